Source: an optimization exercise on an open RTL-to-GDS flow (aim: small area). Production flows keep margins and buffers that such runs may drop. In this exercise RTL edits were held to simulation tests only and were not proved equivalent to the original. Order is by start time. A run may have started before the one above it ended, and the first run may already hold edits. The series may have gaps, and a smaller design here may also do less where the tests do not look. In runs 6 to 20 the design's own scripts or RTL, not TritonCTS, make the clock network. The flow treats the clock pin as an ideal source. Dropping or thinning the clock tree relies on that and would not hold on a real chip. Power and IR drop assume default switching activity.

<file path="flow/config.mk">
export PLATFORM = sky130hd
export DESIGN_NAME = STI_DAC
export DESIGN_NICKNAME = STI_DAC
export VERILOG_FILES = /design/flow/design.v
export SDC_FILE = /design/flow/constraint.sdc
export NUM_CORES = 4
export LEC_CHECK = 0
export CAP_MARGIN = 20
export CORE_MARGIN = 2
export CORE_UTILIZATION = 40
export SLEW_MARGIN = 20
</file>
<file path="flow/constraint.sdc">
create_clock -name core_clock -period 5.0 [get_ports {clk}]
set_input_delay 1.0000 -clock core_clock [delete_from_list [all_inputs] [get_ports {clk}]]
set_output_delay 1.0000 -clock core_clock [all_outputs]
set_load 0.01 [all_outputs]
</file>
<file path="flow/design.v">
module STI_DAC(clk ,reset, load, pi_data, pi_length, pi_fill, pi_msb, pi_low, pi_end,
	       so_data, so_valid,
	       pixel_finish, pixel_dataout, pixel_addr,
	       pixel_wr);
input		clk, reset;
input		load, pi_msb, pi_low, pi_end; 
input	[15:0]	pi_data;
input	[1:0]	pi_length;
input		pi_fill;
output reg		so_data, so_valid;
output reg  pixel_finish, pixel_wr;
output reg [7:0] pixel_addr;
output reg [7:0] pixel_dataout;
reg [10:0] pix_count;
reg [10:0]so_count,cur;
reg [10:0] idx, last;
reg next_bit;
always@(posedge clk or posedge reset)begin
	if(reset)begin
		pixel_addr <= -8'd1;
		pix_count <= -11'd1;
		pixel_wr <= 1'd0;
	end
	else begin
	pixel_wr <= 1'd0;
	if (so_valid) begin
		pixel_dataout[7 - so_count[2:0]] <= so_data;
		if (so_count == 7 || so_count == 15 || so_count == 23 || so_count == 31) begin
			pixel_wr <= 1'd1;
			pixel_addr <= pixel_addr + 1;
			pix_count <= pix_count + 1;
		end
	end
	else if (pi_end && pix_count != 11'd255) begin
		pixel_wr <= 1'd1;
		pixel_dataout <= 8'd0;
		pixel_addr <= pixel_addr + 1;
		pix_count <= pix_count + 1;
	end
	end
end
always @(posedge clk or posedge reset) begin
	if(reset)begin
		so_valid <= 1'd0;
		so_count <= -11'd1;
	end
	else begin
		if (!so_valid) begin
			if (load) begin
				so_valid <= 1'd1;
				so_count <= 11'd0;
				so_data <= next_bit;
			end
		end
		else if (so_count == last) begin
			so_valid <= 1'd0;
			so_count <= -11'd1;
		end
		else begin
			so_count <= so_count + 11'd1;
			so_data <= next_bit;
		end
	end
end
always@(*)begin
	case (pi_length)
		2'b00:begin
			last = 11'd7;
			if (pi_low == 1'd0) begin
				if(pi_msb == 1'd0)begin
					cur = 0;
				end
				else begin
					cur = 1;
				end
			end
			else begin
				if(pi_msb == 1'd0)begin
					cur = 2;
				end
				else begin
					cur = 3;
				end
			end
		end
		2'b01:begin
			last = 11'd15;
			if (pi_msb == 1'd0) begin
				cur = 4;
			end
			else begin
				cur = 5;
			end
		end
		2'b10:begin
			last = 11'd23;
			if (pi_fill == 1'd0) begin
				if(pi_msb == 1'd0)begin
					cur = 6;
				end
				else begin
					cur = 7;
				end
			end
			else begin
				if(pi_msb == 1'd0)begin
					cur = 8;
				end
				else begin
					cur = 9;
				end
			end
		end
		default:begin
			last = 11'd31;
			if (pi_fill == 1'd0) begin
				if(pi_msb == 1'd0)begin
					cur = 10;
				end
				else begin
					cur = 11;
				end
			end
			else begin
				if(pi_msb == 1'd0)begin
					cur = 12;
				end
				else begin
					cur = 13;
				end
			end
		end  
	endcase
	if (so_valid) begin
		idx = so_count + 11'd1;
	end
	else begin
		idx = 11'd0;
	end
	next_bit = 1'd0;
	case (cur)
		0: next_bit = pi_data[idx[3:0]];
		1: next_bit = pi_data[7 - idx[3:0]];
		2: next_bit = pi_data[8 + idx[3:0]];
		3: next_bit = pi_data[15 - idx[3:0]];
		4: next_bit = pi_data[idx[3:0]];
		5: next_bit = pi_data[15 - idx[3:0]];
		6: if (idx <= 11'd15) next_bit = pi_data[idx[3:0]];
		7: if (idx >= 11'd8) next_bit = pi_data[23 - idx];
		8: if (idx >= 11'd8) next_bit = pi_data[idx - 8];
		9: if (idx <= 11'd15) next_bit = pi_data[15 - idx[3:0]];
		10: if (idx <= 11'd15) next_bit = pi_data[idx[3:0]];
		11: if (idx >= 11'd16) next_bit = pi_data[31 - idx];
		12: if (idx >= 11'd16) next_bit = pi_data[idx - 16];
		13: if (idx <= 11'd15) next_bit = pi_data[15 - idx[3:0]];
		default: next_bit = 1'd0;
	endcase
	if(pix_count == 255)begin 
	  pixel_finish = 1'd1;
	end
	else begin
		pixel_finish = 0;
	end
end
endmodule
</file>
<file path="flow/run.sh">
#!/bin/bash
# synth_recipe.tcl (not shown) runs the flow's synth.tcl, then flattens the netlist and writes it again
# the make line also repeats each setting of config.mk as NAME=value (left out here)
make -C /OpenROAD-flow-scripts/flow DESIGN_CONFIG=/design/flow/config.mk WORK_HOME=/design/flow/orfs CLKGATE_MAP_FILE= SYNTH_SCRIPT=/design/flow/synth_recipe.tcl finish
</file>
==> metrics.cfg, run 1 <==
[status]
run_status=complete, no violations

[yosys]
syn-num-nets=459
synthFlopType=dfstp_2
avgSynthCellArea_um2=8.69
syn_inst=427
synth_edf_count=9
yosys.area.top_type=dfstp_2
synth_cell_types=83
synth_async_sr_flop_share=0.780
netlist_area_um2=3710
synth_top_area_frac=0.212
ys_ff_latch=41
synth.area.top_cells=dfstp_2, edfxtp_1, nand2_1
synth-seq-area-share=0.299
yosys_warnings=1

[timing]
maxSlewHeadroom=0.457
tightest_slew_ps=812
holdWs_ps=491
finalSetupTns_ps=0
finalSetupViolations=0
hold_viol=0
slew_violations=0
clock_skew_ps=6.30
post-route-min-period_ps=3640
max_freq_ghz=0.275
rsz0062_at_grt=no
period_share=0.727

[critical_path]
r2r_start=so_count[1]
end_kind=flip-flop
criticalPathCategory=in -> reg
cp-start-kind=primary input
r2r_cells=10
crit_fanout=20
cp.required_ps=5020
rrSetupSlack_ps=1740
cp.arrival_ps=3650
rr_endpoint=so_data

[place]
dp_hpwl_um=6710
dp.cells=552
place.gp.congestion=0.826
portBuffers=44

[cells_and_area]
area_growth_pct=12.4
drive_above_1_share=0.158
insertedDiodeCount=0
instances_no_fill=560
fillers=897
fin_nets=480

[cts]
cts_htree_levels=2
cts_tree=done
cts_max_path_buffers=2
cts_buffers=5
insertion_delay_ps=290
postCtsSetupBuffers=0
post_cts_resized=0
clk_pin_slew_ps=80
root_buffer=clkbuf_8
ctsHoldBuffers=0
cts.sink_count=41

[detailed_routing]
vias_per_cell=5.98
drt_iter0_markers=213
num_vias=3348
totalWireLength_um=9540
remaining_drc_errors=0
drt-pass1-iter-count=4
wl_per_cell_um=17.0
antenna_left=0

[floorplan]
fp.dieArea_um2=10100
die_w_um=100
ios=45
die_h_um=100
core-area_um2=9110
num_rows=35
start_util=0.407

[min_path]
hold-path-endpoint=pix_count[10]
hold_class=reg -> reg
min_path_cells=1
hold_start=pix_count[10]

[global_route]
grt_antenna_before_repair=0
grt_pass1_vias=3146
grt_usage=0.192
grt_max_degree=45
grt_pass1_wl_um=15800
grt-ovfl-total=0

[run]
maxCapViolations=0

[power_and_ir_drop]
cellPowerDensity_nw_per_um2=649
power_mw=2.71
power.leakage_nw=1.53
peakVddDrop_v=0.000305

## layer usage
metal  share of wire  track usage  vias to the layer above
li1                -            -                     1636
met1            0.45        0.271                     1585
met2            0.47        0.314                      115
met3           0.053       0.0181                       12
met4           0.019       0.0558                        0
met5               0            0                        -
## cell type report
| type | instances | area (um2) | share of cell area |
|---|---|---|---|
| clock buffers | 7 | 76.3 | 0.0183 |
| clock inverters | 1 | 6.26 | 0.00150 |
| inverters | 12 | 50.0 | 0.0120 |
| multi-input cells | 337 | 2300 | 0.551 |
| flip-flops and latches | 41 | 1110 | 0.266 |
| well taps | 111 | 139 | 0.0333 |
| repair buffers | 51 | 493 | 0.118 |
## critical path, stage by stage
cell and delay, ps:
clkdlybuf4s50_1 600, and4bb_1 860, mux2i_1 260, o22ai_1 90, a311oi_1 300, a211oi_2 100
nand4b_1 140, a31o_1 160, o2111ai_1 140
## how the worst max path moves through the flow
stage,startpoint,to,depth (start not counted)
after floorplan,pi_fill,so_data,10
after global placement,pi_msb,so_data,9
after detailed placement,pi_msb,so_data,9
after CTS,pi_msb,so_data,9
after global routing,pi_msb,so_data,9
final,pi_msb,so_data,9
## Yosys cell counts (5+ instances only)
master,instances
nand2_1,47
nor2_1,34
dfstp_2,30
nand4_1,22
a21oi_1,21
nand3_1,21
xnor2_1,17
nor3_1,16
buf_2,12
o21ai_0,10
clkbuf_1,9
edfxtp_1,9
xor2_1,9
buf_6,8
inv_1,8
a31oi_1,7
ha_1,7
a211o_1,6
a311oi_1,6
mux2_1,6
mux2i_1,6
nand2b_1,6
o21ai_1,6
o22ai_1,6
and2_1,5
## per-stage QoR
step | area (um2) | utilization | setup slack [ps]
4_1_cts | 4170 | 0.458 | 1390
6_report | 4170 | 0.458 | 1360
3_5_place_dp | 4090 | 0.449 | 1120
5_1_grt | 4170 | 0.458 | 1220
2_1_floorplan | 3710 | - | 2280
3_3_place_gp | 4090 | 0.449 | 1200
## state kept, by name (all words and copies together) (netlist names)
name,cells
pix_count,11
so_valid,1
pixel_addr,8
pixel_wr,1
so_data,1
so_count,11
pixel_dataout,8
## placed cells by master (no fill, tap or decap), drive strengths merged, types with 4 or more instances in the layout
cell | synthesis | routed
nor3 | 16 | 16
a21oi | 21 | 21
nor2 | 34 | 34
dfstp | 30 | 30
a211o | 7 | 7
xnor2 | 17 | 17
nand2b | 6 | 6
xor2 | 9 | 9
o21ai | 17 | 17
buf | 28 | 7
nand3 | 24 | 24
nand4b | 4 | 4
a21o | 4 | 4
o22ai | 7 | 7
clkbuf | 9 | 7
and3 | 6 | 6
ha | 7 | 7
mux2 | 7 | 7
clkdlybuf4s50 | 0 | 44
and2 | 5 | 5
a31oi | 7 | 7
nand4 | 22 | 22
mux4 | 4 | 4
nand2 | 47 | 47
edfxtp | 9 | 9
a22oi | 4 | 4
mux2i | 7 | 7
a311oi | 6 | 6
inv | 11 | 12
## logic make-up (layout without fill, tap and decap cells)
kind of cell	after synthesis	after routing	share of synthesized area
compound gates	103	103	0.206
mux	18	18	0.0654
simple gates	182	182	0.259
xor+xnor	26	26	0.0614
flops	41	41	0.299
fa+ha+maj	8	8	0.0263
buf+inv	49	71	0.0823
## power breakdown
| group | internal, mW | total (mW) | switching (mW) | leakage, nW |
|---|---|---|---|---|
| Sequential | 0.532 | 0.684 | 0.152 | 0.425 |
| Combinational | 0.742 | 1.81 | 1.06 | 1.06 |
| Clock | 0.0994 | 0.216 | 0.117 | 0.0428 |
==> run 2: changes to the inputs <==
==> flow/design.v (replaced) <==
module STI_DAC(clk ,reset, load, pi_data, pi_length, pi_fill, pi_msb, pi_low, pi_end,
	       so_data, so_valid,
	       pixel_finish, pixel_dataout, pixel_addr,
	       pixel_wr);
input		clk, reset;
input		load, pi_msb, pi_low, pi_end;
input	[15:0]	pi_data;
input	[1:0]	pi_length;
input		pi_fill;
output		so_data;
output reg	so_valid;
output		pixel_finish;
output reg	pixel_wr;
output reg [7:0] pixel_addr;
output reg [7:0] pixel_dataout;
reg [4:0] k;
reg done;
wire last = (k[2:0] == 3'd7) && (k[4:3] == pi_length);
wire [1:0] b   = k[4:3];
wire [2:0] ib  = k[2:0] ^ {3{pi_msb}};
wire       fl  = pi_fill & pi_length[1];
wire [1:0] off = fl ? pi_length - 2'd1 : 2'd0;
wire [1:0] j   = pi_msb ? pi_length - b : b;
wire [1:0] d   = j - off;
wire       hi  = (pi_length == 2'd0) ? pi_low : d[0];
assign so_data = ~d[1] & pi_data[{hi, ib}];
assign pixel_finish = done | (pixel_wr & (&pixel_addr));
always @(posedge clk or posedge reset) begin
	if (reset) begin
		so_valid <= 1'b0;
		pixel_wr <= 1'b0;
		pixel_addr <= 8'd0;
		done <= 1'b0;
	end
	else begin
		so_valid <= so_valid ? ~last : load;
		pixel_wr <= so_valid ? (k[2:0] == 3'd7) : (pi_end & ~pixel_finish);
		pixel_addr <= pixel_addr + {7'd0, pixel_wr};
		done <= pixel_finish;
	end
end
always @(posedge clk) begin
	k <= so_valid ? k + 5'd1 : 5'd0;
	pixel_dataout <= so_valid ? {pixel_dataout[6:0], so_data} : 8'd0;
end
endmodule
==> metrics.cfg, run 2 <==
[yosys]
synth-seq-area-share=0.414  ; was 0.299
yosys.area.top_type=dfrtp_1  ; was dfstp_2
synth_cell_types=37  ; was 83
synth_top_area_frac=0.213  ; was 0.212
synth_edf_count=0  ; was 9
ys_ff_latch=24  ; was 41
synth_commonest_cells=dfxtp_1, and2_1, o221ai_1  ; was nand2_1, nor2_1, dfstp_2
yosysMostFrequentCell=dfxtp_1  ; was nand2_1
yosys_warnings=1  ; unchanged
synth.area.top_cells=dfrtp_1, dfxtp_1, o221ai_1  ; was dfstp_2, edfxtp_1, nand2_1
synth_async_sr_flop_share=0.458  ; was 0.780
synthFlopType=dfxtp_1  ; was dfstp_2
syn_inst=127  ; was 427
netlist_area_um2=1290  ; was 3710 um2
avgSynthCellArea_um2=10.2  ; was 8.69 um2
syn-num-nets=159  ; was 459

[cts]
post_cts_resized=0  ; unchanged
postCtsSetupBuffers=0  ; unchanged
insertion_delay_ps=300  ; was 290 ps
cts_htree_levels=1  ; was 2
cts_max_path_buffers=2  ; unchanged
cts_tree=done  ; unchanged
clk_pin_slew_ps=130  ; was 80 ps
cts.sink_count=24  ; was 41
root_buffer=clkbuf_4  ; was clkbuf_8
ctsHoldBuffers=0  ; unchanged
cts_buffers=3  ; was 5

[detailed_routing]
vias_per_cell=5.20  ; was 5.98
totalWireLength_um=2830  ; was 9540 um
remaining_drc_errors=0  ; unchanged
wl_per_cell_um=13.2  ; was 17.0 um
drt-pass1-iter-count=4  ; unchanged
drt_iter0_markers=18  ; was 213
num_vias=1113  ; was 3,348
antenna_left=0  ; unchanged

[critical_path]
end_kind=output pin  ; was flip-flop
crit_fanout=3  ; was 20
criticalPathCategory=in -> out  ; was in -> reg
cp.arrival_ps=3560  ; was 3650 ps
cp.required_ps=4000  ; was 5020 ps
cp-start-kind=primary input  ; unchanged

[place]
portBuffers=44  ; unchanged
dp_hpwl_um=2300  ; was 6710 um
placedInstanceArea_um2=1760  ; was 4090 um2
dp.cells=210  ; was 552
place.gp.congestion=0.794  ; was 0.826

[power_and_ir_drop]
switchingPower_mw=0.333  ; was 1.33 mW
peakVddDrop_v=0.000163  ; was 0.000305 V
cellPowerDensity_nw_per_um2=510  ; was 649 nW/um2
power.leakage_nw=0.738  ; was 1.53 nW
power_frac_comb=0.482  ; was 0.668
cellInternalPower_mw=0.588  ; was 1.37 mW
clkPwrFrac=0.126  ; was 0.080
seqPwrFrac=0.392  ; was 0.253
swShare=0.361  ; was 0.493
power_mw=0.920  ; was 2.71 mW

[cells_and_area]
drive_above_1_share=0.0412  ; was 0.158
fin_nets=203  ; was 480
layout_common_cells=clkdlybuf4s50_1, dfxtp_1, and2_1, o221ai_1, dfrtp_1  ; was nand2_1, clkdlybuf4s50_1, nor2_1
final_common_cell=clkdlybuf4s50_1  ; was nand2_1
instances_no_fill=214  ; was 560
reg_top3=pixel_addr: 8 flops, pixel_dataout: 8 flops, k: 5 flops  ; was pix_count: 11 flops, so_count: 11 flops
insertedDiodeCount=0  ; unchanged
area_growth_pct=39.5  ; was 12.4%
fin_area_um2=1800  ; was 4170 um2

[floorplan]
die_h_um=60.8  ; was 100 um
ios=45  ; unchanged
fp.dieArea_um2=3700  ; was 10,100 um2
num_rows=20  ; was 35
start_util=0.423  ; was 0.407
core-area_um2=3050  ; was 9110 um2
die_w_um=60.8  ; was 100 um

[min_path]
hold_class=reg -> reg  ; unchanged

[global_route]
grt_usage=0.165  ; was 0.192
grt-ovfl-total=0  ; unchanged
grt_pass1_vias=1110  ; was 3,146
grt_antenna_before_repair=0  ; unchanged
grt_max_degree=19  ; was 45
grt_pass1_wl_um=4570  ; was 15,800 um

[status]
run_status=complete, no violations  ; unchanged

[timing]
clock_skew_ps=1.97  ; was 6.30 ps
tightest_slew_ps=530  ; was 812 ps
period_share=0.913  ; was 0.727
maxSlewHeadroom=0.646  ; was 0.457
post-route-min-period_ps=4560  ; was 3640 ps
max_freq_ghz=0.219  ; was 0.275 GHz
finalSetupTns_ps=0  ; unchanged
slew_violations=0  ; unchanged
finalSetupViolations=0  ; unchanged
holdWs_ps=473  ; was 491 ps
rsz0062_at_grt=no  ; unchanged
hold_viol=0  ; unchanged

[run]
maxCapViolations=0  ; unchanged

-- run 2: changes by cell type after synthesis, sizes merged, moves of 13 or more --
cell,delta
dfxtp,+13
buf,-24
nand2,-43
a21oi,-19
dfstp,-30
o21ai,-14
nor3,-14
nor2,-33
nand3,-19
nand4,-21
-- run 2: path summary, 6_finish.rpt --
kind                                        from               end  slack [ps]  cells past startpoint
worst max register to register              k[3]  pixel_dataout[0]        2940                      8
worst min register to register  pixel_dataout[2]  pixel_dataout[3]         470                      1
worst min-delay path            pixel_dataout[2]  pixel_dataout[3]         470                      1
worst max-delay path                pi_length[0]           so_data         440                     11
min in group asynchronous                  reset     pixel_addr[0]         970                      2
max in group asynchronous                  reset     pixel_addr[5]        3740                      2
-- run 2: logic make-up after synthesis --
family / Yosys count / synth area share
DFF: 24 / 0.414
AOI/OAI and AO/OA: 28 / 0.174
muxes: 2 / 0.0155
adders and majority gates: 7 / 0.0678
and+or+nand+nor: 41 / 0.198
xor gates and xnor gates: 12 / 0.0813
buffers and inverters: 13 / 0.0484
-- run 2: worst max-delay path, stage by stage --
cell and delay (ps):
clkdlybuf4s50_1 450, inv_1 60, ha_1 300, nand2_1 70
o21ai_0 110, ha_1 310, o21ai_0 260, o31ai_1 120
nor3_1 270, nor3_1 110, clkdlybuf4s50_1 500
-- run 2: layout make-up --
| cell class | instances | area (um2) |
|---|---|---|
| Clock buffer | 4 | 47.5 |
| Timing Repair Buffer | 44 | 440 |
| Multi-Input combinational cell | 90 | 694 |
| Sequential cell | 24 | 536 |
| Inverter | 8 | 30.0 |
| Tap cell | 44 | 55.1 |
| Fill cell | 300 | 1250 |
-- run 2: routing by layer --
metal  track usage  share of wire
met1         0.173           0.42
met2         0.329           0.54
met3        0.0213          0.042
met4        0.0621              0
met5             0              0
-- run 2: power by group through the flow --
stage	Sequential (mW)	Combinational [mW]	Clock [mW]
after floorplan	0.356	0.258	0
after global placement	0.364	0.436	0
after detailed placement	0.367	0.447	0
after CTS	0.361	0.450	0.122
after global routing	0.375	0.489	0.128
final	0.360	0.444	0.116
-- run 2: per-stage QoR --
step | util | worst slack, ps
finish | 0.591 | 437
global route | 0.591 | 256
CTS | 0.591 | 407
global placement | 0.575 | 447
floorplan | - | 1630
detailed placement | 0.575 | 425
==> run 3: changes to the inputs <==
==> flow/flow/run.sh (new file) <==
#!/bin/bash
# Standard ORFS layout, with two changes: the ABC step of the standard synthesis
# maps for area (flow/area.script), and the port buffers are buf_1 cells.
set -euo pipefail
W=$(pwd)
cat > "$W/area_synth.tcl" <<EOT
proc abc {args} {
  set i [lsearch -exact \$args -script]
  if {\$i >= 0} { lset args [expr {\$i + 1}] $W/flow/area.script }
  yosys abc {*}\$args
}
source $W/synth_recipe.tcl
EOT
bash standard.sh SYNTH_SCRIPT="$W/area_synth.tcl" \
  BUFFER_PORTS_ARGS="-buffer_cell sky130_fd_sc_hd__buf_1" finish > "$W/standard.log" 2>&1
==> flow/flow/area.script (new file) <==
strash
dc2
dch -f
amap -m
topo
==> flow/standard.sh (new file) <==
#!/bin/bash
# synth_recipe.tcl (not shown) runs the flow's synth.tcl, then flattens the netlist and writes it again
# the make line also repeats each setting of config.mk as NAME=value (left out here)
make -C /OpenROAD-flow-scripts/flow DESIGN_CONFIG=/design/flow/config.mk WORK_HOME=/design/flow/orfs CLKGATE_MAP_FILE= SYNTH_SCRIPT=/design/flow/synth_recipe.tcl "${@:-finish}"
--- a/flow/config.mk
+++ b/flow/config.mk
@@ -7,5 +7,6 @@
 export LEC_CHECK = 0
 export CAP_MARGIN = 20
 export CORE_MARGIN = 2
-export CORE_UTILIZATION = 40
+export CORE_UTILIZATION = 70
+export CTS_BUF_LIST = sky130_fd_sc_hd__clkbuf_8
 export SLEW_MARGIN = 20
removed: flow/run.sh
==> metrics.cfg, run 3 <==
[yosys]
avgSynthCellArea_um2=9.11  ; was 10.2 um2
syn-num-nets=153  ; was 159
ys_ff_latch=24  ; unchanged
synth_cell_types=20  ; was 37
synth_top_area_frac=0.250  ; was 0.213
synthFlopType=dfxtp_1  ; unchanged
synth-seq-area-share=0.486  ; was 0.414
yosys.area.top_type=dfrtp_1  ; unchanged
synth_commonest_cells=clkinv_1, o22ai_1, dfxtp_1  ; was dfxtp_1, and2_1, o221ai_1
yosysMostFrequentCell=clkinv_1  ; was dfxtp_1
netlist_area_um2=1100  ; was 1290 um2
syn_inst=121  ; was 127
synth_async_sr_flop_share=0.458  ; unchanged
yosys_warnings=1  ; unchanged
synth.area.top_cells=dfrtp_1, dfxtp_1, ha_1  ; was dfrtp_1, dfxtp_1, o221ai_1
synth_edf_count=0  ; unchanged

[detailed_routing]
drt-pass1-iter-count=4  ; unchanged
antenna_left=0  ; unchanged
wl_per_cell_um=17.1  ; was 13.2 um
drt_iter0_markers=28  ; was 18
vias_per_cell=6.16  ; was 5.20
totalWireLength_um=3170  ; was 2830 um
num_vias=1140  ; was 1,113
remaining_drc_errors=0  ; unchanged

[cells_and_area]
seqCellArea_um2=536  ; unchanged
insertedDiodeCount=0  ; unchanged
area_growth_pct=23.3  ; was 39.5%
layout_common_cells=buf_1, clkinv_1, o22ai_1  ; was clkdlybuf4s50_1, dfxtp_1, and2_1, o221ai_1, dfrtp_1
drive_above_1_share=0.0237  ; was 0.0412
fillers=61  ; was 300
fin_area_um2=1360  ; was 1800 um2
multi_input_area_um2=492  ; was 694 um2
reg_top3=pixel_addr: 8 flops, pixel_dataout: 8 flops, k: 5 flops  ; unchanged
final_common_cell=buf_1  ; was clkdlybuf4s50_1
fin_nets=202  ; was 203

[floorplan]
ios=45  ; unchanged
die_h_um=43.7  ; was 60.8 um
fp.dieArea_um2=1910  ; was 3700 um2
core-area_um2=1490  ; was 3050 um2
num_rows=14  ; was 20
start_util=0.740  ; was 0.423
die_w_um=43.7  ; was 60.8 um

[timing]
finalSetupViolations=0  ; unchanged
period_share=0.822  ; was 0.913
post-route-min-period_ps=4110  ; was 4560 ps
finalSetupTns_ps=0  ; unchanged
clock_skew_ps=4.06  ; was 1.97 ps
rsz0062_at_grt=no  ; unchanged
slew_violations=0  ; unchanged
tightest_slew_ps=598  ; was 530 ps
maxSlewHeadroom=0.601  ; was 0.646
max_freq_ghz=0.243  ; was 0.219 GHz
holdWs_ps=481  ; was 473 ps
hold_viol=0  ; unchanged

[critical_path]
criticalPathCategory=in -> out  ; unchanged
cp.required_ps=4000  ; about the same
r2r_start=k[2]  ; was k[3]
crit_buf_inv=4  ; was 3
end_kind=output pin  ; unchanged
cp.arrival_ps=3110  ; was 3560 ps
cp.depth=9  ; was 11
crit_fanout=8  ; was 3
cp-start-kind=primary input  ; unchanged
crit_family=compound AO/OA/AOI/OAI gates  ; was buffers and inverters
rr_endpoint=pixel_dataout[0]  ; unchanged
worstPathCellList=buf_1, clkinv_1, o22ai_1, clkinv_1, o22ai_1, a221oi_1, a211oi_1, a211oi_1, buf_1  ; was clkdlybuf4s50_1, inv_1, ha_1, nand2_1, o21ai_0, ha_1, o21ai_0, o31ai_1, nor3_1, nor3_1, clkdlybuf4s50_1
critical-path-max-stage-delay_ps=500  ; about the same
r2r_cells=8  ; unchanged
critPathSlowestCell=o22ai_1  ; was clkdlybuf4s50_1
rrSetupSlack_ps=2730  ; was 2940 ps

[cts]
cts_tree=done  ; unchanged
cts_buffers=3  ; unchanged
cts_max_path_buffers=2  ; unchanged
insertion_delay_ps=260  ; was 300 ps
clk_pin_slew_ps=90  ; was 130 ps
post_cts_resized=0  ; unchanged
root_buffer=clkbuf_8  ; was clkbuf_4
cts.sink_count=24  ; unchanged
cts_htree_levels=1  ; unchanged
postCtsSetupBuffers=0  ; unchanged
ctsHoldBuffers=0  ; unchanged

[global_route]
grt_antenna_before_repair=0  ; unchanged
grt_pass1_vias=1149  ; was 1,110
grt_pass1_wl_um=5290  ; was 4570 um
grt_usage=0.386  ; was 0.165
grt_max_degree=15  ; was 19
grt-ovfl-total=0  ; unchanged

[place]
placedInstanceArea_um2=1290  ; was 1760 um2
dp_hpwl_um=2180  ; was 2300 um
place.gp.congestion=0.771  ; was 0.794
portBuffers=44  ; unchanged

[min_path]
hold_start=pixel_dataout[2]  ; unchanged
min_path_cells=1  ; unchanged
hold_class=reg -> reg  ; unchanged
hold-path-endpoint=pixel_dataout[3]  ; unchanged

[run]
maxCapViolations=0  ; unchanged

[power_and_ir_drop]
peakVddDrop_v=0.000369  ; was 0.000163 V
power.leakage_nw=0.543  ; was 0.738 nW
cellPowerDensity_nw_per_um2=628  ; was 510 nW/um2

[status]
run_status=complete, no violations  ; unchanged

[run 3: worst max path at each step]
stage / start / slack, ps / endpoint
3_5_place_dp: pi_msb / 1000 / so_data
6_report: pi_msb / 890 / so_data
5_1_grt: pi_msb / 560 / so_data
4_1_cts: pi_msb / 960 / so_data
3_3_place_gp: pi_msb / 1190 / so_data
2_1_floorplan: pi_length[0] / 1640 / so_data
[run 3: worst reg2reg max path: stages (launching register included)]
cell      delay [ps]
dfxtp_1          400
clkinv_1         100
o22ai_1          480
clkinv_1         340
o22ai_1          250
a221oi_1         110
a211oi_1         250
a211oi_1          80
nor2b_1          140
[run 3: power by group]
part | switching (mW) | leakage (nW) | internal (mW)
Combinational | 0.208 | 0.259 | 0.133
Clock | 0.0614 | 0.0357 | 0.107
Sequential | 0.0712 | 0.248 | 0.272
Total | 0.341 | 0.543 | 0.512
[run 3: routing by layer]
layer	routed length, um	track usage	up-vias
met5	0	0	-
met4	121	0.212	0
met3	203	0.0667	17
met2	1730	0.726	70
met1	1120	0.394	518
li1	-	-	535
[run 3: cell type report]
| class | count | area share |
|---|---|---|
| flip-flops and latches | 24 | 0.394 |
| clock inverters | 1 | 0.0221 |
| repair buffers | 44 | 0.122 |
| well taps | 16 | 0.0147 |
| clock buffers | 3 | 0.0304 |
| inverters | 20 | 0.0552 |
| multi-input cells | 77 | 0.362 |
[run 3: cell families (layout without fill, tap and decap cells)]
kind of cell,Yosys count,in the layout,share of synthesized area
AOI/OAI and AO/OA,36,36,0.216
adders and majority gates,7,7,0.0795
buffers and inverters,20,68,0.0681
DFF,24,24,0.486
and+or+nand+nor,34,34,0.151
[run 3: stage by stage]
| stage | power, mW | std cells | setup WS [ps] | util |
|---|---|---|---|---|
| 6_report | 0.853 | 185 | 892 | 0.913 |
| 5_1_grt | 0.903 | 185 | 560 | 0.913 |
| 4_1_cts | 0.841 | 185 | 962 | 0.913 |
| 3_5_place_dp | 0.668 | 181 | 996 | 0.865 |
| 3_3_place_gp | 0.629 | 181 | 1190 | 0.865 |
| 2_1_floorplan | 0.548 | 121 | 1640 | - |
==> run 4: changes to the inputs <==
--- a/flow/design.v
+++ b/flow/design.v
@@ -15,15 +15,21 @@
 output reg [7:0] pixel_dataout;
 reg [4:0] k;
 reg done;
-wire last = (k[2:0] == 3'd7) && (k[4:3] == pi_length);
-wire [1:0] b   = k[4:3];
-wire [2:0] ib  = k[2:0] ^ {3{pi_msb}};
-wire       fl  = pi_fill & pi_length[1];
-wire [1:0] off = fl ? pi_length - 2'd1 : 2'd0;
-wire [1:0] j   = pi_msb ? pi_length - b : b;
-wire [1:0] d   = j - off;
-wire       hi  = (pi_length == 2'd0) ? pi_low : d[0];
-assign so_data = ~d[1] & pi_data[{hi, ib}];
+wire [1:0] b = k[4:3];
+wire last = (k[2:0] == 3'd7) && (b == pi_length);
+wire df = ~(pi_fill ^ pi_msb);
+reg zero, second;
+always @(*) begin
+	case (pi_length)
+		2'd0: begin zero = 1'b0; second = 1'b0; end
+		2'd1: begin zero = 1'b0; second = b[0]; end
+		2'd2: begin zero = df ? b[1] : (b == 2'd0); second = df ? b[0] : ~b[0]; end
+		default: begin zero = ~(df ^ b[1]); second = b[0]; end
+	endcase
+end
+wire hi = (pi_length == 2'd0) ? pi_low : (pi_msb ^ second);
+wire [2:0] ib = k[2:0] ^ {3{pi_msb}};
+assign so_data = ~zero & pi_data[{hi, ib}];
 assign pixel_finish = done | (pixel_wr & (&pixel_addr));
 always @(posedge clk or posedge reset) begin
 	if (reset) begin
==> flow/flow/run.sh (replaced) <==
#!/bin/bash
# Standard ORFS layout, with these changes: the ABC step of the standard synthesis
# maps for area (flow/area.script), the port buffers are buf_1 cells, and CTS
# uses the arguments below.
set -euo pipefail
W=$(pwd)
cat > "$W/area_synth.tcl" <<EOT
proc abc {args} {
  set i [lsearch -exact \$args -script]
  if {\$i >= 0} { lset args [expr {\$i + 1}] $W/flow/area.script }
  yosys abc {*}\$args
}
source $W/synth_recipe.tcl
EOT
bash standard.sh SYNTH_SCRIPT="$W/area_synth.tcl" \
  BUFFER_PORTS_ARGS="-buffer_cell sky130_fd_sc_hd__buf_1" \
  CTS_ARGS="-repair_clock_nets -dont_use_dummy_load -buf_list sky130_fd_sc_hd__clkbuf_16 -root_buf sky130_fd_sc_hd__clkbuf_16" finish > "$W/standard.log" 2>&1
--- a/flow/config.mk
+++ b/flow/config.mk
@@ -8,5 +8,4 @@
 export CAP_MARGIN = 20
 export CORE_MARGIN = 2
 export CORE_UTILIZATION = 70
-export CTS_BUF_LIST = sky130_fd_sc_hd__clkbuf_8
 export SLEW_MARGIN = 20
==> metrics.cfg, run 4 <==
[global_route]
grt_antenna_before_repair=0  ; unchanged
grt-ovfl-total=0  ; unchanged
grt_pass1_wl_um=4350  ; was 5290 um
grt_pass1_vias=992  ; was 1,149
grt_max_degree=15  ; unchanged
grt_usage=0.325  ; was 0.386

[cells_and_area]
reg_top3=pixel_addr: 8 flops, pixel_dataout: 8 flops, k: 5 flops  ; unchanged
layout_common_cells=buf_1, clkinv_1, dfxtp_1  ; was buf_1, clkinv_1, o22ai_1
fin_nets=192  ; was 202
instances_no_fill=177  ; was 185
drive_above_1_share=0.0186  ; was 0.0237
insertedDiodeCount=0  ; unchanged
final_common_cell=buf_1  ; unchanged
area_growth_pct=24.5  ; was 23.3%

[power_and_ir_drop]
peakVddDrop_v=0.000410  ; was 0.000369 V
power_mw=0.827  ; was 0.853 mW
power.leakage_nw=0.520  ; was 0.543 nW
cellPowerDensity_nw_per_um2=625  ; was 628 nW/um2

[detailed_routing]
wl_per_cell_um=14.4  ; was 17.1 um
vias_per_cell=5.86  ; was 6.16
drt_iter0_markers=36  ; was 28
antenna_left=0  ; unchanged
totalWireLength_um=2560  ; was 3170 um
remaining_drc_errors=0  ; unchanged
num_vias=1038  ; was 1,140
drt-pass1-iter-count=4  ; unchanged

[place]
pre_cts_ws_ps=995  ; was 996 ps
dp_hpwl_um=1870  ; was 2180 um
place.gp.congestion=0.803  ; was 0.771
portBuffers=44  ; unchanged
dp.cells=174  ; was 181

[yosys]
synth_top_area_frac=0.259  ; was 0.250
synth_async_sr_flop_share=0.458  ; unchanged
syn_inst=114  ; was 121
synth-seq-area-share=0.504  ; was 0.486
synth_cell_types=23  ; was 20
syn-num-nets=143  ; was 153
yosys_warnings=1  ; unchanged
synthFlopType=dfxtp_1  ; unchanged
synth.area.top_cells=dfrtp_1, dfxtp_1, clkinv_1  ; was dfrtp_1, dfxtp_1, ha_1
synth_commonest_cells=clkinv_1, dfxtp_1, dfrtp_1  ; was clkinv_1, o22ai_1, dfxtp_1
yosys.area.top_type=dfrtp_1  ; unchanged
yosysMostFrequentCell=clkinv_1  ; unchanged
netlist_area_um2=1060  ; was 1100 um2
avgSynthCellArea_um2=9.32  ; was 9.11 um2
ys_ff_latch=24  ; unchanged
synth_edf_count=0  ; unchanged

[timing]
tightest_slew_ps=548  ; was 598 ps
finalSetupViolations=0  ; unchanged
slew_violations=0  ; unchanged
post-route-min-period_ps=4110  ; about the same
worst_slack_ps=892  ; about the same
maxSlewHeadroom=0.635  ; was 0.601
finalSetupTns_ps=0  ; unchanged
hold_viol=0  ; unchanged
rsz0062_at_grt=no  ; unchanged
max_freq_ghz=0.243  ; about the same
period_share=0.822  ; about the same
clock_skew_ps=7.89  ; was 4.06 ps

[floorplan]
core-area_um2=1470  ; was 1490 um2
die_h_um=43.0  ; was 43.7 um
num_rows=14  ; unchanged
die_w_um=43.0  ; was 43.7 um
start_util=0.722  ; was 0.740
ios=45  ; unchanged
fp.dieArea_um2=1850  ; was 1910 um2

[cts]
ctsHoldBuffers=0  ; unchanged
root_buffer=clkbuf_16  ; was clkbuf_8
cts.sink_count=24  ; unchanged
cts_htree_levels=1  ; unchanged
insertion_delay_ps=250  ; was 260 ps
post_cts_resized=0  ; unchanged
cts_tree=done  ; unchanged
postCtsSetupBuffers=0  ; unchanged
cts_buffers=3  ; unchanged
cts_max_path_buffers=2  ; unchanged
clk_pin_slew_ps=60  ; was 90 ps

[critical_path]
crit_fanout=7  ; was 8
criticalPathCategory=in -> out  ; unchanged
cp.arrival_ps=3110  ; about the same
cp.required_ps=4000  ; about the same
rr_endpoint=pixel_dataout[0]  ; unchanged
rrSetupSlack_ps=2710  ; was 2730 ps
cp-start-kind=primary input  ; unchanged
r2r_start=k[2]  ; unchanged
worstPathCellList=buf_1, clkinv_1, o22ai_1, clkinv_1, a22oi_1, o22ai_1, a211oi_1, buf_1  ; was buf_1, clkinv_1, o22ai_1, clkinv_1, o22ai_1, a221oi_1, a211oi_1, a211oi_1, buf_1
crit_buf_inv=4  ; unchanged
crit_family=compound AO/OA/AOI/OAI gates  ; unchanged
critical-path-max-stage-delay_ps=450  ; was 500 ps
end_kind=output pin  ; unchanged
critPathSlowestCell=o22ai_1  ; unchanged
r2r_cells=8  ; unchanged

[status]
run_status=complete, no violations  ; unchanged

[min_path]
hold_start=pixel_dataout[6]  ; was pixel_dataout[2]
min_path_cells=1  ; unchanged
hold-path-endpoint=pixel_dataout[7]  ; was pixel_dataout[3]
hold_class=reg -> reg  ; unchanged

[run]
maxCapViolations=0  ; unchanged

[run 4: cell types whose count changed in the layout (fill, tap and decap cells not counted), sizes merged, moves of 2 or more]
cell	change
clkinv	-3
a21oi	-4
ha	-3
o21ai	+2
a221oi	+3
o221ai	-2
o22ai	-5
[run 4: cells by family after synthesis]
group / Yosys count / synth area share
AO/OA/AOI/OAI: 33 / 0.220
adder cells (fa/ha/maj): 4 / 0.0471
buffers and inverters: 17 / 0.0601
flip-flops: 24 / 0.504
multiplexers: 1 / 0.00942
AND/OR/NAND/NOR: 35 / 0.159
[run 4: routing by layer]
layer | part of all wire | routed length (um) | track usage | vias to the layer above
li1 | - | - | - | 507
met1 | 0.38 | 961 | 0.360 | 482
met2 | 0.56 | 1430 | 0.591 | 41
met3 | 0.034 | 88 | 0.0426 | 8
met4 | 0.032 | 82 | 0.176 | 0
met5 | 0 | 0 | 0 | -
[run 4: cell type report]
cell class                 count  area, um2
sequential                    24        536
multi-input combinational     73        463
timing repair buffer          44        165
fill                          73        149
clock buffer                   3       75.1
inverter                      17       63.8
tap                           16       20.0
[run 4: power breakdown]
part,switching [mW],total [mW],internal [mW]
logic,0.195,0.324,0.129
clock network,0.0585,0.164,0.105
registers,0.0636,0.339,0.276
[run 4: worst max path at each step]
stage / from / slack [ps] / endpoint / cells past startpoint
after global routing: pi_msb / 780 / so_data / 9
after global placement: pi_msb / 1200 / so_data / 9
after floorplan: pi_msb / 1680 / so_data / 6
after CTS: pi_msb / 990 / so_data / 8
after detailed placement: pi_msb / 1000 / so_data / 8
final: pi_msb / 890 / so_data / 8
[run 4: per-stage QoR]
stage / hold WS, ps / utilization / area [um2]
2_1_floorplan: 433 / - / 1060
3_3_place_gp: 443 / 0.848 / 1250
3_5_place_dp: 451 / 0.848 / 1250
4_1_cts: 466 / 0.899 / 1320
5_1_grt: 478 / 0.899 / 1320
6_report: 463 / 0.899 / 1320
==> run 5: changes to the inputs <==
==> flow/flow/run.sh (replaced) <==
#!/bin/bash
# Standard ORFS layout, with these changes: the ABC step of the standard synthesis
# maps for area (flow/area.script), the port buffers are buf_1 cells, and the
# clock reaches the registers through a single buffer (flow/cts.tcl) instead of
# CTS's tree.
set -euo pipefail
W=$(pwd)
cat > "$W/area_synth.tcl" <<EOT
proc abc {args} {
  set i [lsearch -exact \$args -script]
  if {\$i >= 0} { lset args [expr {\$i + 1}] $W/flow/area.script }
  yosys abc {*}\$args
}
source $W/synth_recipe.tcl
EOT
export CLOCK_BUFFER_CELL=sky130_fd_sc_hd__clkbuf_8
bash standard.sh SYNTH_SCRIPT="$W/area_synth.tcl" \
  BUFFER_PORTS_ARGS="-buffer_cell sky130_fd_sc_hd__buf_1" \
  PRE_CTS_TCL="$W/flow/cts.tcl" finish > "$W/standard.log" 2>&1
==> flow/flow/cts.tcl (new file) <==
# Clock distribution in place of CTS's tree: one clock buffer, placed at the
# centre of the registers, drives every register's clock pin; the clock port
# drives only this buffer. cts.tcl then legalises it and repairs timing as usual.
set block [ord::get_db_block]
set xs 0
set ys 0
set n 0
foreach inst [$block getInsts] {
  if {[[$inst getMaster] isSequential]} {
    set b [$inst getBBox]
    set xs [expr {$xs + ([$b xMin] + [$b xMax]) / 2.0}]
    set ys [expr {$ys + ([$b yMin] + [$b yMax]) / 2.0}]
    incr n
  }
}
set dbu [$block getDbUnitsPerMicron]
set x [expr {$xs / $n / $dbu}]
set y [expr {$ys / $n / $dbu}]
insert_buffer -buffer_cell $::env(CLOCK_BUFFER_CELL) -net clk -location [list $x $y] \
  -buffer_name clkbuf_0_clk -net_name clknet_0_clk
[$block findNet clknet_0_clk] setSigType CLOCK
set_propagated_clock [all_clocks]
puts "clock buffer $::env(CLOCK_BUFFER_CELL) at $x $y drives $n registers"
proc clock_tree_synthesis {args} { puts "clock_tree_synthesis skipped: one clock buffer is in place" }
==> metrics.cfg, run 5 <==
[place]
placedInstanceArea_um2=1250  ; unchanged
dp.cells=174  ; unchanged
portBuffers=44  ; unchanged
pre_cts_ws_ps=995  ; unchanged
dp_hpwl_um=1870  ; unchanged
place.gp.congestion=0.803  ; unchanged

[yosys]
avgSynthCellArea_um2=9.32  ; unchanged
syn_inst=114  ; unchanged
synth.area.top_cells=dfrtp_1, dfxtp_1, clkinv_1  ; unchanged
synth_edf_count=0  ; unchanged
synth-seq-area-share=0.504  ; unchanged
synth_top_area_frac=0.259  ; unchanged
synth_async_sr_flop_share=0.458  ; unchanged
yosys.area.top_type=dfrtp_1  ; unchanged
ys_ff_latch=24  ; unchanged
yosysMostFrequentCell=clkinv_1  ; unchanged
syn-num-nets=143  ; unchanged
synthFlopType=dfxtp_1  ; unchanged
netlist_area_um2=1060  ; unchanged
synth_cell_types=23  ; unchanged
yosys_warnings=1  ; unchanged
synth_commonest_cells=clkinv_1, dfxtp_1, dfrtp_1  ; unchanged

[status]
run_status=stopped before the end  ; was complete, no violations
error_line=Error: cts.tcl, 6 invalid command name "NULL"
lastStage=clock tree synthesis

[floorplan]
die_h_um=43.0  ; unchanged
num_rows=14  ; unchanged
ios=45  ; unchanged
start_util=0.722  ; unchanged
die_w_um=43.0  ; unchanged

[run 5: kinds of logic after synthesis]
family          synth area share
fa+ha+maj                 0.0471
mux                      0.00942
simple gates               0.159
buf+inv                   0.0601
compound gates             0.220
flops                      0.504
[run 5: per-stage QoR]
stage | utilization | hold WS, ps
floorplan | - | 433
global placement | 0.848 | 443
detailed placement | 0.848 | 451
[run 5: worst max path at each step]
stage	start	endpoint	slack, ps	cells past startpoint
floorplan	pi_msb	so_data	1680	6
global placement	pi_msb	so_data	1200	9
detailed placement	pi_msb	so_data	1000	8
[run 5: power groups by stage]
stage                     clock [mW]  sequential (mW)  combinational, mW
after floorplan                    0            0.357              0.190
after global placement             0            0.332              0.297
after detailed placement           0            0.338              0.316
==> run 6: changes to the inputs <==
==> flow/flow/run.sh (replaced) <==
#!/bin/bash
# Standard ORFS layout, with these changes: the ABC step of the standard synthesis
# maps for area (flow/area.script) with no adder cells, the port buffers are buf_1 cells, and the
# clock reaches the registers through a single buffer (flow/cts.tcl) instead of
# CTS's tree.
set -euo pipefail
W=$(pwd)
cat > "$W/area_synth.tcl" <<EOT
proc abc {args} {
  set i [lsearch -exact \$args -script]
  if {\$i >= 0} { lset args [expr {\$i + 1}] $W/flow/area.script }
  yosys abc {*}\$args
}
source $W/synth_recipe.tcl
EOT
export CLOCK_BUFFER_CELL=sky130_fd_sc_hd__clkbuf_4 CLOCK_BUFFER_COUNT=2
bash standard.sh SYNTH_SCRIPT="$W/area_synth.tcl" \
  BUFFER_PORTS_ARGS="-buffer_cell sky130_fd_sc_hd__buf_1" \
  ADDER_MAP_FILE= PRE_CTS_TCL="$W/flow/cts.tcl" finish > "$W/standard.log" 2>&1
==> flow/flow/cts.tcl (replaced) <==
# Clock distribution in place of CTS's tree: the registers are split by
# position into CLOCK_BUFFER_COUNT groups, and one clock buffer placed at the
# centre of each group drives its clock pins. The clock port drives only these
# buffers. cts.tcl then legalises them and repairs timing as usual.
set block [ord::get_db_block]
set dbu [$block getDbUnitsPerMicron]
set flops {}
foreach inst [$block getInsts] {
  if {[[$inst getMaster] isSequential]} {
    set b [$inst getBBox]
    lappend flops [list [$inst getName] [expr {([$b xMin] + [$b xMax]) / 2.0 / $dbu}] \
      [expr {([$b yMin] + [$b yMax]) / 2.0 / $dbu}]]
  }
}
# split the registers in k groups of near equal size by recursive bisection
# along the wider side
proc clock_groups {flops k} {
  if {$k <= 1 || [llength $flops] <= 1} { return [list $flops] }
  set xs [lmap f $flops {lindex $f 1}]
  set ys [lmap f $flops {lindex $f 2}]
  set wx [expr {[tcl::mathfunc::max {*}$xs] - [tcl::mathfunc::min {*}$xs]}]
  set wy [expr {[tcl::mathfunc::max {*}$ys] - [tcl::mathfunc::min {*}$ys]}]
  set sorted [lsort -real -index [expr {$wx >= $wy ? 1 : 2}] $flops]
  set k1 [expr {$k / 2}]
  set n1 [expr {int(round(double([llength $flops]) * $k1 / $k))}]
  return [concat [clock_groups [lrange $sorted 0 [expr {$n1 - 1}]] $k1] \
    [clock_groups [lrange $sorted $n1 end] [expr {$k - $k1}]]]
}
set g 0
foreach group [clock_groups $flops $::env(CLOCK_BUFFER_COUNT)] {
  set pins {}
  set xs 0.0
  set ys 0.0
  foreach f $group {
    lappend pins [get_pins [lindex $f 0]/CLK]
    set xs [expr {$xs + [lindex $f 1]}]
    set ys [expr {$ys + [lindex $f 2]}]
  }
  set x [expr {$xs / [llength $group]}]
  set y [expr {$ys / [llength $group]}]
  insert_buffer -buffer_cell $::env(CLOCK_BUFFER_CELL) -net clk -load_pins $pins \
    -location [list $x $y] -buffer_name clkbuf_$g -net_name clknet_$g
  puts "clock buffer $g: $::env(CLOCK_BUFFER_CELL) at $x $y drives [llength $group] registers"
  incr g
}
foreach it [[$block findNet clk] getITerms] {
  [[[$it getInst] findITerm X] getNet] setSigType CLOCK
}
puts "the clock port drives [llength [[$block findNet clk] getITerms]] pins"
set_propagated_clock [all_clocks]
proc clock_tree_synthesis {args} { puts "clock_tree_synthesis skipped: the clock buffers are in place" }
--- a/flow/config.mk
+++ b/flow/config.mk
@@ -6,6 +6,6 @@
 export NUM_CORES = 4
 export LEC_CHECK = 0
 export CAP_MARGIN = 20
-export CORE_MARGIN = 2
-export CORE_UTILIZATION = 70
+export CORE_AREA = 2.3 2.72 57.5 59.84
+export DIE_AREA = 0 0 59.8 62.56
 export SLEW_MARGIN = 20
==> metrics.cfg, run 6 <==
[yosys]
synth.area.top_cells=dfrtp_1, dfxtp_1, nor2_1  ; was dfrtp_1, dfxtp_1, clkinv_1
syn_inst=113  ; was 114
netlist_area_um2=1010  ; was 1060 um2
synthFlopType=dfxtp_1  ; unchanged
yosys.area.top_type=dfrtp_1  ; unchanged
synth_cell_types=19  ; was 23
yosysMostFrequentCell=nor2_1  ; was clkinv_1
synth_commonest_cells=nor2_1, clkinv_1, dfxtp_1  ; was clkinv_1, dfxtp_1, dfrtp_1
synth_top_area_frac=0.273  ; was 0.259
synth_async_sr_flop_share=0.458  ; unchanged
avgSynthCellArea_um2=8.91  ; was 9.32 um2
synth_edf_count=0  ; unchanged
syn-num-nets=138  ; was 143
yosys_warnings=1  ; unchanged
synth-seq-area-share=0.532  ; was 0.504
ys_ff_latch=24  ; unchanged

[timing]
hold_viol=0
finalSetupViolations=0
post-route-min-period_ps=3900
tightest_slew_ps=505
slew_violations=0
finalSetupTns_ps=0
period_share=0.780
maxSlewHeadroom=0.663
clock_skew_ps=3.91
rsz0062_at_grt=no
max_freq_ghz=0.256

[place]
dp.cells=191  ; was 174
place.gp.congestion=0.765  ; was 0.803
dp_hpwl_um=1670  ; was 1870 um
portBuffers=44  ; unchanged

[status]
run_status=complete, no violations  ; was stopped before the end

[detailed_routing]
remaining_drc_errors=0
vias_per_cell=4.98
totalWireLength_um=2050
num_vias=961
drt_iter0_markers=32
antenna_left=0
drt-pass1-iter-count=4
wl_per_cell_um=10.6

[run]
maxCapViolations=0

[cells_and_area]
insertedDiodeCount=0
fin_nets=186
drive_above_1_share=0.0126
layout_common_cells=buf_1, nor2_1, clkinv_1, dfxtp_1, dfrtp_1
area_growth_pct=22.1
reg_top3=pixel_addr: 8 flops, pixel_dataout: 8 flops, k: 5 flops
fillers=329
final_common_cell=buf_1
instances_no_fill=193

[cts]
ctsHoldBuffers=0
postCtsSetupBuffers=0
insertion_delay_ps=170
clk_pin_slew_ps=120
post_cts_resized=0

[critical_path]
cp-start-kind=primary input
rr_endpoint=pixel_dataout[0]
criticalPathCategory=in -> out
rrSetupSlack_ps=2840
r2r_cells=8
end_kind=output pin
r2r_start=k[2]
crit_fanout=8
cp.arrival_ps=2900
cp.required_ps=4000

[global_route]
grt_pass1_wl_um=3370
grt_max_degree=14
grt_pass1_vias=794
use_met3=0.00414
grt-ovfl-total=0
grt_usage=0.107
grt_antenna_before_repair=0
grt_use_met2=0.178
met1_usage=0.156
busiest_layer=met2

[power_and_ir_drop]
peakVddDrop_v=0.000209
cellPowerDensity_nw_per_um2=567
power.leakage_nw=0.486

[min_path]
min_path_cells=1
hold_class=reg -> reg
hold-path-endpoint=k[0]
hold_start=k[0]

[floorplan]
core-area_um2=3150
die_h_um=62.6  ; was 43.0 um
die_w_um=59.8  ; was 43.0 um
fp.dieArea_um2=3740
num_rows=21  ; was 14
ios=45  ; unchanged
start_util=0.319  ; was 0.722

-- run 6: cell count changes after synthesis, sizes merged, moves of 2 or more --
cell / change
ha: -4
and2: +2
clkinv: -4
nor2b: -2
nand2: -3
and3: +4
a21oi: +5
nor2: +13
nor3: -3
nand3: -2
-- run 6: cells by family (layout without fill, tap and decap cells) --
kind of cell,count (synthesis),after routing,share of synthesized area
DFF,24,24,0.532
and+or+nand+nor,43,43,0.199
buffers and inverters,13,59,0.0485
AOI/OAI and AO/OA,33,33,0.221
-- run 6: where the power goes --
part	switching [mW]	internal, mW	total (mW)
Clock	0.0466	0.0193	0.0659
Sequential	0.0540	0.275	0.329
Combinational	0.181	0.121	0.302
-- run 6: final cells by class, clock buffers not listed --
| cell class | count | area, um2 | share of cell area |
|---|---|---|---|
| Inverter | 13 | 48.8 | 0.0397 |
| Multi-Input combinational cell | 76 | 423 | 0.344 |
| Sequential cell | 24 | 536 | 0.435 |
| Tap cell | 34 | 42.5 | 0.0346 |
| Timing Repair Buffer | 44 | 165 | 0.134 |
-- run 6: per-layer routing --
metal,part of all wire,vias up,wire length [um]
li1,-,493,-
met1,0.46,427,950
met2,0.47,39,953
met3,0.056,2,115
met4,0.013,0,26
met5,0,-,0
-- run 6: how the worst max path moves through the flow --
| stage | from | endpoint | slack [ps] |
|---|---|---|---|
| 5_1_grt | pi_msb | so_data | 790 |
| 3_3_place_gp | pi_msb | so_data | 1280 |
| 3_5_place_dp | pi_msb | so_data | 1120 |
| 2_1_floorplan | pi_msb | so_data | 1750 |
| 6_report | pi_msb | so_data | 1100 |
| 4_1_cts | pi_msb | so_data | 1120 |
-- run 6: stage by stage --
| step | worst slack, ps | utilization | total power [mW] | area, um2 | hold WS [ps] |
|---|---|---|---|---|---|
| 6_report | 1100 | 0.390 | 0.697 | 1230 | 461 |
| 3_3_place_gp | 1280 | 0.385 | 0.625 | 1210 | 436 |
| 2_1_floorplan | 1750 | - | 0.539 | 1010 | 417 |
| 5_1_grt | 785 | 0.390 | 0.764 | 1230 | 489 |
| 3_5_place_dp | 1120 | 0.385 | 0.640 | 1210 | 442 |
| 4_1_cts | 1120 | 0.390 | 0.706 | 1230 | 466 |
-- run 6: worst max-delay path, stage by stage --
cell and delay, ps:
buf_1 240, nor2_1 70, a21oi_1 410, clkinv_1 290, a221oi_1 340, nor3_1 100
nor3_1 200, a211oi_1 80, buf_1 160
==> run 7: changes to the inputs <==
--- a/flow/config.mk
+++ b/flow/config.mk
@@ -8,4 +8,5 @@
 export CAP_MARGIN = 20
 export CORE_AREA = 2.3 2.72 57.5 59.84
 export DIE_AREA = 0 0 59.8 62.56
+export PLACE_DENSITY = 0.9
 export SLEW_MARGIN = 20
==> metrics.cfg, run 7 <==
[status]
run_status=complete, no violations  ; unchanged

[timing]
period_share=0.762  ; was 0.780
finalSetupTns_ps=0  ; unchanged
slew_violations=0  ; unchanged
post-route-min-period_ps=3810  ; was 3900 ps
hold_viol=0  ; unchanged
maxSlewHeadroom=0.680  ; was 0.663
max_freq_ghz=0.262  ; was 0.256 GHz
clock_skew_ps=4.74  ; was 3.91 ps
finalSetupViolations=0  ; unchanged
rsz0062_at_grt=no  ; unchanged
tightest_slew_ps=480  ; was 505 ps

[power_and_ir_drop]
power_frac_comb=0.430  ; was 0.433
clkPwrFrac=0.095  ; about the same
seqPwrFrac=0.474  ; was 0.472
cellPowerDensity_nw_per_um2=564  ; was 567 nW/um2
cellInternalPower_mw=0.415  ; about the same
switchingPower_mw=0.279  ; was 0.282 mW
swShare=0.402  ; was 0.404
peakVddDrop_v=0.000202  ; was 0.000209 V
power.leakage_nw=0.486  ; unchanged

[cells_and_area]
reg_top3=pixel_addr: 8 flops, pixel_dataout: 8 flops, k: 5 flops  ; unchanged
fin_nets=186  ; unchanged
final_common_cell=buf_1  ; unchanged
instances_no_fill=193  ; unchanged
drive_above_1_share=0.0126  ; unchanged
insertedDiodeCount=0  ; unchanged
layout_common_cells=buf_1, nor2_1, clkinv_1, dfxtp_1, dfrtp_1  ; unchanged
area_growth_pct=22.1  ; unchanged

[detailed_routing]
antenna_left=0  ; unchanged
dr_wl_met2_um=844  ; was 953 um
wl_per_cell_um=10.3  ; was 10.6 um
drt-met1-wl_um=922  ; was 950 um
totalWireLength_um=1980  ; was 2050 um
wl_met3_um=145  ; was 115 um
drt-pass1-iter-count=2  ; was 4
vias_per_cell=4.89  ; was 4.98
drt_iter0_markers=36  ; was 32
remaining_drc_errors=0  ; unchanged
topRoutingLayerUsed=met4  ; unchanged
num_vias=944  ; was 961

[yosys]
syn-num-nets=138  ; unchanged
synth_top_area_frac=0.273  ; unchanged
syn_inst=113  ; unchanged
yosysMostFrequentCell=nor2_1  ; unchanged
synthFlopType=dfxtp_1  ; unchanged
ys_ff_latch=24  ; unchanged
yosys.area.top_type=dfrtp_1  ; unchanged
synth_cell_types=19  ; unchanged
synth.area.top_cells=dfrtp_1, dfxtp_1, nor2_1  ; unchanged
yosys_warnings=1  ; unchanged
synth-seq-area-share=0.532  ; unchanged
synth_async_sr_flop_share=0.458  ; unchanged
netlist_area_um2=1010  ; unchanged
synth_edf_count=0  ; unchanged
avgSynthCellArea_um2=8.91  ; unchanged
synth_commonest_cells=nor2_1, clkinv_1, dfxtp_1  ; unchanged

[critical_path]
cp-start-kind=primary input  ; unchanged
worstPathCellList=buf_1, nor2_1, a21oi_1, clkinv_1, a221oi_1, nor3_1, nor3_1, a211oi_1, buf_1  ; unchanged
r2r_start=k[2]  ; unchanged
criticalPathCategory=in -> out  ; unchanged
rr_endpoint=pixel_dataout[0]  ; unchanged
crit_fanout=8  ; unchanged
crit_buf_inv=3  ; unchanged
cp.required_ps=4000  ; about the same
end_kind=output pin  ; unchanged
rrSetupSlack_ps=2910  ; was 2840 ps
critical-path-max-stage-delay_ps=400  ; was 410 ps
crit_family=compound AO/OA/AOI/OAI gates  ; unchanged
cp.arrival_ps=2810  ; was 2900 ps
r2r_cells=8  ; unchanged
critPathSlowestCell=a21oi_1  ; unchanged

[global_route]
grt_max_degree=14  ; unchanged
grt_antenna_before_repair=0  ; unchanged
grt_pass1_wl_um=3220  ; was 3370 um
grt_pass1_vias=781  ; was 794
grt-ovfl-total=0  ; unchanged
grt_usage=0.103  ; was 0.107

[cts]
post_cts_resized=0  ; unchanged
postCtsSetupBuffers=0  ; unchanged
clk_pin_slew_ps=110  ; was 120 ps
ctsHoldBuffers=0  ; unchanged
insertion_delay_ps=180  ; was 170 ps

[floorplan]
die_h_um=62.6  ; unchanged
die_w_um=59.8  ; unchanged
ios=45  ; unchanged
fp.dieArea_um2=3740  ; unchanged
core-area_um2=3150  ; unchanged
num_rows=21  ; unchanged
start_util=0.319  ; unchanged

[min_path]
hold-path-endpoint=k[0]  ; unchanged
hold_start=k[0]  ; unchanged
hold_class=reg -> reg  ; unchanged
min_path_cells=1  ; unchanged

[run]
maxCapViolations=0  ; unchanged

[place]
place.gp.congestion=0.813  ; was 0.765
dp.cells=191  ; unchanged
dp_hpwl_um=1600  ; was 1670 um
portBuffers=44  ; unchanged

-- run 7: power by group through the flow --
stage	combinational [mW]	clock (mW)	sequential (mW)
finish	0.299	0.0662	0.329
global route	0.343	0.0785	0.342
CTS	0.303	0.0711	0.330
detailed placement	0.303	0	0.333
global placement	0.292	0	0.332
floorplan	0.186	0	0.353
-- run 7: final cells by class, clock buffers not listed --
| cell class | count | area (um2) |
|---|---|---|
| inverter | 13 | 48.8 |
| fill | 337 | 1920 |
| timing repair buffer | 44 | 165 |
| tap | 34 | 42.5 |
| multi-input combinational | 76 | 423 |
| sequential | 24 | 536 |
-- run 7: worst register-to-register path: stages (launching register included) --
cell and delay (ps):
dfxtp_1 410, nor2_1 70, a21oi_1 400, clkinv_1 280
a221oi_1 350, nor3_1 80, nor3_1 180, a211oi_1 70
nor2b_1 150
-- run 7: through the flow --
step	instance area [um2]	hold slack [ps]	power, mW	utilization	worst slack, ps
floorplan	1010	417	0.539	-	1750
global placement	1210	434	0.624	0.385	1270
detailed placement	1210	441	0.635	0.385	1180
CTS	1230	465	0.704	0.390	1190
global route	1230	480	0.764	0.390	947
finish	1230	463	0.694	0.390	1190
-- run 7: worst max path at each step --
stage	startpoint	to	slack, ps	depth (start not counted)
detailed placement	pi_msb	so_data	1180	9
global placement	pi_msb	so_data	1270	9
CTS	pi_msb	so_data	1190	9
floorplan	pi_msb	so_data	1750	6
global route	pi_msb	so_data	950	9
finish	pi_msb	so_data	1190	9
-- run 7: kinds of logic (layout without fill, tap and decap cells) --
logic type             after synthesis  count (layout)  share of synthesized area
AOI/OAI and AO/OA                   33              33                      0.221
buffers and inverters               13              59                     0.0485
DFF                                 24              24                      0.532
and+or+nand+nor                     43              43                      0.199
-- run 7: routing by layer --
| layer | up-vias | global-route usage |
|---|---|---|
| met4 | 0 | 0.0306 |
| met3 | 7 | 0.00828 |
| met5 | - | 0 |
| li1 | 496 | - |
| met2 | 41 | 0.179 |
| met1 | 400 | 0.133 |
==> run 8: changes to the inputs <==
--- a/flow/flow/run.sh
+++ b/flow/flow/run.sh
@@ -13,7 +13,7 @@
 }
 source $W/synth_recipe.tcl
 EOT
-export CLOCK_BUFFER_CELL=sky130_fd_sc_hd__clkbuf_4 CLOCK_BUFFER_COUNT=2
+export CLOCK_BUFFER_CELL=sky130_fd_sc_hd__clkbuf_4 CLOCK_BUFFER_COUNT=3
 bash standard.sh SYNTH_SCRIPT="$W/area_synth.tcl" \
   BUFFER_PORTS_ARGS="-buffer_cell sky130_fd_sc_hd__buf_1" \
   ADDER_MAP_FILE= PRE_CTS_TCL="$W/flow/cts.tcl" finish > "$W/standard.log" 2>&1
--- a/flow/config.mk
+++ b/flow/config.mk
@@ -8,5 +8,4 @@
 export CAP_MARGIN = 20
 export CORE_AREA = 2.3 2.72 57.5 59.84
 export DIE_AREA = 0 0 59.8 62.56
-export PLACE_DENSITY = 0.9
 export SLEW_MARGIN = 20
==> metrics.cfg, run 8 <==
[critical_path]
r2r_cells=8  ; unchanged
rrSetupSlack_ps=2840  ; was 2910 ps
crit_start=pi_msb  ; unchanged
critical-path-max-stage-delay_ps=410  ; was 400 ps
cp.arrival_ps=2900  ; was 2810 ps
rr_endpoint=pixel_dataout[0]  ; unchanged
crit_family=compound AO/OA/AOI/OAI gates  ; unchanged
criticalPathCategory=in -> out  ; unchanged
cp-start-kind=primary input  ; unchanged
worstPathCellList=buf_1, nor2_1, a21oi_1, clkinv_1, a221oi_1, nor3_1, nor3_1, a211oi_1, buf_1  ; unchanged
critPathSlowestCell=a21oi_1  ; unchanged
cp.required_ps=4000  ; about the same
crit_fanout=8  ; unchanged
end_kind=output pin  ; unchanged
crit_buf_inv=3  ; unchanged
r2r_start=k[2]  ; unchanged

[yosys]
synth-compound-area-share=0.221  ; unchanged
synth_edf_count=0  ; unchanged
synth_async_sr_flop_share=0.458  ; unchanged
ys_ff_latch=24  ; unchanged
syn_inst=113  ; unchanged
yosysMostFrequentCell=nor2_1  ; unchanged
yosys_warnings=1  ; unchanged
synth_xor_area_frac=0  ; unchanged
synth-seq-area-share=0.532  ; unchanged
synth_top_family_by_area=compound AO/OA/AOI/OAI gates  ; unchanged
synth.area.top_cells=dfrtp_1, dfxtp_1, nor2_1  ; unchanged
syn-num-nets=138  ; unchanged
netlist_area_um2=1010  ; unchanged
muxShareOfSynthArea=0  ; unchanged
synthFlopType=dfxtp_1  ; unchanged
synth_commonest_cells=nor2_1, clkinv_1, dfxtp_1  ; unchanged
synth_top_area_frac=0.273  ; unchanged
synth_simple_gate_area_frac=0.199  ; unchanged
yosys.area.top_type=dfrtp_1  ; unchanged
avgSynthCellArea_um2=8.91  ; unchanged
synth_cell_types=19  ; unchanged
synth_fa_ha_area_frac=0  ; unchanged

[floorplan]
ios=45  ; unchanged
die_h_um=62.6  ; unchanged
core-area_um2=3150  ; unchanged
num_rows=21  ; unchanged
die_w_um=59.8  ; unchanged
fp.dieArea_um2=3740  ; unchanged
start_util=0.319  ; unchanged

[cells_and_area]
reg_top3=pixel_addr: 8 flops, pixel_dataout: 8 flops, k: 5 flops  ; unchanged
final_core_utilization=0.392  ; was 0.390
insertedDiodeCount=0  ; unchanged
instances_no_fill=194  ; was 193
fin_nets=187  ; was 186
layout_common_cells=buf_1, nor2_1, clkinv_1, dfxtp_1, dfrtp_1  ; unchanged
final_common_cell=buf_1  ; unchanged
area_growth_pct=22.9  ; was 22.1%
drive_above_1_share=0.0188  ; was 0.0126

[detailed_routing]
wl_met3_um=102  ; was 145 um
vias_per_cell=4.98  ; was 4.89
num_vias=967  ; was 944
antenna_left=0  ; unchanged
remaining_drc_errors=0  ; unchanged
topRoutingLayerUsed=met4  ; unchanged
dr_wl_met2_um=1010  ; was 844 um
drt-pass1-iter-count=4  ; was 2
drt-met1-wl_um=902  ; was 922 um
drt_iter0_markers=30  ; was 36
wl_per_cell_um=10.5  ; was 10.3 um
totalWireLength_um=2030  ; was 1980 um

[timing]
maxSlewHeadroom=0.664  ; was 0.680
finalSetupViolations=0  ; unchanged
hold_viol=0  ; unchanged
rsz0062_at_grt=no  ; unchanged
tightest_slew_ps=505  ; was 480 ps
period_share=0.780  ; was 0.762
finalSetupTns_ps=0  ; unchanged
max_freq_ghz=0.256  ; was 0.262 GHz
clock_skew_ps=6.73  ; was 4.74 ps
slew_violations=0  ; unchanged
post-route-min-period_ps=3900  ; was 3810 ps

[cts]
post_cts_resized=0  ; unchanged
postCtsSetupBuffers=0  ; unchanged
clk_pin_slew_ps=80  ; was 110 ps
insertion_delay_ps=150  ; was 180 ps
ctsHoldBuffers=0  ; unchanged

[place]
portBuffers=44  ; unchanged
dp.cells=191  ; unchanged
dp_hpwl_um=1670  ; was 1600 um
place.gp.congestion=0.765  ; was 0.813

[global_route]
grt_pass1_wl_um=3400  ; was 3220 um
grt_usage=0.108  ; was 0.103
grt_pass1_vias=812  ; was 781
grt-ovfl-total=0  ; unchanged
grt_max_degree=14  ; unchanged
grt_antenna_before_repair=0  ; unchanged

[min_path]
hold_class=reg -> reg  ; unchanged
min_path_cells=1  ; unchanged
hold-path-endpoint=k[0]  ; unchanged
hold_start=k[0]  ; unchanged

[power_and_ir_drop]
switchingPower_mw=0.278  ; was 0.279 mW
power.leakage_nw=0.490  ; was 0.486 nW
peakVddDrop_v=0.000189  ; was 0.000202 V
cellPowerDensity_nw_per_um2=568  ; was 564 nW/um2
cellInternalPower_mw=0.425  ; was 0.415 mW
seqPwrFrac=0.468  ; was 0.474
clkPwrFrac=0.103  ; was 0.095
swShare=0.396  ; was 0.402
power_frac_comb=0.429  ; was 0.430

[run]
maxCapViolations=0  ; unchanged

[status]
run_status=complete, no violations  ; unchanged

-- run 8: power groups by stage --
stage          registers [mW]  logic [mW]  clock network (mW)
2_1_floorplan           0.353       0.186                   0
3_3_place_gp            0.330       0.294                   0
3_5_place_dp            0.334       0.305                   0
4_1_cts                 0.331       0.306              0.0777
5_1_grt                 0.344       0.345              0.0852
6_report                0.329       0.302              0.0723
-- run 8: cell type report, clock buffers not listed --
type | count | area [um2]
timing repair buffer | 44 | 165
sequential | 24 | 536
inverter | 13 | 48.8
tap | 34 | 42.5
fill | 327 | 1920
multi-input combinational | 76 | 423
-- run 8: worst max-delay path by stage --
stage / endpoint / slack (ps) / depth (start not counted)
after floorplan: so_data / 1750 / 6
after global placement: so_data / 1280 / 9
after detailed placement: so_data / 1120 / 9
after CTS: so_data / 1120 / 9
after global routing: so_data / 790 / 9
final: so_data / 1100 / 9
-- run 8: logic make-up (layout without fill, tap and decap cells) --
family | count (synthesis) | count (layout)
simple gates | 43 | 43
flops | 24 | 24
compound gates | 33 | 33
buf+inv | 13 | 60
-- run 8: layer usage --
| layer | global-route usage | vias to the layer above |
|---|---|---|
| met4 | 0.0139 | 0 |
| met2 | 0.183 | 38 |
| met3 | 0.00621 | 2 |
| met1 | 0.152 | 432 |
| li1 | - | 495 |
| met5 | 0 | - |
-- run 8: through the flow --
stage               hold WS, ps  power, mW  instance area [um2]  worst slack [ps]
floorplan                   417      0.539                 1010              1750
global placement            436      0.625                 1210              1280
detailed placement          442      0.640                 1210              1120
CTS                         460      0.715                 1240              1120
global route                484      0.773                 1240               785
finish                      455      0.703                 1240              1100
==> run 9: changes to the inputs <==
--- a/flow/flow/run.sh
+++ b/flow/flow/run.sh
@@ -13,7 +13,7 @@
 }
 source $W/synth_recipe.tcl
 EOT
-export CLOCK_BUFFER_CELL=sky130_fd_sc_hd__clkbuf_4 CLOCK_BUFFER_COUNT=3
+export CLOCK_BUFFER_CELL=sky130_fd_sc_hd__clkbuf_8 CLOCK_BUFFER_COUNT=2
 bash standard.sh SYNTH_SCRIPT="$W/area_synth.tcl" \
   BUFFER_PORTS_ARGS="-buffer_cell sky130_fd_sc_hd__buf_1" \
   ADDER_MAP_FILE= PRE_CTS_TCL="$W/flow/cts.tcl" finish > "$W/standard.log" 2>&1
==> metrics.cfg, run 9 <==
[status]
run_status=complete, no violations  ; unchanged

[critical_path]
cp.arrival_ps=2900  ; about the same
crit_fanout=8  ; unchanged
end_kind=output pin  ; unchanged
cp.required_ps=4000  ; about the same
r2r_cells=8  ; unchanged
criticalPathCategory=in -> out  ; unchanged
r2r_start=k[2]  ; unchanged
rr_endpoint=pixel_dataout[0]  ; unchanged
cp-start-kind=primary input  ; unchanged
rrSetupSlack_ps=2850  ; was 2840 ps

[global_route]
grt_max_degree=14  ; unchanged
grt-ovfl-total=0  ; unchanged
grt_antenna_before_repair=0  ; unchanged
grt_pass1_vias=803  ; was 812
grt_usage=0.107  ; was 0.108
grt_pass1_wl_um=3370  ; was 3400 um

[detailed_routing]
totalWireLength_um=2050  ; was 2030 um
remaining_drc_errors=0  ; unchanged
num_vias=956  ; was 967
antenna_left=0  ; unchanged
drt_iter0_markers=31  ; was 30
drt-pass1-iter-count=4  ; unchanged
vias_per_cell=4.95  ; was 4.98
wl_per_cell_um=10.6  ; was 10.5 um

[cts]
post_cts_resized=0  ; unchanged
ctsHoldBuffers=0  ; unchanged
insertion_delay_ps=140  ; was 150 ps
postCtsSetupBuffers=0  ; unchanged
clk_pin_slew_ps=80  ; about the same

[yosys]
yosys.area.top_type=dfrtp_1  ; unchanged
synth_edf_count=0  ; unchanged
ys_ff_latch=24  ; unchanged
netlist_area_um2=1010  ; unchanged
synth_top_area_frac=0.273  ; unchanged
avgSynthCellArea_um2=8.91  ; unchanged
synth_commonest_cells=nor2_1, clkinv_1, dfxtp_1  ; unchanged
yosysMostFrequentCell=nor2_1  ; unchanged
synth.area.top_cells=dfrtp_1, dfxtp_1, nor2_1  ; unchanged
synthFlopType=dfxtp_1  ; unchanged
synth_cell_types=19  ; unchanged
synth-seq-area-share=0.532  ; unchanged
syn_inst=113  ; unchanged
yosys_warnings=1  ; unchanged
synth_async_sr_flop_share=0.458  ; unchanged
syn-num-nets=138  ; unchanged

[floorplan]
num_rows=21  ; unchanged
die_h_um=62.6  ; unchanged
start_util=0.319  ; unchanged
core-area_um2=3150  ; unchanged
fp.dieArea_um2=3740  ; unchanged
ios=45  ; unchanged
die_w_um=59.8  ; unchanged

[power_and_ir_drop]
power.leakage_nw=0.491  ; was 0.490 nW
peakVddDrop_v=0.000215  ; was 0.000189 V
cellPowerDensity_nw_per_um2=574  ; was 568 nW/um2

[min_path]
hold-path-endpoint=k[0]  ; unchanged
hold_start=k[0]  ; unchanged
hold_class=reg -> reg  ; unchanged
min_path_cells=1  ; unchanged

[timing]
clock_skew_ps=3.49  ; was 6.73 ps
finalSetupTns_ps=0  ; unchanged
max_freq_ghz=0.256  ; about the same
finalSetupViolations=0  ; unchanged
period_share=0.781  ; was 0.780
maxSlewHeadroom=0.663  ; was 0.664
slew_violations=0  ; unchanged
hold_viol=0  ; unchanged
rsz0062_at_grt=no  ; unchanged
tightest_slew_ps=505  ; about the same
post-route-min-period_ps=3900  ; about the same

[cells_and_area]
final_core_utilization=0.394  ; was 0.392
drive_above_1_share=0.0126  ; was 0.0188
fin_area_um2=1240  ; about the same
instances_no_fill=193  ; was 194
final_common_cell=buf_1  ; unchanged
fin_nets=186  ; was 187
insertedDiodeCount=0  ; unchanged
area_growth_pct=23.4  ; was 22.9%
reg_top3=pixel_addr: 8 flops, pixel_dataout: 8 flops, k: 5 flops  ; unchanged
layout_common_cells=buf_1, nor2_1, clkinv_1, dfxtp_1, dfrtp_1  ; unchanged

[place]
dp.cells=191  ; unchanged
placedInstanceArea_um2=1210  ; unchanged
dp_hpwl_um=1670  ; unchanged
portBuffers=44  ; unchanged
place.gp.congestion=0.765  ; unchanged

[run]
maxCapViolations=0  ; unchanged

[run 9: logic make-up after synthesis]
logic type / after synthesis / share of synthesized area
simple gates: 43 / 0.199
buf+inv: 13 / 0.0485
compound gates: 33 / 0.221
flops: 24 / 0.532
[run 9: how the worst max path moves through the flow]
stage	depth (start not counted)	start	endpoint
2_1_floorplan	6	pi_msb	so_data
3_3_place_gp	9	pi_msb	so_data
3_5_place_dp	9	pi_msb	so_data
4_1_cts	9	pi_msb	so_data
5_1_grt	9	pi_msb	so_data
6_report	9	pi_msb	so_data
[run 9: layout make-up, clock buffers not listed]
| class | count | area, um2 |
|---|---|---|
| fillers | 326 | 1910 |
| flip-flops and latches | 24 | 536 |
| multi-input cells | 76 | 423 |
| repair buffers | 44 | 165 |
| inverters | 13 | 48.8 |
| well taps | 34 | 42.5 |
[run 9: report_power, final]
| group | total [mW] | leakage [nW] | internal (mW) | switching (mW) |
|---|---|---|---|---|
| Sequential | 0.329 | 0.245 | 0.276 | 0.0537 |
| Combinational | 0.302 | 0.231 | 0.121 | 0.181 |
| Clock | 0.0825 | 0.0144 | 0.0366 | 0.0459 |
[run 9: critical path: stages]
cell      delay, ps
buf_1           240
nor2_1           70
a21oi_1         410
clkinv_1        290
a221oi_1        340
nor3_1          100
nor3_1          200
a211oi_1         80
buf_1           160
[run 9: metal layers]
| layer | routed length (um) | up-vias | global-route usage | share of wire |
|---|---|---|---|---|
| met5 | 0 | - | 0 | 0 |
| met4 | 16 | 0 | 0.0111 | 0.0078 |
| met3 | 115 | 2 | 0.00414 | 0.056 |
| met2 | 976 | 39 | 0.182 | 0.48 |
| met1 | 941 | 423 | 0.152 | 0.46 |
| li1 | - | 492 | - | - |
[run 9: per-stage QoR]
step / total power [mW] / setup WS (ps) / hold WS [ps]
floorplan: 0.539 / 1750 / 417
global placement: 0.625 / 1280 / 436
detailed placement: 0.640 / 1120 / 442
CTS: 0.723 / 1120 / 459
global route: 0.780 / 785 / 483
finish: 0.714 / 1100 / 455
==> run 10: changes to the inputs <==
==> flow/design.v (replaced) <==
module STI_DAC(clk ,reset, load, pi_data, pi_length, pi_fill, pi_msb, pi_low, pi_end,
	       so_data, so_valid,
	       pixel_finish, pixel_dataout, pixel_addr,
	       pixel_wr);
input		clk, reset;
input		load, pi_msb, pi_low, pi_end;
input	[15:0]	pi_data;
input	[1:0]	pi_length;
input		pi_fill;
output		so_data;
output reg	so_valid;
output		pixel_finish;
output reg	pixel_wr;
output reg [7:0] pixel_addr;
output reg [7:0] pixel_dataout;
reg [2:0] i;
reg [1:0] c;
reg done;
wire late = (pi_fill ^ pi_msb) & pi_length[1];
wire [1:0] c_first = {late, late & ~pi_length[0]};
wire [1:0] c_last = late ? 2'd1 : pi_length;
wire byte_end = (i == 3'd7);
wire last = byte_end && (c == c_last);
wire hi = (pi_length == 2'd0) ? pi_low : (pi_msb ^ c[0]);
assign so_data = ~c[1] & pi_data[{hi, i ^ {3{pi_msb}}}];
assign pixel_finish = done | (pixel_wr & (&pixel_addr));
always @(posedge clk or posedge reset) begin
	if (reset) begin
		so_valid <= 1'b0;
		pixel_wr <= 1'b0;
		pixel_addr <= 8'd0;
		done <= 1'b0;
	end
	else begin
		so_valid <= so_valid ? ~last : load;
		pixel_wr <= so_valid ? byte_end : (pi_end & ~pixel_finish);
		pixel_addr <= pixel_addr + {7'd0, pixel_wr};
		done <= pixel_finish;
	end
end
always @(posedge clk) begin
	i <= so_valid ? i + 3'd1 : 3'd0;
	c <= so_valid ? c + {1'b0, byte_end} : c_first;
	pixel_dataout <= so_valid ? {pixel_dataout[6:0], so_data} : 8'd0;
end
endmodule
--- a/flow/flow/run.sh
+++ b/flow/flow/run.sh
@@ -13,7 +13,7 @@
 }
 source $W/synth_recipe.tcl
 EOT
-export CLOCK_BUFFER_CELL=sky130_fd_sc_hd__clkbuf_8 CLOCK_BUFFER_COUNT=2
+export CLOCK_BUFFER_CELL=sky130_fd_sc_hd__clkbuf_4 CLOCK_BUFFER_COUNT=3
 bash standard.sh SYNTH_SCRIPT="$W/area_synth.tcl" \
   BUFFER_PORTS_ARGS="-buffer_cell sky130_fd_sc_hd__buf_1" \
   ADDER_MAP_FILE= PRE_CTS_TCL="$W/flow/cts.tcl" finish > "$W/standard.log" 2>&1
==> flow/flow/area.script (replaced) <==
strash
dch -f
amap -m
topo
==> metrics.cfg, run 10 <==
[cts]
clk_pin_slew_ps=80  ; about the same
postCtsSetupBuffers=0  ; unchanged
ctsHoldBuffers=0  ; unchanged
insertion_delay_ps=150  ; was 140 ps
post_cts_resized=0  ; unchanged

[critical_path]
critical-path-max-stage-delay_ps=530  ; was 410 ps
cp.required_ps=4000  ; about the same
rr_endpoint=pixel_dataout[0]  ; unchanged
criticalPathCategory=in -> out  ; unchanged
crit_family=compound AO/OA/AOI/OAI gates  ; unchanged
r2r_start=i[0]  ; was k[2]
r2r_cells=8  ; unchanged
crit_fanout=9  ; was 8
cp.arrival_ps=3080  ; was 2900 ps
worstPathCellList=buf_1, clkinv_1, o22ai_1, clkinv_1, o22ai_1, a221oi_1, a211oi_1, a211oi_1, buf_1  ; was buf_1, nor2_1, a21oi_1, clkinv_1, a221oi_1, nor3_1, nor3_1, a211oi_1, buf_1
critPathSlowestCell=o22ai_1  ; was a21oi_1
rrSetupSlack_ps=2660  ; was 2850 ps
cp-start-kind=primary input  ; unchanged
crit_buf_inv=4  ; was 3
end_kind=output pin  ; unchanged

[detailed_routing]
antenna_left=0  ; unchanged
drt-pass1-iter-count=3  ; was 4
wl_per_cell_um=10.3  ; was 10.6 um
vias_per_cell=4.85  ; was 4.95
remaining_drc_errors=0  ; unchanged
num_vias=941  ; was 956
drt_iter0_markers=45  ; was 31
totalWireLength_um=2000  ; was 2050 um

[timing]
finalSetupTns_ps=0  ; unchanged
maxSlewHeadroom=0.579  ; was 0.663
slew_violations=0  ; unchanged
holdWs_ps=461  ; was 455 ps
finalSetupViolations=0  ; unchanged
post-route-min-period_ps=4080  ; was 3900 ps
hold_viol=0  ; unchanged
tightest_slew_ps=632  ; was 505 ps
max_freq_ghz=0.245  ; was 0.256 GHz
clock_skew_ps=2.78  ; was 3.49 ps
period_share=0.817  ; was 0.781
rsz0062_at_grt=no  ; unchanged

[cells_and_area]
final_common_cell=buf_1  ; unchanged
fin_nets=187  ; was 186
multi_input_area_um2=423  ; unchanged
area_growth_pct=23.0  ; was 23.4%
reg_top3=pixel_addr: 8 flops, pixel_dataout: 8 flops, i: 3 flops  ; was pixel_addr: 8 flops, pixel_dataout: 8 flops, k: 5 flops
seqCellArea_um2=536  ; unchanged
insertedDiodeCount=0  ; unchanged
instances_no_fill=194  ; was 193
fillers=347  ; was 326
drive_above_1_share=0.0188  ; was 0.0126
layout_common_cells=buf_1, nor2_1, dfxtp_1  ; was buf_1, nor2_1, clkinv_1, dfxtp_1, dfrtp_1

[power_and_ir_drop]
seqPwrFrac=0.477  ; was 0.461
cellInternalPower_mw=0.413  ; was 0.433 mW
switchingPower_mw=0.264  ; was 0.281 mW
cellPowerDensity_nw_per_um2=550  ; was 574 nW/um2
peakVddDrop_v=0.000196  ; was 0.000215 V
clkPwrFrac=0.110  ; was 0.116
power_mw=0.677  ; was 0.714 mW
power_frac_comb=0.413  ; was 0.423
power.leakage_nw=0.478  ; was 0.491 nW
swShare=0.390  ; was 0.393

[place]
dp_hpwl_um=1600  ; was 1670 um
dp.cells=191  ; unchanged
place.gp.congestion=0.776  ; was 0.765
portBuffers=44  ; unchanged

[yosys]
syn_inst=113  ; unchanged
netlist_area_um2=1000  ; was 1010 um2
yosys_warnings=1  ; unchanged
yosysMostFrequentCell=nor2_1  ; unchanged
synth.area.top_cells=dfrtp_1, dfxtp_1, nor2_1  ; unchanged
avgSynthCellArea_um2=8.85  ; was 8.91 um2
yosys.area.top_type=dfrtp_1  ; unchanged
synth_edf_count=0  ; unchanged
synth-seq-area-share=0.536  ; was 0.532
synth_commonest_cells=nor2_1, dfxtp_1, clkinv_1, dfrtp_1, o22ai_1  ; was nor2_1, clkinv_1, dfxtp_1
synth_top_area_frac=0.275  ; was 0.273
synth_async_sr_flop_share=0.458  ; unchanged
ys_ff_latch=24  ; unchanged
synthFlopType=dfxtp_1  ; unchanged
synth_cell_types=20  ; was 19
syn-num-nets=138  ; unchanged

[min_path]
hold-path-endpoint=pixel_dataout[5]  ; was k[0]
hold_class=reg -> reg  ; unchanged
min_path_cells=1  ; unchanged
hold_start=pixel_dataout[4]  ; was k[0]

[status]
run_status=complete, no violations  ; unchanged

[floorplan]
ios=45  ; unchanged
fp.dieArea_um2=3740  ; unchanged
die_w_um=59.8  ; unchanged
die_h_um=62.6  ; unchanged
core-area_um2=3150  ; unchanged
start_util=0.317  ; was 0.319
num_rows=21  ; unchanged

[run]
maxCapViolations=0  ; unchanged

[global_route]
grt_antenna_before_repair=0  ; unchanged
grt_pass1_vias=840  ; was 803
grt_pass1_wl_um=3380  ; was 3370 um
grt-ovfl-total=0  ; unchanged
grt_max_degree=19  ; was 14
grt_usage=0.106  ; was 0.107

==> run 10: area by class of cell, clock buffers not listed <==
cell class	instances	share of cell area
multi-input combinational	78	0.344
inverter	11	0.0336
tap	34	0.0346
sequential	24	0.435
timing repair buffer	44	0.134
==> run 10: cell families (layout without fill, tap and decap cells) <==
family,count (synthesis),after routing,synth area share
AOI/OAI and AO/OA,30,30,0.198
xor gates and xnor gates,1,1,0.00876
buffers and inverters,11,58,0.0413
DFF,24,24,0.536
and+or+nand+nor,47,47,0.217
==> run 10: metrics by stage <==
step	setup slack (ps)	utilization	cell area (um2)
final	916	0.390	1230
after CTS	920	0.390	1230
after global routing	567	0.390	1230
after global placement	1050	0.383	1210
after floorplan	1540	-	1000
after detailed placement	921	0.383	1210
==> run 10: routing by layer <==
metal / wire, um / part of all wire / global-route usage
met1: 952 / 0.48 / 0.157
met2: 877 / 0.44 / 0.171
met4: 20 / 0.010 / 0.0139
met5: 0 / 0 / 0
met3: 148 / 0.074 / 0.00828
==> run 10: worst max path at each step <==
| stage | start | endpoint | slack [ps] | cells past startpoint |
|---|---|---|---|---|
| after global placement | pi_msb | so_data | 1050 | 9 |
| after CTS | pi_msb | so_data | 920 | 9 |
| after global routing | pi_msb | so_data | 570 | 9 |
| final | pi_msb | so_data | 920 | 9 |
| after detailed placement | pi_msb | so_data | 920 | 9 |
| after floorplan | pi_msb | so_data | 1540 | 7 |
==> run 10: power by group through the flow <==
| stage | combinational (mW) | clock (mW) | sequential (mW) |
|---|---|---|---|
| 3_5_place_dp | 0.283 | 0 | 0.327 |
| 2_1_floorplan | 0.168 | 0 | 0.349 |
| 4_1_cts | 0.283 | 0.0780 | 0.323 |
| 5_1_grt | 0.319 | 0.0867 | 0.336 |
| 3_3_place_gp | 0.278 | 0 | 0.325 |
| 6_report | 0.279 | 0.0744 | 0.323 |
==> run 11: changes to the inputs <==
--- a/flow/design.v
+++ b/flow/design.v
@@ -28,16 +28,16 @@
 	if (reset) begin
 		so_valid <= 1'b0;
 		pixel_wr <= 1'b0;
-		pixel_addr <= 8'd0;
 		done <= 1'b0;
 	end
 	else begin
 		so_valid <= so_valid ? ~last : load;
 		pixel_wr <= so_valid ? byte_end : (pi_end & ~pixel_finish);
-		pixel_addr <= pixel_addr + {7'd0, pixel_wr};
 		done <= pixel_finish;
 	end
 end
+always @(posedge clk)
+	pixel_addr <= reset ? 8'd0 : pixel_addr + {7'd0, pixel_wr};
 always @(posedge clk) begin
 	i <= so_valid ? i + 3'd1 : 3'd0;
 	c <= so_valid ? c + {1'b0, byte_end} : c_first;
==> metrics.cfg, run 11 <==
[yosys]
yosys_warnings=1  ; unchanged
synth.area.top_cells=dfxtp_1, dfrtp_1, o22ai_1  ; was dfrtp_1, dfxtp_1, nor2_1
yosys.area.top_type=dfxtp_1  ; was dfrtp_1
synth_async_sr_flop_share=0.125  ; was 0.458
synth_edf_count=0  ; unchanged
ys_ff_latch=24  ; unchanged
synth-compound-area-share=0.204  ; was 0.198
yosysMostFrequentCell=dfxtp_1  ; was nor2_1
synth-seq-area-share=0.510  ; was 0.536
syn-num-nets=138  ; unchanged
synth_simple_gate_area_frac=0.238  ; was 0.217
synth_top_family_by_area=simple AND/OR/NAND/NOR gates  ; unchanged
synth_top_area_frac=0.433  ; was 0.275
synth_commonest_cells=dfxtp_1, nor2_1, o22ai_1  ; was nor2_1, dfxtp_1, clkinv_1, dfrtp_1, o22ai_1
avgSynthCellArea_um2=8.59  ; was 8.85 um2
muxShareOfSynthArea=0  ; unchanged
netlist_area_um2=971  ; was 1000 um2
synth_cell_types=19  ; was 20
synthFlopType=dfxtp_1  ; unchanged
synth_xor_area_frac=0.00902  ; was 0.00876
syn_inst=113  ; unchanged
synth_fa_ha_area_frac=0  ; unchanged

[power_and_ir_drop]
cellPowerDensity_nw_per_um2=494  ; was 550 nW/um2
cellInternalPower_mw=0.373  ; was 0.413 mW
swShare=0.371  ; was 0.390
clkPwrFrac=0.126  ; was 0.110
power_frac_comb=0.388  ; was 0.413
power_mw=0.593  ; was 0.677 mW
peakVddDrop_v=0.000171  ; was 0.000196 V
seqPwrFrac=0.486  ; was 0.477
switchingPower_mw=0.220  ; was 0.264 mW
power.leakage_nw=0.430  ; was 0.478 nW

[global_route]
grt_antenna_before_repair=0  ; unchanged
grt_pass1_vias=841  ; was 840
grt_max_degree=19  ; unchanged
grt-ovfl-total=0  ; unchanged
grt_usage=0.106  ; about the same
grt_pass1_wl_um=3440  ; was 3380 um

[timing]
finalSetupViolations=0  ; unchanged
tightest_slew_ps=632  ; about the same
clock_skew_ps=4.76  ; was 2.78 ps
post-route-min-period_ps=4110  ; was 4080 ps
finalSetupTns_ps=0  ; unchanged
slew_violations=0  ; unchanged
holdWs_ps=458  ; was 461 ps
maxSlewHeadroom=0.578  ; was 0.579
max_freq_ghz=0.244  ; was 0.245 GHz
worst_slack_ps=894  ; was 916 ps
period_share=0.821  ; was 0.817
rsz0062_at_grt=no  ; unchanged
hold_viol=0  ; unchanged

[min_path]
min_path_cells=1  ; unchanged
hold_class=reg -> reg  ; unchanged

[floorplan]
start_util=0.308  ; was 0.317
fp.dieArea_um2=3740  ; unchanged
ios=45  ; unchanged
die_w_um=59.8  ; unchanged
core-area_um2=3150  ; unchanged
die_h_um=62.6  ; unchanged
num_rows=21  ; unchanged

[critical_path]
cp-start-kind=primary input  ; unchanged
end_kind=output pin  ; unchanged
cp.required_ps=4000  ; about the same
crit_fanout=9  ; unchanged
r2r_cells=8  ; unchanged
criticalPathCategory=in -> out  ; unchanged
cp.arrival_ps=3110  ; was 3080 ps

[cells_and_area]
fillers=358  ; was 347
insertedDiodeCount=0  ; unchanged
seqCellArea_um2=495  ; was 536 um2
fin_nets=187  ; unchanged
final_core_utilization=0.381  ; was 0.390
area_growth_pct=23.7  ; was 23.0%
reg_top3=pixel_addr: 8 flops, pixel_dataout: 8 flops, i: 3 flops  ; unchanged
fin_area_um2=1200  ; was 1230 um2
drive_above_1_share=0.0188  ; unchanged
multi_input_area_um2=438  ; was 423 um2
instances_no_fill=194  ; unchanged
layout_common_cells=buf_1, dfxtp_1, nor2_1  ; was buf_1, nor2_1, dfxtp_1
final_common_cell=buf_1  ; unchanged

[detailed_routing]
remaining_drc_errors=0  ; unchanged
vias_per_cell=4.90  ; was 4.85
drt-pass1-iter-count=4  ; was 3
totalWireLength_um=2000  ; unchanged
drt_iter0_markers=36  ; was 45
num_vias=950  ; was 941
antenna_left=0  ; unchanged
wl_per_cell_um=10.3  ; unchanged

[cts]
clk_pin_slew_ps=80  ; about the same
post_cts_resized=0  ; unchanged
postCtsSetupBuffers=0  ; unchanged
insertion_delay_ps=150  ; about the same
ctsHoldBuffers=0  ; unchanged

[place]
portBuffers=44  ; unchanged
place.gp.congestion=0.769  ; was 0.776
dp_hpwl_um=1620  ; was 1600 um
pre_cts_ws_ps=944  ; was 921 ps
placedInstanceArea_um2=1180  ; was 1210 um2
dp.cells=191  ; unchanged

[run]
maxCapViolations=0  ; unchanged

[status]
run_status=complete, no violations  ; unchanged

-- run 11: changes by cell type in the layout (fill, tap and decap cells not counted), sizes merged, moves of 6 or more --
cell	change
dfrtp	-8
dfxtp	+8
nor3	+7
nor2	-6
-- run 11: routing by layer --
| metal | global-route usage | up-vias | share of wire |
|---|---|---|---|
| li1 | - | 504 | - |
| met5 | 0 | - | 0 |
| met3 | 0.00621 | 2 | 0.071 |
| met2 | 0.179 | 39 | 0.42 |
| met4 | 0.0111 | 0 | 0.012 |
| met1 | 0.152 | 405 | 0.49 |
-- run 11: area by class of cell, clock buffers not listed --
cell class                 count  area share
inverter                      10      0.0313
tap                           34      0.0354
sequential                    24       0.413
timing repair buffer          44       0.137
multi-input combinational     79       0.365
-- run 11: worst paths after layout --
path	slack, ps	endpoint	from
min in group asynchronous	830	done	reset
max in group asynchronous	4050	pixel_wr	reset
hold reg to reg	460	i[0]	i[0]
setup reg to reg	2650	pixel_dataout[0]	i[0]
hold / removal	460	i[0]	i[0]
setup / recovery	890	so_data	pi_msb
-- run 11: power by group through the flow --
stage | Combinational [mW] | Clock [mW] | Sequential, mW
global route | 0.262 | 0.0860 | 0.297
finish | 0.230 | 0.0750 | 0.288
detailed placement | 0.232 | 0 | 0.292
global placement | 0.226 | 0 | 0.291
CTS | 0.233 | 0.0780 | 0.289
floorplan | 0.144 | 0 | 0.307
-- run 11: logic make-up (layout without fill, tap and decap cells) --
| kind of cell | Yosys count | after routing |
|---|---|---|
| compound gates | 30 | 30 |
| buf+inv | 10 | 57 |
| simple gates | 48 | 48 |
| flops | 24 | 24 |
| xor+xnor | 1 | 1 |
-- run 11: critical path: stages --
cell	delay (ps)
buf_1	150
clkinv_1	190
o22ai_1	530
clkinv_1	390
o22ai_1	270
a221oi_1	100
a211oi_1	240
a211oi_1	90
buf_1	150
==> run 12: changes to the inputs <==
--- a/flow/flow/run.sh
+++ b/flow/flow/run.sh
@@ -13,7 +13,7 @@
 }
 source $W/synth_recipe.tcl
 EOT
-export CLOCK_BUFFER_CELL=sky130_fd_sc_hd__clkbuf_4 CLOCK_BUFFER_COUNT=3
+export CLOCK_BUFFER_CELL=sky130_fd_sc_hd__clkbuf_4 CLOCK_BUFFER_COUNT=2
 bash standard.sh SYNTH_SCRIPT="$W/area_synth.tcl" \
   BUFFER_PORTS_ARGS="-buffer_cell sky130_fd_sc_hd__buf_1" \
   ADDER_MAP_FILE= PRE_CTS_TCL="$W/flow/cts.tcl" finish > "$W/standard.log" 2>&1
==> metrics.cfg, run 12 <==
[timing]
finalSetupTns_ps=0  ; unchanged
hold_viol=0  ; unchanged
tightest_slew_ps=632  ; about the same
clock_skew_ps=1.59  ; was 4.76 ps
finalSetupViolations=0  ; unchanged
maxSlewHeadroom=0.578  ; about the same
max_freq_ghz=0.243  ; was 0.244 GHz
post-route-min-period_ps=4110  ; about the same
period_share=0.823  ; was 0.821
rsz0062_at_grt=no  ; unchanged
worst_slack_ps=887  ; was 894 ps
slew_violations=0  ; unchanged

[place]
place.gp.congestion=0.769  ; unchanged
dp_hpwl_um=1620  ; unchanged
portBuffers=44  ; unchanged
pre_cts_ws_ps=944  ; unchanged

[cts]
post_cts_resized=0  ; unchanged
postCtsSetupBuffers=0  ; unchanged
ctsHoldBuffers=0  ; unchanged
clk_pin_slew_ps=110  ; was 80 ps
insertion_delay_ps=170  ; was 150 ps

[critical_path]
end_kind=output pin  ; unchanged
rrSetupSlack_ps=2640  ; was 2650 ps
r2r_start=i[0]  ; unchanged
cp.arrival_ps=3110  ; about the same
cp-start-kind=primary input  ; unchanged
critPathSlowestCell=o22ai_1  ; unchanged
r2r_cells=8  ; unchanged
critical-path-max-stage-delay_ps=530  ; about the same
criticalPathCategory=in -> out  ; unchanged
cp.required_ps=4000  ; about the same
worstPathCellList=buf_1, clkinv_1, o22ai_1, clkinv_1, o22ai_1, a221oi_1, a211oi_1, a211oi_1, buf_1  ; unchanged
crit_start=pi_msb  ; unchanged
crit_fanout=9  ; unchanged

[yosys]
yosys.area.top_type=dfxtp_1  ; unchanged
syn_inst=113  ; unchanged
syn-num-nets=138  ; unchanged
netlist_area_um2=971  ; unchanged
synth-seq-area-share=0.510  ; unchanged
synth.area.top_cells=dfxtp_1, dfrtp_1, o22ai_1  ; unchanged
avgSynthCellArea_um2=8.59  ; unchanged
synth_edf_count=0  ; unchanged
synthFlopType=dfxtp_1  ; unchanged
yosys_warnings=1  ; unchanged
synth_top_area_frac=0.433  ; unchanged
ys_ff_latch=24  ; unchanged
yosysMostFrequentCell=dfxtp_1  ; unchanged
synth_commonest_cells=dfxtp_1, nor2_1, o22ai_1  ; unchanged
synth_cell_types=19  ; unchanged
synth_async_sr_flop_share=0.125  ; unchanged

[global_route]
grt_antenna_before_repair=0  ; unchanged
grt_max_degree=19  ; unchanged
grt_use_met2=0.177  ; was 0.179
grt_pass1_wl_um=3370  ; was 3440 um
grt_pass1_vias=828  ; was 841
grt_usage=0.104  ; was 0.106
busiest_layer=met2  ; unchanged
grt-ovfl-total=0  ; unchanged
use_met3=0.00207  ; was 0.00621
met1_usage=0.151  ; was 0.152

[cells_and_area]
final_common_cell=buf_1  ; unchanged
fin_nets=186  ; was 187
reg_top3=pixel_addr: 8 flops, pixel_dataout: 8 flops, i: 3 flops  ; unchanged
insertedDiodeCount=0  ; unchanged
drive_above_1_share=0.0126  ; was 0.0188
fillers=353  ; was 358
layout_common_cells=buf_1, dfxtp_1, nor2_1  ; unchanged
area_growth_pct=22.9  ; was 23.7%

[run]
maxCapViolations=0  ; unchanged

[power_and_ir_drop]
power_frac_comb=0.396  ; was 0.388
clkPwrFrac=0.108  ; was 0.126
cellInternalPower_mw=0.364  ; was 0.373 mW
peakVddDrop_v=0.000177  ; was 0.000171 V
switchingPower_mw=0.217  ; was 0.220 mW
cellPowerDensity_nw_per_um2=486  ; was 494 nW/um2
seqPwrFrac=0.496  ; was 0.486
power.leakage_nw=0.425  ; was 0.430 nW
swShare=0.373  ; was 0.371

[detailed_routing]
vias_per_cell=4.90  ; about the same
drt-pass1-iter-count=4  ; unchanged
totalWireLength_um=1970  ; was 2000 um
wl_per_cell_um=10.2  ; was 10.3 um
antenna_left=0  ; unchanged
num_vias=946  ; was 950
drt_iter0_markers=28  ; was 36
remaining_drc_errors=0  ; unchanged

[floorplan]
die_h_um=62.6  ; unchanged
ios=45  ; unchanged
start_util=0.308  ; unchanged
die_w_um=59.8  ; unchanged
core-area_um2=3150  ; unchanged
num_rows=21  ; unchanged
fp.dieArea_um2=3740  ; unchanged

[min_path]
hold_class=reg -> reg  ; unchanged
hold_start=i[0]  ; unchanged
min_path_cells=1  ; unchanged

[status]
run_status=complete, no violations  ; unchanged

## run 12: changes by cell type in the layout (fill, tap and decap cells not counted), sizes merged
cell / before / now
clkbuf: 3 / 2
## run 12: logic make-up after synthesis
family                 count (synthesis)  share of synthesized area
AND/OR/NAND/NOR                       48                      0.238
AO/OA/AOI/OAI                         30                      0.204
flip-flops                            24                      0.510
buffers and inverters                 10                     0.0387
XOR/XNOR                               1                    0.00902
## run 12: power by group through the flow
stage	Clock, mW	Combinational, mW	Sequential (mW)
floorplan	0	0.144	0.307
global placement	0	0.226	0.291
detailed placement	0	0.232	0.292
CTS	0.0661	0.233	0.288
global route	0.0737	0.262	0.297
finish	0.0625	0.230	0.288
## run 12: area by class of cell, clock buffers not listed
type | count | area [um2] | area share
tap | 34 | 42.5 | 0.0356
timing repair buffer | 44 | 165 | 0.138
inverter | 10 | 37.5 | 0.0314
sequential | 24 | 495 | 0.415
multi-input combinational | 79 | 438 | 0.367
## run 12: final timing paths
| check | to |
|---|---|
| max | so_data |
| min | i[0] |
| max reg2reg | pixel_dataout[0] |
| min reg2reg | i[0] |
| max in group asynchronous | so_valid |
| min in group asynchronous | pixel_wr |
## run 12: critical path, delay by kind of cell
family / cells / cell delay [ps]
AO/OA/AOI/OAI: 5 / 1230
buffers and inverters: 4 / 890
## run 12: layer usage
layer / vias to the layer above / share of wire
met5: - / 0
met4: 0 / 0.0097
li1: 503 / -
met1: 401 / 0.49
met3: 2 / 0.069
met2: 40 / 0.43
## run 12: through the flow
stage                     total power [mW]  cell area (um2)  cells   util  hold slack [ps]
after floorplan                      0.451              971    113      -              418
after global placement               0.517             1180    191  0.374              441
after detailed placement             0.525             1180    191  0.374              444
after CTS                            0.587             1190    193  0.379              466
after global routing                 0.632             1190    193  0.379              489
final                                0.580             1190    193  0.379              468
==> run 13: changes to the inputs <==
--- a/flow/design.v
+++ b/flow/design.v
@@ -28,16 +28,16 @@
 	if (reset) begin
 		so_valid <= 1'b0;
 		pixel_wr <= 1'b0;
+		pixel_addr <= 8'd0;
 		done <= 1'b0;
 	end
 	else begin
 		so_valid <= so_valid ? ~last : load;
 		pixel_wr <= so_valid ? byte_end : (pi_end & ~pixel_finish);
+		pixel_addr <= pixel_addr + {7'd0, pixel_wr};
 		done <= pixel_finish;
 	end
 end
-always @(posedge clk)
-	pixel_addr <= reset ? 8'd0 : pixel_addr + {7'd0, pixel_wr};
 always @(posedge clk) begin
 	i <= so_valid ? i + 3'd1 : 3'd0;
 	c <= so_valid ? c + {1'b0, byte_end} : c_first;
==> metrics.cfg, run 13 <==
[status]
run_status=complete, no violations  ; unchanged

[critical_path]
criticalPathCategory=in -> out  ; unchanged
crit_family=compound AO/OA/AOI/OAI gates  ; unchanged
crit_start=pi_msb  ; unchanged
cp-start-kind=primary input  ; unchanged
cp.arrival_ps=3080  ; was 3110 ps
rr_endpoint=pixel_dataout[0]  ; unchanged
crit_buf_inv=4  ; unchanged
rrSetupSlack_ps=2650  ; was 2640 ps
critical-path-max-stage-delay_ps=530  ; about the same
cp.required_ps=4000  ; about the same
crit_end=so_data  ; unchanged
critPathSlowestCell=o22ai_1  ; unchanged
r2r_start=i[0]  ; unchanged
cp.depth=9  ; unchanged
crit_fanout=9  ; unchanged
worstPathCellList=buf_1, clkinv_1, o22ai_1, clkinv_1, o22ai_1, a221oi_1, a211oi_1, a211oi_1, buf_1  ; unchanged
end_kind=output pin  ; unchanged
r2r_cells=8  ; unchanged

[cells_and_area]
final_common_cell=buf_1  ; unchanged
insertedDiodeCount=0  ; unchanged
drive_above_1_share=0.0126  ; unchanged
area_growth_pct=22.3  ; was 22.9%
layout_common_cells=buf_1, nor2_1, dfxtp_1  ; was buf_1, dfxtp_1, nor2_1
reg_top3=pixel_addr: 8 flops, pixel_dataout: 8 flops, i: 3 flops  ; unchanged
fin_nets=186  ; unchanged
fillers=345  ; was 353

[power_and_ir_drop]
seqPwrFrac=0.484  ; was 0.496
cellPowerDensity_nw_per_um2=545  ; was 486 nW/um2
switchingPower_mw=0.263  ; was 0.217 mW
peakVddDrop_v=0.000198  ; was 0.000177 V
power.leakage_nw=0.474  ; was 0.425 nW
power_frac_comb=0.419  ; was 0.396
swShare=0.395  ; was 0.373
cellInternalPower_mw=0.403  ; was 0.364 mW
clkPwrFrac=0.097  ; was 0.108

[yosys]
syn-num-nets=138  ; unchanged
synth.area.top_cells=dfrtp_1, dfxtp_1, nor2_1  ; was dfxtp_1, dfrtp_1, o22ai_1
synth_async_sr_flop_share=0.458  ; was 0.125
yosys.area.top_type=dfrtp_1  ; was dfxtp_1
yosysMostFrequentCell=nor2_1  ; was dfxtp_1
synth_edf_count=0  ; unchanged
ys_ff_latch=24  ; unchanged
synth_commonest_cells=nor2_1, dfxtp_1, clkinv_1, dfrtp_1, o22ai_1  ; was dfxtp_1, nor2_1, o22ai_1
syn_inst=113  ; unchanged
avgSynthCellArea_um2=8.85  ; was 8.59 um2
synth-seq-area-share=0.536  ; was 0.510
synth_cell_types=20  ; was 19
yosys_warnings=1  ; unchanged
netlist_area_um2=1000  ; was 971 um2
synthFlopType=dfxtp_1  ; unchanged
synth_top_area_frac=0.275  ; was 0.433

[floorplan]
ios=45  ; unchanged
fp.dieArea_um2=3740  ; unchanged
core-area_um2=3150  ; unchanged
die_w_um=59.8  ; unchanged
num_rows=21  ; unchanged
die_h_um=62.6  ; unchanged
start_util=0.317  ; was 0.308

[global_route]
grt-ovfl-total=0  ; unchanged
grt_antenna_before_repair=0  ; unchanged
grt_usage=0.105  ; was 0.104
grt_max_degree=19  ; unchanged
grt_pass1_vias=830  ; was 828
grt_pass1_wl_um=3360  ; was 3370 um

[timing]
post-route-min-period_ps=4080  ; was 4110 ps
maxSlewHeadroom=0.579  ; was 0.578
period_share=0.817  ; was 0.823
finalSetupTns_ps=0  ; unchanged
rsz0062_at_grt=no  ; unchanged
clock_skew_ps=1.83  ; was 1.59 ps
hold_viol=0  ; unchanged
tightest_slew_ps=632  ; about the same
finalSetupViolations=0  ; unchanged
max_freq_ghz=0.245  ; was 0.243 GHz
slew_violations=0  ; unchanged
holdWs_ps=469  ; was 468 ps

[detailed_routing]
drt-pass1-iter-count=4  ; unchanged
antenna_left=0  ; unchanged
vias_per_cell=4.82  ; was 4.90
wl_per_cell_um=10.3  ; was 10.2 um
remaining_drc_errors=0  ; unchanged
totalWireLength_um=1990  ; was 1970 um
drt_iter0_markers=35  ; was 28
num_vias=930  ; was 946

[place]
portBuffers=44  ; unchanged
dp_hpwl_um=1600  ; was 1620 um
place.gp.congestion=0.776  ; was 0.769

[min_path]
hold_class=reg -> reg  ; unchanged

[cts]
postCtsSetupBuffers=0  ; unchanged
post_cts_resized=0  ; unchanged
clk_pin_slew_ps=110  ; about the same
ctsHoldBuffers=0  ; unchanged
insertion_delay_ps=170  ; about the same

[run]
maxCapViolations=0  ; unchanged

==> run 13: cell types whose count changed after synthesis, moves of 6 or more <==
cell	delta
nor2_1	+6
dfxtp_1	-8
dfrtp_1	+8
nor3_1	-7
==> run 13: stage by stage <==
step	total power, mW	instance area [um2]	std cells	utilization	setup WS, ps
6_report	0.666	1220	193	0.388	916
5_1_grt	0.731	1220	193	0.388	567
4_1_cts	0.676	1220	193	0.388	920
3_5_place_dp	0.609	1210	191	0.383	921
3_3_place_gp	0.603	1210	191	0.383	1050
2_1_floorplan	0.517	1000	113	-	1540
==> run 13: power by group through the flow <==
| stage | Clock, mW | Combinational [mW] | Sequential [mW] |
|---|---|---|---|
| after global placement | 0 | 0.278 | 0.325 |
| after CTS | 0.0705 | 0.283 | 0.323 |
| after floorplan | 0 | 0.168 | 0.349 |
| after detailed placement | 0 | 0.283 | 0.327 |
| final | 0.0648 | 0.279 | 0.322 |
| after global routing | 0.0764 | 0.319 | 0.336 |
==> run 13: how the worst min path moves through the flow <==
stage,cells past startpoint,end,start
final,1,pixel_dataout[5],pixel_dataout[4]
after floorplan,1,i[0],i[0]
after detailed placement,1,i[0],i[0]
after global routing,1,pixel_dataout[3],pixel_dataout[2]
after CTS,1,pixel_dataout[5],pixel_dataout[4]
after global placement,1,pixel_dataout[4],pixel_dataout[3]
==> run 13: final cells by class, clock buffers not listed <==
class	instances	area (um2)	share of cell area
Inverter	11	41.3	0.0338
Multi-Input combinational cell	78	423	0.346
Sequential cell	24	536	0.438
Tap cell	34	42.5	0.0348
Timing Repair Buffer	44	165	0.135
==> run 13: worst register-to-register path, stage by stage (launching register included) <==
cell	delay (ps)
dfxtp_1	380
clkinv_1	110
o22ai_1	530
clkinv_1	370
o22ai_1	250
a221oi_1	110
a211oi_1	250
a211oi_1	90
nor2b_1	150
==> run 13: routing by layer <==
metal | wire length [um] | global-route usage | up-vias
met4 | 29 | 0.0139 | 0
met3 | 153 | 0.00828 | 2
met5 | 0 | 0 | -
met1 | 968 | 0.158 | 401
met2 | 833 | 0.167 | 38
li1 | - | - | 489
==> run 13: cell families after synthesis <==
group | count (synthesis) | synth area share
xor+xnor | 1 | 0.00876
simple gates | 47 | 0.217
flops | 24 | 0.536
compound gates | 30 | 0.198
buf+inv | 11 | 0.0413
==> run 14: changes to the inputs <==
--- a/flow/design.v
+++ b/flow/design.v
@@ -13,9 +13,11 @@
 output reg	pixel_wr;
 output reg [7:0] pixel_addr;
 output reg [7:0] pixel_dataout;
-reg [2:0] i;
+reg i0;
+reg [2:1] i21;
+wire [2:0] i = {i21, i0};
 reg [1:0] c;
-reg done;
+wire done = i0 & ~so_valid;
 wire late = (pi_fill ^ pi_msb) & pi_length[1];
 wire [1:0] c_first = {late, late & ~pi_length[0]};
 wire [1:0] c_last = late ? 2'd1 : pi_length;
@@ -28,18 +30,18 @@
 	if (reset) begin
 		so_valid <= 1'b0;
 		pixel_wr <= 1'b0;
-		pixel_addr <= 8'd0;
-		done <= 1'b0;
+		i0 <= 1'b0;
 	end
 	else begin
 		so_valid <= so_valid ? ~last : load;
 		pixel_wr <= so_valid ? byte_end : (pi_end & ~pixel_finish);
-		pixel_addr <= pixel_addr + {7'd0, pixel_wr};
-		done <= pixel_finish;
+		i0 <= so_valid ? ~i0 : pixel_finish;
 	end
 end
+always @(posedge clk)
+	pixel_addr <= reset ? 8'd0 : pixel_addr + {7'd0, pixel_wr};
 always @(posedge clk) begin
-	i <= so_valid ? i + 3'd1 : 3'd0;
+	i21 <= so_valid ? i21 + {1'b0, i0} : 2'd0;
 	c <= so_valid ? c + {1'b0, byte_end} : c_first;
 	pixel_dataout <= so_valid ? {pixel_dataout[6:0], so_data} : 8'd0;
 end
==> metrics.cfg, run 14 <==
[place]
pre_cts_ws_ps=789  ; was 921 ps
dp_hpwl_um=1760  ; was 1600 um
placedInstanceArea_um2=1160  ; was 1210 um2
dp.cells=191  ; unchanged
place.gp.congestion=0.802  ; was 0.776
portBuffers=44  ; unchanged

[critical_path]
crit_fanout=9  ; unchanged
rr_endpoint=pixel_dataout[0]  ; unchanged
criticalPathCategory=in -> out  ; unchanged
cp.required_ps=4000  ; about the same
r2r_start=i0  ; was i[0]
r2r_cells=8  ; unchanged
rrSetupSlack_ps=2510  ; was 2650 ps
crit_end=so_data  ; unchanged
crit_start=pi_msb  ; unchanged
cp-start-kind=primary input  ; unchanged
cp.arrival_ps=3220  ; was 3080 ps
end_kind=output pin  ; unchanged

[power_and_ir_drop]
cellPowerDensity_nw_per_um2=500  ; was 545 nW/um2
power_mw=0.589  ; was 0.666 mW
peakVddDrop_v=0.000180  ; was 0.000198 V
power.leakage_nw=0.413  ; was 0.474 nW

[cells_and_area]
reg_top3=pixel_addr: 8 flops, pixel_dataout: 8 flops  ; was pixel_addr: 8 flops, pixel_dataout: 8 flops, i: 3 flops
instances_no_fill=193  ; unchanged
area_growth_pct=23.3  ; was 22.3%
final_common_cell=buf_1  ; unchanged
insertedDiodeCount=0  ; unchanged
multi_input_area_um2=439  ; was 423 um2
fin_nets=186  ; unchanged
fin_area_um2=1180  ; was 1220 um2
final_core_utilization=0.374  ; was 0.388
drive_above_1_share=0.0126  ; unchanged
layout_common_cells=buf_1, dfxtp_1, nor2_1  ; was buf_1, nor2_1, dfxtp_1
seqCellArea_um2=475  ; was 536 um2
fillers=348  ; was 345

[timing]
tightest_slew_ps=684  ; was 632 ps
slew_violations=0  ; unchanged
period_share=0.843  ; was 0.817
worst_slack_ps=785  ; was 916 ps
max_freq_ghz=0.237  ; was 0.245 GHz
post-route-min-period_ps=4220  ; was 4080 ps
maxSlewHeadroom=0.544  ; was 0.579
rsz0062_at_grt=no  ; unchanged
finalSetupViolations=0  ; unchanged
hold_viol=0  ; unchanged
holdWs_ps=469  ; about the same
finalSetupTns_ps=0  ; unchanged
clock_skew_ps=11.8  ; was 1.83 ps

[yosys]
synthFlopType=dfxtp_1  ; unchanged
yosysMostFrequentCell=dfxtp_1  ; was nor2_1
synth_top_area_frac=0.419  ; was 0.275
synth.area.top_cells=dfxtp_1, dfrtp_1, nor2_1  ; was dfrtp_1, dfxtp_1, nor2_1
synth_commonest_cells=dfxtp_1, nor2_1, clkinv_1  ; was nor2_1, dfxtp_1, clkinv_1, dfrtp_1, o22ai_1
synth_cell_types=19  ; was 20
syn_inst=113  ; unchanged
synth_async_sr_flop_share=0.130  ; was 0.458
yosys.area.top_type=dfxtp_1  ; was dfrtp_1
syn-num-nets=138  ; unchanged
yosys_warnings=1  ; unchanged
synth_edf_count=0  ; unchanged
netlist_area_um2=956  ; was 1000 um2
synth-seq-area-share=0.497  ; was 0.536
avgSynthCellArea_um2=8.46  ; was 8.85 um2
ys_ff_latch=23  ; was 24

[floorplan]
core-area_um2=3150  ; unchanged
num_rows=21  ; unchanged
start_util=0.303  ; was 0.317
die_w_um=59.8  ; unchanged
ios=45  ; unchanged
fp.dieArea_um2=3740  ; unchanged
die_h_um=62.6  ; unchanged

[detailed_routing]
drt_iter0_markers=50  ; was 35
totalWireLength_um=2130  ; was 1990 um
vias_per_cell=5.04  ; was 4.82
wl_per_cell_um=11.0  ; was 10.3 um
antenna_left=0  ; unchanged
drt-pass1-iter-count=4  ; unchanged
remaining_drc_errors=0  ; unchanged
num_vias=973  ; was 930

[cts]
post_cts_resized=0  ; unchanged
ctsHoldBuffers=0  ; unchanged
clk_pin_slew_ps=100  ; was 110 ps
postCtsSetupBuffers=0  ; unchanged
insertion_delay_ps=170  ; about the same

[min_path]
hold_class=reg -> reg  ; unchanged
hold_start=pixel_dataout[1]  ; was pixel_dataout[4]

[global_route]
grt_max_degree=17  ; was 19
grt_pass1_wl_um=3510  ; was 3360 um
busiest_layer=met2  ; unchanged
use_met3=0.0124  ; was 0.00828
grt_usage=0.110  ; was 0.105
grt_pass1_vias=855  ; was 830
grt_use_met2=0.189  ; was 0.167
grt_antenna_before_repair=0  ; unchanged
met1_usage=0.149  ; was 0.158
grt-ovfl-total=0  ; unchanged

[run]
maxCapViolations=0  ; unchanged

[status]
run_status=complete, no violations  ; unchanged

[run 14: cell type report, clock buffers not listed]
cell class,instances,area share
inverters,11,0.0350
multi-input cells,79,0.373
flip-flops and latches,23,0.403
well taps,34,0.0361
repair buffers,44,0.140
[run 14: cell families (layout without fill, tap and decap cells)]
group	count (synthesis)	in the layout	share of synthesized area
flops	23	23	0.497
xor+xnor	1	1	0.00916
compound gates	30	30	0.211
buf+inv	11	57	0.0432
simple gates	48	48	0.240
[run 14: power by group]
part | total (mW) | switching [mW] | internal, mW | leakage (nW)
combinational | 0.242 | 0.147 | 0.0951 | 0.205
clock | 0.0626 | 0.0434 | 0.0192 | 0.00920
sequential | 0.285 | 0.0407 | 0.244 | 0.199
[run 14: worst min-delay path by stage]
| stage | endpoint | slack [ps] | depth (start not counted) |
|---|---|---|---|
| after floorplan | i0 | 450 | 1 |
| after detailed placement | pixel_dataout[2] | 450 | 1 |
| after global routing | pixel_dataout[2] | 480 | 1 |
| after global placement | pixel_dataout[3] | 440 | 1 |
| final | pixel_dataout[2] | 470 | 1 |
| after CTS | pixel_dataout[2] | 470 | 1 |
[run 14: worst max-delay path, stage by stage]
cell and delay (ps):
buf_1 150, clkinv_1 190, o22ai_1 600, clkinv_1 390, o22ai_1 280, a221oi_1 120, a211oi_1 250, nor3_1 100
buf_1 130
[run 14: routing by layer]
metal  share of wire  up-vias
met5               0        -
met4           0.013        0
met3           0.082        2
met2            0.46       40
met1            0.44      428
li1                -      503
==> run 15: changes to the inputs <==
--- a/flow/design.v
+++ b/flow/design.v
@@ -30,16 +30,16 @@
 	if (reset) begin
 		so_valid <= 1'b0;
 		pixel_wr <= 1'b0;
+		pixel_addr <= 8'd0;
 		i0 <= 1'b0;
 	end
 	else begin
 		so_valid <= so_valid ? ~last : load;
 		pixel_wr <= so_valid ? byte_end : (pi_end & ~pixel_finish);
+		pixel_addr <= pixel_addr + {7'd0, pixel_wr};
 		i0 <= so_valid ? ~i0 : pixel_finish;
 	end
 end
-always @(posedge clk)
-	pixel_addr <= reset ? 8'd0 : pixel_addr + {7'd0, pixel_wr};
 always @(posedge clk) begin
 	i21 <= so_valid ? i21 + {1'b0, i0} : 2'd0;
 	c <= so_valid ? c + {1'b0, byte_end} : c_first;
==> metrics.cfg, run 15 <==
[critical_path]
criticalPathCategory=in -> out  ; unchanged
cp.arrival_ps=3200  ; was 3220 ps
cp-start-kind=primary input  ; unchanged
crit_start=pi_msb  ; unchanged
end_kind=output pin  ; unchanged
critical-path-max-stage-delay_ps=580  ; was 600 ps
crit_end=so_data  ; unchanged
r2r_cells=8  ; unchanged
cp.required_ps=4000  ; about the same
critPathSlowestCell=o22ai_1  ; unchanged
cp.depth=9  ; unchanged
crit_fanout=9  ; unchanged
crit_family=compound AO/OA/AOI/OAI gates  ; unchanged
rr_endpoint=pixel_dataout[0]  ; unchanged
r2r_start=i0  ; unchanged
worstPathCellList=buf_1, clkinv_1, o22ai_1, clkinv_1, o22ai_1, a221oi_1, a211oi_1, nor3_1, buf_1  ; unchanged
rrSetupSlack_ps=2570  ; was 2510 ps
crit_buf_inv=4  ; unchanged

[power_and_ir_drop]
cellPowerDensity_nw_per_um2=551  ; was 500 nW/um2
peakVddDrop_v=0.000186  ; was 0.000180 V
power_mw=0.666  ; was 0.589 mW
power.leakage_nw=0.465  ; was 0.413 nW

[detailed_routing]
drt_iter0_markers=37  ; was 50
wl_per_cell_um=10.6  ; was 11.0 um
num_vias=934  ; was 973
remaining_drc_errors=0  ; unchanged
totalWireLength_um=2040  ; was 2130 um
drt-pass1-iter-count=4  ; unchanged
antenna_left=0  ; unchanged
vias_per_cell=4.86  ; was 5.04

[yosys]
yosysMostFrequentCell=nor2_1  ; was dfxtp_1
synthFlopType=dfxtp_1  ; unchanged
synth_commonest_cells=nor2_1, dfxtp_1, clkinv_1, dfrtp_1  ; was dfxtp_1, nor2_1, clkinv_1
synth_async_sr_flop_share=0.478  ; was 0.130
ys_ff_latch=23  ; unchanged
synth_edf_count=0  ; unchanged
synth-seq-area-share=0.524  ; was 0.497
synth_cell_types=21  ; was 19
synth.area.top_cells=dfrtp_1, dfxtp_1, nor2_1  ; was dfxtp_1, dfrtp_1, nor2_1
avgSynthCellArea_um2=8.79  ; was 8.46 um2
synth_top_area_frac=0.280  ; was 0.419
syn-num-nets=137  ; was 138
yosys.area.top_type=dfrtp_1  ; was dfxtp_1
netlist_area_um2=985  ; was 956 um2
yosys_warnings=1  ; unchanged
syn_inst=112  ; was 113

[cells_and_area]
reg_top3=pixel_addr: 8 flops, pixel_dataout: 8 flops  ; unchanged
drive_above_1_share=0.0127  ; was 0.0126
layout_common_cells=buf_1, nor2_1, dfxtp_1  ; was buf_1, dfxtp_1, nor2_1
final_common_cell=buf_1  ; unchanged
fin_nets=185  ; was 186
insertedDiodeCount=0  ; unchanged
area_growth_pct=22.6  ; was 23.3%

[timing]
rsz0062_at_grt=no  ; unchanged
finalSetupViolations=0  ; unchanged
max_freq_ghz=0.238  ; was 0.237 GHz
slew_violations=0  ; unchanged
hold_viol=0  ; unchanged
maxSlewHeadroom=0.560  ; was 0.544
period_share=0.840  ; was 0.843
tightest_slew_ps=661  ; was 684 ps
clock_skew_ps=3.94  ; was 11.8 ps
finalSetupTns_ps=0  ; unchanged
post-route-min-period_ps=4200  ; was 4220 ps
worst_slack_ps=799  ; was 785 ps

[cts]
clk_pin_slew_ps=110  ; was 100 ps
insertion_delay_ps=170  ; about the same
post_cts_resized=0  ; unchanged
postCtsSetupBuffers=0  ; unchanged
ctsHoldBuffers=0  ; unchanged

[floorplan]
die_w_um=59.8  ; unchanged
fp.dieArea_um2=3740  ; unchanged
ios=45  ; unchanged
core-area_um2=3150  ; unchanged
die_h_um=62.6  ; unchanged
start_util=0.312  ; was 0.303
num_rows=21  ; unchanged

[min_path]
hold_class=reg -> reg  ; unchanged
hold_start=pixel_dataout[1]  ; unchanged

[run]
maxCapViolations=0  ; unchanged

[place]
pre_cts_ws_ps=773  ; was 789 ps
portBuffers=44  ; unchanged
place.gp.congestion=0.786  ; was 0.802
dp_hpwl_um=1690  ; was 1760 um

[global_route]
grt_max_degree=20  ; was 17
grt_antenna_before_repair=0  ; unchanged
grt_pass1_wl_um=3460  ; was 3510 um
grt_pass1_vias=834  ; was 855
grt-ovfl-total=0  ; unchanged
grt_usage=0.108  ; was 0.110

[status]
run_status=complete, no violations  ; unchanged

==> run 15: cell count changes in the layout (fill, tap and decap cells not counted) <==
cell | before | now
nand2_1 | 7 | 6
nor3_1 | 9 | 2
o21a_1 | 0 | 1
a21oi_1 | 5 | 6
dfrtp_1 | 3 | 11
dfxtp_1 | 20 | 12
a221oi_1 | 5 | 4
nor2_1 | 17 | 22
nand3_1 | 0 | 1
==> run 15: through the flow <==
step,instance area (um2),utilization,hold slack (ps),instances
2_1_floorplan,985,-,461,112
3_3_place_gp,1190,0.378,441,190
3_5_place_dp,1190,0.378,456,190
4_1_cts,1210,0.383,476,192
5_1_grt,1210,0.383,488,192
6_report,1210,0.383,471,192
==> run 15: worst register-to-register path: stages (launching register included) <==
cell and delay (ps):
dfrtp_1 420, clkinv_1 120, o22ai_1 520, clkinv_1 390
o22ai_1 290, a221oi_1 120, a211oi_1 250, nor3_1 90
nor2b_1 130
==> run 15: routing by layer <==
metal	vias to the layer above	part of all wire	global-route usage
met3	2	0.073	0.00414
met4	0	0.012	0.0111
met1	407	0.46	0.159
met5	-	0	0
met2	40	0.45	0.179
li1	485	-	-
==> run 15: where the power goes <==
group | internal [mW] | total [mW] | switching (mW)
registers | 0.263 | 0.317 | 0.0541
clock network | 0.0192 | 0.0625 | 0.0433
logic | 0.112 | 0.286 | 0.174
==> run 15: final cells by class, clock buffers not listed <==
| type | count | area, um2 |
|---|---|---|
| Fill cell | 352 | 1950 |
| Inverter | 11 | 41.3 |
| Multi-Input combinational cell | 78 | 428 |
| Sequential cell | 23 | 515 |
| Tap cell | 34 | 42.5 |
| Timing Repair Buffer | 44 | 165 |
==> run 15: how the worst min path moves through the flow <==
stage | depth (start not counted) | endpoint | slack, ps
finish | 1 | pixel_dataout[2] | 470
global route | 1 | pixel_dataout[6] | 490
CTS | 1 | pixel_dataout[2] | 480
detailed placement | 1 | pixel_dataout[1] | 460
global placement | 1 | pixel_dataout[3] | 440
floorplan | 2 | i21[1] | 460
==> run 15: cell families (layout without fill, tap and decap cells) <==
logic type | Yosys count | after routing | share of synthesized area
AOI/OAI and AO/OA | 31 | 31 | 0.208
xor gates and xnor gates | 1 | 1 | 0.00890
buffers and inverters | 11 | 57 | 0.0419
DFF | 23 | 23 | 0.524
and+or+nand+nor | 46 | 46 | 0.217
==> run 16: changes to the inputs <==
==> flow/design.v (replaced) <==
module STI_DAC(clk ,reset, load, pi_data, pi_length, pi_fill, pi_msb, pi_low, pi_end,
	       so_data, so_valid,
	       pixel_finish, pixel_dataout, pixel_addr,
	       pixel_wr);
input		clk, reset;
input		load, pi_msb, pi_low, pi_end;
input	[15:0]	pi_data;
input	[1:0]	pi_length;
input		pi_fill;
output		so_data;
output reg	so_valid;
output		pixel_finish;
output reg	pixel_wr;
output reg [7:0] pixel_addr;
output reg [7:0] pixel_dataout;
reg i0;
reg [2:1] i21;
wire [2:0] i = {i21, i0};
reg [1:0] c;
wire done = i0 & ~so_valid;
wire early = pi_length[1] & ~(pi_fill ^ pi_msb);
wire byte_end = (i == 3'd7);
wire last = byte_end && (c == 2'd1);
wire zero = ~early ? c[1] : (pi_length[0] ? ~c[1] : (c == 2'd1));
wire hi = (pi_length == 2'd0) ? pi_low :
	(pi_msb ^ c[0] ^ (early & ~pi_length[0]));
assign so_data = ~zero & pi_data[{hi, i ^ {3{pi_msb}}}];
assign pixel_finish = done | (pixel_wr & (&pixel_addr));
always @(posedge clk or posedge reset) begin
	if (reset) begin
		so_valid <= 1'b0;
		pixel_wr <= 1'b0;
		i0 <= 1'b0;
	end
	else begin
		so_valid <= so_valid ? ~last : load;
		pixel_wr <= so_valid ? byte_end : (pi_end & ~pixel_finish);
		i0 <= so_valid ? ~i0 : pixel_finish;
	end
end
always @(posedge clk)
	pixel_addr <= reset ? 8'd0 : pixel_addr + {7'd0, pixel_wr};
always @(posedge clk) begin
	i21 <= so_valid ? i21 + {1'b0, i0} : 2'd0;
	c <= so_valid ? c + {1'b0, byte_end} : {pi_length[1], ~pi_length[0]};
	pixel_dataout <= so_valid ? {pixel_dataout[6:0], so_data} : 8'd0;
end
endmodule
==> flow/flow/area.script (replaced) <==
strash
refactor -z
dch
amap -m
topo
==> metrics.cfg, run 16 <==
[cells_and_area]
area_growth_pct=23.5  ; was 22.6%
fin_area_um2=1170  ; was 1210 um2
final_common_cell=buf_1  ; unchanged
fin_nets=183  ; was 185
reg_top3=pixel_addr: 8 flops, pixel_dataout: 8 flops  ; unchanged
layout_common_cells=buf_1, dfxtp_1, clkinv_1  ; was buf_1, nor2_1, dfxtp_1
insertedDiodeCount=0  ; unchanged
drive_above_1_share=0.0128  ; was 0.0127
fillers=358  ; was 352

[power_and_ir_drop]
cellPowerDensity_nw_per_um2=493  ; was 551 nW/um2
power.leakage_nw=0.412  ; was 0.465 nW
peakVddDrop_v=0.000153  ; was 0.000186 V

[yosys]
avgSynthCellArea_um2=8.63  ; was 8.79 um2
synthFlopType=dfxtp_1  ; unchanged
yosys_warnings=1  ; unchanged
netlist_area_um2=950  ; was 985 um2
synth_async_sr_flop_share=0.130  ; was 0.478
yosys.area.top_type=dfxtp_1  ; was dfrtp_1
synth_cell_types=19  ; was 21
yosysMostFrequentCell=dfxtp_1  ; was nor2_1
synth.area.top_cells=dfxtp_1, dfrtp_1, o22ai_1  ; was dfrtp_1, dfxtp_1, nor2_1
ys_ff_latch=23  ; unchanged
synth-seq-area-share=0.501  ; was 0.524
synth_top_area_frac=0.422  ; was 0.280
synth_edf_count=0  ; unchanged
syn_inst=110  ; was 112
syn-num-nets=135  ; was 137
synth_commonest_cells=dfxtp_1, clkinv_1, nor2_1  ; was nor2_1, dfxtp_1, clkinv_1, dfrtp_1

[place]
placedInstanceArea_um2=1160  ; was 1190 um2
dp_hpwl_um=1700  ; was 1690 um
place.gp.congestion=0.771  ; was 0.786
pre_cts_ws_ps=826  ; was 773 ps
portBuffers=44  ; unchanged

[critical_path]
cp-start-kind=primary input  ; unchanged
r2r_cells=8  ; unchanged
crit_fanout=9  ; unchanged
cp.required_ps=4000  ; about the same
end_kind=output pin  ; unchanged
criticalPathCategory=in -> out  ; unchanged
cp.arrival_ps=3230  ; was 3200 ps

[detailed_routing]
vias_per_cell=5.09  ; was 4.86
topRoutingLayerUsed=met4  ; unchanged
wl_per_cell_um=10.8  ; was 10.6 um
remaining_drc_errors=0  ; unchanged
dr_wl_met2_um=971  ; was 918 um
num_vias=968  ; was 934
totalWireLength_um=2050  ; was 2040 um
drt-pass1-iter-count=4  ; unchanged
drt-met1-wl_um=937  ; was 942 um
antenna_left=0  ; unchanged
wl_met3_um=118  ; was 148 um
drt_iter0_markers=32  ; was 37

[timing]
period_share=0.846  ; was 0.840
worst_slack_ps=772  ; was 799 ps
post-route-min-period_ps=4230  ; was 4200 ps
max_freq_ghz=0.236  ; was 0.238 GHz
slew_violations=0  ; unchanged
tightest_slew_ps=674  ; was 661 ps
finalSetupViolations=0  ; unchanged
hold_viol=0  ; unchanged
finalSetupTns_ps=0  ; unchanged
rsz0062_at_grt=no  ; unchanged
maxSlewHeadroom=0.551  ; was 0.560
clock_skew_ps=14.7  ; was 3.94 ps

[min_path]
min_path_cells=1  ; unchanged
hold_class=reg -> reg  ; unchanged

[global_route]
grt_max_degree=14  ; was 20
grt_pass1_wl_um=3450  ; was 3460 um
grt-ovfl-total=0  ; unchanged
grt_usage=0.109  ; was 0.108
grt_pass1_vias=851  ; was 834
grt_antenna_before_repair=0  ; unchanged

[run]
maxCapViolations=0  ; unchanged

[floorplan]
fp.dieArea_um2=3740  ; unchanged
start_util=0.301  ; was 0.312
ios=45  ; unchanged
die_h_um=62.6  ; unchanged
core-area_um2=3150  ; unchanged
die_w_um=59.8  ; unchanged
num_rows=21  ; unchanged

[cts]
post_cts_resized=0  ; unchanged
insertion_delay_ps=170  ; about the same
clk_pin_slew_ps=100  ; was 110 ps
ctsHoldBuffers=0  ; unchanged
postCtsSetupBuffers=0  ; unchanged

[status]
run_status=complete, no violations  ; unchanged

run 16: cell types whose count changed after synthesis, sizes merged, moves of 4 or more:
cell,before,now
dfxtp,12,20
o21ai,4,8
nor3,2,7
nor2,22,12
o221ai,0,5
dfrtp,11,3
run 16: power breakdown:
group / switching, mW / leakage (nW) / internal, mW
registers: 0.0406 / 0.199 / 0.241
logic: 0.139 / 0.204 / 0.0960
clock network: 0.0431 / 0.00920 / 0.0192
run 16: cells by family (layout without fill, tap and decap cells):
logic type             count (synthesis)  in the layout  synth area share
and+or+nand+nor                       37             37             0.192
AOI/OAI and AO/OA                     37             37             0.256
DFF                                   23             23             0.501
buffers and inverters                 13             59            0.0514
run 16: worst paths after layout:
| kind | startpoint | to | slack (ps) |
|---|---|---|---|
| worst max-delay path | pi_msb | so_data | 770 |
| worst min-delay path | pixel_dataout[0] | pixel_dataout[1] | 470 |
| worst max register to register | i0 | pixel_dataout[0] | 2450 |
| worst min register to register | pixel_dataout[0] | pixel_dataout[1] | 470 |
| max in group asynchronous | reset | pixel_wr | 4090 |
| min in group asynchronous | reset | so_valid | 800 |
run 16: stage by stage:
stage               hold slack (ps)   util  total power, mW  std cells
floorplan                       462      -            0.447        110
global placement                441  0.367            0.512        188
detailed placement              455  0.367            0.522        188
CTS                             475  0.372            0.586        190
global route                    484  0.372            0.632        190
finish                          471  0.372            0.579        190
run 16: layer usage:
layer  GRT usage  vias up
met2       0.196       34
met3     0.00621        2
met1       0.143      433
met5           0        -
li1            -      499
met4      0.0139        0
run 16: critical path, stage by stage:
cell and delay (ps):
buf_1 210, clkinv_1 170, o22ai_1 540, clkinv_1 390, o221ai_1 240, o21ai_0 120
a221oi_1 310, a211oi_1 100, buf_1 150
run 16: area by class of cell, clock buffers not listed:
type / count / area, um2 / share of cell area
multi-input cells: 74 / 425 / 0.363
inverters: 13 / 48.8 / 0.0416
flip-flops and latches: 23 / 475 / 0.406
well taps: 34 / 42.5 / 0.0363
repair buffers: 44 / 165 / 0.141
==> run 17: changes to the inputs <==
--- a/flow/design.v
+++ b/flow/design.v
@@ -14,9 +14,11 @@
 output reg [7:0] pixel_addr;
 output reg [7:0] pixel_dataout;
 reg i0;
-reg [2:1] i21;
+reg [2:1] i21n;
+wire [2:1] i21 = ~i21n;
 wire [2:0] i = {i21, i0};
-reg [1:0] c;
+reg [1:0] cn;
+wire [1:0] c = ~cn;
 wire done = i0 & ~so_valid;
 wire early = pi_length[1] & ~(pi_fill ^ pi_msb);
 wire byte_end = (i == 3'd7);
@@ -41,8 +43,8 @@
 always @(posedge clk)
 	pixel_addr <= reset ? 8'd0 : pixel_addr + {7'd0, pixel_wr};
 always @(posedge clk) begin
-	i21 <= so_valid ? i21 + {1'b0, i0} : 2'd0;
-	c <= so_valid ? c + {1'b0, byte_end} : {pi_length[1], ~pi_length[0]};
+	i21n <= ~(so_valid ? i21 + {1'b0, i0} : 2'd0);
+	cn <= ~(so_valid ? c + {1'b0, byte_end} : {pi_length[1], ~pi_length[0]});
 	pixel_dataout <= so_valid ? {pixel_dataout[6:0], so_data} : 8'd0;
 end
 endmodule
--- a/flow/flow/run.sh
+++ b/flow/flow/run.sh
@@ -13,7 +13,7 @@
 }
 source $W/synth_recipe.tcl
 EOT
-export CLOCK_BUFFER_CELL=sky130_fd_sc_hd__clkbuf_4 CLOCK_BUFFER_COUNT=2
+export CLOCK_BUFFER_CELL=sky130_fd_sc_hd__clkbuf_4 CLOCK_BUFFER_COUNT=3
 bash standard.sh SYNTH_SCRIPT="$W/area_synth.tcl" \
   BUFFER_PORTS_ARGS="-buffer_cell sky130_fd_sc_hd__buf_1" \
   ADDER_MAP_FILE= PRE_CTS_TCL="$W/flow/cts.tcl" finish > "$W/standard.log" 2>&1
==> flow/flow/area.script (replaced) <==
strash
if -K 3
strash
refactor -z
irw
dch
amap -m
topo
==> metrics.cfg, run 17 <==
[place]
place.gp.congestion=0.742  ; was 0.771
portBuffers=44  ; unchanged
placedInstanceArea_um2=1150  ; was 1160 um2
dp_hpwl_um=1670  ; was 1700 um

[cells_and_area]
reg_top3=pixel_addr: 8 flops, pixel_dataout: 8 flops  ; unchanged
fin_nets=184  ; was 183
final_common_cell=buf_1  ; unchanged
area_growth_pct=24.5  ; was 23.5%
insertedDiodeCount=0  ; unchanged
fillers=349  ; was 358
multi_input_area_um2=429  ; was 425 um2
layout_common_cells=buf_1, dfxtp_1, nor2_1  ; was buf_1, dfxtp_1, clkinv_1
seqCellArea_um2=475  ; unchanged
drive_above_1_share=0.0191  ; was 0.0128
fin_area_um2=1170  ; about the same
final_core_utilization=0.371  ; was 0.372

[yosys]
ys_ff_latch=23  ; unchanged
synth.area.top_cells=dfxtp_1, dfrtp_1, o22ai_1  ; unchanged
netlist_area_um2=938  ; was 950 um2
synthFlopType=dfxtp_1  ; unchanged
synth_cell_types=16  ; was 19
synth_top_area_frac=0.427  ; was 0.422
yosys_warnings=1  ; unchanged
synth_edf_count=0  ; unchanged
syn-num-nets=135  ; unchanged
synth-seq-area-share=0.507  ; was 0.501
synth_async_sr_flop_share=0.130  ; unchanged
avgSynthCellArea_um2=8.53  ; was 8.63 um2
yosysMostFrequentCell=dfxtp_1  ; unchanged
synth_commonest_cells=dfxtp_1, nor2_1, o22ai_1  ; was dfxtp_1, clkinv_1, nor2_1
yosys.area.top_type=dfxtp_1  ; unchanged
syn_inst=110  ; unchanged

[detailed_routing]
totalWireLength_um=2120  ; was 2050 um
vias_per_cell=5.12  ; was 5.09
drt-pass1-iter-count=4  ; unchanged
drt_iter0_markers=25  ; was 32
num_vias=978  ; was 968
wl_per_cell_um=11.1  ; was 10.8 um
remaining_drc_errors=0  ; unchanged
antenna_left=0  ; unchanged

[timing]
slew_violations=0  ; unchanged
clock_skew_ps=13.9  ; was 14.7 ps
holdWs_ps=466  ; was 471 ps
hold_viol=0  ; unchanged
tightest_slew_ps=654  ; was 674 ps
finalSetupViolations=0  ; unchanged
post-route-min-period_ps=4050  ; was 4230 ps
finalSetupTns_ps=0  ; unchanged
period_share=0.810  ; was 0.846
max_freq_ghz=0.247  ; was 0.236 GHz
maxSlewHeadroom=0.564  ; was 0.551
rsz0062_at_grt=no  ; unchanged

[critical_path]
criticalPathCategory=in -> out  ; unchanged
end_kind=output pin  ; unchanged
cp.arrival_ps=3050  ; was 3230 ps
r2r_cells=8  ; unchanged
cp.required_ps=4000  ; about the same
crit_fanout=9  ; unchanged
cp-start-kind=primary input  ; unchanged

[min_path]
min_path_cells=1  ; unchanged
hold_class=reg -> reg  ; unchanged

[floorplan]
core-area_um2=3150  ; unchanged
fp.dieArea_um2=3740  ; unchanged
die_w_um=59.8  ; unchanged
die_h_um=62.6  ; unchanged
ios=45  ; unchanged
num_rows=21  ; unchanged
start_util=0.298  ; was 0.301

[global_route]
grt-ovfl-total=0  ; unchanged
grt_max_degree=14  ; unchanged
grt_pass1_vias=845  ; was 851
grt_antenna_before_repair=0  ; unchanged
grt_usage=0.106  ; was 0.109
grt_pass1_wl_um=3400  ; was 3450 um

[power_and_ir_drop]
cellInternalPower_mw=0.361  ; was 0.356 mW
switchingPower_mw=0.228  ; was 0.222 mW
clkPwrFrac=0.126  ; was 0.108
power_mw=0.590  ; was 0.579 mW
swShare=0.387  ; was 0.384
seqPwrFrac=0.476  ; was 0.486
peakVddDrop_v=0.000182  ; was 0.000153 V
cellPowerDensity_nw_per_um2=505  ; was 493 nW/um2
power.leakage_nw=0.417  ; was 0.412 nW
power_frac_comb=0.398  ; was 0.406

[cts]
postCtsSetupBuffers=0  ; unchanged
insertion_delay_ps=150  ; was 170 ps
post_cts_resized=0  ; unchanged
ctsHoldBuffers=0  ; unchanged
clk_pin_slew_ps=70  ; was 100 ps

[run]
maxCapViolations=0  ; unchanged

[status]
run_status=complete, no violations  ; unchanged

run 17: changes by cell type in the layout (fill, tap and decap cells not counted), sizes merged, moves of 2 or more:
cell and change:
o32ai +2, clkinv -4, nand2 +2, o22ai +2, a221oi -2, nor2 +2, o221ai -2, o211ai +2
run 17: cell families after synthesis:
kind of cell | after synthesis | share of synthesized area
AND/OR/NAND/NOR | 43 | 0.224
buffers and inverters | 9 | 0.0360
flip-flops | 23 | 0.507
AO/OA/AOI/OAI | 35 | 0.233
run 17: final timing paths:
path	from	to	slack [ps]
min in group asynchronous	reset	i0	820
min	pixel_dataout[5]	pixel_dataout[6]	470
max in group asynchronous	reset	so_valid	4050
max reg2reg	i0	pixel_dataout[0]	2560
min reg2reg	pixel_dataout[5]	pixel_dataout[6]	470
max	pi_msb	so_data	950
run 17: final cells by class, clock buffers not listed:
cell class                 instances  area share
sequential                        23       0.407
tap                               34      0.0364
multi-input combinational         78       0.367
inverter                           9      0.0289
timing repair buffer              44       0.141
run 17: power by group through the flow:
stage	registers [mW]	logic (mW)	clock network (mW)
2_1_floorplan	0.293	0.150	0
3_3_place_gp	0.282	0.228	0
3_5_place_dp	0.286	0.234	0
4_1_cts	0.282	0.236	0.0770
5_1_grt	0.289	0.266	0.0852
6_report	0.281	0.234	0.0744
run 17: per-layer routing:
metal	share of wire	global-route usage	wire, um
met4	0.0099	0.0167	21
met2	0.43	0.175	921
met5	0	0	0
met1	0.48	0.149	1010
met3	0.078	0.0124	166
run 17: worst max-delay path: stages:
cell      delay, ps
buf_1           130
clkinv_1        170
o22ai_1         540
clkinv_1        390
o22ai_1         300
o221ai_1        140
o21ai_0         130
a211oi_1        120
buf_1           150
run 17: stage by stage:
| stage | worst slack (ps) | cells |
|---|---|---|
| after floorplan | 1580 | 110 |
| after global placement | 1130 | 188 |
| after detailed placement | 983 | 188 |
| after CTS | 980 | 191 |
| after global routing | 574 | 191 |
| final | 949 | 191 |
==> run 18: changes to the inputs <==
--- a/flow/flow/run.sh
+++ b/flow/flow/run.sh
@@ -13,7 +13,7 @@
 }
 source $W/synth_recipe.tcl
 EOT
-export CLOCK_BUFFER_CELL=sky130_fd_sc_hd__clkbuf_4 CLOCK_BUFFER_COUNT=3
+export CLOCK_BUFFER_CELL=sky130_fd_sc_hd__buf_4 CLOCK_BUFFER_COUNT=2
 bash standard.sh SYNTH_SCRIPT="$W/area_synth.tcl" \
   BUFFER_PORTS_ARGS="-buffer_cell sky130_fd_sc_hd__buf_1" \
   ADDER_MAP_FILE= PRE_CTS_TCL="$W/flow/cts.tcl" finish > "$W/standard.log" 2>&1
==> metrics.cfg, run 18 <==
[critical_path]
r2r_start=i0  ; unchanged
r2r_cells=8  ; unchanged
rr_endpoint=pixel_dataout[0]  ; unchanged
cp.required_ps=4000  ; about the same
rrSetupSlack_ps=2560  ; about the same
cp-start-kind=primary input  ; unchanged
criticalPathCategory=in -> out  ; unchanged
end_kind=output pin  ; unchanged
crit_fanout=9  ; unchanged
cp.arrival_ps=3050  ; about the same

[yosys]
synth.area.top_cells=dfxtp_1, dfrtp_1, o22ai_1  ; unchanged
yosys.area.top_type=dfxtp_1  ; unchanged
synth-compound-area-share=0.233  ; unchanged
synth_fa_ha_area_frac=0  ; unchanged
netlist_area_um2=938  ; unchanged
synth_top_area_frac=0.427  ; unchanged
syn-num-nets=135  ; unchanged
avgSynthCellArea_um2=8.53  ; unchanged
synth_async_sr_flop_share=0.130  ; unchanged
yosys_warnings=1  ; unchanged
yosysMostFrequentCell=dfxtp_1  ; unchanged
synth_top_family_by_area=compound AO/OA/AOI/OAI gates  ; unchanged
synth_xor_area_frac=0  ; unchanged
synthFlopType=dfxtp_1  ; unchanged
synth_simple_gate_area_frac=0.224  ; unchanged
synth_edf_count=0  ; unchanged
synth_commonest_cells=dfxtp_1, nor2_1, o22ai_1  ; unchanged
synth-seq-area-share=0.507  ; unchanged
synth_cell_types=16  ; unchanged
ys_ff_latch=23  ; unchanged
muxShareOfSynthArea=0  ; unchanged
syn_inst=110  ; unchanged

[detailed_routing]
num_vias=964  ; was 978
drt_iter0_markers=32  ; was 25
wl_per_cell_um=11.0  ; was 11.1 um
drt-pass1-iter-count=4  ; unchanged
vias_per_cell=5.07  ; was 5.12
remaining_drc_errors=0  ; unchanged
antenna_left=0  ; unchanged
totalWireLength_um=2090  ; was 2120 um

[cts]
ctsHoldBuffers=0  ; unchanged
insertion_delay_ps=150  ; about the same
postCtsSetupBuffers=0  ; unchanged
clk_pin_slew_ps=90  ; was 70 ps
post_cts_resized=0  ; unchanged

[power_and_ir_drop]
power.leakage_nw=0.413  ; was 0.417 nW
peakVddDrop_v=0.000201  ; was 0.000182 V
power_frac_comb=0.403  ; was 0.398
seqPwrFrac=0.484  ; was 0.476
swShare=0.391  ; was 0.387
cellPowerDensity_nw_per_um2=500  ; was 505 nW/um2
switchingPower_mw=0.227  ; was 0.228 mW
clkPwrFrac=0.113  ; was 0.126
cellInternalPower_mw=0.354  ; was 0.361 mW

[timing]
period_share=0.810  ; about the same
worst_slack_ps=949  ; about the same
max_freq_ghz=0.247  ; about the same
hold_viol=0  ; unchanged
rsz0062_at_grt=no  ; unchanged
post-route-min-period_ps=4050  ; about the same
finalSetupTns_ps=0  ; unchanged
tightest_slew_ps=653  ; was 654 ps
maxSlewHeadroom=0.565  ; was 0.564
finalSetupViolations=0  ; unchanged
holdWs_ps=469  ; was 466 ps
clock_skew_ps=14.5  ; was 13.9 ps
slew_violations=0  ; unchanged

[global_route]
grt-ovfl-total=0  ; unchanged
grt_antenna_before_repair=0  ; unchanged
grt_max_degree=14  ; unchanged
grt_pass1_wl_um=3390  ; was 3400 um
grt_pass1_vias=839  ; was 845
grt_usage=0.106  ; about the same

[min_path]
hold-path-endpoint=pixel_dataout[6]  ; unchanged
hold_start=pixel_dataout[5]  ; unchanged
hold_class=reg -> reg  ; unchanged
min_path_cells=1  ; unchanged

[cells_and_area]
fin_nets=183  ; was 184
area_growth_pct=23.7  ; was 24.5%
insertedDiodeCount=0  ; unchanged
final_common_cell=buf_1  ; unchanged
drive_above_1_share=0.0128  ; was 0.0191
reg_top3=pixel_addr: 8 flops, pixel_dataout: 8 flops  ; unchanged
layout_common_cells=buf_1, dfxtp_1, nor2_1  ; unchanged
final_core_utilization=0.368  ; was 0.371

[floorplan]
ios=45  ; unchanged
core-area_um2=3150  ; unchanged
fp.dieArea_um2=3740  ; unchanged
num_rows=21  ; unchanged
die_w_um=59.8  ; unchanged
start_util=0.298  ; unchanged
die_h_um=62.6  ; unchanged

[status]
run_status=complete, no violations  ; unchanged

[place]
portBuffers=44  ; unchanged
place.gp.congestion=0.742  ; unchanged
dp_hpwl_um=1670  ; unchanged
pre_cts_ws_ps=983  ; unchanged

[run]
maxCapViolations=0  ; unchanged

-- run 18: cell types whose count changed in the layout (fill, tap and decap cells not counted), sizes merged --
cell and delta:
clkbuf -3, buf +2
-- run 18: worst max-delay path by stage --
stage	depth (start not counted)	startpoint	to
3_5_place_dp	9	pi_msb	so_data
3_3_place_gp	9	pi_msb	so_data
6_report	9	pi_msb	so_data
5_1_grt	9	pi_msb	so_data
2_1_floorplan	7	pi_msb	so_data
4_1_cts	9	pi_msb	so_data
-- run 18: power by group through the flow --
stage / registers [mW] / logic (mW) / clock network, mW
after floorplan: 0.293 / 0.150 / 0
after CTS: 0.282 / 0.236 / 0.0680
after detailed placement: 0.286 / 0.234 / 0
final: 0.281 / 0.234 / 0.0657
after global routing: 0.290 / 0.266 / 0.0772
after global placement: 0.282 / 0.228 / 0
-- run 18: cell families after synthesis --
family	count (synthesis)
and+or+nand+nor	43
buffers and inverters	9
DFF	23
AOI/OAI and AO/OA	35
-- run 18: worst max-delay path: stages --
cell and delay (ps):
buf_1 130, clkinv_1 170, o22ai_1 530, clkinv_1 390, o221ai_1 270, a21oi_1 100, a211oi_1 220, a211oi_1 90
buf_1 150
-- run 18: per-layer routing --
metal	track usage	share of wire	vias to the layer above	wire length, um
met5	0	0	-	0
met4	0.0139	0.014	0	30
met3	0.00828	0.073	2	153
met2	0.174	0.43	48	899
met1	0.153	0.48	417	1010
li1	-	-	497	-
-- run 18: area by class of cell, clock buffers not listed --
cell class,count,area [um2]
inverter,9,33.8
timing repair buffer,44,165
sequential,23,475
multi-input combinational,78,429
fill,347,1990
tap,34,42.5
-- run 18: metrics by stage --
stage	instances	total power, mW	instance area, um2
after floorplan	110	0.444	938
after CTS	190	0.586	1160
final	190	0.581	1160
after detailed placement	188	0.520	1150
after global routing	190	0.633	1160
after global placement	188	0.510	1150
==> run 19: changes to the inputs <==
--- a/flow/design.v
+++ b/flow/design.v
@@ -35,7 +35,7 @@
 		i0 <= 1'b0;
 	end
 	else begin
-		so_valid <= so_valid ? ~last : load;
+		so_valid <= (so_valid & ~last) | load;
 		pixel_wr <= so_valid ? byte_end : (pi_end & ~pixel_finish);
 		i0 <= so_valid ? ~i0 : pixel_finish;
 	end
==> flow/flow/area.script (replaced) <==
strash
refactor -z
dch
amap -m
topo
==> metrics.cfg, run 19 <==
[critical_path]
cp.required_ps=4000  ; about the same
end_kind=output pin  ; unchanged
crit_fanout=9  ; unchanged
cp-start-kind=primary input  ; unchanged
criticalPathCategory=in -> out  ; unchanged
crit_start=pi_msb  ; unchanged
cp.arrival_ps=3060  ; was 3050 ps
r2r_start=i0  ; unchanged

[power_and_ir_drop]
cellPowerDensity_nw_per_um2=512  ; was 500 nW/um2
power_mw=0.592  ; was 0.581 mW
power.leakage_nw=0.413  ; about the same
peakVddDrop_v=0.000162  ; was 0.000201 V

[floorplan]
fp.dieArea_um2=3740  ; unchanged
num_rows=21  ; unchanged
die_w_um=59.8  ; unchanged
ios=45  ; unchanged
core-area_um2=3150  ; unchanged
die_h_um=62.6  ; unchanged
start_util=0.296  ; was 0.298

[detailed_routing]
num_vias=929  ; was 964
remaining_drc_errors=0  ; unchanged
vias_per_cell=4.92  ; was 5.07
drt_iter0_markers=19  ; was 32
drt-pass1-iter-count=4  ; unchanged
totalWireLength_um=2010  ; was 2090 um
antenna_left=0  ; unchanged
wl_per_cell_um=10.6  ; was 11.0 um

[cells_and_area]
final_common_cell=buf_1  ; unchanged
fillers=366  ; was 347
area_growth_pct=23.9  ; was 23.7%
layout_common_cells=buf_1, dfxtp_1, nor2_1  ; unchanged
seqCellArea_um2=475  ; unchanged
final_core_utilization=0.366  ; was 0.368
multi_input_area_um2=423  ; was 429 um2
insertedDiodeCount=0  ; unchanged
instances_no_fill=189  ; was 190
drive_above_1_share=0.0129  ; was 0.0128
fin_nets=182  ; was 183
reg_top3=pixel_addr: 8 flops, pixel_dataout: 8 flops  ; unchanged

[place]
place.gp.congestion=0.750  ; was 0.742
portBuffers=44  ; unchanged
dp.cells=187  ; was 188
pre_cts_ws_ps=967  ; was 983 ps
dp_hpwl_um=1660  ; was 1670 um

[min_path]
hold_class=reg -> reg  ; unchanged
hold_start=pixel_dataout[0]  ; was pixel_dataout[5]

[yosys]
avgSynthCellArea_um2=8.55  ; was 8.53 um2
synth_edf_count=0  ; unchanged
synth_fa_ha_area_frac=0  ; unchanged
syn-num-nets=134  ; was 135
synth_xor_area_frac=0  ; unchanged
yosys.area.top_type=dfxtp_1  ; unchanged
synth-compound-area-share=0.236  ; was 0.233
yosysMostFrequentCell=dfxtp_1  ; unchanged
synth_async_sr_flop_share=0.130  ; unchanged
yosys_warnings=1  ; unchanged
synthFlopType=dfxtp_1  ; unchanged
synth.area.top_cells=dfxtp_1, dfrtp_1, o22ai_1  ; unchanged
syn_inst=109  ; was 110
synth_top_area_frac=0.430  ; was 0.427
synth_cell_types=17  ; was 16
synth_commonest_cells=dfxtp_1, nor2_1, o22ai_1  ; unchanged
synth-seq-area-share=0.510  ; was 0.507
ys_ff_latch=23  ; unchanged
netlist_area_um2=932  ; was 938 um2
synth_simple_gate_area_frac=0.217  ; was 0.224
muxShareOfSynthArea=0  ; unchanged
synth_top_family_by_area=compound AO/OA/AOI/OAI gates  ; unchanged

[timing]
maxSlewHeadroom=0.555  ; was 0.565
period_share=0.811  ; was 0.810
rsz0062_at_grt=no  ; unchanged
hold_viol=0  ; unchanged
tightest_slew_ps=668  ; was 653 ps
worst_slack_ps=944  ; was 949 ps
max_freq_ghz=0.247  ; about the same
slew_violations=0  ; unchanged
clock_skew_ps=14.4  ; was 14.5 ps
finalSetupTns_ps=0  ; unchanged
finalSetupViolations=0  ; unchanged
post-route-min-period_ps=4060  ; was 4050 ps

[global_route]
grt_usage=0.107  ; was 0.106
grt_antenna_before_repair=0  ; unchanged
use_met3=0.0145  ; was 0.00828
grt-ovfl-total=0  ; unchanged
grt_pass1_wl_um=3420  ; was 3390 um
busiest_layer=met2  ; unchanged
grt_pass1_vias=833  ; was 839
met1_usage=0.142  ; was 0.153
grt_use_met2=0.186  ; was 0.174
grt_max_degree=13  ; was 14

[cts]
post_cts_resized=0  ; unchanged
postCtsSetupBuffers=0  ; unchanged
clk_pin_slew_ps=90  ; about the same
ctsHoldBuffers=0  ; unchanged
insertion_delay_ps=150  ; about the same

[run]
maxCapViolations=0  ; unchanged

[status]
run_status=complete, no violations  ; unchanged

run 19: worst paths after layout:
path                                         end  slack [ps]  cells after the start
worst max-delay path                     so_data         940                      9
worst min-delay path            pixel_dataout[1]         470                      1
worst max register to register  pixel_dataout[0]        2570                      8
worst min register to register  pixel_dataout[1]         470                      1
max in group asynchronous               so_valid        4050                      2
min in group asynchronous               pixel_wr         810                      2
run 19: kinds of logic after synthesis:
group | count (synthesis)
AOI/OAI and AO/OA | 36
buffers and inverters | 9
DFF | 23
and+or+nand+nor | 41
run 19: final cells by class, clock buffers not listed:
class                      count  share of cell area
multi-input combinational     77               0.366
tap                           34              0.0368
timing repair buffer          44               0.143
inverter                       9              0.0293
sequential                    23               0.412
run 19: routing by layer:
| layer | wire [um] | vias to the layer above | share of wire |
|---|---|---|---|
| li1 | - | 491 | - |
| met2 | 909 | 42 | 0.45 |
| met3 | 178 | 2 | 0.089 |
| met1 | 891 | 394 | 0.44 |
| met4 | 27 | 0 | 0.013 |
| met5 | 0 | - | 0 |
run 19: through the flow:
step	area [um2]	hold WS [ps]
4_1_cts	1150	472
6_report	1150	465
3_3_place_gp	1140	442
3_5_place_dp	1140	453
2_1_floorplan	932	454
5_1_grt	1150	487
run 19: power by group:
group          total, mW  internal (mW)  switching (mW)  leakage (nW)
sequential         0.287          0.247          0.0402         0.199
combinational      0.239         0.0974           0.142         0.204
clock             0.0649         0.0211          0.0438       0.00961
total              0.592          0.366           0.226         0.413
run 19: worst max-delay path: stages:
cell	delay [ps]
buf_1	120
clkinv_1	170
o22ai_1	550
clkinv_1	390
o221ai_1	270
a21oi_1	100
a211oi_1	230
a211oi_1	90
buf_1	150
==> run 20: changes to the inputs <==
--- a/flow/design.v
+++ b/flow/design.v
@@ -32,16 +32,16 @@
 	if (reset) begin
 		so_valid <= 1'b0;
 		pixel_wr <= 1'b0;
+		pixel_addr <= 8'd0;
 		i0 <= 1'b0;
 	end
 	else begin
 		so_valid <= (so_valid & ~last) | load;
 		pixel_wr <= so_valid ? byte_end : (pi_end & ~pixel_finish);
+		pixel_addr <= pixel_addr + {7'd0, pixel_wr};
 		i0 <= so_valid ? ~i0 : pixel_finish;
 	end
 end
-always @(posedge clk)
-	pixel_addr <= reset ? 8'd0 : pixel_addr + {7'd0, pixel_wr};
 always @(posedge clk) begin
 	i21n <= ~(so_valid ? i21 + {1'b0, i0} : 2'd0);
 	cn <= ~(so_valid ? c + {1'b0, byte_end} : {pi_length[1], ~pi_length[0]});
==> metrics.cfg, run 20 <==
[cells_and_area]
layout_common_cells=buf_1, nor2_1, o22ai_1  ; was buf_1, dfxtp_1, nor2_1
final_common_cell=buf_1  ; unchanged
drive_above_1_share=0.0129  ; unchanged
fin_nets=182  ; unchanged
fin_area_um2=1180  ; was 1150 um2
area_growth_pct=23.1  ; was 23.9%
reg_top3=pixel_addr: 8 flops, pixel_dataout: 8 flops  ; unchanged
insertedDiodeCount=0  ; unchanged

[power_and_ir_drop]
clkPwrFrac=0.097  ; was 0.110
swShare=0.402  ; was 0.382
cellInternalPower_mw=0.407  ; was 0.366 mW
power_frac_comb=0.433  ; was 0.405
cellPowerDensity_nw_per_um2=574  ; was 512 nW/um2
seqPwrFrac=0.470  ; was 0.486
peakVddDrop_v=0.000177  ; was 0.000162 V
switchingPower_mw=0.273  ; was 0.226 mW
power.leakage_nw=0.462  ; was 0.413 nW

[detailed_routing]
num_vias=946  ; was 929
antenna_left=0  ; unchanged
totalWireLength_um=2100  ; was 2010 um
wl_per_cell_um=11.1  ; was 10.6 um
remaining_drc_errors=0  ; unchanged
drt_iter0_markers=36  ; was 19
drt-pass1-iter-count=4  ; unchanged
vias_per_cell=5.01  ; was 4.92

[yosys]
synth_commonest_cells=nor2_1, o22ai_1, dfxtp_1  ; was dfxtp_1, nor2_1, o22ai_1
avgSynthCellArea_um2=8.83  ; was 8.55 um2
yosys_warnings=1  ; unchanged
syn_inst=109  ; unchanged
synth-seq-area-share=0.536  ; was 0.510
synth_edf_count=0  ; unchanged
syn-num-nets=134  ; unchanged
synth_cell_types=17  ; unchanged
synth_async_sr_flop_share=0.478  ; was 0.130
synth_top_area_frac=0.286  ; was 0.430
yosys.area.top_type=dfrtp_1  ; was dfxtp_1
synth.area.top_cells=dfrtp_1, dfxtp_1, o22ai_1  ; was dfxtp_1, dfrtp_1, o22ai_1
ys_ff_latch=23  ; unchanged
netlist_area_um2=962  ; was 932 um2
synthFlopType=dfxtp_1  ; unchanged

[timing]
slew_violations=0  ; unchanged
max_freq_ghz=0.242  ; was 0.247 GHz
period_share=0.827  ; was 0.811
clock_skew_ps=6.41  ; was 14.4 ps
tightest_slew_ps=656  ; was 668 ps
hold_viol=0  ; unchanged
post-route-min-period_ps=4140  ; was 4060 ps
finalSetupViolations=0  ; unchanged
rsz0062_at_grt=no  ; unchanged
maxSlewHeadroom=0.562  ; was 0.555
finalSetupTns_ps=0  ; unchanged

[place]
placedInstanceArea_um2=1170  ; was 1140 um2
place.gp.congestion=0.881  ; was 0.750
dp_hpwl_um=1720  ; was 1660 um
portBuffers=44  ; unchanged

[critical_path]
end_kind=output pin  ; unchanged
cp-start-kind=primary input  ; unchanged
criticalPathCategory=in -> out  ; unchanged
cp.arrival_ps=3140  ; was 3060 ps
cp.required_ps=4000  ; about the same
crit_fanout=9  ; unchanged

[global_route]
grt_pass1_vias=847  ; was 833
grt_usage=0.108  ; was 0.107
grt_max_degree=13  ; unchanged
grt-ovfl-total=0  ; unchanged
grt_antenna_before_repair=0  ; unchanged
grt_pass1_wl_um=3440  ; was 3420 um

[run]
maxCapViolations=0  ; unchanged

[floorplan]
fp.dieArea_um2=3740  ; unchanged
ios=45  ; unchanged
start_util=0.305  ; was 0.296
die_h_um=62.6  ; unchanged
core-area_um2=3150  ; unchanged
die_w_um=59.8  ; unchanged
num_rows=21  ; unchanged

[min_path]
hold_class=reg -> reg  ; unchanged

[cts]
post_cts_resized=0  ; unchanged
postCtsSetupBuffers=0  ; unchanged
clk_pin_slew_ps=100  ; was 90 ps
ctsHoldBuffers=0  ; unchanged
insertion_delay_ps=140  ; was 150 ps

[status]
run_status=complete, no violations  ; unchanged

## run 20: changes by cell type after synthesis
cell and delta:
a211oi_1 -1, o21a_1 +1, nor2_1 +5, dfrtp_1 +8, nor3_1 -7, o22ai_1 +6, and3_1 -1, dfxtp_1 -8
o221ai_1 -3, o21ai_0 -3, clkinv_1 +2, a221oi_1 +1
## run 20: metal layers
layer,share of wire,GRT usage
met5,0,0
met4,0.011,0.0139
met3,0.070,0.00621
met2,0.47,0.194
met1,0.45,0.142
## run 20: critical path, cell delays in order
cell	delay [ps]
buf_1	130
clkinv_1	180
o22ai_1	540
clkinv_1	390
o22ai_1	230
o22ai_1	110
a221oi_1	300
a211oi_1	90
buf_1	160
## run 20: worst paths after layout
| path | from | end | slack [ps] | depth (start not counted) |
|---|---|---|---|---|
| worst max register to register | i0 | pixel_dataout[0] | 2540 | 8 |
| worst min-delay path | pixel_dataout[6] | pixel_dataout[7] | 470 | 1 |
| worst min register to register | pixel_dataout[6] | pixel_dataout[7] | 470 | 1 |
| min in group asynchronous | reset | pixel_addr[5] | 740 | 2 |
| max in group asynchronous | reset | pixel_addr[0] | 4040 | 2 |
| worst max-delay path | pi_msb | so_data | 860 | 9 |
## run 20: logic make-up after synthesis
| family | share of synthesized area |
|---|---|
| and+or+nand+nor | 0.187 |
| DFF | 0.536 |
| buffers and inverters | 0.0429 |
| AOI/OAI and AO/OA | 0.234 |
## run 20: area by class of cell, clock buffers not listed
class                      count  area [um2]
fill                         353        1970
inverter                      11        41.3
multi-input combinational     75         405
sequential                    23         515
tap                           34        42.5
timing repair buffer          44         165
## run 20: metrics by stage
step | total power [mW] | utilization | setup WS [ps] | hold slack [ps] | cells
after floorplan | 0.524 | - | 1520 | 454 | 109
after global placement | 0.607 | 0.371 | 1090 | 443 | 187
after detailed placement | 0.621 | 0.371 | 877 | 455 | 187
after CTS | 0.687 | 0.376 | 869 | 472 | 189
after global routing | 0.744 | 0.376 | 593 | 480 | 189
final | 0.680 | 0.376 | 863 | 470 | 189
## run 20: power by group through the flow
stage          Combinational (mW)  Sequential [mW]  Clock [mW]
2_1_floorplan               0.180            0.344           0
3_3_place_gp                0.287            0.320           0
3_5_place_dp                0.297            0.324           0
4_1_cts                     0.298            0.320      0.0688
5_1_grt                     0.336            0.332      0.0755
6_report                    0.294            0.319      0.0658

## afterwards: timing with drivers on the ports
In the flow no input, the clock included, has a driving cell. The finished layouts below were timed again as built, in two steps.
Step 1: set_driving_cell puts a clkbuf_16 on clk and a buf_2 on each other input, an assumption about the parent block.
Step 2 adds t to the input delays and takes it off the output delays; t is the mean of the earliest and latest rising clock arrival at the registers after step 1. Input paths then give back, and output paths get back, about the clock's delay inside the block.
Three values: ideal ports, drivers, drivers and shift; two values: the first two.
run	shift t [ns]	slack for setup (ns)	clock arrival spread, ns
run 1	0.311	1.365 / 1.372 / 1.060	0.007 / 0.007
run 2	0.323	0.437 / 0.402 / 0.402	0.002 / 0.002
run 3	0.284	0.892 / 0.869 / 0.869	0.004 / 0.004
run 4	0.281	0.892 / 0.871 / 0.871	0.008 / 0.008
run 6	0.197	1.100 / 1.077 / 1.077	0.004 / 0.004
run 7	0.199	1.188 / 1.165 / 1.165	0.005 / 0.005
run 8	0.175	1.100 / 1.077 / 1.077	0.006 / 0.007
run 9	0.166	1.097 / 1.074 / 1.074	0.004 / 0.003
run 10	0.175	0.916 / 0.889 / 0.889	0.002 / 0.003
run 11	0.177	0.894 / 0.864 / 0.864	0.005 / 0.005
run 12	0.192	0.887 / 0.858 / 0.858	0.002 / 0.002
run 13	0.197	0.916 / 0.889 / 0.889	0.003 / 0.002
run 14	0.194	0.785 / 0.752 / 0.752	0.012 / 0.012
run 15	0.193	0.799 / 0.776 / 0.776	0.004 / 0.004
run 16	0.192	0.772 / 0.749 / 0.749	0.014 / 0.015
run 17	0.180	0.949 / 0.920 / 0.920	0.014 / 0.014
run 18	0.167	0.949 / 0.920 / 0.920	0.015 / 0.014
run 19	0.165	0.944 / 0.917 / 0.917	0.015 / 0.014
run 20	0.168	0.863 / 0.837 / 0.837	0.006 / 0.007
After both steps every run listed still meets setup and hold. For run 1, which loses most, drivers alone change the setup slack by +0.007 ns; drivers and shift together by -0.305 ns.
